This design comes from an exercise in tuning for small area on the open sky130 flow, not from production work.
Where RTL was checked, it was by simulation tests only, not by an equivalence proof against the original.
The runs stand in the order in which they began. Some may have run side by side, so a run need not build on the results above it, and the first need not be the original design.
The series may have gaps, and a smaller design here may also do less where the tests do not look.
For runs 3 to 6, only the layout was checked, not whether the RTL still works.
Power and IR drop assume default switching activity. The flow treats the clock pin as an ideal source, which a real chip does not have.

**flow/config.mk**
```make
export PLATFORM = sky130hd
export DESIGN_NAME = uart_eeprom_demo
export DESIGN_NICKNAME = uart_eeprom_demo
export VERILOG_FILES = /design/flow/design.v
export SDC_FILE = /design/flow/constraint.sdc
export NUM_CORES = 4
export LEC_CHECK = 0
export CAP_MARGIN = 40
export CORE_MARGIN = 2
export CORE_UTILIZATION = 40
export SLEW_MARGIN = 40
```
**flow/constraint.sdc**
```tcl
create_clock -name core_clock -period 20.0 [get_ports {clk}]
set_input_delay 4.0000 -clock core_clock [delete_from_list [all_inputs] [get_ports {clk}]]
set_output_delay 4.0000 -clock core_clock [all_outputs]
set_load 0.01 [all_outputs]
```
**flow/design.v**
```verilog
module uart_rx #(
	parameter CLK_FRE 	= 50,      	 
	parameter BAUD_RATE = 115200 	 
)(
	input                        clk,               
	input                        rst_n,             
	output reg[7:0]              rx_data,           
	output reg                   rx_data_valid,     
	input                        rx_pin             
);
reg[15:0]       cnt;         
reg[3:0]        bit_cnt;     
localparam BAUD_DIV_CNT = CLK_FRE * 1000000 / BAUD_RATE;
wire cnt_done       = (cnt == BAUD_DIV_CNT - 1);
wire half_cnt_done  = (cnt == BAUD_DIV_CNT/2 - 1);  
localparam S_IDLE = 1'b0;
localparam S_RECV = 1'b1;
reg state;
always@(posedge clk) begin
	if(~rst_n) state <= S_IDLE;
	else case(state)
	S_IDLE: begin
        if(rx_pin==1'b0) state <= S_RECV;
	end
	S_RECV: begin
		if(half_cnt_done && bit_cnt == 10-1) state <= S_IDLE;
	end
	default: state <= S_IDLE;
    endcase
end
always@(posedge clk) begin
	if(~rst_n) cnt <= 0;
    else if(state == S_RECV) begin
        if(cnt_done) cnt <= 0;
	    else cnt <= cnt +  1;	
    end
    else cnt <= 0;
end
always@(posedge clk) begin
	if(~rst_n) bit_cnt <= 0;
    else if(state == S_RECV) begin
		if(half_cnt_done) 
            bit_cnt <= bit_cnt + 1;
		else bit_cnt <= bit_cnt;
    end
    else bit_cnt <= 0;
end
reg [9:0] rx_bits;
always@(posedge clk) begin
	if(~rst_n) rx_bits <= 10'd0;
    else if(state == S_RECV) begin
		if(half_cnt_done) 
            rx_bits[bit_cnt] <= rx_pin;  
		else rx_bits <= rx_bits;
    end
    else rx_bits <= 0;
end
wire recv_done = (half_cnt_done && bit_cnt == 9);
always@(posedge clk) begin
	if(~rst_n) rx_data <= 8'd0;
    else if(recv_done) 
        rx_data <= rx_bits[8:1];  
	else rx_data <= rx_data;
end
always@(posedge clk) begin
	if(~rst_n) rx_data_valid <= 1'b0;
	else if(recv_done)
		rx_data_valid <= 1'b1;
	else rx_data_valid <= 1'b0;
end
endmodule 
module uart_tx #(
	parameter CLK_FRE = 50,       
	parameter BAUD_RATE = 115200  
)
(
	input                        clk,               
	input                        rst_n,             
	input[7:0]                   tx_data,           
	input                        tx_data_req,       
	output reg                   tx_data_ready,     
	output reg                   tx_pin             
);
localparam   BAUD_DIV_CNT = CLK_FRE * 1000000 / BAUD_RATE;
reg[15:0]    cnt;        
reg[3:0]     bit_cnt;    
wire cnt_done = (cnt == BAUD_DIV_CNT-1);
localparam S_IDLE = 1'b0;
localparam S_SEND = 1'b1;
reg state;
always@(posedge clk) begin
	if(~rst_n) state <= S_IDLE;
	else case(state)
	S_IDLE: begin
        if(tx_data_req) state <= S_SEND;
	end
	S_SEND: begin
		if(cnt_done && bit_cnt == 9) state <= S_IDLE;
	end
	default: state <= S_IDLE;
    endcase
end
always@(posedge clk) begin
	if(~rst_n) cnt <= 0;
    else if(state == S_SEND) begin
        if(cnt_done) cnt <= 0;
	    else cnt <= cnt +  1;	
    end
	else cnt <= 0;
end
reg [9:0] tx_bits;  
always@(posedge clk) begin
	if(~rst_n) tx_bits <= 0;
	else if(state == S_IDLE && tx_data_req) tx_bits <= {1'b1, tx_data[7:0],1'b0}; 
    else tx_bits <= tx_bits;
end
always@(posedge clk) begin
	if(~rst_n) bit_cnt <= 3'd0;
	else if(state == S_SEND) begin
        if(cnt_done) bit_cnt <= bit_cnt + 1;
		else bit_cnt <= bit_cnt;
    end
	else bit_cnt <= 0;
end
always@(posedge clk) begin
	if(~rst_n) tx_pin <= 1'b1;
	else if(state == S_SEND) 
		tx_pin <= tx_bits[bit_cnt];
	else tx_pin <= 1'b1;
end
always@(*) begin
	if(state == S_IDLE) tx_data_ready <= 1'b1;
    else tx_data_ready <= 1'b0;
end
endmodule 
`timescale 1ns/1ps
module eeprom_iic_drv #(
	parameter SYS_CLK_FRE   = 50,  
    parameter IIC_CLK_FRE   = 400000,  
    parameter REG_ADDR_SIZE = 2     
)(
	input			clk, 
	input			rst_n,
	output reg		iic_scl, 
	input  wire 	iic_sda_in,   
	output  reg 	iic_sda_out,  
	output  reg 	iic_sda_out_en,  
    input [6:0]                 dev_addr,
	input           	        wr_byte_req,
    input [23:0]                wr_byte_addr,    
    input [5:0] 		        wr_byte_num_sub1,  
	input [7:0] 	            wr_byte_data,
	output reg 	                wr_byte_rden,    	
	output reg 	                wr_byte_busy,
	input           	        rd_byte_req,
    input [23:0]                rd_byte_addr,
    input [5:0] 		        rd_byte_num_sub1,  
	output reg [8-1:0]          rd_byte_data,	
	output reg 	                rd_byte_valid,
    output reg	                rd_byte_busy
);
localparam IIC_CLK_CNT = (SYS_CLK_FRE*1000000) / (IIC_CLK_FRE);
reg [31:0] clk_cnt;
reg iic_clk;
always@(posedge clk) begin
	if(~rst_n) clk_cnt <= 0;
    else if(clk_cnt == IIC_CLK_CNT-1) clk_cnt <= 0;
	else clk_cnt <= clk_cnt + 1'd1;
end
wire iic_clk_start  = (clk_cnt == 0);
wire iic_clk_mid    = (clk_cnt == IIC_CLK_CNT/2-1);
wire iic_clk_done   = (clk_cnt == IIC_CLK_CNT-1);
wire iic_clk_4_1    = (clk_cnt == IIC_CLK_CNT/4-1);
wire iic_clk_4_3    = (clk_cnt == IIC_CLK_CNT*3/4-1);
always@(posedge clk) begin
	if(~rst_n) iic_clk <= 1'b0;
	else if(iic_clk_4_1) iic_clk <= 1'b1;
    else if(iic_clk_4_3) iic_clk <= 1'b0;
    else iic_clk <= iic_clk;
end
reg [3:0] bit_cnt;
reg [7:0] byte_cnt;
reg op_reading;
wire iic_byte_done          = (iic_clk_done && bit_cnt == (9-1)); 
wire iic_wr_addr_done       = (iic_byte_done && byte_cnt == (REG_ADDR_SIZE-1)); 
wire iic_rd_bytes_done      = (iic_byte_done && byte_cnt == rd_byte_num_sub1); 
wire iic_wr_bytes_done      = (iic_byte_done && byte_cnt == wr_byte_num_sub1); 
localparam	S_IDLE		        = 0;
localparam	S_START		        = 1;
localparam	S_DEV_WADDR		    = 2;
localparam	S_REG_ADDR		    = 3;
localparam	S_WRITE_BYTE		= 4;
localparam	S_RESTART		    = 5;
localparam	S_DEV_RADDR		    = 6;
localparam	S_READ_BYTE		    = 7;
localparam	S_STOP              = 8;
reg [3:0] c_state; 
reg [3:0] n_state; 
always @(posedge clk) begin
    if(~rst_n) c_state <= S_IDLE;
    else c_state <= n_state;
end
always @(*) begin
    if(!rst_n) n_state = S_IDLE;
    else begin
        case(c_state)
        S_IDLE: begin
            if(iic_clk_done) begin
                if(wr_byte_req) n_state = S_START;       
                else if(rd_byte_req) n_state = S_START;  
                else n_state = S_IDLE;
            end
            else n_state = S_IDLE;
        end
        S_START: 
            if(iic_clk_done) n_state = S_DEV_WADDR;
            else n_state = S_START;
        S_DEV_WADDR:    
            if(iic_byte_done) n_state = S_REG_ADDR;  
            else n_state = S_DEV_WADDR;
        S_REG_ADDR:
            if(iic_wr_addr_done) begin
                if(op_reading == 1'b1) n_state = S_RESTART;  
                else n_state = S_WRITE_BYTE; 
            end
            else n_state = S_REG_ADDR;
        S_WRITE_BYTE: 
            if(iic_wr_bytes_done) n_state = S_STOP;
            else n_state = S_WRITE_BYTE;
        S_RESTART: 
            if(iic_clk_done) n_state = S_DEV_RADDR;
            else n_state = S_RESTART;
        S_DEV_RADDR: 
            if(iic_byte_done) n_state = S_READ_BYTE;
            else n_state = S_DEV_RADDR;
        S_READ_BYTE: 
            if(iic_rd_bytes_done) n_state = S_STOP;
            else n_state = S_READ_BYTE;
        S_STOP: 
            if(iic_clk_done) n_state = S_IDLE;
            else n_state = S_STOP;
        default: n_state = S_IDLE;
        endcase
    end
end
always @(posedge clk) begin
    if(c_state == S_IDLE && iic_clk_done) begin
        if(wr_byte_req) op_reading <= 1'b0;
        else if(rd_byte_req) op_reading <= 1'b1;
    end
    else op_reading <= op_reading;
end
always @(posedge clk) begin
    if(!rst_n) bit_cnt <= 0;
    else if(c_state != n_state) bit_cnt <= 0;  
    else if(iic_clk_done) begin
        if(bit_cnt == 8) bit_cnt <= 0;
        else bit_cnt <= bit_cnt + 1;
    end
    else bit_cnt <= bit_cnt;
end
always @(posedge clk) begin
    if(!rst_n) byte_cnt <= 0;
    else if(c_state != n_state) byte_cnt <= 0;
    else if(iic_byte_done)
        byte_cnt <= byte_cnt + 1;
    else byte_cnt <= byte_cnt;
end
wire [8:0] dev_wr_addr_z = {dev_addr[6:0],1'b0,1'b0};  
wire [8:0] dev_rd_addr_z = {dev_addr[6:0],1'b1,1'b0};  
wire [8:0] reg_addr_arr_z[0:2];
assign reg_addr_arr_z[2] = op_reading ? {rd_byte_addr[23:16],1'b0} : {wr_byte_addr[23:16],1'b0}; 
assign reg_addr_arr_z[1] = op_reading ? {rd_byte_addr[15:8],1'b0} :  {wr_byte_addr[15:8],1'b0};  
assign reg_addr_arr_z[0] = op_reading ? {rd_byte_addr[7:0],1'b0} :   {wr_byte_addr[7:0],1'b0};
wire [9-1:0] rd_byte_z      =  {8'h00,1'b0};  
wire [9-1:0] rd_last_byte_z =  {8'h00,1'b1};  
wire [9-1:0] wr_byte_z      =  {wr_byte_data[7:0],1'b0};
always@(posedge clk) begin
    if(~rst_n)  
        iic_scl <= 1'b1;
    else 
    case(c_state) 
    S_IDLE:   
        iic_scl <= 1'b1;
    S_START:   
        if(iic_clk_start) iic_scl <= 1'b1;
        else if(iic_clk_4_3) iic_scl <= 1'b0;
        else iic_scl <= iic_scl;
    S_STOP: 
        if(iic_clk_start) iic_scl <= 1'b0;
        else if(iic_clk_4_1) iic_scl <= 1'b1;
        else iic_scl <= iic_scl;
    default: iic_scl <= iic_clk;
    endcase
end
always@(posedge clk) begin
    if(~rst_n) iic_sda_out <= 1'b1;
    else 
    case(c_state) 
    S_IDLE: iic_sda_out <= 1'b1;
    S_START:  
        if(iic_clk_start) iic_sda_out <= 1'b1;
        else if(iic_clk_4_1) iic_sda_out <= 1'b0;
        else iic_sda_out <= iic_sda_out;
    S_DEV_WADDR:        
        iic_sda_out <= dev_wr_addr_z[(9-1)-bit_cnt];  
    S_REG_ADDR:         
        iic_sda_out <= reg_addr_arr_z[byte_cnt][(9-1)-bit_cnt];
    S_WRITE_BYTE:       
        iic_sda_out <= wr_byte_z[(9-1)-bit_cnt];
    S_RESTART: 
        if(iic_clk_start) iic_sda_out <= 1'b1;
        else if(iic_clk_mid) iic_sda_out <= 1'b0;
        else iic_sda_out <= iic_sda_out;
    S_DEV_RADDR:        
        iic_sda_out <= dev_rd_addr_z[(9-1)-bit_cnt];  
    S_READ_BYTE:   
        if(byte_cnt == rd_byte_num_sub1) iic_sda_out <= rd_last_byte_z[(9-1)-bit_cnt];  
        else iic_sda_out <= rd_byte_z[(9-1)-bit_cnt];  
    S_STOP:      
        if(iic_clk_start) iic_sda_out <= 1'b0;
        else if(iic_clk_4_3) iic_sda_out <= 1'b1;
    default: iic_sda_out <= 1'b1;
    endcase
end
always @(*) begin
    if(c_state == S_READ_BYTE) begin
        if(bit_cnt == 8) iic_sda_out_en = 1'b1;
        else iic_sda_out_en = 1'b0;
    end
    else begin
        if(bit_cnt == 8) iic_sda_out_en = 1'b0;
        else iic_sda_out_en = 1'b1;
    end
end
always @(posedge clk) begin
    if(c_state == S_WRITE_BYTE && iic_clk_mid && (bit_cnt == 8)) 
        wr_byte_rden <= 1'b1;
    else wr_byte_rden <= 1'b0;
end
reg [8:0] rd_bits_shift;
always @(posedge clk) begin
    if(!rst_n) rd_bits_shift <= 0;
    else if(c_state == S_READ_BYTE && iic_clk_mid)
        rd_bits_shift <= {rd_bits_shift[6:0],iic_sda_in};
    else rd_bits_shift <= rd_bits_shift;
end
always @(posedge clk) begin
    if(!rst_n) rd_byte_data <= 8'h00;
    else if(c_state == S_READ_BYTE && iic_clk_mid && (bit_cnt == 8)) 
        rd_byte_data <= rd_bits_shift[7:0];
    else rd_byte_data <= rd_byte_data;
end
always @(posedge clk) begin
    if(!rst_n) rd_byte_valid <= 1'b0;
    else if(c_state == S_READ_BYTE && iic_clk_mid && (bit_cnt == 8)) 
        rd_byte_valid <= 1'b1;
    else rd_byte_valid <= 1'b0;
end
wire ee_busy = (c_state != S_IDLE);
always@(*) rd_byte_busy = (ee_busy & op_reading);
always@(*) wr_byte_busy = (ee_busy & ~op_reading);
endmodule
`timescale 1ns/1ps
module uart2eeprom_control  #(
    parameter MAX_BYTE_NUM = 64
)(
	input			clk, 
	input			rst_n,
    input [7:0]    rx_data,           
    input          rx_data_valid,     
    output reg          				wr_byte_req,
    output reg [7:0] 					wr_byte_num_sub1,
    output reg [23:0]   				wr_byte_addr,    
    output reg [7:0] 					wr_byte_data,	
    input  wire        					wr_byte_rden,
    input  wire      					wr_byte_busy
);
localparam ARRAY_SIZE = MAX_BYTE_NUM+6;
reg [7:0] rx_data_shift[0:ARRAY_SIZE-1];  
always @(posedge clk) begin
    if(!rst_n)
        rx_data_shift[0] <= 8'h00;	
	else if(rx_data_valid) 
        rx_data_shift[0] <= rx_data;
	else rx_data_shift[0] <= rx_data_shift[0];	
end
genvar i;  
generate for(i=1;i<ARRAY_SIZE;i=i+1) begin 
	always @(posedge clk) begin
		if(!rst_n) 
			rx_data_shift[i] <= 8'h00;	
		else if(rx_data_valid) 
			rx_data_shift[i] <= rx_data_shift[i-1]; 
		else rx_data_shift[i] <= rx_data_shift[i];			
	end
end
endgenerate
localparam EE_WR_HEADER = 16'hEEC0;
localparam EE_RD_HEADER = 16'hEEC1;
wire ee_wr_header_found = ({rx_data_shift[5],rx_data_shift[4]} == EE_WR_HEADER);
always @(posedge clk) 
	if(ee_wr_header_found) wr_byte_addr <= {rx_data_shift[3],rx_data_shift[2],rx_data_shift[1]};
always @(posedge clk) 
	if(ee_wr_header_found) wr_byte_num_sub1 <= rx_data_shift[0]-1;  
wire [8:0] ee_wr_hi_idx = 9'd6 + wr_byte_num_sub1;
wire ee_wr_req = (ee_wr_hi_idx < ARRAY_SIZE) &&
                 ({rx_data_shift[ee_wr_hi_idx],rx_data_shift[ee_wr_hi_idx-9'd1]} == EE_WR_HEADER);
reg ee_wr_req_d0;
reg ee_wr_req_d1;
always @(posedge clk) ee_wr_req_d0 <= ee_wr_req;
always @(posedge clk) ee_wr_req_d1 <= ee_wr_req_d0;
wire ee_wr_req_rise = ~ee_wr_req_d1 & ee_wr_req_d0;
reg wr_byte_busy_d0;
reg wr_byte_busy_d1;
always @(posedge clk) wr_byte_busy_d0 <= wr_byte_busy;
always @(posedge clk) wr_byte_busy_d1 <= wr_byte_busy_d0;
wire wr_byte_busy_rise = ~wr_byte_busy_d1 & wr_byte_busy_d0;
wire wr_byte_busy_fall = wr_byte_busy_d1 & ~wr_byte_busy_d0;
localparam S_IDLE  		= 0;
localparam S_WRITE_REQ  = 1;
localparam S_WRITE_WAIT = 2;
reg [1:0] state;
always @(posedge clk) begin
	if(~rst_n) state <= S_IDLE;
	else begin
	case(state)
	S_IDLE: begin
		if(ee_wr_req_rise) state <= S_WRITE_REQ;	
		else state <= S_IDLE;
	end
	S_WRITE_REQ: begin
        if(wr_byte_busy_rise) state <= S_WRITE_WAIT;
		else state <= S_WRITE_REQ;
	end
	S_WRITE_WAIT: begin
		if(wr_byte_busy_fall) state <= S_IDLE;
		else state <= S_WRITE_WAIT;
	end
	default: state <= S_IDLE;
	endcase
	end
end
always @(*) wr_byte_req = (state == S_WRITE_REQ);
reg [7:0] wr_byte_cnt;
always @(posedge clk) begin
	if(~rst_n) wr_byte_cnt <= 0;
	else if(state == S_IDLE) wr_byte_cnt <= 0;
	else if(wr_byte_rden) wr_byte_cnt <= wr_byte_cnt + 1;
	else wr_byte_cnt <= wr_byte_cnt;
end
wire [7:0] wr_byte_idx = wr_byte_num_sub1-wr_byte_cnt;
always @(posedge clk) wr_byte_data <= (wr_byte_idx < ARRAY_SIZE) ? rx_data_shift[wr_byte_idx] : 8'h00;
endmodule
`timescale 1ns/1ps
module eeprom2uart_control #(
    parameter MAX_BYTE_NUM = 64
)(
	input			clk, 
	input			rst_n,
    input [7:0]             rx_data,           
    input                   rx_data_valid,     
    output reg              rd_byte_req,
    output reg [5:0] 	    rd_byte_num_sub1,
    output reg [23:0]       rd_byte_addr,
    input [7:0] 	        rd_byte_data,	
    input 	                rd_byte_valid,
    input                   rd_byte_busy,
    input                   tx_data_ready,
    output reg [7:0] 		tx_data,
    output reg 				tx_data_req
);
localparam ARRAY_SIZE = 6;
reg [7:0] rx_data_shift[0:ARRAY_SIZE-1];  
always @(posedge clk) begin
    if(!rst_n)
        rx_data_shift[0] <= 8'h00;	
	else if(rx_data_valid) 
        rx_data_shift[0] <= rx_data;
	else rx_data_shift[0] <= rx_data_shift[0];	
end
genvar i;
generate for(i=1;i<ARRAY_SIZE;i=i+1) begin: loop_rx_arr
	always @(posedge clk) begin
		if(!rst_n) 
			rx_data_shift[i] <= 8'h00;	
		else if(rx_data_valid) 
			rx_data_shift[i] <= rx_data_shift[i-1]; 
		else rx_data_shift[i] <= rx_data_shift[i];			
	end
end
endgenerate
localparam EE_WR_HEADER = 16'hEEC0;
localparam EE_RD_HEADER = 16'hEEC1;
wire ee_rd_req = ({rx_data_shift[5],rx_data_shift[4]} == EE_RD_HEADER);
always @(posedge clk) 
	if(ee_rd_req) rd_byte_addr <= {rx_data_shift[3],rx_data_shift[2],rx_data_shift[1]};
always @(posedge clk) 
	if(ee_rd_req) rd_byte_num_sub1 <= rx_data_shift[0]-1;  
reg ee_rd_req_d0;
reg ee_rd_req_d1;
always @(posedge clk) ee_rd_req_d0 <= ee_rd_req;
always @(posedge clk) ee_rd_req_d1 <= ee_rd_req_d0;
wire ee_rd_req_rise = ~ee_rd_req_d1 & ee_rd_req_d0;
reg rd_byte_busy_d0;
reg rd_byte_busy_d1;
always @(posedge clk) rd_byte_busy_d0 <= rd_byte_busy;
always @(posedge clk) rd_byte_busy_d1 <= rd_byte_busy_d0;
wire rd_byte_busy_rise = ~rd_byte_busy_d1 & rd_byte_busy_d0;
wire rd_byte_busy_fall = rd_byte_busy_d1 & ~rd_byte_busy_d0;
reg tx_data_ready_d0;
reg tx_data_ready_d1;
always @(posedge clk) tx_data_ready_d0 <= tx_data_ready;
always @(posedge clk) tx_data_ready_d1 <= tx_data_ready_d0;
wire tx_data_ready_rise = ~tx_data_ready_d1 & tx_data_ready_d0;
wire tx_data_ready_fall = tx_data_ready_d1 & ~tx_data_ready_d0;
wire tx_bytes_done;
localparam S_IDLE  		= 0;
localparam S_READ_REQ   = 1;
localparam S_READ_WAIT  = 2;
localparam S_TX_REQ     = 3;
localparam S_TX_WAIT    = 4;
localparam S_TX_DONE    = 5;
reg [2:0] state;
always @(posedge clk) begin
	if(~rst_n) state <= S_IDLE;
	else begin
	case(state)
	S_IDLE: begin
		if(ee_rd_req_rise) state <= S_READ_REQ;	
		else state <= S_IDLE;
	end
	S_READ_REQ: begin
		if(rd_byte_busy_rise) state <= S_READ_WAIT;
		else state <= S_READ_REQ;
	end
	S_READ_WAIT: begin
		if(rd_byte_busy_fall) state <= S_TX_REQ;
		else state <= S_READ_WAIT;
	end
    S_TX_REQ: begin
        if(tx_data_ready_fall) state <= S_TX_WAIT;
        else state <= S_TX_REQ;
    end
    S_TX_WAIT: begin
        if(tx_data_ready_rise) state <= S_TX_DONE;
        else state <= S_TX_WAIT;
    end
    S_TX_DONE: begin
        if(tx_bytes_done) state <= S_IDLE;
        else state <= S_TX_REQ;
    end
	default: state <= S_IDLE;
	endcase
	end
end
always @(*) rd_byte_req = (state == S_READ_REQ);
reg [7:0] tx_data_shift[0:MAX_BYTE_NUM-1];  
always @(posedge clk) begin
    if(!rst_n) 
        tx_data_shift[0] <= 8'h00;	
	else if(rd_byte_valid) 
        tx_data_shift[0] <= rd_byte_data;	
end
generate for(i=1;i<MAX_BYTE_NUM;i=i+1) begin: loop_tx_arr
	always @(posedge clk) begin
		if(!rst_n) 
			tx_data_shift[i] <= 8'h00;	
		else if(rd_byte_valid) 
			tx_data_shift[i] <= tx_data_shift[i-1]; 
	end
end
endgenerate
reg [7:0] tx_byte_cnt;
always @(posedge clk) begin
	if(~rst_n) tx_byte_cnt <= 0;
	else if(state == S_IDLE) tx_byte_cnt <= 0;
	else if(state == S_TX_DONE) tx_byte_cnt <= tx_byte_cnt + 1;
	else tx_byte_cnt <= tx_byte_cnt;
end
assign tx_bytes_done = (tx_byte_cnt == rd_byte_num_sub1);
always @(*) tx_data_req <= (state == S_TX_REQ);
wire [7:0] tx_byte_idx = rd_byte_num_sub1-tx_byte_cnt;
always @(*) tx_data <= (tx_byte_idx < MAX_BYTE_NUM) ? tx_data_shift[tx_byte_idx] : 8'h00;  
endmodule
`timescale 1ns/1ps
module uart_eeprom_demo #(
	parameter SYS_CLK_FRE = 50,  
    parameter IIC_CLK_FRE = 400000,  
	parameter BAUD_RATE	= 115200,
	parameter MAX_BYTE_NUM = 64,
    parameter [6:0] DEV_ADDR= {4'b1010, 3'b000},
    parameter REG_ADDR_SIZE = 2
)(
	input			clk, 
	input			rst_n,
	output			ee_scl, 
	input			ee_sda_i,
	output			ee_sda_o,
	output			ee_sda_oe,
    output wire 	uart_txd,
    input wire 		uart_rxd	
);
wire [7:0]    			rx_data;           
wire          			rx_data_valid;     
wire [7:0] 				tx_data;
wire 					tx_data_req;
wire					tx_data_ready;
wire           	        wr_byte_req;
wire [7:0] 		        wr_byte_num_sub1;
wire [23:0]            	wr_byte_addr;    
wire [7:0] 	            wr_byte_data;	
wire 	                wr_byte_rden;
wire                    wr_byte_busy;
wire 					wr_byte_error;
wire           	        rd_byte_req;
wire [7:0] 		        rd_byte_num_sub1;
wire [23:0]             rd_byte_addr;
wire [7:0] 	            rd_byte_data;	
wire 	                rd_byte_valid;
wire                    rd_byte_busy;
uart_rx #(
	.BAUD_RATE(BAUD_RATE),
	.CLK_FRE(SYS_CLK_FRE)
)u0_uart_rx(		
	.clk(clk),	
	.rst_n(rst_n),
	.rx_pin(uart_rxd),
	.rx_data(rx_data),
	.rx_data_valid(rx_data_valid)
);
uart2eeprom_control #(
	.MAX_BYTE_NUM(MAX_BYTE_NUM)
)u_uart2eeprom_control(
	.clk        (clk   ), 
	.rst_n      (rst_n ),
	.rx_data(rx_data),
	.rx_data_valid(rx_data_valid),
	.wr_byte_req    	(wr_byte_req ),
	.wr_byte_num_sub1  	(wr_byte_num_sub1 ),
	.wr_byte_addr   	(wr_byte_addr),  
	.wr_byte_data   	(wr_byte_data),	
	.wr_byte_rden   	(wr_byte_rden),
	.wr_byte_busy   	(wr_byte_busy)
);
wire 	iic_sda_in = ee_sda_i;   
wire 	iic_sda_out;  
wire 	iic_sda_out_en;  
assign ee_sda_o  = iic_sda_out;
assign ee_sda_oe = iic_sda_out_en;
eeprom_iic_drv #(
	.SYS_CLK_FRE(SYS_CLK_FRE),
    .IIC_CLK_FRE(IIC_CLK_FRE),
    .REG_ADDR_SIZE(REG_ADDR_SIZE)
)u_eeprom_iic_drv(
	.clk        (clk   ), 
	.rst_n      (rst_n ),
	.iic_scl       		(ee_scl   		), 
	.iic_sda_in     	(iic_sda_in  	),       
	.iic_sda_out     	(iic_sda_out  	),  
	.iic_sda_out_en   	(iic_sda_out_en ),  
	.dev_addr		(DEV_ADDR),
	.wr_byte_req    	(wr_byte_req ),
	.wr_byte_num_sub1 	(wr_byte_num_sub1 ),
	.wr_byte_addr   	(wr_byte_addr),  
	.wr_byte_data   	(wr_byte_data),	
	.wr_byte_rden   	(wr_byte_rden),
	.wr_byte_busy   	(wr_byte_busy),
	.rd_byte_req    	(rd_byte_req  ),
	.rd_byte_num_sub1  	(rd_byte_num_sub1  ),
	.rd_byte_addr   	(rd_byte_addr ),   
	.rd_byte_data   	(rd_byte_data ),	
	.rd_byte_valid  	(rd_byte_valid),
    .rd_byte_busy   	(rd_byte_busy )	
);
eeprom2uart_control #(
	.MAX_BYTE_NUM(MAX_BYTE_NUM)
)u_eeprom2uart_control(
	.clk        (clk   ), 
	.rst_n      (rst_n ),
	.rx_data(rx_data),
	.rx_data_valid(rx_data_valid),
	.rd_byte_req    	(rd_byte_req  ),
	.rd_byte_num_sub1 	(rd_byte_num_sub1  ),
	.rd_byte_addr   	(rd_byte_addr ),   
	.rd_byte_data   	(rd_byte_data ),	
	.rd_byte_valid  	(rd_byte_valid),
    .rd_byte_busy   	(rd_byte_busy ),
	.tx_data		(tx_data),  
	.tx_data_req	(tx_data_req), 
	.tx_data_ready	(tx_data_ready)		
);
uart_tx #(
	.BAUD_RATE(BAUD_RATE),
	.CLK_FRE(SYS_CLK_FRE)
)u1_uart_tx(		
	.clk(clk),	
	.rst_n(rst_n),
	.tx_data		(tx_data),  
	.tx_data_req	(tx_data_req), 
	.tx_data_ready	(tx_data_ready),
	.tx_pin			(uart_txd)
);
endmodule
```
**flow/run.sh**
```bash
#!/bin/bash
# synth_recipe.tcl (not shown) runs the flow's synth.tcl, then flattens the netlist and writes it again
# the make line also repeats each setting of config.mk as NAME=value (left out here)
make -C /OpenROAD-flow-scripts/flow DESIGN_CONFIG=/design/flow/config.mk WORK_HOME=/design/flow/orfs CLKGATE_MAP_FILE= SYNTH_SCRIPT=/design/flow/synth_recipe.tcl finish
```
==> results.json, run 1 <==
{
  "hold_fails_final_rpt": 0,
  "run_status": "complete, no violations",
  "final_antenna_net_count": 0,
  "timing.critical_path.to_type": "output port",
  "syn_to_final_growth_pct": 12.79,
  "syn_nets": 7284,
  "timing.critical_path.arrival_ns": 3.31,
  "mappedNetlistArea_mm2": 0.06750,
  "globalRouteOverflowTotal": 0,
  "numCtsBuffers": 147,
  "timing.final.crit_period_ns": 7.310,
  "first_global_vias": 58600,
  "ff_to_ff_setup_slack_ns": 12.70,
  "final_cells": 9397,
  "fp.dieH_um": 414.8,
  "yosys.cell_count.top_type": "dfxtp_1",
  "maxCapViolations": 0,
  "dp.final_hpwl_mm": 217.8,
  "routed_wire_length_per_instance_um": 34.42,
  "route.detailed.vias_per_inst": 6.536,
  "placeableCoreArea_mm2": 0.1674,
  "tightestPinTransition_ns": 1.016,
  "tritoncts": "built",
  "cts_max_path_buffers": 3,
  "post-route-period-util_pct": 36.55,
  "floorplan.initialDensity_pct": 40.32,
  "number_of_nets_in_the_layout": 7107,
  "timing.critical_path.from_type": "register",
  "grt_max_degree": 231,
  "ys_ff_latch": 1312,
  "cts.repair_timing.setup_buffer_count": 0,
  "numClockSinks": 1312,
  "via_count_of_the_routed_design": 61420,
  "clock_latency_ns": 0.87,
  "hold-path-cell-count": 0,
  "synth_async_sr_flop_share_pct": 0,
  "criticalPathCategory": "reg -> out",
  "placed_cells": 9113,
  "worstRegToRegCells": 17,
  "firstDrtPassIters": 9,
  "multiInputGateArea_mm2": 0.03901,
  "gp_congestion": 1.058,
  "reg2reg_to": "u_uart2eeprom_control.ee_wr_req_d0$_DFF_P_",
  "timing.final.setup_violations": 0,
  "root_buffer": "clkbuf_16",
  "cp.required_ns": 16.00,
  "slowest_cp_cell": "dfxtp_1",
  "cell_types_with_the_largest_area_share_after_synthesis": "dfxtp_1 37%, mux2i_1 17%, nor2b_1 10%",
  "critical_path.cell_chain": "inv_1, ha_1, nand3b_1, xnor2_1, clkdlybuf4s50_1",
  "critical_path_peak_fanout": 13,
  "die_width_um": 414.8,
  "fin_util_pct": 45.48,
  "setup_tns_ns": 0,
  "synthesis.area_per_instance_um2": 9.327,
  "layout-drive-gt1-share_pct": 9.200,
  "yosys_warnings": 11,
  "synth_sequential_area_ratio_pct": 39.85,
  "clkTransAtPathRegs_ns": 0.06,
  "postRouteWirelength_mm": 323.4,
  "hold_class": "reg -> reg",
  "synth_largest_type_area_fraction_pct": 37.05,
  "timing.max_slew.rel_slack_pct": 31.95,
  "synth.distinct_cells": 92,
  "synthDominantAreaCellType": "dfxtp_1",
  "worstHoldStart": "u_eeprom2uart_control.ee_rd_req_d0$_DFF_P_",
  "finalClockSkew_ns": 0.06472,
  "first_pass_grt_wire_length_mm": 451.6,
  "rsz_0062_raised_after_global_routing": "false",
  "synth_common_cells": "1,249 x dfxtp_1, 1,154 x mux2i_1, 1,110 x nor2b_1",
  "peak_per_stage_delay_on_the_critical_path_ns": 0.67,
  "io_buffer_count": 7,
  "placement_rows": 150,
  "drc_errors": 0,
  "netlist_instances": 7237,
  "postSynth.topFlopCell": "dfxtp_1",
  "globalRouteTotalUtil_pct": 36.17,
  "cts-htree-levels": 4,
  "worstHoldEndpoint": "u_eeprom2uart_control.ee_rd_req_d1$_DFF_P_",
  "drt_iter0_markers": 8646,
  "cts_repair_resize_count": 0,
  "antenna_found_initial": 29,
  "slew_violations": 0,
  "fmaxAchievable_ghz": 0.1368,
  "die_area_mm2": 0.1720,
  "r2r_start": "u_uart2eeprom_control.wr_byte_num_sub1[1]$_DFFE_PN_",
  "ff_latch_area_mm2": 0.02690,
  "filler_cell_count": 16060,
  "synth-edff-count": 63,
  "cts-hold-fix-buffers": 0,
  "design.portCount": 8
}
## area by class of cell
class / instances / share of cell area (%)
Multi-Input combinational cell: 5287 / 51.24
Sequential cell: 1312 / 35.34
Clock buffer: 193 / 5.381
Tap cell: 2204 / 3.622
Timing Repair Buffer: 241 / 2.598
Clock inverter: 70 / 1.410
Inverter: 71 / 0.3501
Antenna cell: 19 / 0.06245
## state kept, by name, indices dropped and copies added (netlist names), 6 cells and up
signal	cells
u_eeprom2uart_control.tx_data_shift	512
u_uart2eeprom_control.rx_data_shift	512
u_eeprom2uart_control.rx_data_shift	48
u_eeprom_iic_drv.clk_cnt	32
u_eeprom2uart_control.rd_byte_addr	24
u_uart2eeprom_control.wr_byte_addr	24
u0_uart_rx.cnt	16
u1_uart_tx.cnt	16
u1_uart_tx.tx_bits	9
u0_uart_rx.rx_bits	8
u0_uart_rx.rx_data	8
u_eeprom2uart_control.tx_byte_cnt	8
u_eeprom_iic_drv.byte_cnt	8
u_eeprom_iic_drv.rd_bits_shift	8
u_eeprom_iic_drv.rd_byte_data	8
u_uart2eeprom_control.wr_byte_cnt	8
u_uart2eeprom_control.wr_byte_data	8
u_uart2eeprom_control.wr_byte_num_sub1	8
u_eeprom2uart_control.rd_byte_num_sub1	6
## stage by stage
step	setup slack (ns)	hold slack (ns)	area (um2)
6_report	12.69	0.3604	76130
2_1_floorplan	14.66	0.3235	67500
3_5_place_dp	13.01	0.3551	70800
5_1_grt	12.50	0.3628	76090
4_1_cts	12.62	0.3630	75970
3_3_place_gp	12.80	0.3493	70510
## placed cells by master (no fill, tap or decap), types with 108 or more instances in the layout
master and instances:
buf_4 210, nor2b_1 1106, a22oi_1 318, a222oi_1 108, clkbuf_16 151, o21ai_0 163, nand3_1 179, a21oi_1 206
a221oi_1 110, dfxtp_1 1247, mux2i_1 1154, nor2_1 236, a22o_1 108, nand2_1 378
## critical path: cells and delay by family (launching register included)
kind,cells,cell delay (ns)
buf+inv,2,0.84
fa+ha+maj,1,0.33
simple gates,1,0.40
xor+xnor,1,0.24
flops,1,0.67
## cells by family after synthesis
logic type	count (synthesis)	share of synthesized area [%]
compound gates	1541	16.83
flops	1312	39.85
buf+inv	638	3.615
simple gates	2393	19.52
fa+ha+maj	43	0.8194
xor+xnor	123	1.681
mux	1187	17.68
## per-layer routing
layer	track usage, %	vias up	routed length (um)
met3	10.09	1425	30440
met1	43.43	29890	124700
li1	-	26340	-
met2	55.34	3749	139200
met4	26.44	14	28900
met5	0	-	92
## worst max path at each step
stage                                               endpoint                                      from  slack (ns)
after floorplan           u1_uart_tx.tx_bits[4]$_SDFFE_PN0P_                                     rst_n       14.66
after detailed placement  u1_uart_tx.tx_bits[1]$_SDFFE_PN0P_                                     rst_n       13.01
final                                              ee_sda_oe  u_eeprom_iic_drv.bit_cnt[0]$_SDFFE_PP0P_       12.69
after global routing                               ee_sda_oe  u_eeprom_iic_drv.bit_cnt[0]$_SDFFE_PP0P_       12.50
after global placement    u1_uart_tx.tx_bits[3]$_SDFFE_PN0P_                                     rst_n       12.80
after CTS                                          ee_sda_oe  u_eeprom_iic_drv.bit_cnt[0]$_SDFFE_PP0P_       12.62
Power of run 1 is not shown: the default activity estimate is doubtful for this run.
==> inputs of run 2 (changes only) <==
==> flow/design.v (replaced) <==
`timescale 1ns/1ps
module uart_eeprom_demo #(
	parameter SYS_CLK_FRE = 50,
	parameter IIC_CLK_FRE = 400000,
	parameter BAUD_RATE	= 115200,
	parameter MAX_BYTE_NUM = 64,
	parameter [6:0] DEV_ADDR= {4'b1010, 3'b000},
	parameter REG_ADDR_SIZE = 2
)(
	input			clk,
	input			rst_n,
	output reg		ee_scl,
	input			ee_sda_i,
	output reg		ee_sda_o,
	output reg		ee_sda_oe,
	output reg	 	uart_txd,
	input wire 		uart_rxd
);
integer j;
reg [5:0] ph;
always @(posedge clk) ph <= ph + 6'd1;
reg        rx_state;
reg [8:0]  rx_cnt;
reg [3:0]  rx_bit;
reg [7:0]  rx_sh;
reg        rx_vld;
wire rx_half = (rx_cnt == 9'd216);
wire rx_full = (rx_cnt == 9'd433);
wire rx_done = rx_half && (rx_bit == 4'd9);
always @(posedge clk) begin
	if (!rst_n) rx_state <= 1'b0;
	else if (!rx_state) begin
		if (!uart_rxd) rx_state <= 1'b1;
	end
	else if (rx_done) rx_state <= 1'b0;
end
always @(posedge clk) begin
	if (!rst_n) rx_cnt <= 9'd0;
	else if (rx_state) rx_cnt <= rx_full ? 9'd0 : rx_cnt + 9'd1;
	else rx_cnt <= 9'd0;
end
always @(posedge clk) begin
	if (!rst_n) rx_bit <= 4'd0;
	else if (rx_state) begin
		if (rx_half) rx_bit <= rx_bit + 4'd1;
	end
	else rx_bit <= 4'd0;
end
always @(posedge clk)
	if (rx_state && rx_half && rx_bit != 4'd9) rx_sh <= {uart_rxd, rx_sh[7:1]};
always @(posedge clk) begin
	if (!rst_n) rx_vld <= 1'b0;
	else rx_vld <= rx_done;
end
reg [7:0] S [0:6];
always @(posedge clk) if (rx_vld) begin
	S[0] <= rx_sh;
	for (j = 1; j < 7; j = j + 1) S[j] <= S[j-1];
end
reg [6:0] rxc;
always @(posedge clk) begin
	if (!rst_n) rxc <= 7'd0;
	else if (rx_vld && rxc != 7'd70) rxc <= rxc + 7'd1;
end
wire s5_ee   = (S[5] == 8'hEE);
wire s4_c0   = (S[4][7:1] == 7'b1100000);
wire hdr_any = (rxc >= 7'd6) && s5_ee && s4_c0;
wire hdr_wr  = hdr_any && !S[4][0];
wire hdr_rd  = hdr_any &&  S[4][0];
reg hf6;
always @(posedge clk) if (rx_vld) hf6 <= s5_ee && s4_c0 && !S[4][0];
reg [8:0] RR [0:63];
reg [5:0] rhead;                         
always @(posedge clk) begin
	for (j = 0; j < 63; j = j + 1) RR[j] <= RR[j+1];
	RR[63] <= (ph == rhead + 6'd1) ? {hf6, S[6]} : RR[0];
end
always @(posedge clk) if (rx_vld) rhead <= rhead + 6'd1;
reg [7:0]  wns;
reg [15:0] waddr;
always @(posedge clk) if (hdr_wr) begin
	waddr <= {S[2], S[1]};
	wns   <= S[0] - 8'd1;
end
wire [5:0] fpos = rhead + 6'd1 - wns[5:0] - ph;
wire ee_wr_req = (wns[7:6] == 2'd0) && ({1'b0, wns[5:0]} + 7'd6 < rxc) &&
                 ((wns[5:0] == 6'd0) ? hf6 : RR[fpos][8]);
reg wreq_d0, wreq_d1, wbusy_d0, wbusy_d1;
wire wr_byte_busy;
always @(posedge clk) begin
	wreq_d0  <= ee_wr_req;
	wreq_d1  <= wreq_d0;
	wbusy_d0 <= wr_byte_busy;
	wbusy_d1 <= wbusy_d0;
end
localparam W_IDLE = 2'd0, W_REQ = 2'd1, W_WAIT = 2'd2;
reg [1:0] wstate;
always @(posedge clk) begin
	if (!rst_n) wstate <= W_IDLE;
	else case (wstate)
	W_IDLE: if (~wreq_d1 & wreq_d0) wstate <= W_REQ;
	W_REQ:  if (~wbusy_d1 & wbusy_d0) wstate <= W_WAIT;
	W_WAIT: if (wbusy_d1 & ~wbusy_d0) wstate <= W_IDLE;
	default: wstate <= W_IDLE;
	endcase
end
wire wr_byte_req = (wstate == W_REQ);
reg  wr_byte_rden;
reg [7:0] wcnt;
always @(posedge clk) begin
	if (!rst_n) wcnt <= 8'd0;
	else if (wstate == W_IDLE) wcnt <= 8'd0;
	else if (wr_byte_rden) wcnt <= wcnt + 8'd1;
end
wire [7:0] widx = wns - wcnt;
wire [5:0] wpos = rhead + 6'd7 - widx[5:0] - ph;
reg  [7:0] wdat;
always @(*) begin
	if (widx >= {1'b0, rxc}) wdat = 8'h00;
	else if (widx < 8'd7) wdat = S[widx[2:0]];
	else wdat = RR[wpos][7:0];
end
reg [7:0] wr_byte_data;
always @(posedge clk) wr_byte_data <= wdat;
reg [5:0]  rns;
reg [15:0] raddr;
always @(posedge clk) if (hdr_rd) begin
	raddr <= {S[2], S[1]};
	rns   <= S[0][5:0] - 6'd1;
end
reg rreq_d0, rreq_d1, rbusy_d0, rbusy_d1, txr_d0, txr_d1;
wire rd_byte_busy;
wire tx_ready;
always @(posedge clk) begin
	rreq_d0  <= hdr_rd;
	rreq_d1  <= rreq_d0;
	rbusy_d0 <= rd_byte_busy;
	rbusy_d1 <= rbusy_d0;
	txr_d0   <= tx_ready;
	txr_d1   <= txr_d0;
end
localparam E_IDLE = 3'd0, E_RREQ = 3'd1, E_RWAIT = 3'd2, E_TREQ = 3'd3, E_TWAIT = 3'd4, E_TDONE = 3'd5;
reg [2:0] estate;
reg [7:0] tbc;
wire tx_bytes_done = (tbc == {2'b00, rns});
always @(posedge clk) begin
	if (!rst_n) estate <= E_IDLE;
	else case (estate)
	E_IDLE:  if (~rreq_d1 & rreq_d0) estate <= E_RREQ;
	E_RREQ:  if (~rbusy_d1 & rbusy_d0) estate <= E_RWAIT;
	E_RWAIT: if (rbusy_d1 & ~rbusy_d0) estate <= E_TREQ;
	E_TREQ:  if (txr_d1 & ~txr_d0) estate <= E_TWAIT;
	E_TWAIT: if (~txr_d1 & txr_d0) estate <= E_TDONE;
	E_TDONE: estate <= tx_bytes_done ? E_IDLE : E_TREQ;
	default: estate <= E_IDLE;
	endcase
end
wire rd_byte_req = (estate == E_RREQ);
wire tx_req      = (estate == E_TREQ);
always @(posedge clk) begin
	if (!rst_n) tbc <= 8'd0;
	else if (estate == E_IDLE) tbc <= 8'd0;
	else if (estate == E_TDONE) tbc <= tbc + 8'd1;
end
reg [7:0] TR [0:63];
reg [5:0] thead;                         
reg       tpend;                         
reg [6:0] tcnt;                          
reg [7:0] rd_bits;
reg       rd_vld;
wire tcommit = tpend && (ph == thead + 6'd1);
always @(posedge clk) begin
	for (j = 0; j < 63; j = j + 1) TR[j] <= TR[j+1];
	TR[63] <= tcommit ? rd_bits : TR[0];
end
always @(posedge clk) begin
	if (rd_vld) tpend <= 1'b1;
	else if (tcommit) tpend <= 1'b0;
	if (tcommit) thead <= thead + 6'd1;
end
always @(posedge clk) begin
	if (!rst_n) tcnt <= 7'd0;
	else if (rd_vld && tcnt != 7'd64) tcnt <= tcnt + 7'd1;
end
reg       tx_state;
reg [8:0] tx_cnt;
reg [3:0] tx_bit;
reg [7:0] tx_d;
reg       tx_fetch;
reg [5:0] tx_tgt;
wire tx_cdone = (tx_cnt == 9'd433);
assign tx_ready = !tx_state;
wire tx_load = !tx_state && tx_req;
wire [7:0] tidx = {2'b00, rns} - tbc;
always @(posedge clk) begin
	if (!rst_n) tx_state <= 1'b0;
	else if (!tx_state) begin
		if (tx_req) tx_state <= 1'b1;
	end
	else if (tx_cdone && tx_bit == 4'd9) tx_state <= 1'b0;
end
always @(posedge clk) begin
	if (!rst_n) tx_cnt <= 9'd0;
	else if (tx_state) tx_cnt <= tx_cdone ? 9'd0 : tx_cnt + 9'd1;
	else tx_cnt <= 9'd0;
end
always @(posedge clk) begin
	if (!rst_n) tx_bit <= 4'd0;
	else if (tx_state) begin
		if (tx_cdone) tx_bit <= tx_bit + 4'd1;
	end
	else tx_bit <= 4'd0;
end
always @(posedge clk) begin
	if (tx_load) begin
		tx_d     <= 8'h00;
		tx_fetch <= (tidx < {1'b0, tcnt});
		tx_tgt   <= thead - tidx[5:0];
	end
	else if (tx_fetch && ph == tx_tgt) begin
		tx_d     <= TR[0];
		tx_fetch <= 1'b0;
	end
end
always @(posedge clk) begin
	if (!rst_n) uart_txd <= 1'b1;
	else if (tx_state) begin
		case (tx_bit)
		4'd0: uart_txd <= 1'b0;
		4'd1: uart_txd <= tx_d[0];
		4'd2: uart_txd <= tx_d[1];
		4'd3: uart_txd <= tx_d[2];
		4'd4: uart_txd <= tx_d[3];
		4'd5: uart_txd <= tx_d[4];
		4'd6: uart_txd <= tx_d[5];
		4'd7: uart_txd <= tx_d[6];
		4'd8: uart_txd <= tx_d[7];
		default: uart_txd <= 1'b1;
		endcase
	end
	else uart_txd <= 1'b1;
end
reg [6:0] clk_cnt;
always @(posedge clk) begin
	if (!rst_n) clk_cnt <= 7'd0;
	else if (clk_cnt == 7'd124) clk_cnt <= 7'd0;
	else clk_cnt <= clk_cnt + 7'd1;
end
wire iic_clk_start = (clk_cnt == 7'd0);
wire iic_clk_mid   = (clk_cnt == 7'd61);
wire iic_clk_done  = (clk_cnt == 7'd124);
wire iic_clk_4_1   = (clk_cnt == 7'd30);
wire iic_clk_4_3   = (clk_cnt == 7'd92);
reg iic_clk;
always @(posedge clk) begin
	if (!rst_n) iic_clk <= 1'b0;
	else if (iic_clk_4_1) iic_clk <= 1'b1;
	else if (iic_clk_4_3) iic_clk <= 1'b0;
end
reg [3:0] bit_cnt;
reg [7:0] byte_cnt;
reg op_reading;
wire iic_byte_done     = iic_clk_done && (bit_cnt == 4'd8);
wire iic_wr_addr_done  = iic_byte_done && (byte_cnt == 8'd1);
wire iic_rd_bytes_done = iic_byte_done && (byte_cnt == {2'b00, rns});
wire iic_wr_bytes_done = iic_byte_done && (byte_cnt == {2'b00, wns[5:0]});
localparam S_IDLE = 4'd0, S_START = 4'd1, S_DEV_WADDR = 4'd2, S_REG_ADDR = 4'd3,
           S_WRITE_BYTE = 4'd4, S_RESTART = 4'd5, S_DEV_RADDR = 4'd6,
           S_READ_BYTE = 4'd7, S_STOP = 4'd8;
reg [3:0] c_state, n_state;
always @(posedge clk) begin
	if (!rst_n) c_state <= S_IDLE;
	else c_state <= n_state;
end
always @(*) begin
	if (!rst_n) n_state = S_IDLE;
	else begin
		case (c_state)
		S_IDLE:       n_state = (iic_clk_done && (wr_byte_req || rd_byte_req)) ? S_START : S_IDLE;
		S_START:      n_state = iic_clk_done ? S_DEV_WADDR : S_START;
		S_DEV_WADDR:  n_state = iic_byte_done ? S_REG_ADDR : S_DEV_WADDR;
		S_REG_ADDR:   n_state = iic_wr_addr_done ? (op_reading ? S_RESTART : S_WRITE_BYTE) : S_REG_ADDR;
		S_WRITE_BYTE: n_state = iic_wr_bytes_done ? S_STOP : S_WRITE_BYTE;
		S_RESTART:    n_state = iic_clk_done ? S_DEV_RADDR : S_RESTART;
		S_DEV_RADDR:  n_state = iic_byte_done ? S_READ_BYTE : S_DEV_RADDR;
		S_READ_BYTE:  n_state = iic_rd_bytes_done ? S_STOP : S_READ_BYTE;
		S_STOP:       n_state = iic_clk_done ? S_IDLE : S_STOP;
		default:      n_state = S_IDLE;
		endcase
	end
end
always @(posedge clk) begin
	if (c_state == S_IDLE && iic_clk_done) begin
		if (wr_byte_req) op_reading <= 1'b0;
		else if (rd_byte_req) op_reading <= 1'b1;
	end
end
always @(posedge clk) begin
	if (!rst_n) bit_cnt <= 4'd0;
	else if (c_state != n_state) bit_cnt <= 4'd0;
	else if (iic_clk_done) bit_cnt <= (bit_cnt == 4'd8) ? 4'd0 : bit_cnt + 4'd1;
end
always @(posedge clk) begin
	if (!rst_n) byte_cnt <= 8'd0;
	else if (c_state != n_state) byte_cnt <= 8'd0;
	else if (iic_byte_done) byte_cnt <= byte_cnt + 8'd1;
end
wire [8:0] dev_wr_addr_z = {DEV_ADDR, 1'b0, 1'b0};
wire [8:0] dev_rd_addr_z = {DEV_ADDR, 1'b1, 1'b0};
wire [7:0] reg_addr_byte = op_reading ? (byte_cnt[0] ? raddr[15:8] : raddr[7:0])
                                      : (byte_cnt[0] ? waddr[15:8] : waddr[7:0]);
wire [8:0] reg_addr_z = {reg_addr_byte, 1'b0};
wire [8:0] wr_byte_z  = {wr_byte_data, 1'b0};
wire [3:0] sel = 4'd8 - bit_cnt;
always @(posedge clk) begin
	if (!rst_n) ee_scl <= 1'b1;
	else case (c_state)
	S_IDLE:  ee_scl <= 1'b1;
	S_START: if (iic_clk_start) ee_scl <= 1'b1; else if (iic_clk_4_3) ee_scl <= 1'b0;
	S_STOP:  if (iic_clk_start) ee_scl <= 1'b0; else if (iic_clk_4_1) ee_scl <= 1'b1;
	default: ee_scl <= iic_clk;
	endcase
end
always @(posedge clk) begin
	if (!rst_n) ee_sda_o <= 1'b1;
	else case (c_state)
	S_IDLE:       ee_sda_o <= 1'b1;
	S_START:      if (iic_clk_start) ee_sda_o <= 1'b1; else if (iic_clk_4_1) ee_sda_o <= 1'b0;
	S_DEV_WADDR:  ee_sda_o <= dev_wr_addr_z[sel];
	S_REG_ADDR:   ee_sda_o <= reg_addr_z[sel];
	S_WRITE_BYTE: ee_sda_o <= wr_byte_z[sel];
	S_RESTART:    if (iic_clk_start) ee_sda_o <= 1'b1; else if (iic_clk_mid) ee_sda_o <= 1'b0;
	S_DEV_RADDR:  ee_sda_o <= dev_rd_addr_z[sel];
	S_READ_BYTE:  ee_sda_o <= (bit_cnt == 4'd8) && (byte_cnt == {2'b00, rns});
	S_STOP:       if (iic_clk_start) ee_sda_o <= 1'b0; else if (iic_clk_4_3) ee_sda_o <= 1'b1;
	default:      ee_sda_o <= 1'b1;
	endcase
end
always @(*) begin
	if (c_state == S_READ_BYTE) ee_sda_oe = (bit_cnt == 4'd8);
	else ee_sda_oe = (bit_cnt != 4'd8);
end
always @(posedge clk)
	wr_byte_rden <= (c_state == S_WRITE_BYTE) && iic_clk_mid && (bit_cnt == 4'd8);
always @(posedge clk)
	if (c_state == S_READ_BYTE && iic_clk_mid && bit_cnt != 4'd8)
		rd_bits <= {rd_bits[6:0], ee_sda_i};
always @(posedge clk) begin
	if (!rst_n) rd_vld <= 1'b0;
	else rd_vld <= (c_state == S_READ_BYTE) && iic_clk_mid && (bit_cnt == 4'd8);
end
wire ee_busy = (c_state != S_IDLE);
assign rd_byte_busy = ee_busy & op_reading;
assign wr_byte_busy = ee_busy & ~op_reading;
endmodule
==> run 2 against run 1 <==
Still clean. Via count down 62%. Synthesized cell count shrank 57%. Hold slack worse by 0.045 ns. Sequential share of layout area is 26 points higher. Synthesized area fell by 41%. Clock skew down 0.041 ns. Final area fell by 39%. Count of clock-buffer cells in the layout shrank 19. Register-to-register slack better by 0.30 ns. Global-route usage decreased by 19 points. Die area down 40%. First-iteration DRC count is 80% lower. Critical path type unchanged. Critical endpoint unchanged. Highest routed layer is now met4.
==> results.json, run 2 <==
{
  "run_status": "complete, no violations",
  "clock_latency_ns": 0.73,
  "tightestPinTransition_ns": 0.9092,
  "floorplan.initialDensity_pct": 40.19,
  "timing.critical_path.to_type": "output port",
  "hold_fails_final_rpt": 0,
  "post-route-period-util_pct": 35.37,
  "placeableCoreArea_mm2": 0.09971,
  "mostFrequentLayoutCells": "1,213 x dfxtp_1, 168 x nand2_1, 142 x nor2_1",
  "criticalPathCategory": "reg -> out",
  "globalRouteTotalUtil_pct": 16.74,
  "synthDominantAreaCellType": "dfxtp_1",
  "route.detailed.vias_per_inst": 5.080,
  "timing.critical_path.arrival_ns": 3.07,
  "critical_path_peak_fanout": 10,
  "cts_max_path_buffers": 3,
  "syn_nets": 3181,
  "setup_tns_ns": 0,
  "fp.dieH_um": 320.5,
  "placement_rows": 116,
  "cts-htree-levels": 4,
  "netlist_instances": 3083,
  "antenna_found_initial": 0,
  "design.portCount": 8,
  "tritoncts": "built",
  "synth_async_sr_flop_share_pct": 0,
  "critical_path.cell_chain": "inv_1, ha_1, and3b_1, xnor2_1, clkdlybuf4s50_1",
  "top_register": "RR",
  "finalClockSkew_ns": 0.02361,
  "timing.final.crit_period_ns": 7.074,
  "final_common_cell": "dfxtp_1",
  "ys_ff_latch": 1353,
  "io_buffer_count": 7,
  "synth_sequential_area_ratio_pct": 71.06,
  "root_buffer": "clkbuf_16",
  "mappedNetlistArea_mm2": 0.04008,
  "cp.required_ns": 16.00,
  "yosys_warnings": 4,
  "routed_wire_length_per_instance_um": 18.92,
  "drt_iter0_markers": 1752,
  "number_of_nets_in_the_layout": 3229,
  "grt_max_degree": 65,
  "via_count_of_the_routed_design": 23040,
  "synth_largest_type_area_fraction_pct": 60.64,
  "postRouteWirelength_mm": 85.80,
  "yosys.cell_count.top_type": "dfxtp_1",
  "numCtsBuffers": 130,
  "firstDrtPassIters": 6,
  "rsz_0062_raised_after_global_routing": "false",
  "first_pass_grt_wire_length_mm": 134.3,
  "fmaxAchievable_ghz": 0.1414,
  "syn_to_final_growth_pct": 15.10,
  "synth_common_cells": "1,214 x dfxtp_1, 168 x nand2_1, 145 x nor2_1",
  "die_width_um": 320.5,
  "synth.distinct_cells": 84,
  "gp_congestion": 0.8370,
  "synthesis.area_per_instance_um2": 13.00,
  "drc_errors": 0,
  "timing.max_slew.rel_slack_pct": 39.39,
  "hold-worst-slack_ns": 0.3151,
  "clkTransAtPathRegs_ns": 0.07,
  "numClockSinks": 1353,
  "slew_violations": 0,
  "die_area_mm2": 0.1027,
  "globalRouteOverflowTotal": 0,
  "dp.final_hpwl_mm": 54.28,
  "cell_types_with_the_largest_area_share_after_synthesis": "dfxtp_1 61%, edfxtp_1 10%, ha_1 2.6%",
  "largest_register_ffs": 576,
  "hold_class": "reg -> reg",
  "synth-edff-count": 139,
  "peak_per_stage_delay_on_the_critical_path_ns": 0.68,
  "timing.final.setup_violations": 0,
  "maxCapViolations": 0,
  "final_antenna_net_count": 0,
  "slowest_cp_cell": "dfxtp_1",
  "postSynth.topFlopCell": "dfxtp_1",
  "cts.repair_timing.setup_buffer_count": 0,
  "cts-hold-fix-buffers": 0,
  "largest_registers": "RR (576), TR (512), S (56)",
  "timing.critical_path.from_type": "register",
  "cts_repair_resize_count": 0,
  "first_global_vias": 23070,
  "layout-drive-gt1-share_pct": 10.69
}
-- run 2: cell count changes after synthesis, sizes merged, moves of 125 or more --
| cell | previous run | this run |
|---|---|---|
| nand2 | 381 | 168 |
| a21oi | 215 | 90 |
| nor2b | 1110 | 15 |
| a22oi | 318 | 110 |
| mux2i | 1154 | 53 |
| clkbuf | 416 | 78 |
-- run 2: worst paths after layout --
check | slack, ns | depth (start not counted) | start | to
min | 0.32 | 0 | TR[13][0]$_DFF_P_ | TR[12][0]$_DFF_P_
min reg2reg | 0.32 | 0 | TR[13][0]$_DFF_P_ | TR[12][0]$_DFF_P_
max | 12.93 | 5 | bit_cnt[0]$_SDFFE_PP0P_ | ee_sda_oe
max reg2reg | 13.00 | 20 | wns[0]$_DFFE_PP_ | wr_byte_data[4]$_SDFF_PP0_
-- run 2: worst max-delay path: cells and delay by family, from the launching register on --
family,cells,cell delay (ns)
adder cells (fa/ha/maj),1,0.30
AND/OR/NAND/NOR,1,0.26
buffers and inverters,2,0.89
XOR/XNOR,1,0.20
flip-flops,1,0.68
-- run 2: cell families (layout without fill, tap and decap cells) --
| kind of cell | count (synthesis) | count (layout) | synth area share (%) |
|---|---|---|---|
| AOI/OAI and AO/OA | 503 | 503 | 9.038 |
| buffers and inverters | 227 | 380 | 2.288 |
| DFF | 1353 | 1353 | 71.06 |
| adders and majority gates | 95 | 95 | 3.184 |
| and+or+nand+nor | 673 | 673 | 8.473 |
| muxes | 94 | 94 | 2.869 |
| other | 0 | 1 | 0 |
| xor gates and xnor gates | 138 | 138 | 3.091 |
-- run 2: through the flow --
step | util, % | instances | worst slack [ns] | area [um2]
floorplan | - | 3083 | 14.42 | 40080
global placement | 41.74 | 4297 | 13.13 | 41620
detailed placement | 41.81 | 4297 | 13.19 | 41690
CTS | 46.25 | 4534 | 12.87 | 46120
global route | 46.26 | 4534 | 12.71 | 46130
finish | 46.26 | 4535 | 12.93 | 46130
-- run 2: routing by layer --
layer  wire length [um]  share of wire (%)  vias to the layer above  GRT usage, %
met5                  0                  0                        -             0
met4               2390                2.8                        0         6.448
met3               5548                6.5                      185         3.770
met2              37680                 44                      654         25.43
met1              40190                 47                    11140         23.20
li1                   -                  -                    11060             -
-- run 2: layout make-up --
class / instances / area, um2
multi-input combinational: 1503 / 10870
clock buffer: 174 / 3687
sequential: 1353 / 28480
antenna: 1 / 2.502
timing repair buffer: 45 / 359.1
inverter: 98 / 367.9
tap: 1298 / 1624
clock inverter: 63 / 743.2
fill: 8867 / 53580
Power of run 2 is not shown: the default activity estimate is doubtful for this run.
==> inputs of run 3 (changes only) <==
--- a/flow/design.v
+++ b/flow/design.v
@@ -69,22 +69,45 @@
 wire hdr_rd  = hdr_any &&  S[4][0];
 reg hf6;
 always @(posedge clk) if (rx_vld) hf6 <= s5_ee && s4_c0 && !S[4][0];
-reg [8:0] RR [0:63];
+reg [7:0] RR [0:63];
 reg [5:0] rhead;                         
+wire [7:0] rtap = (ph == rhead + 6'd1) ? S[6] : RR[0];    
 always @(posedge clk) begin
 	for (j = 0; j < 63; j = j + 1) RR[j] <= RR[j+1];
-	RR[63] <= (ph == rhead + 6'd1) ? {hf6, S[6]} : RR[0];
+	RR[63] <= rtap;
 end
 always @(posedge clk) if (rx_vld) rhead <= rhead + 6'd1;
+reg  tap_ee;
+always @(posedge clk) tap_ee <= (rtap == 8'hEE);
+wire tap_pair = tap_ee && (rtap == 8'hC0);
 reg [7:0]  wns;
 reg [15:0] waddr;
 always @(posedge clk) if (hdr_wr) begin
 	waddr <= {S[2], S[1]};
 	wns   <= S[0] - 8'd1;
 end
-wire [5:0] fpos = rhead + 6'd1 - wns[5:0] - ph;
-wire ee_wr_req = (wns[7:6] == 2'd0) && ({1'b0, wns[5:0]} + 7'd6 < rxc) &&
-                 ((wns[5:0] == 6'd0) ? hf6 : RR[fpos][8]);
+wire [6:0] rxc_nx = (rxc == 7'd70) ? rxc : rxc + 7'd1;
+reg fA;
+always @(posedge clk) if (ph == rhead + 6'd3 - wns[5:0]) fA <= tap_pair;
+wire pA = (wns[5:0] == 6'd0) ? (s5_ee && s4_c0 && !S[4][0]) :
+          (wns[5:0] == 6'd1) ? hf6 : fA;
+wire v1 = (wns[7:6] == 2'd0) && ({1'b0, wns[5:0]} + 7'd6 < rxc_nx) && pA;
+reg fB;
+always @(posedge clk) if (ph == rhead + 6'd4 - rx_sh[5:0]) fB <= tap_pair;
+wire [7:0] bm1 = rx_sh - 8'd1;
+wire pB = (rx_sh == 8'd1) ? (s5_ee && s4_c0 && !S[4][0]) :
+          (rx_sh == 8'd2) ? hf6 : fB;
+wire v2 = (bm1[7:6] == 2'd0) && ({1'b0, bm1[5:0]} + 7'd6 < rxc_nx) && pB;
+reg v2r, rx_vld_d, ee_wr_req;
+always @(posedge clk) begin
+	rx_vld_d <= rx_vld;
+	if (rx_vld) v2r <= v2;
+end
+always @(posedge clk) begin
+	if (!rst_n) ee_wr_req <= 1'b0;
+	else if (rx_vld) ee_wr_req <= v1;
+	else if (rx_vld_d && hdr_wr) ee_wr_req <= v2r;
+end
 reg wreq_d0, wreq_d1, wbusy_d0, wbusy_d1;
 wire wr_byte_busy;
 always @(posedge clk) begin
@@ -118,7 +141,7 @@
 always @(*) begin
 	if (widx >= {1'b0, rxc}) wdat = 8'h00;
 	else if (widx < 8'd7) wdat = S[widx[2:0]];
-	else wdat = RR[wpos][7:0];
+	else wdat = RR[wpos];
 end
 reg [7:0] wr_byte_data;
 always @(posedge clk) wr_byte_data <= wdat;
--- a/flow/config.mk
+++ b/flow/config.mk
@@ -8,4 +8,5 @@
 export CAP_MARGIN = 40
 export CORE_MARGIN = 2
 export CORE_UTILIZATION = 40
+export CTS_BUF_LIST = sky130_fd_sc_hd__clkbuf_4
 export SLEW_MARGIN = 40
==> run 3 against run 2 <==
Count of clock-buffer cells in the layout up 286. Final cell count rose by 4.1%. Critical path depth stayed put. Wire length down 2.3%. Non-clock buffer count grew 3. Largest cell class unchanged.
==> results.json, run 3 <==
{
  "run_status": "complete, no violations",
  "postRouteWirelength_mm": 83.85,
  "peak_per_stage_delay_on_the_critical_path_ns": 0.58,
  "cell_types_with_the_largest_area_share_after_synthesis": "dfxtp_1 60%, edfxtp_1 11%, ha_1 3.4%",
  "synth-edff-count": 142,
  "via_count_of_the_routed_design": 23510,
  "dp.final_hpwl_mm": 52.34,
  "postSynth.topFlopCell": "dfxtp_1",
  "cts-hold-fix-buffers": 0,
  "globalRouteTotalUtil_pct": 17.20,
  "cp.required_ns": 16.00,
  "mostFrequentLayoutCells": "1,151 x dfxtp_1, 460 x clkbuf_4, 172 x nand2_1",
  "final_common_cell": "dfxtp_1",
  "timing.final.setup_violations": 0,
  "fraction_of_the_mapped_netlist_area_in_compound_gates_pct": 9.065,
  "timing.critical_path.to_type": "output port",
  "yosys_warnings": 4,
  "drt_iter0_markers": 2039,
  "layout-drive-gt1-share_pct": 17.13,
  "die_area_mm2": 0.09906,
  "critical_path.cell_chain": "inv_1, ha_1, and3b_1, xnor2_1, clkdlybuf4s50_1",
  "synth_fa_ha_area_share_pct": 3.901,
  "largest_registers": "RR (512), TR (512), S (56)",
  "route.detailed.vias_per_inst": 4.979,
  "slowest_cp_cell": "dfxtp_1",
  "synth-xor-area-share_pct": 3.904,
  "worstRegToRegCells": 19,
  "clkTransAtPathRegs_ns": 0.07,
  "number_of_nets_in_the_layout": 3364,
  "timing.critical_path.from_type": "register",
  "placeableCoreArea_mm2": 0.09529,
  "die_width_um": 314.7,
  "cts_max_path_buffers": 4,
  "numClockSinks": 1295,
  "synth_largest_type_area_fraction_pct": 59.77,
  "clock_latency_ns": 1.14,
  "netlist_instances": 2984,
  "setup_tns_ns": 0,
  "synth_async_sr_flop_share_pct": 0,
  "synth_sequential_area_ratio_pct": 70.81,
  "numCtsBuffers": 325,
  "design.portCount": 8,
  "yosys.cell_count.top_type": "dfxtp_1",
  "antenna_found_initial": 3,
  "cts_repair_resize_count": 0,
  "maxCapViolations": 0,
  "worstHoldStart": "TR[7][1]$_DFF_P_",
  "cts-htree-levels": 5,
  "tritoncts": "built",
  "fmaxAchievable_ghz": 0.1376,
  "final_antenna_net_count": 0,
  "yosys-mux-area-fraction_pct": 1.707,
  "critical_path_peak_fanout": 10,
  "main_combinational_cell_family_by_area_after_synthesis": "compound AO/OA/AOI/OAI gates",
  "timing.final.crit_period_ns": 7.265,
  "rsz_0062_raised_after_global_routing": "false",
  "mappedNetlistArea_mm2": 0.03862,
  "timing.max_slew.rel_slack_pct": 41.52,
  "grt_max_degree": 74,
  "timing.critical_path.arrival_ns": 3.27,
  "root_buffer": "clkbuf_4",
  "ff_to_ff_setup_slack_ns": 12.95,
  "worstHoldEndpoint": "TR[6][1]$_DFF_P_",
  "io_buffer_count": 7,
  "first_pass_grt_wire_length_mm": 133.3,
  "synthesis.area_per_instance_um2": 12.94,
  "synth.distinct_cells": 82,
  "syn_nets": 3103,
  "yosys.area_share.simple_pct": 8.242,
  "gp_congestion": 0.8540,
  "floorplan.initialDensity_pct": 40.53,
  "fp.dieH_um": 314.7,
  "hold-path-cell-count": 0,
  "firstDrtPassIters": 9,
  "reg2reg_to": "wr_byte_data[0]$_SDFF_PP0_",
  "post-route-period-util_pct": 36.33,
  "synth_common_cells": "1,153 x dfxtp_1, 172 x nand2_1, 155 x nor2_1",
  "hold_fails_final_rpt": 0,
  "placement_rows": 113,
  "syn_to_final_growth_pct": 14.07,
  "synthDominantAreaCellType": "dfxtp_1",
  "cts.repair_timing.setup_buffer_count": 0,
  "drc_errors": 0,
  "first_global_vias": 23980,
  "routed_wire_length_per_instance_um": 17.76,
  "hold_class": "reg -> reg",
  "finalClockSkew_ns": 0.1064,
  "criticalPathCategory": "reg -> out",
  "slew_violations": 0,
  "globalRouteOverflowTotal": 0,
  "tightestPinTransition_ns": 0.8772,
  "ys_ff_latch": 1295,
  "r2r_start": "wns[0]$_DFFE_PP_"
}
## run 3: cell types whose count changed in the layout (fill, tap and decap cells not counted), sizes merged, moves of 15 or more
cell    change
a222oi     +35
a22oi      -44
clkbuf    +286
clkinv     +31
dfxtp      -61
ha         +24
mux2       -18
mux2i      -22
o21ai      +15
xor2       +19
## run 3: final cells by class
cell class | instances | area [um2]
multi-input cells | 1462 | 10520
well taps | 1265 | 1583
fillers | 8743 | 51240
flip-flops and latches | 1295 | 27350
clock buffers | 460 | 3453
inverters | 113 | 424.2
diodes | 5 | 12.51
repair buffers | 48 | 420.4
clock inverters | 73 | 296.5
## run 3: through the flow
stage | hold WS [ns] | util (%) | area (um2) | setup slack (ns) | std cells
floorplan | 0.3096 | - | 38620 | 14.45 | 2984
global placement | 0.3096 | 42.18 | 40200 | 13.17 | 4179
detailed placement | 0.3121 | 42.23 | 40240 | 13.02 | 4181
CTS | 0.2460 | 46.16 | 43990 | 12.51 | 4714
global route | 0.2591 | 46.23 | 44050 | 12.46 | 4719
finish | 0.2521 | 46.23 | 44060 | 12.73 | 4721
## run 3: kinds of logic (layout without fill, tap and decap cells)
kind of cell    Yosys count  count (layout)
xor+xnor                167             167
simple gates            646             646
mux                      51              51
compound gates          483             483
fa+ha+maj               115             115
other cells               0               5
buf+inv                 227             694
flops                  1295            1295
## run 3: worst max path at each step
stage	end	depth (start not counted)	startpoint
final	ee_sda_oe	5	bit_cnt[0]$_SDFFE_PP0P_
after global routing	ee_sda_oe	5	bit_cnt[0]$_SDFFE_PP0P_
after CTS	ee_sda_oe	5	bit_cnt[0]$_SDFFE_PP0P_
after detailed placement	wr_byte_data[0]$_SDFF_PP0_	20	wns[0]$_DFFE_PP_
after global placement	wr_byte_data[0]$_SDFF_PP0_	20	wns[0]$_DFFE_PP_
after floorplan	ee_sda_oe	6	bit_cnt[0]$_SDFFE_PP0P_
## run 3: worst max-delay path, delay by kind of cell, from the launching register on
family,cells,cell delay (ns)
AND/OR/NAND/NOR,1,0.26
flip-flops,1,0.58
adder cells (fa/ha/maj),1,0.29
buffers and inverters,2,0.80
XOR/XNOR,1,0.25
## run 3: metal layers
| layer | wire length (um) | part of all wire (%) | global-route usage (%) | up-vias |
|---|---|---|---|---|
| met5 | 0 | 0 | 0 | - |
| met2 | 37000 | 44 | 25.54 | 862 |
| li1 | - | - | - | 11280 |
| met3 | 6092 | 7.3 | 4.677 | 158 |
| met4 | 1721 | 2.1 | 7.143 | 0 |
| met1 | 39040 | 47 | 23.67 | 11210 |
Power of run 3 is not shown: the default activity estimate is doubtful for this run.
==> inputs of run 4 (changes only) <==
--- a/flow/config.mk
+++ b/flow/config.mk
@@ -8,5 +8,6 @@
 export CAP_MARGIN = 40
 export CORE_MARGIN = 2
 export CORE_UTILIZATION = 40
-export CTS_BUF_LIST = sky130_fd_sc_hd__clkbuf_4
+export CTS_BUF_LIST = sky130_fd_sc_hd__clkbuf_2 sky130_fd_sc_hd__clkbuf_4 sky130_fd_sc_hd__clkbuf_8
+export CTS_CLUSTER_SIZE = 30
 export SLEW_MARGIN = 40
==> run 4 against run 3 <==
Flip-flop and latch count is the same. Via count down 2.7%. Hold slack improved by 0.039 ns. Final cell count is 3.8% lower. Die area unchanged. Final area grew 1.4%. Count of clock-buffer cells in the layout decreased by 151. Sequential share of layout area shrank 0.87 points.
==> results.json, run 4 <==
{
  "via_count_of_the_routed_design": 22860,
  "r2r_start": "wns[0]$_DFFE_PP_",
  "globalRouteTotalUtil_pct": 17.01,
  "peak_per_stage_delay_on_the_critical_path_ns": 1.00,
  "dr.max_layer_used": "met4",
  "cts_max_path_buffers": 3,
  "synthesis.area_per_instance_um2": 12.94,
  "criticalPathCategory": "reg -> reg",
  "timing.critical_path.arrival_ns": 7.82,
  "fp.dieH_um": 314.7,
  "placement_rows": 113,
  "mappedNetlistArea_mm2": 0.03862,
  "stdcell_area_mm2": 0.04468,
  "slew_violations": 0,
  "mostFrequentLayoutCells": "1,151 x dfxtp_1, 238 x clkbuf_8, 172 x nand2_1",
  "synth.distinct_cells": 82,
  "slowest_cp_cell": "fa_1",
  "clock_latency_ns": 0.89,
  "number_of_nets_in_the_layout": 3232,
  "routed_wire_length_per_instance_um": 18.34,
  "timing.final.setup_violations": 0,
  "synth_async_sr_flop_share_pct": 0,
  "firstDrtPassIters": 7,
  "drc_errors": 0,
  "timing.critical_path.from_type": "register",
  "synth_common_cells": "1,153 x dfxtp_1, 172 x nand2_1, 155 x nor2_1",
  "first_global_vias": 22870,
  "syn_nets": 3103,
  "netlist_instances": 2984,
  "ff_latch_area_mm2": 0.02735,
  "rsz_0062_raised_after_global_routing": "false",
  "worstSetupStartpoint": "wns[0]$_DFFE_PP_",
  "postSynth.topFlopCell": "dfxtp_1",
  "cts-htree-levels": 4,
  "antenna_found_initial": 1,
  "ys_ff_latch": 1295,
  "maxCapViolations": 0,
  "run_status": "complete, no violations",
  "synth-edff-count": 142,
  "root_buffer": "clkbuf_8",
  "tightestPinTransition_ns": 0.9044,
  "route.detailed.vias_per_inst": 5.034,
  "cts.repair_timing.setup_buffer_count": 0,
  "largest_registers": "RR (512), TR (512), S (56)",
  "hold_class": "reg -> reg",
  "syn_to_final_growth_pct": 15.69,
  "placed_cell_area_mm2": 0.04024,
  "synthDominantAreaCellType": "dfxtp_1",
  "layout-drive-gt1-share_pct": 14.14,
  "timing.final.crit_period_ns": 7.051,
  "met2RoutedLength_mm": 36.20,
  "grt_max_degree": 74,
  "final_antenna_net_count": 0,
  "clkTransAtPathRegs_ns": 0.06,
  "gp_congestion": 0.8540,
  "cell_types_with_the_largest_area_share_after_synthesis": "dfxtp_1 60%, edfxtp_1 11%, ha_1 3.4%",
  "yosys_warnings": 4,
  "critical_path.cell_chain": "inv_1, ha_1, inv_1, fa_1, inv_1, fa_1, ha_1, ha_1, inv_1, fa_1, xnor2_2, buf_4, nand2_1, nor2_2, buf_4, a22oi_1, mux4_2, a41o_1, a211oi_1",
  "final_common_cell": "dfxtp_1",
  "placeableCoreArea_mm2": 0.09529,
  "io_buffer_count": 7,
  "setup_tns_ns": 0,
  "numClockSinks": 1295,
  "critPathTopFamily": "adder cells",
  "die_area_mm2": 0.09906,
  "dp.final_hpwl_mm": 52.34,
  "floorplan.initialDensity_pct": 40.53,
  "routedLengthMet1_mm": 38.75,
  "die_width_um": 314.7,
  "finalClockSkew_ns": 0.04380,
  "globalRouteOverflowTotal": 0,
  "timing.critical_path.to_type": "register",
  "fin_util_pct": 46.89,
  "hold-worst-slack_ns": 0.2909,
  "numCtsBuffers": 193,
  "fmaxAchievable_ghz": 0.1418,
  "critical_path_peak_fanout": 25,
  "synth_sequential_area_ratio_pct": 70.81,
  "drt_iter0_markers": 2145,
  "cp.required_ns": 20.77,
  "cts-hold-fix-buffers": 0,
  "multiInputGateArea_mm2": 0.01052,
  "post-route-period-util_pct": 35.26,
  "cts_repair_resize_count": 0,
  "filler_cell_count": 8523,
  "design.portCount": 8,
  "first_pass_grt_wire_length_mm": 130.9,
  "worstHoldStart": "TR[20][6]$_DFF_P_",
  "crit_buf_inv": 6,
  "detailroute.wirelength.met3_mm": 6.224,
  "timing.max_slew.rel_slack_pct": 39.71,
  "crit_path_frequent_cell": "inv_1",
  "yosys.cell_count.top_type": "dfxtp_1",
  "synth_largest_type_area_fraction_pct": 59.77,
  "postRouteWirelength_mm": 83.31,
  "tritoncts": "built",
  "hold_fails_final_rpt": 0
}
run 4: cell types whose count changed in the layout (fill, tap and decap cells not counted), sizes merged:
cell      change
bufinv        +5
clkbuf      -151
clkinv       -37
clkinvlp      -1
diode         -3
inv           +8
run 4: path summary, 6_finish.rpt:
| check | to | slack, ns | cells past startpoint |
|---|---|---|---|
| hold reg to reg | TR[19][6]$_DFF_P_ | 0.29 | 0 |
| setup / recovery | wr_byte_data[0]$_SDFF_PP0_ | 12.95 | 19 |
| hold / removal | TR[19][6]$_DFF_P_ | 0.29 | 0 |
| setup reg to reg | wr_byte_data[0]$_SDFF_PP0_ | 12.95 | 19 |
run 4: layer usage:
layer,global-route usage (%),up-vias
met5,0,-
met4,6.861,0
met3,4.309,163
met2,25.23,843
met1,23.71,10970
li1,-,10890
run 4: stage by stage:
step	setup WS, ns	std cells
final	12.95	4542
after global routing	12.56	4541
after CTS	12.82	4538
after detailed placement	13.02	4181
after global placement	13.17	4179
after floorplan	14.45	2984
run 4: area by class of cell:
class	instances	share of cell area (%)
antenna	2	0.01120
clock buffer	309	8.524
clock inverter	48	1.285
inverter	113	0.9493
multi-input combinational	1462	23.54
sequential	1295	61.21
tap	1265	3.542
timing repair buffer	48	0.9409
run 4: cell families (layout without fill, tap and decap cells):
logic type      count (synthesis)  in the layout  synth area share [%]
simple gates                  646            646                 8.242
fa+ha+maj                     115            115                 3.901
mux                            51             51                 1.707
xor+xnor                      167            167                 3.904
flops                        1295           1295                 70.81
buf+inv                       227            518                 2.375
compound gates                483            483                 9.065
other cells                     0              2                     0
Power of run 4 is not shown: the default activity estimate is doubtful for this run.
==> inputs of run 5 (changes only) <==
--- a/flow/design.v
+++ b/flow/design.v
@@ -17,8 +17,6 @@
 	input wire 		uart_rxd
 );
 integer j;
-reg [5:0] ph;
-always @(posedge clk) ph <= ph + 6'd1;
 reg        rx_state;
 reg [8:0]  rx_cnt;
 reg [3:0]  rx_bit;
@@ -52,31 +50,31 @@
 	if (!rst_n) rx_vld <= 1'b0;
 	else rx_vld <= rx_done;
 end
-reg [7:0] S [0:6];
-always @(posedge clk) if (rx_vld) begin
-	S[0] <= rx_sh;
-	for (j = 1; j < 7; j = j + 1) S[j] <= S[j-1];
-end
-reg [6:0] rxc;
+reg rclr;
 always @(posedge clk) begin
-	if (!rst_n) rxc <= 7'd0;
-	else if (rx_vld && rxc != 7'd70) rxc <= rxc + 7'd1;
+	if (!rst_n) rclr <= 1'b1;
+	else if (rx_vld) rclr <= 1'b0;
 end
 wire s5_ee   = (S[5] == 8'hEE);
 wire s4_c0   = (S[4][7:1] == 7'b1100000);
-wire hdr_any = (rxc >= 7'd6) && s5_ee && s4_c0;
+reg  [7:0] S [0:6];
+reg  hf6;                                
+always @(posedge clk) if (rx_vld || rclr) begin
+	S[0] <= rx_vld ? rx_sh : 8'h00;
+	for (j = 1; j < 7; j = j + 1) S[j] <= S[j-1];
+	hf6  <= s5_ee && s4_c0 && !S[4][0];
+end
+wire hdr_any = !rclr && s5_ee && s4_c0;
 wire hdr_wr  = hdr_any && !S[4][0];
 wire hdr_rd  = hdr_any &&  S[4][0];
-reg hf6;
-always @(posedge clk) if (rx_vld) hf6 <= s5_ee && s4_c0 && !S[4][0];
 reg [7:0] RR [0:63];
-reg [5:0] rhead;                         
-wire [7:0] rtap = (ph == rhead + 6'd1) ? S[6] : RR[0];    
+reg [5:0] q;
+always @(posedge clk) if (!rx_vld) q <= q - 6'd1;
+wire [7:0] rtap = rclr ? 8'h00 : (q == 6'd2) ? S[6] : RR[0];
 always @(posedge clk) begin
 	for (j = 0; j < 63; j = j + 1) RR[j] <= RR[j+1];
 	RR[63] <= rtap;
 end
-always @(posedge clk) if (rx_vld) rhead <= rhead + 6'd1;
 reg  tap_ee;
 always @(posedge clk) tap_ee <= (rtap == 8'hEE);
 wire tap_pair = tap_ee && (rtap == 8'hC0);
@@ -86,19 +84,19 @@
 	waddr <= {S[2], S[1]};
 	wns   <= S[0] - 8'd1;
 end
-wire [6:0] rxc_nx = (rxc == 7'd70) ? rxc : rxc + 7'd1;
 reg fA;
-always @(posedge clk) if (ph == rhead + 6'd3 - wns[5:0]) fA <= tap_pair;
+always @(posedge clk) if (q == wns[5:0]) fA <= tap_pair;
 wire pA = (wns[5:0] == 6'd0) ? (s5_ee && s4_c0 && !S[4][0]) :
           (wns[5:0] == 6'd1) ? hf6 : fA;
-wire v1 = (wns[7:6] == 2'd0) && ({1'b0, wns[5:0]} + 7'd6 < rxc_nx) && pA;
-reg fB;
-always @(posedge clk) if (ph == rhead + 6'd4 - rx_sh[5:0]) fB <= tap_pair;
+wire v1 = (wns[7:6] == 2'd0) && pA;
 wire [7:0] bm1 = rx_sh - 8'd1;
+reg fB;
+always @(posedge clk) if (q == bm1[5:0]) fB <= tap_pair;
 wire pB = (rx_sh == 8'd1) ? (s5_ee && s4_c0 && !S[4][0]) :
           (rx_sh == 8'd2) ? hf6 : fB;
-wire v2 = (bm1[7:6] == 2'd0) && ({1'b0, bm1[5:0]} + 7'd6 < rxc_nx) && pB;
+wire v2 = (bm1[7:6] == 2'd0) && pB;
 reg v2r, rx_vld_d, ee_wr_req;
+wire relatch = rx_vld_d && hdr_wr;      
 always @(posedge clk) begin
 	rx_vld_d <= rx_vld;
 	if (rx_vld) v2r <= v2;
@@ -106,7 +104,7 @@
 always @(posedge clk) begin
 	if (!rst_n) ee_wr_req <= 1'b0;
 	else if (rx_vld) ee_wr_req <= v1;
-	else if (rx_vld_d && hdr_wr) ee_wr_req <= v2r;
+	else if (relatch) ee_wr_req <= v2r;
 end
 reg wreq_d0, wreq_d1, wbusy_d0, wbusy_d1;
 wire wr_byte_busy;
@@ -136,12 +134,37 @@
 	else if (wr_byte_rden) wcnt <= wcnt + 8'd1;
 end
 wire [7:0] widx = wns - wcnt;
-wire [5:0] wpos = rhead + 6'd7 - widx[5:0] - ph;
+wire [7:0] rt16 = RR[16];
+wire [7:0] rt32 = RR[32];
+wire [7:0] rt48 = RR[48];
+wire [5:0] p0 = q + 6'd4 - widx[5:0];
+wire x0_at = (p0[3:0] == 4'd0);
+wire x1_at = (p0[3:0] == 4'd15);
+wire [1:0] xsel = p0[5:4] + {1'b0, x1_at};
+reg  [7:0] xtap;
+always @(*) begin
+	case (xsel)
+	2'd0: xtap = rtap;
+	2'd1: xtap = rt16;
+	2'd2: xtap = rt32;
+	default: xtap = rt48;
+	endcase
+end
+wire [5:0] py = q + 6'd5 - bm1[5:0] + wcnt[5:0];
+wire [7:0] ytap = py[5] ? rt32 : rtap;
+reg  [7:0] X0, X1, Y0;
+always @(posedge clk) begin
+	if (rx_vld || wr_byte_rden) X0 <= X1;
+	else if (relatch) X0 <= Y0;
+	else if (x0_at) X0 <= xtap;
+	if (!rx_vld && !relatch && !wr_byte_rden && x1_at) X1 <= xtap;
+	if (py[4:0] == 5'd0) Y0 <= ytap;
+end
 reg  [7:0] wdat;
 always @(*) begin
-	if (widx >= {1'b0, rxc}) wdat = 8'h00;
+	if (widx >= 8'd70) wdat = 8'h00;
 	else if (widx < 8'd7) wdat = S[widx[2:0]];
-	else wdat = RR[wpos];
+	else wdat = X0;
 end
 reg [7:0] wr_byte_data;
 always @(posedge clk) wr_byte_data <= wdat;
@@ -186,31 +209,31 @@
 	else if (estate == E_TDONE) tbc <= tbc + 8'd1;
 end
 reg [7:0] TR [0:63];
-reg [5:0] thead;                         
+reg [5:0] tq;                            
 reg       tpend;                         
-reg [6:0] tcnt;                          
+reg       tclr;                          
 reg [7:0] rd_bits;
 reg       rd_vld;
-wire tcommit = tpend && (ph == thead + 6'd1);
+wire tcommit = tpend && (tq == 6'd63);
 always @(posedge clk) begin
 	for (j = 0; j < 63; j = j + 1) TR[j] <= TR[j+1];
-	TR[63] <= tcommit ? rd_bits : TR[0];
+	TR[63] <= tclr ? 8'h00 : tcommit ? rd_bits : TR[0];
 end
 always @(posedge clk) begin
 	if (rd_vld) tpend <= 1'b1;
 	else if (tcommit) tpend <= 1'b0;
-	if (tcommit) thead <= thead + 6'd1;
+	if (!tcommit) tq <= tq - 6'd1;
 end
 always @(posedge clk) begin
-	if (!rst_n) tcnt <= 7'd0;
-	else if (rd_vld && tcnt != 7'd64) tcnt <= tcnt + 7'd1;
+	if (!rst_n) tclr <= 1'b1;
+	else if (rd_vld) tclr <= 1'b0;
 end
 reg       tx_state;
 reg [8:0] tx_cnt;
 reg [3:0] tx_bit;
-reg [7:0] tx_d;
-reg       tx_fetch;
-reg [5:0] tx_tgt;
+reg       tx_nz;                         
+reg [5:0] tx_tgt;                        
+reg       nb;                            
 wire tx_cdone = (tx_cnt == 9'd433);
 assign tx_ready = !tx_state;
 wire tx_load = !tx_state && tx_req;
@@ -236,32 +259,17 @@
 end
 always @(posedge clk) begin
 	if (tx_load) begin
-		tx_d     <= 8'h00;
-		tx_fetch <= (tidx < {1'b0, tcnt});
-		tx_tgt   <= thead - tidx[5:0];
-	end
-	else if (tx_fetch && ph == tx_tgt) begin
-		tx_d     <= TR[0];
-		tx_fetch <= 1'b0;
+		tx_nz  <= (tidx[7:6] == 2'd0);
+		tx_tgt <= tq - tidx[5:0];
 	end
+	else tx_tgt <= tx_tgt - 6'd1;
+	if (tx_tgt == 6'd1) nb <= tx_nz & TR[0][tx_bit[2:0]];
 end
 always @(posedge clk) begin
 	if (!rst_n) uart_txd <= 1'b1;
-	else if (tx_state) begin
-		case (tx_bit)
-		4'd0: uart_txd <= 1'b0;
-		4'd1: uart_txd <= tx_d[0];
-		4'd2: uart_txd <= tx_d[1];
-		4'd3: uart_txd <= tx_d[2];
-		4'd4: uart_txd <= tx_d[3];
-		4'd5: uart_txd <= tx_d[4];
-		4'd6: uart_txd <= tx_d[5];
-		4'd7: uart_txd <= tx_d[6];
-		4'd8: uart_txd <= tx_d[7];
-		default: uart_txd <= 1'b1;
-		endcase
-	end
-	else uart_txd <= 1'b1;
+	else if (!tx_state) uart_txd <= 1'b1;
+	else if (tx_cnt == 9'd0)
+		uart_txd <= (tx_bit == 4'd0) ? 1'b0 : (tx_bit == 4'd9) ? 1'b1 : nb;
 end
 reg [6:0] clk_cnt;
 always @(posedge clk) begin
==> flow/flow/run.sh (new file) <==
#!/bin/bash
# Standard layout, with clock tree synthesis using small clock buffers,
# larger sink clusters and no dummy loads.
set -euo pipefail
export CTS_ARGS="-sink_clustering_enable -repair_clock_nets -buf_list sky130_fd_sc_hd__clkbuf_4 -sink_clustering_size 10 -sink_clustering_max_diameter 50 -dont_use_dummy_load"
bash standard.sh > standard_flow.log 2>&1
==> flow/standard.sh (new file) <==
#!/bin/bash
# synth_recipe.tcl (not shown) runs the flow's synth.tcl, then flattens the netlist and writes it again
# the make line also repeats each setting of config.mk as NAME=value (left out here)
make -C /OpenROAD-flow-scripts/flow DESIGN_CONFIG=/design/flow/config.mk WORK_HOME=/design/flow/orfs CLKGATE_MAP_FILE= SYNTH_SCRIPT=/design/flow/synth_recipe.tcl "${@:-finish}"
--- a/flow/config.mk
+++ b/flow/config.mk
@@ -8,6 +8,4 @@
 export CAP_MARGIN = 40
 export CORE_MARGIN = 2
 export CORE_UTILIZATION = 40
-export CTS_BUF_LIST = sky130_fd_sc_hd__clkbuf_2 sky130_fd_sc_hd__clkbuf_4 sky130_fd_sc_hd__clkbuf_8
-export CTS_CLUSTER_SIZE = 30
 export SLEW_MARGIN = 40
removed: flow/run.sh
==> run 5 against run 4 <==
Final cell count shrank 22%. Wire length decreased by 36%. Final area shrank 17%. Die area decreased by 11%. Count of clock-buffer cells in the layout down 152. Critical endpoint is now ee_sda_oe. Critical path depth decreased by 14. Worst setup slack improved by 0.041 ns. Via count shrank 30%. Register-to-register slack better by 2.1 ns. Critical path type is now reg -> out. First-iteration DRC count down 61%. Clock skew up 0.066 ns.
==> results.json, run 5 <==
{
  "run_status": "complete, no violations",
  "criticalPathCategory": "reg -> out",
  "fin_util_pct": 43.35,
  "drc_errors": 0,
  "r2r_start": "wns[0]$_DFFE_PP_",
  "final_common_cell": "dfxtp_1",
  "clkTransAtPathRegs_ns": 0.10,
  "synth-edff-count": 161,
  "cts_max_path_buffers": 3,
  "mappedNetlistArea_mm2": 0.03440,
  "peak_per_stage_delay_on_the_critical_path_ns": 0.64,
  "routed_wire_length_per_instance_um": 14.87,
  "fp.dieH_um": 297.3,
  "globalRouteTotalUtil_pct": 12.36,
  "route.detailed.vias_per_inst": 4.498,
  "syn_nets": 2385,
  "first_global_vias": 16520,
  "placed_cells": 3401,
  "synth.distinct_cells": 86,
  "largest_registers": "RR (512), TR (512), S (56)",
  "floorplan.initialDensity_pct": 40.40,
  "cts-htree-levels": 4,
  "timing.critical_path.arrival_ns": 3.01,
  "netlist_instances": 2302,
  "drt_iter0_markers": 827,
  "fmaxAchievable_ghz": 0.1427,
  "final_antenna_net_count": 0,
  "tightestPinTransition_ns": 0.9167,
  "leakagePower_nw": 14.19,
  "die_width_um": 297.3,
  "antenna_found_initial": 1,
  "mostFrequentLayoutCells": "1,132 x dfxtp_1, 161 x edfxtp_1, 157 x clkbuf_4",
  "number_of_nets_in_the_layout": 2500,
  "critPathTopFamily": "buffers and inverters",
  "rsz_0062_raised_after_global_routing": "false",
  "numCtsBuffers": 157,
  "timing.max_slew.rel_slack_pct": 38.42,
  "dp.final_hpwl_mm": 34.03,
  "ff_to_ff_setup_slack_ns": 15.00,
  "synth_largest_type_area_fraction_pct": 65.93,
  "gr-usage-met2_pct": 18.95,
  "ff_latch_area_mm2": 0.02752,
  "met3_usage_pct": 3.360,
  "hold_class": "reg -> reg",
  "globalRouteOverflowTotal": 0,
  "cts_repair_resize_count": 0,
  "timing.final.crit_period_ns": 7.010,
  "design.portCount": 8,
  "synthDominantAreaCellType": "dfxtp_1",
  "synthesis.area_per_instance_um2": 14.94,
  "cts.repair_timing.setup_buffer_count": 0,
  "first_pass_grt_wire_length_mm": 86.96,
  "grt_most_used_layer": "met2",
  "critical_path.cell_chain": "inv_1, ha_1, and3b_1, xnor2_1, clkdlybuf4s50_1",
  "io_buffer_count": 7,
  "placement_rows": 107,
  "via_count_of_the_routed_design": 16020,
  "yosys_warnings": 4,
  "timing.critical_path.to": "ee_sda_oe",
  "hold_fails_final_rpt": 0,
  "postRouteWirelength_mm": 52.96,
  "tritoncts": "built",
  "cts-hold-fix-buffers": 0,
  "finalClockSkew_ns": 0.1102,
  "finalWorstSetupSlack_ns": 12.99,
  "timing.critical_path.depth": 5,
  "clock_latency_ns": 0.98,
  "timing.critical_path.to_type": "output port",
  "ys_ff_latch": 1294,
  "power_density_mw_per_mm2": 108.5,
  "timing.critical_path.from_type": "register",
  "setup_tns_ns": 0,
  "post-route-period-util_pct": 35.05,
  "layout-drive-gt1-share_pct": 9.524,
  "crit_buf_inv": 2,
  "global_route_track_usage_on_met1_pct": 16.38,
  "numClockSinks": 1294,
  "maxCapViolations": 0,
  "filler_cell_count": 7690,
  "postSynth.topFlopCell": "dfxtp_1",
  "slew_violations": 0,
  "synth_sequential_area_ratio_pct": 79.99,
  "worstRegToRegCells": 16,
  "synth_async_sr_flop_share_pct": 0,
  "cell_types_with_the_largest_area_share_after_synthesis": "dfxtp_1 66%, edfxtp_1 14%, ha_1 2.5%",
  "timing.final.setup_violations": 0,
  "reg2reg_to": "X0[0]$_DFFE_PP_",
  "die_area_mm2": 0.08836,
  "place_worst_setup_slack_ns": 13.68,
  "firstDrtPassIters": 5,
  "worstSetupStartpoint": "bit_cnt[0]$_SDFFE_PP0P_",
  "synth_common_cells": "1,133 x dfxtp_1, 161 x edfxtp_1, 125 x nor2_1",
  "multiInputGateArea_mm2": 0.006336,
  "grt_max_degree": 49,
  "cp.required_ns": 16.00,
  "slowest_cp_cell": "dfxtp_1",
  "final_cells": 3561,
  "ir_worst_vdd_uv": 62.71,
  "placeableCoreArea_mm2": 0.08515,
  "yosys.cell_count.top_type": "dfxtp_1",
  "critical_path_peak_fanout": 14,
  "root_buffer": "clkbuf_4",
  "syn_to_final_growth_pct": 7.307,
  "gp_congestion": 0.8036
}
[run 5: cell count changes in the layout (fill, tap and decap cells not counted), sizes merged, moves of 42 or more]
cell / previous run / this run
o21ai: 78 / 28
clkbuf: 309 / 157
nand3: 81 / 39
a222oi: 60 / 0
a22oi: 66 / 0
nand2: 172 / 77
[run 5: stage by stage]
| stage | hold slack (ns) | cell area [um2] | power [mW] |
|---|---|---|---|
| 6_report | 0.2563 | 36910 | 4.004 |
| 5_1_grt | 0.2493 | 36910 | 4.206 |
| 4_1_cts | 0.2419 | 36880 | 4.078 |
| 3_5_place_dp | 0.3121 | 35700 | 2.975 |
| 2_1_floorplan | 0.3096 | 34400 | 2.918 |
| 3_3_place_gp | 0.3096 | 35690 | 2.966 |
[run 5: worst min-delay path by stage]
stage | from | slack [ns] | cells after the start | to
floorplan | RR[1][0]$_DFF_P_ | 0.31 | 0 | RR[0][0]$_DFF_P_
global placement | TR[28][0]$_DFF_P_ | 0.31 | 0 | TR[27][0]$_DFF_P_
detailed placement | TR[44][5]$_DFF_P_ | 0.31 | 0 | TR[43][5]$_DFF_P_
finish | RR[47][0]$_DFF_P_ | 0.26 | 0 | RR[46][0]$_DFF_P_
global route | TR[17][6]$_DFF_P_ | 0.25 | 0 | TR[16][6]$_DFF_P_
CTS | TR[17][6]$_DFF_P_ | 0.24 | 0 | TR[16][6]$_DFF_P_
[run 5: cell families after synthesis]
group	share of synthesized area (%)
flip-flops	79.99
AND/OR/NAND/NOR	6.423
buffers and inverters	1.713
AO/OA/AOI/OAI	3.637
XOR/XNOR	2.855
adder cells (fa/ha/maj)	3.092
multiplexers	2.291
[run 5: power breakdown]
part,internal [mW],total [mW],switching (mW),leakage [nW]
clock,0.362,1.09,0.729,0.722
sequential,2.65,2.67,0.0249,10.8
combinational,0.106,0.240,0.135,2.68
[run 5: layout make-up]
| class | instances | share of cell area (%) |
|---|---|---|
| clock buffer | 157 | 3.193 |
| tap | 1144 | 3.878 |
| multi-input combinational | 863 | 17.16 |
| sequential | 1294 | 74.54 |
| antenna | 2 | 0.01356 |
| inverter | 88 | 0.8948 |
| timing repair buffer | 13 | 0.3118 |
[run 5: metal layers]
layer  vias to the layer above  wire length, um
li1                       7927                -
met2                       316            23340
met5                         -                0
met4                         0             1642
met3                       120             2481
met1                      7654            25500
==> inputs of run 6 (changes only) <==
==> flow/flow/run.sh (replaced) <==
#!/bin/bash
# Standard layout, with clock tree synthesis using small clock buffers,
# larger sink clusters and no dummy loads.
set -euo pipefail
export CTS_ARGS="-sink_clustering_enable -repair_clock_nets -buf_list sky130_fd_sc_hd__clkbuf_8 -sink_clustering_size 16 -sink_clustering_max_diameter 80 -dont_use_dummy_load"
bash standard.sh > standard_flow.log 2>&1
==> run 6 against run 5 <==
Still clean on timing, DRC and antenna. Hold slack improved by 0.041 ns. Count of clock-buffer cells in the layout fell by 66. Non-clock buffer count did not move. First-iteration DRC count down 7.4%. Largest cell class unchanged. Largest power group unchanged.
==> results.json, run 6 <==
{
  "power_density_mw_per_mm2": 109.2,
  "critical_path_peak_fanout": 14,
  "numClockSinks": 1294,
  "timing.max_slew.rel_slack_pct": 40.26,
  "power_total_mw": 4.039,
  "timing.final.setup_violations": 0,
  "stdcell_area_mm2": 0.03699,
  "globalRouteOverflowTotal": 0,
  "syn_nets": 2385,
  "die_width_um": 297.3,
  "clock_latency_ns": 0.70,
  "route.detailed.vias_per_inst": 4.490,
  "rsz_0062_raised_after_global_routing": "false",
  "floorplan.initialDensity_pct": 40.40,
  "placeableCoreArea_mm2": 0.08515,
  "globalRouteTotalUtil_pct": 12.05,
  "root_buffer": "clkbuf_8",
  "synth_largest_type_area_fraction_pct": 65.93,
  "largest_registers": "RR (512), TR (512), S (56)",
  "io_buffer_count": 7,
  "finalClockSkew_ns": 0.03863,
  "firstDrtPassIters": 7,
  "gp_congestion": 0.8036,
  "maxCapViolations": 0,
  "finalWorstSetupSlack_ns": 13.27,
  "numCtsBuffers": 91,
  "fmaxAchievable_ghz": 0.1485,
  "timing.final.crit_period_ns": 6.733,
  "timing.critical_path.from_type": "register",
  "first_global_vias": 15990,
  "number_of_nets_in_the_layout": 2434,
  "design.portCount": 8,
  "antenna_found_initial": 3,
  "layout-drive-gt1-share_pct": 6.982,
  "fp.dieH_um": 297.3,
  "fin_util_pct": 43.44,
  "syn_to_final_growth_pct": 7.522,
  "drt_iter0_markers": 766,
  "hold_class": "reg -> reg",
  "dp.final_hpwl_mm": 34.03,
  "ff_to_ff_setup_slack_ns": 14.94,
  "synthDominantAreaCellType": "dfxtp_1",
  "via_count_of_the_routed_design": 15690,
  "setup_tns_ns": 0,
  "post-route-period-util_pct": 33.66,
  "criticalPathCategory": "reg -> out",
  "clkTransAtPathRegs_ns": 0.10,
  "placed_cell_area_mm2": 0.03570,
  "cts_max_path_buffers": 3,
  "synth_common_cells": "1,133 x dfxtp_1, 161 x edfxtp_1, 125 x nor2_1",
  "cts-htree-levels": 3,
  "r2r_start": "wns[0]$_DFFE_PP_",
  "worstHoldStart": "RR[23][6]$_DFF_P_",
  "run_status": "complete, no violations",
  "cp.required_ns": 16.00,
  "synth.distinct_cells": 86,
  "synth_sequential_area_ratio_pct": 79.99,
  "mostFrequentLayoutCells": "1,132 x dfxtp_1, 161 x edfxtp_1, 122 x nor2_1",
  "final_common_cell": "dfxtp_1",
  "synthesis.area_per_instance_um2": 14.94,
  "synth_async_sr_flop_share_pct": 0,
  "cts-hold-fix-buffers": 0,
  "tritoncts": "built",
  "ys_ff_latch": 1294,
  "routed_wire_length_per_instance_um": 15.03,
  "postRouteWirelength_mm": 52.53,
  "worstSetupStartpoint": "bit_cnt[0]$_SDFFE_PP0P_",
  "mappedNetlistArea_mm2": 0.03440,
  "hold_fails_final_rpt": 0,
  "timing.critical_path.to_type": "output port",
  "yosys_warnings": 4,
  "grt_max_degree": 49,
  "place_worst_setup_slack_ns": 13.68,
  "timing.critical_path.arrival_ns": 2.73,
  "cell_types_with_the_largest_area_share_after_synthesis": "dfxtp_1 66%, edfxtp_1 14%, ha_1 2.5%",
  "die_area_mm2": 0.08836,
  "slew_violations": 0,
  "drc_errors": 0,
  "synth-edff-count": 161,
  "postSynth.topFlopCell": "dfxtp_1",
  "tightestPinTransition_ns": 0.8892,
  "cts_repair_resize_count": 0,
  "first_pass_grt_wire_length_mm": 85.35,
  "leakagePower_nw": 14.13,
  "placement_rows": 107,
  "ir_worst_vdd_uv": 52.01,
  "final_antenna_net_count": 0,
  "cts.repair_timing.setup_buffer_count": 0,
  "yosys.cell_count.top_type": "dfxtp_1",
  "netlist_instances": 2302
}
run 6: layer usage:
layer | global-route usage, % | vias to the layer above | part of all wire, %
met4 | 5.375 | 0 | 3.5
met3 | 2.366 | 116 | 4.7
li1 | - | 7731 | -
met5 | 0 | - | 0
met2 | 18.64 | 317 | 44
met1 | 16.42 | 7530 | 48
run 6: critical path: stages (launching register included):
cell and delay, ns:
dfxtp_1 0.64, inv_1 0.18, ha_1 0.28, and3b_1 0.22, xnor2_1 0.16, clkdlybuf4s50_1 0.57
run 6: final timing paths:
path,endpoint,depth (start not counted)
setup reg to reg,X0[0]$_DFFE_PP_,16
hold reg to reg,RR[22][6]$_DFF_P_,0
hold / removal,RR[22][6]$_DFF_P_,0
setup / recovery,ee_sda_oe,5
run 6: cell type report:
type / instances / area [um2]
multi-input combinational: 863 / 6336
antenna: 2 / 5.005
fill: 7608 / 48160
timing repair buffer: 13 / 115.1
clock buffer: 91 / 1252
sequential: 1294 / 27520
tap: 1144 / 1431
inverter: 88 / 330.3
run 6: cell families (layout without fill, tap and decap cells):
logic type	Yosys count	in the layout	synth area share [%]
mux	64	64	2.291
xor+xnor	108	108	2.855
fa+ha+maj	79	79	3.092
simple gates	426	426	6.423
other cells	0	2	0
compound gates	186	186	3.637
buf+inv	145	192	1.713
flops	1294	1294	79.99
run 6: metrics by stage:
stage               hold slack, ns  cells
detailed placement          0.3121   3401
global route                0.3017   3494
CTS                         0.2933   3492
finish                      0.2971   3495
floorplan                   0.3096   2302
global placement            0.3096   3401
run 6: power breakdown:
group,leakage [nW],internal (mW),switching [mW]
combinational,2.68,0.106,0.135
clock,0.654,0.409,0.717
sequential,10.8,2.65,0.0253
total,14.1,3.16,0.877
==> inputs of run 7 (changes only) <==
--- a/flow/design.v
+++ b/flow/design.v
@@ -166,8 +166,6 @@
 	else if (widx < 8'd7) wdat = S[widx[2:0]];
 	else wdat = X0;
 end
-reg [7:0] wr_byte_data;
-always @(posedge clk) wr_byte_data <= wdat;
 reg [5:0]  rns;
 reg [15:0] raddr;
 always @(posedge clk) if (hdr_rd) begin
@@ -326,11 +324,16 @@
 		else if (rd_byte_req) op_reading <= 1'b1;
 	end
 end
-always @(posedge clk) begin
-	if (!rst_n) bit_cnt <= 4'd0;
-	else if (c_state != n_state) bit_cnt <= 4'd0;
-	else if (iic_clk_done) bit_cnt <= (bit_cnt == 4'd8) ? 4'd0 : bit_cnt + 4'd1;
-end
+reg [3:0] bit_cnt_nx;
+always @(*) begin
+	if (!rst_n) bit_cnt_nx = 4'd0;
+	else if (c_state != n_state) bit_cnt_nx = 4'd0;
+	else if (iic_clk_done) bit_cnt_nx = (bit_cnt == 4'd8) ? 4'd0 : bit_cnt + 4'd1;
+	else bit_cnt_nx = bit_cnt;
+end
+always @(posedge clk) bit_cnt <= bit_cnt_nx;
+reg wbit;
+always @(posedge clk) wbit <= (bit_cnt_nx[3] == 1'b0) && wdat[3'd7 - bit_cnt_nx[2:0]];
 always @(posedge clk) begin
 	if (!rst_n) byte_cnt <= 8'd0;
 	else if (c_state != n_state) byte_cnt <= 8'd0;
@@ -341,7 +344,6 @@
 wire [7:0] reg_addr_byte = op_reading ? (byte_cnt[0] ? raddr[15:8] : raddr[7:0])
                                       : (byte_cnt[0] ? waddr[15:8] : waddr[7:0]);
 wire [8:0] reg_addr_z = {reg_addr_byte, 1'b0};
-wire [8:0] wr_byte_z  = {wr_byte_data, 1'b0};
 wire [3:0] sel = 4'd8 - bit_cnt;
 always @(posedge clk) begin
 	if (!rst_n) ee_scl <= 1'b1;
@@ -359,7 +361,7 @@
 	S_START:      if (iic_clk_start) ee_sda_o <= 1'b1; else if (iic_clk_4_1) ee_sda_o <= 1'b0;
 	S_DEV_WADDR:  ee_sda_o <= dev_wr_addr_z[sel];
 	S_REG_ADDR:   ee_sda_o <= reg_addr_z[sel];
-	S_WRITE_BYTE: ee_sda_o <= wr_byte_z[sel];
+	S_WRITE_BYTE: ee_sda_o <= wbit;
 	S_RESTART:    if (iic_clk_start) ee_sda_o <= 1'b1; else if (iic_clk_mid) ee_sda_o <= 1'b0;
 	S_DEV_RADDR:  ee_sda_o <= dev_rd_addr_z[sel];
 	S_READ_BYTE:  ee_sda_o <= (bit_cnt == 4'd8) && (byte_cnt == {2'b00, rns});
==> flow/flow/run.sh (replaced) <==
#!/bin/bash
# Standard layout, with clock tree synthesis using small clock buffers,
# larger sink clusters and no dummy loads.
set -euo pipefail
export CTS_ARGS="-sink_clustering_enable -repair_clock_nets -buf_list sky130_fd_sc_hd__clkbuf_4 -sink_clustering_size 10 -sink_clustering_max_diameter 50 -dont_use_dummy_load"
bash standard.sh > standard_flow.log 2>&1
==> run 7 against run 6 <==
Final cell count increased by 1.4%. Total power decreased by 1.4%. Worst setup slack got worse by 0.19 ns. Synthesized cell count decreased by 1.2%. Die area decreased by 0.29%. Sequential power about the same. Wire length decreased by 0.85%. Synthesized area decreased by 0.29%. Core utilization about the same. Via count increased by 1.8%. Non-clock buffer count increased by 4. Largest cell class unchanged.
==> results.json, run 7 <==
{
  "run_status": "complete, no violations",
  "route.detailed.vias_per_inst": 4.507,
  "ys_ff_latch": 1287,
  "layout-drive-gt1-share_pct": 9.625,
  "globalRouteOverflowTotal": 0,
  "tightestPinTransition_ns": 0.7963,
  "worstSetupStartpoint": "bit_cnt[0]$_DFF_P_",
  "cts_max_path_buffers": 3,
  "synth-xor-area-share_pct": 2.962,
  "antenna_found_initial": 4,
  "timing.critical_path.from_type": "register",
  "syn_to_final_growth_pct": 7.569,
  "power_total_mw": 3.981,
  "design.portCount": 8,
  "clock_latency_ns": 1.01,
  "cts.repair_timing.setup_buffer_count": 0,
  "critical_path.cell_chain": "inv_1, ha_1, and3b_1, xnor2_1, clkdlybuf4s50_1",
  "number_of_nets_in_the_layout": 2485,
  "cts-htree-levels": 4,
  "setup_tns_ns": 0,
  "first_pass_grt_wire_length_mm": 85.42,
  "mappedNetlistArea_mm2": 0.03430,
  "numClockSinks": 1287,
  "cts-hold-fix-buffers": 0,
  "final_antenna_net_count": 0,
  "die_width_um": 296.8,
  "leakagePower_nw": 14.16,
  "tritoncts": "built",
  "firstDrtPassIters": 5,
  "maxCapViolations": 0,
  "largest_registers": "RR (512), TR (512), S (56)",
  "clkTransAtPathRegs_ns": 0.09,
  "synth_sequential_area_ratio_pct": 79.82,
  "slew_violations": 0,
  "final_common_cell": "dfxtp_1",
  "yosys_warnings": 4,
  "timing.final.crit_period_ns": 6.921,
  "multiInputGateArea_mm2": 0.006466,
  "yosys.area_share.simple_pct": 6.143,
  "yosys-mux-area-fraction_pct": 3.163,
  "filler_cell_count": 7530,
  "worstRegToRegCells": 19,
  "synth.distinct_cells": 78,
  "cts_repair_resize_count": 0,
  "rsz_0062_raised_after_global_routing": "false",
  "criticalPathCategory": "reg -> out",
  "synthesis.area_per_instance_um2": 15.08,
  "hold-worst-slack_ns": 0.2537,
  "fraction_of_the_mapped_netlist_area_in_compound_gates_pct": 3.312,
  "post-route-period-util_pct": 34.60,
  "timing.critical_path.to_type": "output port",
  "placeableCoreArea_mm2": 0.08501,
  "critical_path_peak_fanout": 11,
  "critPathTopFamily": "buffers and inverters",
  "placement_rows": 107,
  "main_combinational_cell_family_by_area_after_synthesis": "simple AND/OR/NAND/NOR gates",
  "synthDominantAreaCellType": "dfxtp_1",
  "globalRouteTotalUtil_pct": 12.21,
  "peak_per_stage_delay_on_the_critical_path_ns": 0.55,
  "synth_largest_type_area_fraction_pct": 65.72,
  "first_global_vias": 16290,
  "dp.final_hpwl_mm": 33.43,
  "drt_iter0_markers": 764,
  "slowest_cp_cell": "clkdlybuf4s50_1",
  "gp_congestion": 0.8504,
  "ir_worst_vdd_uv": 55.60,
  "synth_async_sr_flop_share_pct": 0,
  "crit_buf_inv": 2,
  "finalClockSkew_ns": 0.1044,
  "via_count_of_the_routed_design": 15980,
  "hold_fails_final_rpt": 0,
  "root_buffer": "clkbuf_4",
  "timing.critical_path.depth": 5,
  "timing.final.setup_violations": 0,
  "ff_latch_area_mm2": 0.02738,
  "io_buffer_count": 7,
  "mostFrequentLayoutCells": "1,125 x dfxtp_1, 161 x edfxtp_1, 155 x clkbuf_4",
  "postSynth.topFlopCell": "dfxtp_1",
  "hold_class": "reg -> reg",
  "timing.max_slew.rel_slack_pct": 46.92,
  "synth_fa_ha_area_share_pct": 3.101,
  "cp.required_ns": 16.00,
  "place_worst_setup_slack_ns": 13.25,
  "yosys.cell_count.top_type": "dfxtp_1",
  "netlist_instances": 2275,
  "reg2reg_to": "X0[7]$_DFFE_PP_",
  "routed_wire_length_per_instance_um": 14.69,
  "finalWorstSetupSlack_ns": 13.08,
  "postRouteWirelength_mm": 52.09,
  "timing.critical_path.to": "ee_sda_oe",
  "ff_to_ff_setup_slack_ns": 14.25,
  "r2r_start": "wns[0]$_DFFE_PP_",
  "cell_types_with_the_largest_area_share_after_synthesis": "dfxtp_1 66%, edfxtp_1 14%, ha_1 2.5%",
  "drc_errors": 0,
  "stdcell_area_mm2": 0.03690,
  "synth_common_cells": "1,126 x dfxtp_1, 161 x edfxtp_1, 133 x nor2_1",
  "numCtsBuffers": 155,
  "placed_cell_area_mm2": 0.03571,
  "floorplan.initialDensity_pct": 40.35,
  "synth-edff-count": 161,
  "grt_max_degree": 58,
  "timing.critical_path.arrival_ns": 2.92,
  "die_area_mm2": 0.08811,
  "fmaxAchievable_ghz": 0.1445,
  "syn_nets": 2358,
  "power_density_mw_per_mm2": 107.9,
  "fp.dieH_um": 296.8
}
run 7: metal layers:
layer	vias to the layer above	GRT usage (%)	wire, um
met5	-	0	0
met4	0	5.487	1568
met3	118	3.782	2784
met2	328	18.20	22600
met1	7663	16.31	25130
li1	7868	-	-
run 7: kinds of logic (layout without fill, tap and decap cells):
kind of cell / Yosys count / after routing
AO/OA/AOI/OAI: 167 / 167
flip-flops: 1287 / 1287
other: 0 / 1
buffers and inverters: 130 / 255
AND/OR/NAND/NOR: 420 / 420
adder cells (fa/ha/maj): 79 / 79
multiplexers: 76 / 76
XOR/XNOR: 116 / 116
run 7: worst min-delay path by stage:
stage               cells after the start           endpoint  slack [ns]              start
finish                                  0  RR[27][3]$_DFF_P_        0.25  RR[28][3]$_DFF_P_
global route                            0  RR[27][3]$_DFF_P_        0.26  RR[28][3]$_DFF_P_
CTS                                     0  RR[18][2]$_DFF_P_        0.25  RR[19][2]$_DFF_P_
detailed placement                      0  RR[29][1]$_DFF_P_        0.31  RR[30][1]$_DFF_P_
global placement                        0  TR[33][0]$_DFF_P_        0.31  TR[34][0]$_DFF_P_
floorplan                               0   RR[0][0]$_DFF_P_        0.31   RR[1][0]$_DFF_P_
run 7: per-stage QoR:
| step | utilization (%) | instances |
|---|---|---|
| 3_5_place_dp | 42.01 | 3389 |
| 4_1_cts | 43.38 | 3544 |
| 2_1_floorplan | - | 2275 |
| 3_3_place_gp | 41.96 | 3387 |
| 5_1_grt | 43.40 | 3545 |
| 6_report | 43.40 | 3545 |
run 7: power breakdown:
part           internal [mW]  switching [mW]
Clock                  0.357           0.728
Combinational          0.110           0.129
Sequential              2.63          0.0234
Total                   3.10           0.880
run 7: layout make-up:
type,count,share of cell area [%]
inverter,83,0.8444
clock buffer,155,3.154
sequential,1287,74.20
multi-input combinational,858,17.53
antenna,1,0.006782
tap,1144,3.880
timing repair buffer,17,0.3866
==> inputs of run 8 (changes only) <==
==> flow/run.sh (new file) <==
#!/bin/bash
# synth_recipe.tcl (not shown) runs the flow's synth.tcl, then flattens the netlist and writes it again
# the make line also repeats each setting of config.mk as NAME=value (left out here)
make -C /OpenROAD-flow-scripts/flow DESIGN_CONFIG=/design/flow/config.mk WORK_HOME=/design/flow/orfs CLKGATE_MAP_FILE= SYNTH_SCRIPT=/design/flow/synth_recipe.tcl finish
--- a/flow/config.mk
+++ b/flow/config.mk
@@ -8,4 +8,7 @@
 export CAP_MARGIN = 40
 export CORE_MARGIN = 2
 export CORE_UTILIZATION = 40
+export CTS_BUF_LIST = sky130_fd_sc_hd__clkbuf_4
+export CTS_CLUSTER_DIAMETER = 50
+export CTS_CLUSTER_SIZE = 10
 export SLEW_MARGIN = 40
removed: flow/flow/run.sh
removed: flow/standard.sh
==> run 8 against run 7 <==
Still clean on timing, DRC and antenna. Sequential share of layout area down 1.3 points. Non-clock buffer count unchanged. Via count up 0.70%. First-iteration DRC count up 9.0%. Final area up 1.8%. Final cell count up 1.8%. Synthesized cell count unchanged. Die area unchanged. Critical path depth unchanged.
==> results.json, run 8 <==
{
  "gp_congestion": 0.8504,
  "ff_latch_area_mm2": 0.02738,
  "power_density_mw_per_mm2": 113.0,
  "ir_worst_vdd_uv": 56.05,
  "fin_util_pct": 44.19,
  "yosys_warnings": 4,
  "ff_to_ff_setup_slack_ns": 14.26,
  "place_worst_setup_slack_ns": 13.25,
  "worstHoldStart": "RR[19][2]$_DFF_P_",
  "fp.dieH_um": 296.8,
  "floorplan.initialDensity_pct": 40.35,
  "globalRouteTotalUtil_pct": 12.25,
  "timing.final.crit_period_ns": 6.960,
  "finalClockSkew_ns": 0.06216,
  "timing.critical_path.to_type": "output port",
  "synth_largest_type_area_fraction_pct": 65.72,
  "ys_ff_latch": 1287,
  "timing.critical_path.from_type": "register",
  "final_cells": 3609,
  "grt_max_degree": 58,
  "cts-htree-levels": 4,
  "leakagePower_nw": 14.51,
  "drt_iter0_markers": 833,
  "hold_fails_final_rpt": 0,
  "synth_common_cells": "1,126 x dfxtp_1, 161 x edfxtp_1, 133 x nor2_1",
  "hold-path-cell-count": 0,
  "placed_cells": 3389,
  "route.detailed.vias_per_inst": 4.458,
  "hold-worst-slack_ns": 0.2844,
  "mostFrequentLayoutCells": "1,125 x dfxtp_1, 186 x clkbuf_4, 161 x edfxtp_1",
  "final_antenna_net_count": 0,
  "critPathTopFamily": "buffers and inverters",
  "worstHoldEndpoint": "RR[18][2]$_DFF_P_",
  "cts.repair_timing.setup_buffer_count": 0,
  "clock_latency_ns": 1.01,
  "synth_async_sr_flop_share_pct": 0,
  "postSynth.topFlopCell": "dfxtp_1",
  "postRouteWirelength_mm": 52.26,
  "layout-drive-gt1-share_pct": 11.73,
  "yosys.cell_count.top_type": "dfxtp_1",
  "placed_cell_area_mm2": 0.03571,
  "drc_errors": 0,
  "finalWorstSetupSlack_ns": 13.04,
  "setup_tns_ns": 0,
  "fmaxAchievable_ghz": 0.1437,
  "crit_buf_inv": 2,
  "filler_cell_count": 7508,
  "slowest_cp_cell": "clkdlybuf4s50_1",
  "critical_path_peak_fanout": 11,
  "antenna_found_initial": 5,
  "rsz_0062_raised_after_global_routing": "false",
  "power_total_mw": 4.245,
  "maxCapViolations": 0,
  "firstDrtPassIters": 5,
  "largest_registers": "RR (512), TR (512), S (56)",
  "slew_violations": 0,
  "critical_path.cell_chain": "inv_1, ha_1, and3b_1, xnor2_1, clkdlybuf4s50_1",
  "criticalPathCategory": "reg -> out",
  "placeableCoreArea_mm2": 0.08501,
  "post-route-period-util_pct": 34.80,
  "design.portCount": 8,
  "first_global_vias": 16390,
  "timing.max_slew.rel_slack_pct": 47.42,
  "cell_types_with_the_largest_area_share_after_synthesis": "dfxtp_1 66%, edfxtp_1 14%, ha_1 2.5%",
  "stdcell_area_mm2": 0.03757,
  "via_count_of_the_routed_design": 16090,
  "run_status": "complete, no violations",
  "worstRegToRegCells": 19,
  "root_buffer": "clkbuf_4",
  "reg2reg_to": "X0[6]$_DFFE_PP_",
  "synth_sequential_area_ratio_pct": 79.82,
  "first_pass_grt_wire_length_mm": 85.76,
  "synthesis.area_per_instance_um2": 15.08,
  "syn_nets": 2358,
  "die_area_mm2": 0.08811,
  "timing.final.setup_violations": 0,
  "cts_repair_resize_count": 0,
  "synthDominantAreaCellType": "dfxtp_1",
  "globalRouteOverflowTotal": 0,
  "cp.required_ns": 16.00,
  "numCtsBuffers": 155,
  "numClockSinks": 1287,
  "dp.final_hpwl_mm": 33.43,
  "cts-hold-fix-buffers": 0,
  "multiInputGateArea_mm2": 0.006466,
  "r2r_start": "wns[0]$_DFFE_PP_",
  "peak_per_stage_delay_on_the_critical_path_ns": 0.55,
  "final_common_cell": "dfxtp_1",
  "io_buffer_count": 7,
  "cts_max_path_buffers": 3,
  "timing.critical_path.arrival_ns": 2.96,
  "die_width_um": 296.8,
  "clkTransAtPathRegs_ns": 0.11,
  "synth-edff-count": 161,
  "synth.distinct_cells": 78,
  "routed_wire_length_per_instance_um": 14.48,
  "tritoncts": "built",
  "tightestPinTransition_ns": 0.7886,
  "netlist_instances": 2275,
  "placement_rows": 107,
  "mappedNetlistArea_mm2": 0.03430,
  "number_of_nets_in_the_layout": 2485,
  "syn_to_final_growth_pct": 9.525,
  "hold_class": "reg -> reg"
}
[run 8: cell counts after synthesis]
Identical to the previous run, type by type.
[run 8: final cells by class]
class / instances / share of cell area [%]
diodes: 2 / 0.01332
well taps: 1144 / 3.810
multi-input cells: 858 / 17.21
repair buffers: 17 / 0.3797
flip-flops and latches: 1287 / 72.88
clock inverters: 32 / 1.159
inverters: 83 / 0.8293
clock buffers: 186 / 3.717
[run 8: how the worst max path moves through the flow]
stage | end | slack, ns | cells past startpoint | start
after floorplan | ee_sda_oe | 14.55 | 6 | bit_cnt[0]$_DFF_P_
after global placement | wbit$_DFF_P_ | 13.26 | 11 | rst_n
after detailed placement | wbit$_DFF_P_ | 13.25 | 11 | rst_n
after CTS | ee_sda_oe | 12.87 | 5 | bit_cnt[0]$_DFF_P_
after global routing | ee_sda_oe | 12.78 | 5 | bit_cnt[0]$_DFF_P_
final | ee_sda_oe | 13.04 | 5 | bit_cnt[0]$_DFF_P_
[run 8: cell families after synthesis]
kind of cell,count (synthesis),synth area share (%)
AND/OR/NAND/NOR,420,6.143
XOR/XNOR,116,2.962
buffers and inverters,130,1.503
multiplexers,76,3.163
AO/OA/AOI/OAI,167,3.312
flip-flops,1287,79.82
adder cells (fa/ha/maj),79,3.101
[run 8: per-layer routing]
metal  routed length (um)  global-route usage, %  share of wire (%)  vias up
li1                     -                      -                  -     7936
met1                25280                  16.35                 48     7718
met2                22780                  18.30                 44      325
met3                 2752                  3.687                5.3      110
met4                 1450                  5.620                2.8        0
met5                    0                      0                  0        -
[run 8: power by group]
part	total [mW]	internal [mW]	leakage [nW]	switching [mW]
sequential	2.66	2.63	10.7	0.0233
clock	1.35	0.568	1.07	0.782
combinational	0.238	0.110	2.71	0.129
==> inputs of run 9 (changes only) <==
--- a/flow/design.v
+++ b/flow/design.v
@@ -22,8 +22,9 @@
 reg [3:0]  rx_bit;
 reg [7:0]  rx_sh;
 reg        rx_vld;
-wire rx_half = (rx_cnt == 9'd216);
-wire rx_full = (rx_cnt == 9'd433);
+wire [8:0] rx_cnt_inc = {rx_cnt[7:0], ~(rx_cnt[8] ^ rx_cnt[4])};
+wire rx_half = (rx_cnt == 9'h026);       
+wire rx_full = (rx_cnt == 9'h0b6);       
 wire rx_done = rx_half && (rx_bit == 4'd9);
 always @(posedge clk) begin
 	if (!rst_n) rx_state <= 1'b0;
@@ -34,7 +35,7 @@
 end
 always @(posedge clk) begin
 	if (!rst_n) rx_cnt <= 9'd0;
-	else if (rx_state) rx_cnt <= rx_full ? 9'd0 : rx_cnt + 9'd1;
+	else if (rx_state) rx_cnt <= rx_full ? 9'd0 : rx_cnt_inc;
 	else rx_cnt <= 9'd0;
 end
 always @(posedge clk) begin
@@ -232,7 +233,8 @@
 reg       tx_nz;                         
 reg [5:0] tx_tgt;                        
 reg       nb;                            
-wire tx_cdone = (tx_cnt == 9'd433);
+wire tx_cdone = (tx_cnt == 9'h0b6);      
+wire [8:0] tx_cnt_inc = {tx_cnt[7:0], ~(tx_cnt[8] ^ tx_cnt[4])};
 assign tx_ready = !tx_state;
 wire tx_load = !tx_state && tx_req;
 wire [7:0] tidx = {2'b00, rns} - tbc;
@@ -245,7 +247,7 @@
 end
 always @(posedge clk) begin
 	if (!rst_n) tx_cnt <= 9'd0;
-	else if (tx_state) tx_cnt <= tx_cdone ? 9'd0 : tx_cnt + 9'd1;
+	else if (tx_state) tx_cnt <= tx_cdone ? 9'd0 : tx_cnt_inc;
 	else tx_cnt <= 9'd0;
 end
 always @(posedge clk) begin
@@ -272,14 +274,14 @@
 reg [6:0] clk_cnt;
 always @(posedge clk) begin
 	if (!rst_n) clk_cnt <= 7'd0;
-	else if (clk_cnt == 7'd124) clk_cnt <= 7'd0;
-	else clk_cnt <= clk_cnt + 7'd1;
+	else if (clk_cnt == 7'h50) clk_cnt <= 7'd0;
+	else clk_cnt <= {clk_cnt[5:0], ~(clk_cnt[6] ^ clk_cnt[5])};
 end
-wire iic_clk_start = (clk_cnt == 7'd0);
-wire iic_clk_mid   = (clk_cnt == 7'd61);
-wire iic_clk_done  = (clk_cnt == 7'd124);
-wire iic_clk_4_1   = (clk_cnt == 7'd30);
-wire iic_clk_4_3   = (clk_cnt == 7'd92);
+wire iic_clk_start = (clk_cnt == 7'h00);    
+wire iic_clk_mid   = (clk_cnt == 7'h5e);    
+wire iic_clk_done  = (clk_cnt == 7'h50);    
+wire iic_clk_4_1   = (clk_cnt == 7'h43);    
+wire iic_clk_4_3   = (clk_cnt == 7'h13);    
 reg iic_clk;
 always @(posedge clk) begin
 	if (!rst_n) iic_clk <= 1'b0;
==> flow/flow/run.sh (new file) <==
#!/bin/bash
# Standard layout, with clock tree synthesis using small clock buffers,
# larger sink clusters and no dummy loads.
set -euo pipefail
export CTS_ARGS="-sink_clustering_enable -repair_clock_nets -buf_list sky130_fd_sc_hd__clkbuf_4 -sink_clustering_size 10 -sink_clustering_max_diameter 50 -dont_use_dummy_load"
bash standard.sh > standard_flow.log 2>&1
==> flow/standard.sh (new file) <==
#!/bin/bash
# synth_recipe.tcl (not shown) runs the flow's synth.tcl, then flattens the netlist and writes it again
# the make line also repeats each setting of config.mk as NAME=value (left out here)
make -C /OpenROAD-flow-scripts/flow DESIGN_CONFIG=/design/flow/config.mk WORK_HOME=/design/flow/orfs CLKGATE_MAP_FILE= SYNTH_SCRIPT=/design/flow/synth_recipe.tcl "${@:-finish}"
--- a/flow/config.mk
+++ b/flow/config.mk
@@ -7,8 +7,5 @@
 export LEC_CHECK = 0
 export CAP_MARGIN = 40
 export CORE_MARGIN = 2
-export CORE_UTILIZATION = 40
-export CTS_BUF_LIST = sky130_fd_sc_hd__clkbuf_4
-export CTS_CLUSTER_DIAMETER = 50
-export CTS_CLUSTER_SIZE = 10
+export CORE_UTILIZATION = 65
 export SLEW_MARGIN = 40
removed: flow/run.sh
==> run 9 against run 8 <==
Sequential share of layout area is 3.4 points higher. Sequential power hardly changed. Via count is 2.8% lower. Clock power is 22% lower. Non-clock buffer count is 3 lower. Die area is 39% lower. Critical path type unchanged. Critical endpoint unchanged. Largest power group unchanged.
==> results.json, run 9 <==
{
  "run_status": "complete, no violations",
  "root_buffer": "clkbuf_4",
  "finalClockSkew_ns": 0.08684,
  "mostFrequentLayoutCells": "1,125 x dfxtp_1, 161 x edfxtp_1, 148 x clkbuf_4",
  "hold_fails_final_rpt": 0,
  "timing.max_slew.rel_slack_pct": 46.66,
  "timing.critical_path.to_type": "output port",
  "first_global_vias": 15660,
  "drt_iter0_markers": 919,
  "postRouteWirelength_mm": 50.79,
  "routed_wire_length_per_instance_um": 16.71,
  "share_clk_of_total_power_pct": 26.7,
  "synth-edff-count": 161,
  "multiInputGateArea_mm2": 0.006080,
  "route.detailed.vias_per_inst": 5.144,
  "netlist_instances": 2239,
  "mappedNetlistArea_mm2": 0.03389,
  "placement_rows": 83,
  "drc_errors": 0,
  "worstHoldStart": "RR[42][6]$_DFF_P_",
  "syn_to_final_growth_pct": 5.856,
  "synth_largest_type_area_fraction_pct": 66.52,
  "cts-htree-levels": 4,
  "filler_cell_count": 3464,
  "r2r_start": "wns[0]$_DFFE_PP_",
  "clock_latency_ns": 0.97,
  "cts_max_path_buffers": 3,
  "cts_repair_resize_count": 0,
  "slew_violations": 0,
  "cts.repair_timing.setup_buffer_count": 0,
  "final_common_cell": "dfxtp_1",
  "antenna_found_initial": 3,
  "floorplan.initialDensity_pct": 65.92,
  "ir_worst_vdd_uv": 85.04,
  "hold-worst-slack_ns": 0.2662,
  "total_internal_power_mw": 3.078,
  "grt_max_degree": 49,
  "numClockSinks": 1287,
  "layout-drive-gt1-share_pct": 9.207,
  "placeableCoreArea_mm2": 0.05141,
  "fmaxAchievable_ghz": 0.1434,
  "critical_path_peak_fanout": 7,
  "design.portCount": 8,
  "io_buffer_count": 7,
  "synth.distinct_cells": 82,
  "clkTransAtPathRegs_ns": 0.09,
  "tritoncts": "built",
  "criticalPathCategory": "reg -> out",
  "syn_nets": 2312,
  "globalRouteTotalUtil_pct": 19.98,
  "worstHoldEndpoint": "RR[41][6]$_DFF_P_",
  "power_switching_share_pct": 21.81,
  "power.net_switching_mw": 0.8585,
  "maxCapViolations": 0,
  "pwr-share-seq_pct": 67.5,
  "yosys_warnings": 4,
  "timing.critical_path.from_type": "register",
  "die_width_um": 232.3,
  "yosys.cell_count.top_type": "dfxtp_1",
  "synth_async_sr_flop_share_pct": 0,
  "via_count_of_the_routed_design": 15630,
  "firstDrtPassIters": 8,
  "postSynth.topFlopCell": "dfxtp_1",
  "post-route-period-util_pct": 34.86,
  "ff_latch_area_mm2": 0.02738,
  "power_density_mw_per_mm2": 109.7,
  "pwr-share-comb_pct": 5.9,
  "hold-path-cell-count": 0,
  "cp.required_ns": 16.00,
  "rsz_0062_raised_after_global_routing": "false",
  "timing.final.crit_period_ns": 6.972,
  "gp_congestion": 0.8823,
  "setup_tns_ns": 0,
  "first_pass_grt_wire_length_mm": 82.81,
  "leakagePower_nw": 14.07,
  "worstRegToRegCells": 19,
  "synth_common_cells": "1,126 x dfxtp_1, 161 x edfxtp_1, 113 x nor2_1",
  "globalRouteOverflowTotal": 0,
  "die_area_mm2": 0.05398,
  "reg2reg_to": "X0[6]$_DFFE_PP_",
  "ff_to_ff_setup_slack_ns": 14.54,
  "synthDominantAreaCellType": "dfxtp_1",
  "tightestPinTransition_ns": 0.8001,
  "timing.critical_path.arrival_ns": 2.97,
  "largest_registers": "RR (512), TR (512), S (56)",
  "fp.dieH_um": 232.3,
  "number_of_nets_in_the_layout": 2432,
  "cell_types_with_the_largest_area_share_after_synthesis": "dfxtp_1 67%, edfxtp_1 14%, ha_1 2.2%",
  "numCtsBuffers": 148,
  "final_antenna_net_count": 0,
  "cts-hold-fix-buffers": 0,
  "hold_class": "reg -> reg",
  "ys_ff_latch": 1287,
  "timing.final.setup_violations": 0,
  "dp.final_hpwl_mm": 33.18,
  "synthesis.area_per_instance_um2": 15.14,
  "synth_sequential_area_ratio_pct": 80.78
}
run 9: cell types whose count changed after synthesis, moves of 5 or more:
cell,delta
clkbuf_1,+5
xnor2_1,-16
nand3_1,-6
o22ai_1,+6
and3_1,-6
nor2_1,-20
ha_1,-10
mux4_2,-7
and2_1,+15
o21a_1,+5
run 9: power groups by stage:
stage,combinational (mW),clock [mW],sequential [mW]
global route,0.255,1.19,2.66
detailed placement,0.233,0,2.72
floorplan,0.174,0,2.70
finish,0.231,1.05,2.66
CTS,0.234,1.10,2.66
global placement,0.216,0,2.72
run 9: cell families (layout without fill, tap and decap cells):
logic type               after synthesis  count (layout)  share of synthesized area [%]
flip-flops                          1287            1287                          80.78
AND/OR/NAND/NOR                      398             398                          5.985
AO/OA/AOI/OAI                        188             188                          3.722
buffers and inverters                130             248                          1.469
XOR/XNOR                              97              97                          2.507
multiplexers                          70              70                          2.765
adder cells (fa/ha/maj)               69              69                          2.769
other                                  0               2                              0
run 9: per-layer routing:
layer,up-vias,track usage [%],part of all wire (%)
met5,-,0,0
met1,7500,27.67,48
met4,0,8.974,3.0
met2,312,30.09,45
met3,100,4.875,4.3
li1,7722,-,-
run 9: through the flow:
step                setup slack, ns  utilization (%)  power [mW]  instances  cell area, um2
finish                        13.03            69.78       3.937       3039           35870
global route                  12.80            69.78       4.111       3039           35870
CTS                           12.92            69.71       3.986       3036           35840
detailed placement            13.04            67.55       2.949       2888           34720
global placement              13.13            67.50       2.931       2888           34700
floorplan                     14.28                -       2.877       2239           33890
run 9: worst max-delay path by stage:
stage / to / slack [ns] / start
after floorplan: wbit$_DFF_P_ / 14.28 / rst_n
final: ee_sda_oe / 13.03 / bit_cnt[0]$_DFF_P_
after CTS: ee_sda_oe / 12.92 / bit_cnt[0]$_DFF_P_
after global routing: ee_sda_oe / 12.80 / bit_cnt[0]$_DFF_P_
after global placement: wbit$_DFF_P_ / 13.13 / rst_n
after detailed placement: wbit$_DFF_P_ / 13.04 / rst_n
run 9: area by class of cell:
| cell class | count | share of cell area [%] |
|---|---|---|
| Sequential cell | 1287 | 76.32 |
| Antenna cell | 2 | 0.01395 |
| Tap cell | 680 | 2.372 |
| Multi-Input combinational cell | 822 | 16.95 |
| Timing Repair Buffer | 14 | 0.3523 |
| Clock buffer | 148 | 3.097 |
| Inverter | 86 | 0.8999 |
run 9: critical path: stages, from the launching register on:
cell	delay, ns
dfxtp_1	0.44
clkinv_1	0.26
ha_1	0.31
and3b_1	0.24
xnor2_1	0.22
clkdlybuf4s50_1	0.58
==> inputs of run 10 (changes only) <==
==> flow/flow/run.sh (replaced) <==
#!/bin/bash
# Standard layout, with clock tree synthesis using small clock buffers,
# larger sink clusters and no dummy loads.
set -euo pipefail
export CTS_ARGS="-sink_clustering_enable -repair_clock_nets -buf_list sky130_fd_sc_hd__clkbuf_4 -root_buf sky130_fd_sc_hd__clkbuf_4 -sink_clustering_buffer sky130_fd_sc_hd__clkbuf_8 -sink_clustering_size 20 -sink_clustering_max_diameter 60 -dont_use_dummy_load"
bash standard.sh > standard_flow.log 2>&1
==> run 10 against run 9 <==
Still clean. Count of clock-buffer cells in the layout down 70. Sequential share of layout area up 0.21 points. Synthesized cell count unchanged. Hold slack worse by 0.033 ns. Final area down 0.27%. Largest cell class unchanged. Largest power group unchanged. Highest routed layer unchanged.
==> results.json, run 10 <==
{
  "run_status": "complete, no violations",
  "timing.critical_path.arrival_ns": 2.81,
  "layout-drive-gt1-share_pct": 6.384,
  "cts_repair_resize_count": 0,
  "io_buffer_count": 7,
  "ys_ff_latch": 1287,
  "critical_path_peak_fanout": 7,
  "finalClockSkew_ns": 0.1069,
  "number_of_nets_in_the_layout": 2362,
  "timing.max_slew.rel_slack_pct": 45.23,
  "hold-worst-slack_ns": 0.2334,
  "synth_async_sr_flop_share_pct": 0,
  "power_density_mw_per_mm2": 109.0,
  "fmaxAchievable_ghz": 0.1469,
  "first_pass_grt_wire_length_mm": 81.13,
  "maxCapViolations": 0,
  "fp.dieH_um": 232.3,
  "synth-edff-count": 161,
  "slew_violations": 0,
  "dp.final_hpwl_mm": 33.18,
  "tritoncts": "built",
  "fin_util_pct": 69.60,
  "via_count_of_the_routed_design": 15170,
  "globalRouteOverflowTotal": 0,
  "route.detailed.vias_per_inst": 5.111,
  "slowest_cp_cell": "clkdlybuf4s50_1",
  "firstDrtPassIters": 5,
  "synth_largest_type_area_fraction_pct": 66.52,
  "grt_max_degree": 49,
  "placed_cell_area_mm2": 0.03472,
  "peak_per_stage_delay_on_the_critical_path_ns": 0.57,
  "cts-hold-fix-buffers": 0,
  "largest_registers": "RR (512), TR (512), S (56)",
  "mostFrequentLayoutCells": "1,125 x dfxtp_1, 161 x edfxtp_1, 110 x nor2_1",
  "hold_class": "reg -> reg",
  "power_total_mw": 3.899,
  "place_worst_setup_slack_ns": 13.04,
  "cell_types_with_the_largest_area_share_after_synthesis": "dfxtp_1 67%, edfxtp_1 14%, ha_1 2.2%",
  "placed_cells": 2888,
  "antenna_found_initial": 2,
  "finalWorstSetupSlack_ns": 13.19,
  "synthesis.area_per_instance_um2": 15.14,
  "postRouteWirelength_mm": 50.24,
  "clock_latency_ns": 0.88,
  "cts-htree-levels": 3,
  "critical_path.cell_chain": "clkinv_1, ha_1, and3b_1, xnor2_1, clkdlybuf4s50_1",
  "clkTransAtPathRegs_ns": 0.11,
  "timing.critical_path.to_type": "output port",
  "synth_sequential_area_ratio_pct": 80.78,
  "design.portCount": 8,
  "post-route-period-util_pct": 34.04,
  "yosys.cell_count.top_type": "dfxtp_1",
  "final_common_cell": "dfxtp_1",
  "ir_worst_vdd_uv": 89.78,
  "gp_congestion": 0.8823,
  "filler_cell_count": 3437,
  "die_area_mm2": 0.05398,
  "rsz_0062_raised_after_global_routing": "false",
  "floorplan.initialDensity_pct": 65.92,
  "hold_fails_final_rpt": 0,
  "globalRouteTotalUtil_pct": 19.42,
  "final_antenna_net_count": 0,
  "numClockSinks": 1287,
  "first_global_vias": 14980,
  "placement_rows": 83,
  "die_width_um": 232.3,
  "final_cells": 2969,
  "synthDominantAreaCellType": "dfxtp_1",
  "timing.critical_path.from_type": "register",
  "numCtsBuffers": 78,
  "drc_errors": 0,
  "leakagePower_nw": 13.92,
  "drt_iter0_markers": 967,
  "tightestPinTransition_ns": 0.8216,
  "timing.final.setup_violations": 0,
  "root_buffer": "clkbuf_4",
  "routed_wire_length_per_instance_um": 16.92,
  "syn_to_final_growth_pct": 5.571,
  "criticalPathCategory": "reg -> out",
  "placeableCoreArea_mm2": 0.05141,
  "stdcell_area_mm2": 0.03578,
  "timing.final.crit_period_ns": 6.808,
  "yosys_warnings": 4,
  "postSynth.topFlopCell": "dfxtp_1",
  "netlist_instances": 2239,
  "cp.required_ns": 16.00,
  "cts_max_path_buffers": 3,
  "cts.repair_timing.setup_buffer_count": 0,
  "synth_common_cells": "1,126 x dfxtp_1, 161 x edfxtp_1, 113 x nor2_1",
  "synth.distinct_cells": 82,
  "syn_nets": 2312,
  "mappedNetlistArea_mm2": 0.03389,
  "setup_tns_ns": 0
}
run 10: cell counts after synthesis:
Identical to the previous run, type by type.
run 10: power breakdown:
| group | switching [mW] | internal (mW) | total, mW |
|---|---|---|---|
| Sequential | 0.0230 | 2.63 | 2.66 |
| Combinational | 0.126 | 0.104 | 0.230 |
| Clock | 0.684 | 0.329 | 1.01 |
| Total | 0.833 | 3.07 | 3.90 |
run 10: worst paths after layout:
path / start / to / slack [ns] / cells past startpoint
worst min-delay path: TR[56][5]$_DFF_P_ / TR[55][5]$_DFF_P_ / 0.23 / 0
worst min register to register: TR[56][5]$_DFF_P_ / TR[55][5]$_DFF_P_ / 0.23 / 0
worst max register to register: wns[0]$_DFFE_PP_ / X0[6]$_DFFE_PP_ / 14.57 / 19
worst max-delay path: bit_cnt[0]$_DFF_P_ / ee_sda_oe / 13.19 / 5
run 10: cell type report:
cell class                      count  area (um2)  area share, %
Sequential cell                  1287       27380          76.52
Multi-Input combinational cell    822        6077          16.99
Clock buffer                       78        1017          2.843
Tap cell                          680       850.8          2.378
Inverter                           86       322.8         0.9023
Timing Repair Buffer               14       126.4         0.3532
Antenna cell                        2       5.005        0.01399
run 10: worst max-delay path: cells and delay by family (launching register included):
family	cells	cell delay, ns
buffers and inverters	2	0.83
flip-flops	1	0.43
adder cells (fa/ha/maj)	1	0.31
AND/OR/NAND/NOR	1	0.24
XOR/XNOR	1	0.22
run 10: cells by family (layout without fill, tap and decap cells):
logic type / after synthesis / in the layout / share of synthesized area (%)
compound gates: 188 / 188 / 3.722
xor+xnor: 97 / 97 / 2.507
fa+ha+maj: 69 / 69 / 2.769
buf+inv: 130 / 178 / 1.469
flops: 1287 / 1287 / 80.78
mux: 70 / 70 / 2.765
other cells: 0 / 2 / 0
simple gates: 398 / 398 / 5.985
run 10: routing by layer:
metal	track usage [%]	share of wire (%)	vias to the layer above	wire length [um]
li1	-	-	7535	-
met2	29.23	44	252	22130
met4	8.193	3.2	0	1629
met3	3.266	3.9	84	1954
met1	28.11	49	7303	24530
met5	0	0	-	0
==> inputs of run 11 (changes only) <==
==> flow/flow/run.sh (replaced) <==
#!/bin/bash
# Standard layout, with clock tree synthesis using small clock buffers,
# larger sink clusters and no dummy loads.
set -euo pipefail
export CTS_ARGS="-sink_clustering_enable -repair_clock_nets -buf_list sky130_fd_sc_hd__clkbuf_4 -root_buf sky130_fd_sc_hd__clkbuf_4 -sink_clustering_buffer sky130_fd_sc_hd__clkbuf_16 -sink_clustering_size 36 -sink_clustering_max_diameter 70 -dont_use_dummy_load"
bash standard.sh > standard_flow.log 2>&1
==> run 11 against run 10 <==
Final area rose by 0.20%. Highest routed layer unchanged. Final cell count fell by 1.0%. Global-route usage rose by 0.44 points. Flip-flop and latch count did not move. Hold slack improved by 0.022 ns. Critical path type unchanged. Synthesized area did not move. Core utilization rose by 0.14 points. Synthesized cell count did not move. Sequential power barely moved. Register-to-register slack got worse by 0.02 ns. Clock power rose by 5%. Non-clock buffer count did not move. Still clean.
==> results.json, run 11 <==
{
  "syn_nets": 2312,
  "final_common_cell": "dfxtp_1",
  "hold_class": "reg -> reg",
  "placeableCoreArea_mm2": 0.05141,
  "synth_largest_type_area_fraction_pct": 66.52,
  "layout-drive-gt1-share_pct": 5.098,
  "cp.required_ns": 16.00,
  "cts-htree-levels": 2,
  "fmaxAchievable_ghz": 0.1440,
  "synth_async_sr_flop_share_pct": 0,
  "via_count_of_the_routed_design": 15060,
  "post-route-period-util_pct": 34.72,
  "final_cells": 2938,
  "finalClockSkew_ns": 0.1223,
  "number_of_nets_in_the_layout": 2331,
  "grt_max_degree": 49,
  "timing.max_slew.rel_slack_pct": 46.61,
  "placed_cells": 2888,
  "timing.critical_path.from_type": "register",
  "pwr-share-seq_pct": 67.2,
  "timing.critical_path.to_type": "output port",
  "synth_sequential_area_ratio_pct": 80.78,
  "run_status": "complete, no violations",
  "critical_path_peak_fanout": 7,
  "synth-edff-count": 161,
  "mappedNetlistArea_mm2": 0.03389,
  "die_area_mm2": 0.05398,
  "netlist_instances": 2239,
  "cell_types_with_the_largest_area_share_after_synthesis": "dfxtp_1 67%, edfxtp_1 14%, ha_1 2.2%",
  "placement_rows": 83,
  "drt_iter0_markers": 970,
  "globalRouteOverflowTotal": 0,
  "hold_fails_final_rpt": 0,
  "worstSetupStartpoint": "bit_cnt[0]$_DFF_P_",
  "first_global_vias": 15020,
  "hold-worst-slack_ns": 0.2550,
  "power_density_mw_per_mm2": 110.2,
  "clock_latency_ns": 0.98,
  "fp.dieH_um": 232.3,
  "pwr-share-comb_pct": 5.8,
  "drc_errors": 0,
  "cts-hold-fix-buffers": 0,
  "postSynth.topFlopCell": "dfxtp_1",
  "tritoncts": "built",
  "io_buffer_count": 7,
  "yosys_warnings": 4,
  "ir_worst_vdd_uv": 106.5,
  "cts_repair_resize_count": 0,
  "place_worst_setup_slack_ns": 13.04,
  "power.net_switching_mw": 0.8317,
  "timing.critical_path.to": "ee_sda_oe",
  "dp.final_hpwl_mm": 33.18,
  "synthesis.area_per_instance_um2": 15.14,
  "syn_to_final_growth_pct": 5.782,
  "first_pass_grt_wire_length_mm": 83.22,
  "yosys.cell_count.top_type": "dfxtp_1",
  "design.portCount": 8,
  "antenna_found_initial": 2,
  "firstDrtPassIters": 5,
  "root_buffer": "clkbuf_4",
  "share_clk_of_total_power_pct": 26.9,
  "timing.final.setup_violations": 0,
  "worstRegToRegCells": 19,
  "die_width_um": 232.3,
  "r2r_start": "wns[0]$_DFFE_PP_",
  "numCtsBuffers": 47,
  "ff_to_ff_setup_slack_ns": 14.55,
  "largest_registers": "RR (512), TR (512), S (56)",
  "mostFrequentLayoutCells": "1,125 x dfxtp_1, 161 x edfxtp_1, 110 x nor2_1",
  "total_internal_power_mw": 3.120,
  "synthDominantAreaCellType": "dfxtp_1",
  "cts.repair_timing.setup_buffer_count": 0,
  "reg2reg_to": "X0[6]$_DFFE_PP_",
  "synth_common_cells": "1,126 x dfxtp_1, 161 x edfxtp_1, 113 x nor2_1",
  "ys_ff_latch": 1287,
  "gp_congestion": 0.8823,
  "slew_violations": 0,
  "cts_max_path_buffers": 3,
  "globalRouteTotalUtil_pct": 19.86,
  "clkTransAtPathRegs_ns": 0.12,
  "postRouteWirelength_mm": 51.74,
  "timing.final.crit_period_ns": 6.944,
  "setup_tns_ns": 0,
  "leakagePower_nw": 13.93,
  "power_switching_share_pct": 21.05,
  "route.detailed.vias_per_inst": 5.127,
  "finalWorstSetupSlack_ns": 13.06,
  "numClockSinks": 1287,
  "criticalPathCategory": "reg -> out",
  "routed_wire_length_per_instance_um": 17.61,
  "synth.distinct_cells": 82,
  "tightestPinTransition_ns": 0.8008,
  "floorplan.initialDensity_pct": 65.92,
  "timing.critical_path.arrival_ns": 2.94,
  "final_antenna_net_count": 0,
  "maxCapViolations": 0,
  "rsz_0062_raised_after_global_routing": "false"
}
==> run 11: cell families after synthesis <==
group	share of synthesized area (%)
flops	80.78
simple gates	5.985
compound gates	3.722
buf+inv	1.469
xor+xnor	2.507
mux	2.765
fa+ha+maj	2.769
==> run 11: area by class of cell <==
class	instances	area, um2
diodes	2	5.005
fillers	3345	15560
repair buffers	14	126.4
well taps	680	850.8
clock buffers	47	1089
flip-flops and latches	1287	27380
multi-input cells	822	6077
inverters	86	322.8
==> run 11: how the worst min path moves through the flow <==
stage                      startpoint           endpoint  slack [ns]  depth (start not counted)
global route        TR[62][4]$_DFF_P_  TR[61][4]$_DFF_P_        0.25                          0
detailed placement  TR[12][6]$_DFF_P_  TR[11][6]$_DFF_P_        0.31                          0
finish              TR[62][4]$_DFF_P_  TR[61][4]$_DFF_P_        0.25                          0
floorplan            RR[1][0]$_DFF_P_   RR[0][0]$_DFF_P_        0.31                          0
global placement     RR[2][7]$_DFF_P_   RR[1][7]$_DFF_P_        0.31                          0
CTS                 TR[60][4]$_DFF_P_  TR[59][4]$_DFF_P_        0.25                          0
==> run 11: through the flow <==
| step | power [mW] | instance area, um2 | utilization [%] |
|---|---|---|---|
| floorplan | 2.877 | 33890 | - |
| global placement | 2.931 | 34700 | 67.50 |
| detailed placement | 2.949 | 34720 | 67.55 |
| CTS | 3.984 | 35810 | 69.67 |
| global route | 4.087 | 35850 | 69.73 |
| finish | 3.952 | 35850 | 69.74 |
==> run 11: critical path, stage by stage, from the launching register on <==
cell,delay [ns]
dfxtp_1,0.45
clkinv_1,0.26
ha_1,0.31
and3b_1,0.24
xnor2_1,0.20
clkdlybuf4s50_1,0.57
==> run 11: power groups by stage <==
stage                     sequential [mW]  clock, mW  combinational (mW)
after global routing                 2.66       1.17               0.256
after floorplan                      2.70          0               0.174
after CTS                            2.66       1.09               0.234
after detailed placement             2.72          0               0.233
final                                2.66       1.06               0.231
after global placement               2.72          0               0.216
==> run 11: per-layer routing <==
layer,global-route usage [%],up-vias,wire length (um)
met4,6.050,0,1515
met1,28.42,7303,25140
met3,2.972,80,1515
met5,0,-,0
met2,31.63,193,23580
li1,-,7486,-
==> inputs of run 12 (changes only) <==
==> flow/flow/run.sh (replaced) <==
#!/bin/bash
# Layout = the standard flow (standard.sh) with two changes:
#  1. synthesis maps the logic with an area-oriented ABC script
#     (flow/abc_area_map.script) in place of ORFS's abc_speed.script; the
#     rest of the synthesis (synth_recipe.tcl, registers, flatten, renames)
#     is unchanged;
#  2. clock tree synthesis uses small clock buffers, fixed sink clusters and
#     no dummy loads.
set -euo pipefail
here=$(pwd)
rm -rf "$here/scripts_area"
cp -r "$FLOW_HOME/scripts" "$here/scripts_area"
cp "$here/flow/abc_area_map.script" "$here/scripts_area/abc_speed.script"
sed "s|^make -C|make SCRIPTS_DIR=$here/scripts_area -C|" standard.sh > standard_area_synth.sh
bash standard_area_synth.sh synth > synth_flow.log 2>&1
export CTS_ARGS="-sink_clustering_enable -repair_clock_nets -buf_list sky130_fd_sc_hd__clkbuf_4 -root_buf sky130_fd_sc_hd__clkbuf_4 -sink_clustering_buffer sky130_fd_sc_hd__clkbuf_8 -sink_clustering_size 16 -sink_clustering_max_diameter 50 -dont_use_dummy_load"
bash standard.sh > standard_flow.log 2>&1
==> flow/flow/abc_area_map.script (new file) <==
strash
dc2
dch -f
amap
strash
dc2
dch -f
amap
==> run 12 against run 11 <==
Global-route usage increased by 0.28 points. First-iteration DRC count decreased by 3.6%. Flip-flop and latch count unchanged. Count of clock-buffer cells in the layout increased by 51. Combinational power increased by 22%. Core utilization increased by 0.81 points. Hold slack improved by 0.016 ns. Critical path type is now in -> reg. Largest power group unchanged.
==> results.json, run 12 <==
{
  "final_cells": 3051,
  "run_status": "complete, no violations",
  "synth_common_cells": "1,126 x dfxtp_1, 194 x clkinv_1, 161 x edfxtp_1",
  "io_buffer_count": 7,
  "hold_fails_final_rpt": 0,
  "reg2reg_to": "X0[7]$_DFFE_PP_",
  "route.detailed.vias_per_inst": 5.195,
  "largest_registers": "RR (512), TR (512), S (56)",
  "antenna_found_initial": 2,
  "postSynth.topFlopCell": "dfxtp_1",
  "power_density_mw_per_mm2": 115.6,
  "synthesis.area_per_instance_um2": 14.61,
  "yosys_warnings": 4,
  "root_buffer": "clkbuf_4",
  "fmaxAchievable_ghz": 0.1393,
  "timing.critical_path.from_type": "input port",
  "critical_path.cell_chain": "clkdlybuf4s50_1, clkinv_1, nor2_1, clkinv_1, a31oi_1, o21ai_0, nor4_1, clkinv_1, nor2_1, o221ai_1, clkinv_1, a221oi_1, or3_1, a31oi_1",
  "mappedNetlistArea_mm2": 0.03306,
  "filler_cell_count": 3272,
  "place_worst_setup_slack_ns": 12.06,
  "setup_tns_ns": 0,
  "netlist_instances": 2263,
  "placeableCoreArea_mm2": 0.05017,
  "timing.critical_path.depth": 14,
  "die_area_mm2": 0.05268,
  "numClockSinks": 1287,
  "drt_iter0_markers": 935,
  "postRouteWirelength_mm": 51.11,
  "slew_violations": 0,
  "hold-path-cell-count": 0,
  "routed_wire_length_per_instance_um": 16.75,
  "cts.repair_timing.setup_buffer_count": 0,
  "floorplan.initialDensity_pct": 65.89,
  "final_antenna_net_count": 0,
  "grt_max_degree": 58,
  "synthDominantAreaCellType": "dfxtp_1",
  "multiInputGateArea_mm2": 0.005019,
  "peak_per_stage_delay_on_the_critical_path_ns": 0.67,
  "placement_rows": 82,
  "post-route-period-util_pct": 35.89,
  "timing.critical_path.arrival_ns": 7.95,
  "cts_repair_resize_count": 0,
  "yosys.cell_count.top_type": "dfxtp_1",
  "design.portCount": 8,
  "layout-drive-gt1-share_pct": 4.882,
  "cp.required_ns": 20.77,
  "drc_errors": 0,
  "rsz_0062_raised_after_global_routing": "false",
  "die_width_um": 229.5,
  "fin_util_pct": 70.55,
  "gp_congestion": 0.8675,
  "r2r_start": "wns[0]$_DFFE_PP_",
  "first_pass_grt_wire_length_mm": 83.44,
  "crit_path_frequent_cell": "clkinv_1",
  "slowest_cp_cell": "clkdlybuf4s50_1",
  "number_of_nets_in_the_layout": 2451,
  "via_count_of_the_routed_design": 15850,
  "synth-edff-count": 161,
  "ff_to_ff_setup_slack_ns": 13.62,
  "globalRouteOverflowTotal": 0,
  "crit_buf_inv": 5,
  "finalClockSkew_ns": 0.1105,
  "critPathTopFamily": "buffers and inverters",
  "timing.final.setup_violations": 0,
  "globalRouteTotalUtil_pct": 20.14,
  "leakagePower_nw": 13.32,
  "syn_nets": 2336,
  "mostFrequentLayoutCells": "1,126 x dfxtp_1, 194 x clkinv_1, 161 x edfxtp_1",
  "timing.final.crit_period_ns": 7.178,
  "synth.distinct_cells": 50,
  "ff_latch_area_mm2": 0.02738,
  "worstHoldEndpoint": "TR[55][3]$_DFF_P_",
  "placed_cells": 2949,
  "synth_largest_type_area_fraction_pct": 68.19,
  "numCtsBuffers": 98,
  "dp.final_hpwl_mm": 33.61,
  "timing.max_slew.rel_slack_pct": 44.89,
  "finalWorstSetupSlack_ns": 12.82,
  "tritoncts": "built",
  "fp.dieH_um": 229.5,
  "clock_latency_ns": 0.93,
  "cell_types_with_the_largest_area_share_after_synthesis": "dfxtp_1 68%, edfxtp_1 15%, ha_1 2.2%",
  "tightestPinTransition_ns": 0.8255,
  "firstDrtPassIters": 6,
  "cts_max_path_buffers": 3,
  "cts-hold-fix-buffers": 0,
  "cts-htree-levels": 3,
  "clkTransAtPathRegs_ns": 0.10,
  "final_common_cell": "dfxtp_1",
  "worstRegToRegCells": 23,
  "timing.critical_path.to_type": "register",
  "syn_to_final_growth_pct": 7.066,
  "ys_ff_latch": 1287,
  "ir_worst_vdd_uv": 89.84,
  "first_global_vias": 15870,
  "synth_sequential_area_ratio_pct": 82.81,
  "synth_async_sr_flop_share_pct": 0,
  "maxCapViolations": 0,
  "worstHoldStart": "TR[56][3]$_DFF_P_",
  "critical_path_peak_fanout": 9,
  "criticalPathCategory": "in -> reg",
  "hold_class": "reg -> reg"
}
run 12: changes by cell type in the layout (fill, tap and decap cells not counted), sizes merged, moves of 18 or more:
cell | before | now
clkinv | 1 | 194
inv | 85 | 0
clkbuf | 47 | 99
xnor2 | 52 | 1
mux2i | 43 | 0
xor2 | 45 | 2
nand2 | 74 | 110
and2 | 29 | 1
o21ai | 45 | 73
o221ai | 3 | 27
a22oi | 2 | 23
mux4 | 18 | 0
run 12: logic make-up (layout without fill, tap and decap cells):
| family | count (synthesis) | count (layout) | share of synthesized area [%] |
|---|---|---|---|
| flip-flops | 1287 | 1287 | 82.81 |
| AND/OR/NAND/NOR | 381 | 381 | 5.170 |
| AO/OA/AOI/OAI | 329 | 329 | 6.896 |
| buffers and inverters | 194 | 307 | 2.203 |
| adder cells (fa/ha/maj) | 69 | 69 | 2.839 |
| XOR/XNOR | 3 | 3 | 0.07950 |
| other | 0 | 3 | 0 |
run 12: layer usage:
metal | part of all wire, % | global-route usage (%) | up-vias
met5 | 0 | 0 | -
met4 | 2.6 | 7.082 | 0
met3 | 4.4 | 4.021 | 107
met2 | 45 | 31.57 | 343
met1 | 47 | 28.25 | 7528
li1 | - | - | 7871
run 12: worst max path at each step:
| stage | slack (ns) | start | to |
|---|---|---|---|
| CTS | 12.99 | rst_n | wbit$_DFF_P_ |
| detailed placement | 12.06 | rst_n | wbit$_DFF_P_ |
| global route | 12.53 | rst_n | wbit$_DFF_P_ |
| finish | 12.82 | rst_n | wbit$_DFF_P_ |
| global placement | 12.24 | rst_n | wbit$_DFF_P_ |
| floorplan | 13.33 | rst_n | wbit$_DFF_P_ |
run 12: cell type report:
type | count | area share (%)
sequential | 1287 | 77.35
antenna | 3 | 0.02121
inverter | 194 | 2.057
timing repair buffer | 15 | 0.3676
tap | 672 | 2.376
multi-input combinational | 782 | 14.18
clock buffer | 98 | 3.652
run 12: power breakdown:
part,switching (mW),total (mW),internal (mW)
Sequential,0.0343,2.69,2.66
Clock,0.706,1.12,0.412
Combinational,0.176,0.281,0.105
Total,0.917,4.09,3.17
run 12: through the flow:
stage	area [um2]	hold WS (ns)	power (mW)
4_1_cts	35370	0.2755	4.127
3_5_place_dp	34080	0.3121	3.025
3_3_place_gp	34040	0.3097	3.007
6_report	35390	0.2706	4.091
5_1_grt	35390	0.2666	4.274
2_1_floorplan	33060	0.3096	2.946
==> inputs of run 13 (changes only) <==
--- a/flow/flow/run.sh
+++ b/flow/flow/run.sh
@@ -13,5 +13,5 @@
 cp "$here/flow/abc_area_map.script" "$here/scripts_area/abc_speed.script"
 sed "s|^make -C|make SCRIPTS_DIR=$here/scripts_area -C|" standard.sh > standard_area_synth.sh
 bash standard_area_synth.sh synth > synth_flow.log 2>&1
-export CTS_ARGS="-sink_clustering_enable -repair_clock_nets -buf_list sky130_fd_sc_hd__clkbuf_4 -root_buf sky130_fd_sc_hd__clkbuf_4 -sink_clustering_buffer sky130_fd_sc_hd__clkbuf_8 -sink_clustering_size 16 -sink_clustering_max_diameter 50 -dont_use_dummy_load"
+export CTS_ARGS="-sink_clustering_enable -repair_clock_nets -buf_list sky130_fd_sc_hd__clkbuf_4 -root_buf sky130_fd_sc_hd__clkbuf_4 -sink_clustering_buffer sky130_fd_sc_hd__clkbuf_8 -sink_clustering_size 18 -sink_clustering_max_diameter 55 -dont_use_dummy_load"
 bash standard.sh > standard_flow.log 2>&1
==> run 13 against run 12 <==
Still clean. Via count decreased by 0.78%. Synthesized area unchanged. Non-clock buffer count unchanged. Critical path type unchanged. Largest power group unchanged. Highest routed layer unchanged.
==> results.json, run 13 <==
{
  "tightestPinTransition_ns": 0.8211,
  "numCtsBuffers": 85,
  "synth-edff-count": 161,
  "setup_tns_ns": 0,
  "globalRouteOverflowTotal": 0,
  "gp_congestion": 0.8675,
  "slew_violations": 0,
  "share_clk_of_total_power_pct": 26.1,
  "postSynth.topFlopCell": "dfxtp_1",
  "ys_ff_latch": 1287,
  "cell_types_with_the_largest_area_share_after_synthesis": "dfxtp_1 68%, edfxtp_1 15%, ha_1 2.2%",
  "timing.critical_path.arrival_ns": 7.96,
  "synth_largest_type_area_fraction_pct": 68.19,
  "drc_errors": 0,
  "pwr-share-comb_pct": 7.0,
  "clkTransAtPathRegs_ns": 0.12,
  "power_switching_share_pct": 22.44,
  "placement_rows": 82,
  "synth_sequential_area_ratio_pct": 82.81,
  "syn_to_final_growth_pct": 6.510,
  "cts-htree-levels": 3,
  "root_buffer": "clkbuf_4",
  "rsz_0062_raised_after_global_routing": "false",
  "die_width_um": 229.5,
  "die_area_mm2": 0.05268,
  "fmaxAchievable_ghz": 0.1387,
  "postRouteWirelength_mm": 50.74,
  "cts_max_path_buffers": 3,
  "first_global_vias": 15680,
  "leakagePower_nw": 13.22,
  "power_total_mw": 4.023,
  "cts_repair_resize_count": 0,
  "cts.repair_timing.setup_buffer_count": 0,
  "total_internal_power_mw": 3.120,
  "first_pass_grt_wire_length_mm": 82.28,
  "firstDrtPassIters": 5,
  "synthesis.area_per_instance_um2": 14.61,
  "mostFrequentLayoutCells": "1,126 x dfxtp_1, 194 x clkinv_1, 161 x edfxtp_1",
  "via_count_of_the_routed_design": 15730,
  "hold_fails_final_rpt": 0,
  "grt_most_used_layer": "met2",
  "yosys_warnings": 4,
  "io_buffer_count": 7,
  "power.net_switching_mw": 0.9029,
  "synth_common_cells": "1,126 x dfxtp_1, 194 x clkinv_1, 161 x edfxtp_1",
  "met3_usage_pct": 3.586,
  "final_common_cell": "dfxtp_1",
  "cts-hold-fix-buffers": 0,
  "tritoncts": "built",
  "grt_max_degree": 58,
  "pwr-share-seq_pct": 66.9,
  "placed_cell_area_mm2": 0.03408,
  "dp.final_hpwl_mm": 33.61,
  "run_status": "complete, no violations",
  "netlist_instances": 2263,
  "placed_cells": 2949,
  "placeableCoreArea_mm2": 0.05017,
  "global_route_track_usage_on_met1_pct": 27.99,
  "worstHoldStart": "TR[13][4]$_DFF_P_",
  "yosys.cell_count.top_type": "dfxtp_1",
  "timing.max_slew.rel_slack_pct": 45.18,
  "criticalPathCategory": "in -> reg",
  "floorplan.initialDensity_pct": 65.89,
  "hold_class": "reg -> reg",
  "clock_latency_ns": 0.87,
  "post-route-period-util_pct": 36.05,
  "routed_wire_length_per_instance_um": 16.71,
  "mappedNetlistArea_mm2": 0.03306,
  "timing.critical_path.from_type": "input port",
  "final_cells": 3036,
  "stdcell_area_mm2": 0.03521,
  "number_of_nets_in_the_layout": 2438,
  "critical_path_peak_fanout": 9,
  "synth_async_sr_flop_share_pct": 0,
  "layout-drive-gt1-share_pct": 4.359,
  "largest_registers": "RR (512), TR (512), S (56)",
  "numClockSinks": 1287,
  "timing.final.crit_period_ns": 7.209,
  "drt_iter0_markers": 1051,
  "synth.distinct_cells": 50,
  "antenna_found_initial": 1,
  "worstSetupStartpoint": "rst_n",
  "synthDominantAreaCellType": "dfxtp_1",
  "power_density_mw_per_mm2": 114.2,
  "route.detailed.vias_per_inst": 5.180,
  "timing.critical_path.to_type": "register",
  "syn_nets": 2336,
  "finalClockSkew_ns": 0.1490,
  "cp.required_ns": 20.75,
  "globalRouteTotalUtil_pct": 19.84,
  "r2r_start": "wns[0]$_DFFE_PP_",
  "ir_worst_vdd_uv": 89.47,
  "gr-usage-met2_pct": 30.93,
  "design.portCount": 8,
  "fp.dieH_um": 229.5,
  "timing.final.setup_violations": 0,
  "final_antenna_net_count": 0,
  "maxCapViolations": 0
}
run 13: cell types whose count changed in the layout (fill, tap and decap cells not counted), sizes merged:
cell / delta
clkbuf: -13
diode: -2
run 13: worst paths after layout:
path                       end  cells past startpoint  slack (ns)
max               wbit$_DFF_P_                     14       12.79
max reg2reg    X0[4]$_DFFE_PP_                     23       13.57
min reg2reg  TR[12][4]$_DFF_P_                      0        0.29
min          TR[12][4]$_DFF_P_                      0        0.29
run 13: critical path: stages:
cell and delay (ns):
clkdlybuf4s50_1 0.67, clkinv_1 0.14, nor2_1 0.25, clkinv_1 0.13, a31oi_1 0.22, o21ai_0 0.11, nor4_1 0.49, clkinv_1 0.37
nor2_1 0.28, o221ai_1 0.37, clkinv_1 0.26, a221oi_1 0.12, or3_1 0.40, a31oi_1 0.14
run 13: power by group through the flow:
stage	Sequential [mW]	Combinational (mW)	Clock (mW)
2_1_floorplan	2.74	0.207	0
3_3_place_gp	2.75	0.257	0
3_5_place_dp	2.75	0.275	0
4_1_cts	2.69	0.277	1.09
5_1_grt	2.70	0.323	1.18
6_report	2.69	0.281	1.05
run 13: cells by family after synthesis:
| logic type | Yosys count | synth area share [%] |
|---|---|---|
| flops | 1287 | 82.81 |
| simple gates | 381 | 5.170 |
| compound gates | 329 | 6.896 |
| buf+inv | 194 | 2.203 |
| fa+ha+maj | 69 | 2.839 |
| xor+xnor | 3 | 0.07950 |
run 13: stage by stage:
stage,hold WS (ns),util (%),worst slack [ns]
after global routing,0.2893,70.18,12.49
after global placement,0.3097,67.84,12.24
after floorplan,0.3096,-,13.33
after CTS,0.2902,70.15,12.98
final,0.2909,70.18,12.79
after detailed placement,0.3121,67.93,12.06
run 13: final cells by class:
| type | instances | area (um2) |
|---|---|---|
| clock buffers | 85 | 1114 |
| diodes | 1 | 2.502 |
| repair buffers | 15 | 130.1 |
| inverters | 194 | 728.2 |
| flip-flops and latches | 1287 | 27380 |
| fillers | 3318 | 14960 |
| well taps | 672 | 840.8 |
| multi-input cells | 782 | 5019 |
run 13: per-layer routing:
metal	part of all wire, %	routed length [um]	vias to the layer above
met5	0	0	-
met4	2.5	1282	0
met3	4.2	2117	87
met2	45	22890	301
met1	48	24450	7481
li1	-	-	7856
==> inputs of run 14 (changes only) <==
==> flow/flow/abc_area_map.script (replaced) <==
strash
ifraig
dc2
dch -f
amap
strash
dc2
dch -f
amap
==> run 14 against run 13 <==
Still clean on timing, DRC and antenna. Core utilization is essentially flat. Die area down 0.27%. Clock power is essentially flat. Register-to-register slack improved by 0.35 ns. Clock skew down 0.0037 ns. Global-route usage is 0.31 points lower. Maximum frequency rose by 4.5%. Combinational power decreased by 22%. Hold slack improved by 0.0076 ns. Critical path depth down 8. First-iteration DRC count increased by 1.9%. Flip-flop and latch count did not move. Largest cell class unchanged. Largest power group unchanged.
==> results.json, run 14 <==
{
  "run_status": "complete, no violations",
  "peak_per_stage_delay_on_the_critical_path_ns": 0.57,
  "io_buffer_count": 7,
  "drc_errors": 0,
  "synthesis.area_per_instance_um2": 14.70,
  "synth_sequential_area_ratio_pct": 83.04,
  "cp.required_ns": 16.00,
  "crit_path_frequent_cell": "clkinv_1",
  "design.portCount": 8,
  "numClockSinks": 1287,
  "route.detailed.vias_per_inst": 5.190,
  "gp_congestion": 0.8774,
  "ys_ff_latch": 1287,
  "yosys.cell_count.top_type": "dfxtp_1",
  "final_cells": 3018,
  "syn_to_final_growth_pct": 6.626,
  "placed_cells": 2932,
  "stdcell_area_mm2": 0.03515,
  "largest_registers": "RR (512), TR (512), S (56)",
  "dp.final_hpwl_mm": 32.99,
  "timing.critical_path.arrival_ns": 2.90,
  "clkTransAtPathRegs_ns": 0.10,
  "postSynth.topFlopCell": "dfxtp_1",
  "first_global_vias": 15600,
  "numCtsBuffers": 85,
  "timing.final.crit_period_ns": 6.897,
  "netlist_instances": 2243,
  "firstDrtPassIters": 7,
  "maxCapViolations": 0,
  "cts_repair_resize_count": 0,
  "timing.critical_path.to_type": "output port",
  "synthDominantAreaCellType": "dfxtp_1",
  "postRouteWirelength_mm": 49.79,
  "r2r_start": "wns[0]$_DFFE_PP_",
  "synth_async_sr_flop_share_pct": 0,
  "synth-edff-count": 161,
  "cts-htree-levels": 3,
  "placeableCoreArea_mm2": 0.05007,
  "placement_rows": 82,
  "ir_worst_vdd_uv": 93.06,
  "rsz_0062_raised_after_global_routing": "false",
  "timing.max_slew.rel_slack_pct": 46.86,
  "leakagePower_nw": 13.19,
  "ff_to_ff_setup_slack_ns": 13.92,
  "finalClockSkew_ns": 0.1453,
  "first_pass_grt_wire_length_mm": 81.16,
  "routed_wire_length_per_instance_um": 16.50,
  "fmaxAchievable_ghz": 0.1450,
  "timing.final.setup_violations": 0,
  "layout-drive-gt1-share_pct": 4.520,
  "final_common_cell": "dfxtp_1",
  "post-route-period-util_pct": 34.49,
  "power_density_mw_per_mm2": 112.1,
  "mostFrequentLayoutCells": "1,126 x dfxtp_1, 199 x clkinv_1, 161 x edfxtp_1",
  "slew_violations": 0,
  "worstHoldStart": "TR[1][1]$_DFF_P_",
  "placed_cell_area_mm2": 0.03402,
  "floorplan.initialDensity_pct": 65.85,
  "root_buffer": "clkbuf_4",
  "timing.critical_path.from_type": "register",
  "globalRouteOverflowTotal": 0,
  "fp.dieH_um": 229.2,
  "hold_fails_final_rpt": 0,
  "die_width_um": 229.2,
  "tritoncts": "built",
  "number_of_nets_in_the_layout": 2420,
  "cts_max_path_buffers": 3,
  "criticalPathCategory": "reg -> out",
  "tightestPinTransition_ns": 0.7769,
  "mappedNetlistArea_mm2": 0.03297,
  "via_count_of_the_routed_design": 15660,
  "worstSetupStartpoint": "bit_cnt[0]$_DFF_P_",
  "die_area_mm2": 0.05254,
  "drt_iter0_markers": 1071,
  "cts-hold-fix-buffers": 0,
  "hold_class": "reg -> reg",
  "synth_largest_type_area_fraction_pct": 68.37,
  "final_antenna_net_count": 0,
  "cts.repair_timing.setup_buffer_count": 0,
  "synth.distinct_cells": 48,
  "critical_path_peak_fanout": 8,
  "globalRouteTotalUtil_pct": 19.53,
  "slowest_cp_cell": "clkdlybuf4s50_1",
  "antenna_found_initial": 1,
  "syn_nets": 2316,
  "synth_common_cells": "1,126 x dfxtp_1, 199 x clkinv_1, 161 x edfxtp_1",
  "cell_types_with_the_largest_area_share_after_synthesis": "dfxtp_1 68%, edfxtp_1 15%, clkinv_1 2.3%",
  "setup_tns_ns": 0,
  "yosys_warnings": 4,
  "clock_latency_ns": 0.88,
  "grt_max_degree": 58,
  "critical_path.cell_chain": "clkinv_1, ha_1, nand3_1, clkinv_1, o21ai_0, clkdlybuf4s50_1"
}
-- run 14: cell types whose count changed after synthesis, sizes merged, moves of 10 or more --
cell and delta:
nand2 -36, nor3 +13, o22ai +16, a21oi +10, o221ai -10, o21ai -23
a222oi +10, nor2 +22
-- run 14: metrics by stage --
step	total power [mW]	utilization [%]	hold WS [ns]	setup WS, ns
after floorplan	2.882	-	0.3096	13.72
after global placement	2.935	67.85	0.3096	12.61
after detailed placement	2.949	67.95	0.3121	12.54
after CTS	3.980	70.18	0.2899	12.99
after global routing	4.111	70.21	0.2914	12.86
final	3.940	70.21	0.2986	13.10
-- run 14: worst paths after layout --
| kind | to | cells after the start |
|---|---|---|
| min reg2reg | TR[0][1]$_DFF_P_ | 0 |
| max | ee_sda_oe | 6 |
| max reg2reg | X0[4]$_DFFE_PP_ | 27 |
| min | TR[0][1]$_DFF_P_ | 0 |
-- run 14: cell families after synthesis --
family | synth area share [%]
flops | 83.04
fa+ha+maj | 2.846
compound gates | 6.892
buf+inv | 2.266
simple gates | 4.960
-- run 14: critical path, delay by kind of cell (launching register included) --
kind | cells | cell delay [ns]
buffers and inverters | 3 | 0.94
AOI/OAI and AO/OA | 1 | 0.22
adders and majority gates | 1 | 0.26
and+or+nand+nor | 1 | 0.18
DFF | 1 | 0.50
-- run 14: cell type report --
| cell class | count | area [um2] |
|---|---|---|
| flip-flops and latches | 1287 | 27380 |
| fillers | 3363 | 14910 |
| multi-input cells | 757 | 4931 |
| clock buffers | 85 | 1114 |
| well taps | 672 | 840.8 |
| inverters | 199 | 747.0 |
| repair buffers | 17 | 142.6 |
| diodes | 1 | 2.502 |
-- run 14: power by group --
| group | switching (mW) | total [mW] | internal (mW) |
|---|---|---|---|
| logic | 0.141 | 0.220 | 0.0783 |
| clock network | 0.691 | 1.05 | 0.358 |
| registers | 0.0284 | 2.67 | 2.64 |
| total | 0.861 | 3.94 | 3.08 |
-- run 14: metal layers --
| layer | wire (um) | track usage [%] |
|---|---|---|
| met1 | 24060 | 28.11 |
| met2 | 21930 | 29.76 |
| met3 | 2422 | 3.586 |
| met4 | 1380 | 7.589 |
| met5 | 0 | 0 |
==> inputs of run 15 (changes only) <==
==> flow/flow/abc_area_map.script (replaced) <==
strash
dc2
dch -f
amap
strash
dc2
dch -f
amap
--- a/flow/config.mk
+++ b/flow/config.mk
@@ -5,7 +5,7 @@
 export SDC_FILE = /design/flow/constraint.sdc
 export NUM_CORES = 4
 export LEC_CHECK = 0
-export CAP_MARGIN = 40
+export CAP_MARGIN = 10
 export CORE_MARGIN = 2
 export CORE_UTILIZATION = 65
-export SLEW_MARGIN = 40
+export SLEW_MARGIN = 10
==> run 15 against run 14 <==
First-iteration DRC count down 4.9%. Clock power about the same. Flip-flop and latch count unchanged. Wire length up 0.87%. Register-to-register slack worse by 0.12 ns. Largest power group unchanged. Final cell count up 0.56%. Combinational power up 25%. Worst setup slack worse by 0.35 ns. Synthesized area up 0.27%. Maximum frequency down 4.8%. Global-route usage up 0.093 points. Non-clock buffer count down 3.
==> results.json, run 15 <==
{
  "synth_largest_type_area_fraction_pct": 68.19,
  "power_switching_share_pct": 22.34,
  "mappedNetlistArea_mm2": 0.03306,
  "cts.repair_timing.setup_buffer_count": 0,
  "placed_cell_area_mm2": 0.03404,
  "design.portCount": 8,
  "post-route-period-util_pct": 36.24,
  "timing.critical_path.to_type": "register",
  "number_of_nets_in_the_layout": 2437,
  "synth_common_cells": "1,126 x dfxtp_1, 194 x clkinv_1, 161 x edfxtp_1",
  "synthesis.area_per_instance_um2": 14.61,
  "ys_ff_latch": 1287,
  "globalRouteTotalUtil_pct": 19.62,
  "timing.max_slew.rel_slack_pct": 20.80,
  "timing.final.setup_violations": 0,
  "placement_rows": 82,
  "ir_worst_vdd_uv": 83.48,
  "share_clk_of_total_power_pct": 26.1,
  "die_width_um": 229.5,
  "mostFrequentLayoutCells": "1,126 x dfxtp_1, 194 x clkinv_1, 161 x edfxtp_1",
  "cp.required_ns": 20.70,
  "critical_path_peak_fanout": 9,
  "timing.critical_path.from_type": "input port",
  "slew_violations": 0,
  "postRouteWirelength_mm": 50.23,
  "placeableCoreArea_mm2": 0.05017,
  "synth_sequential_area_ratio_pct": 82.81,
  "yosys_warnings": 4,
  "final_common_cell": "dfxtp_1",
  "power_density_mw_per_mm2": 114.2,
  "hold_class": "reg -> reg",
  "firstDrtPassIters": 5,
  "numCtsBuffers": 85,
  "cts-htree-levels": 3,
  "timing.final.crit_period_ns": 7.247,
  "fp.dieH_um": 229.5,
  "floorplan.initialDensity_pct": 65.89,
  "cts_max_path_buffers": 3,
  "routed_wire_length_per_instance_um": 16.55,
  "hold_fails_final_rpt": 0,
  "die_area_mm2": 0.05268,
  "layout-drive-gt1-share_pct": 4.064,
  "criticalPathCategory": "in -> reg",
  "clock_latency_ns": 0.89,
  "finalClockSkew_ns": 0.1139,
  "synth.distinct_cells": 50,
  "dp.final_hpwl_mm": 33.56,
  "postSynth.topFlopCell": "dfxtp_1",
  "pwr-share-comb_pct": 6.9,
  "multiInputGateArea_mm2": 0.004970,
  "largest_registers": "RR (512), TR (512), S (56)",
  "synth-edff-count": 161,
  "total_internal_power_mw": 3.118,
  "fmaxAchievable_ghz": 0.1380,
  "numClockSinks": 1287,
  "globalRouteOverflowTotal": 0,
  "io_buffer_count": 7,
  "hold-path-cell-count": 0,
  "netlist_instances": 2263,
  "clkTransAtPathRegs_ns": 0.10,
  "first_pass_grt_wire_length_mm": 81.36,
  "drc_errors": 0,
  "root_buffer": "clkbuf_4",
  "rsz_0062_raised_after_global_routing": "false",
  "synth_async_sr_flop_share_pct": 0,
  "timing.critical_path.arrival_ns": 7.95,
  "run_status": "complete, no violations",
  "maxCapViolations": 0,
  "final_antenna_net_count": 0,
  "grt_max_degree": 58,
  "ff_latch_area_mm2": 0.02738,
  "pwr-share-seq_pct": 67.0,
  "cts-hold-fix-buffers": 0,
  "syn_nets": 2336,
  "power.net_switching_mw": 0.8970,
  "worstRegToRegCells": 24,
  "stdcell_area_mm2": 0.03515,
  "cell_types_with_the_largest_area_share_after_synthesis": "dfxtp_1 68%, edfxtp_1 15%, ha_1 2.2%",
  "route.detailed.vias_per_inst": 5.178,
  "yosys.cell_count.top_type": "dfxtp_1",
  "tightestPinTransition_ns": 1.179,
  "drt_iter0_markers": 1018,
  "leakagePower_nw": 13.21,
  "tritoncts": "built",
  "setup_tns_ns": 0,
  "antenna_found_initial": 1,
  "synthDominantAreaCellType": "dfxtp_1",
  "via_count_of_the_routed_design": 15720,
  "first_global_vias": 15580,
  "syn_to_final_growth_pct": 6.340,
  "cts_repair_resize_count": 0,
  "gp_congestion": 0.8675,
  "filler_cell_count": 3355
}
[run 15: cell count changes after synthesis, moves of 10 or more]
| cell | previous run | this run |
|---|---|---|
| a21oi_1 | 60 | 50 |
| a222oi_1 | 19 | 9 |
| nand2_1 | 74 | 110 |
| nor2_1 | 153 | 131 |
| nor3_1 | 58 | 45 |
| o21ai_0 | 50 | 73 |
| o221ai_1 | 17 | 27 |
| o22ai_1 | 43 | 27 |
[run 15: power groups by stage]
| stage | Combinational (mW) | Clock, mW | Sequential, mW |
|---|---|---|---|
| after floorplan | 0.207 | 0 | 2.74 |
| after global placement | 0.257 | 0 | 2.75 |
| after detailed placement | 0.271 | 0 | 2.75 |
| after CTS | 0.273 | 1.09 | 2.69 |
| after global routing | 0.316 | 1.18 | 2.70 |
| final | 0.275 | 1.05 | 2.69 |
[run 15: layer usage]
layer	share of wire (%)	GRT usage (%)	wire, um
met2	44	30.14	22090
met1	48	27.62	23870
met5	0	0	0
met4	3.3	8.340	1659
met3	5.2	3.723	2614
[run 15: per-stage QoR]
stage	std cells	util, %	hold WS (ns)	setup slack, ns	power (mW)
global placement	2949	67.84	0.3097	12.24	3.007
floorplan	2263	-	0.3096	13.33	2.946
finish	3035	70.07	0.2744	12.75	4.015
global route	3035	70.07	0.2691	12.41	4.190
CTS	3034	70.06	0.2679	12.92	4.049
detailed placement	2949	67.84	0.3121	12.05	3.021
[run 15: kinds of logic (layout without fill, tap and decap cells)]
| logic type | Yosys count | count (layout) | synth area share, % |
|---|---|---|---|
| fa+ha+maj | 69 | 69 | 2.839 |
| flops | 1287 | 1287 | 82.81 |
| other cells | 0 | 1 | 0 |
| xor+xnor | 3 | 3 | 0.07950 |
| simple gates | 381 | 381 | 5.170 |
| buf+inv | 194 | 293 | 2.203 |
| compound gates | 329 | 329 | 6.896 |
[run 15: worst paths after layout]
kind / start / end / slack [ns]
worst max-delay path: rst_n / wbit$_DFF_P_ / 12.75
worst min-delay path: TR[1][3]$_DFF_P_ / TR[0][3]$_DFF_P_ / 0.27
worst max register to register: wns[0]$_DFFE_PP_ / X0[4]$_DFFE_PP_ / 13.80
worst min register to register: TR[1][3]$_DFF_P_ / TR[0][3]$_DFF_P_ / 0.27
[run 15: critical path: stages]
cell and delay [ns]:
clkdlybuf4s50_1 0.68, clkinv_1 0.14, nor2_1 0.23, clkinv_1 0.13, a31oi_1 0.22, o21ai_0 0.11, nor4_1 0.47, clkinv_1 0.37
nor2_1 0.28, o221ai_1 0.38, clkinv_1 0.28, a221oi_1 0.12, or3_1 0.41, a31oi_1 0.13
[run 15: layout make-up]
type | count | area share [%]
inverter | 194 | 2.071
sequential | 1287 | 77.88
tap | 672 | 2.392
clock buffer | 85 | 3.168
timing repair buffer | 14 | 0.3488
antenna | 1 | 0.007118
multi-input combinational | 782 | 14.14
==> inputs of run 16 (changes only) <==
==> flow/flow/abc_area_map.script (replaced) <==
strash
ifraig
dc2
dch -f
amap
strash
dc2
dch -f
amap
==> run 16 against run 15 <==
Still clean. Worst setup slack improved by 0.37 ns. Synthesized area decreased by 0.27%. Count of clock-buffer cells in the layout unchanged. Wire length decreased by 0.40%. Sequential power about the same. Final area decreased by 0.16%. Maximum frequency increased by 5.4%. Clock power about the same. Highest routed layer unchanged.
==> results.json, run 16 <==
{
  "run_status": "complete, no violations",
  "antenna_found_initial": 2,
  "root_buffer": "clkbuf_4",
  "slew_violations": 0,
  "critical_path_peak_fanout": 8,
  "postSynth.topFlopCell": "dfxtp_1",
  "layout-drive-gt1-share_pct": 4.266,
  "yosys.cell_count.top_type": "dfxtp_1",
  "gp_congestion": 0.8774,
  "post-route-period-util_pct": 34.39,
  "synth_common_cells": "1,126 x dfxtp_1, 199 x clkinv_1, 161 x edfxtp_1",
  "setup_tns_ns": 0,
  "filler_cell_count": 3310,
  "power_density_mw_per_mm2": 112.1,
  "rsz_0062_raised_after_global_routing": "false",
  "largest_registers": "RR (512), TR (512), S (56)",
  "io_buffer_count": 7,
  "crit_path_frequent_cell": "clkinv_1",
  "syn_to_final_growth_pct": 6.459,
  "crit_buf_inv": 3,
  "netlist_instances": 2243,
  "number_of_nets_in_the_layout": 2419,
  "design.portCount": 8,
  "globalRouteTotalUtil_pct": 19.83,
  "timing.final.crit_period_ns": 6.877,
  "globalRouteOverflowTotal": 0,
  "cts-hold-fix-buffers": 0,
  "timing.critical_path.to_type": "output port",
  "mappedNetlistArea_mm2": 0.03297,
  "maxCapViolations": 0,
  "postRouteWirelength_mm": 50.03,
  "cts.repair_timing.setup_buffer_count": 0,
  "ir_worst_vdd_uv": 85.61,
  "via_count_of_the_routed_design": 15670,
  "synth_sequential_area_ratio_pct": 83.04,
  "cts_repair_resize_count": 0,
  "place_worst_setup_slack_ns": 12.52,
  "routed_wire_length_per_instance_um": 16.57,
  "placed_cells": 2931,
  "synth_async_sr_flop_share_pct": 0,
  "placement_rows": 82,
  "route.detailed.vias_per_inst": 5.189,
  "first_pass_grt_wire_length_mm": 82.35,
  "ys_ff_latch": 1287,
  "synthesis.area_per_instance_um2": 14.70,
  "finalWorstSetupSlack_ns": 13.12,
  "mostFrequentLayoutCells": "1,126 x dfxtp_1, 199 x clkinv_1, 161 x edfxtp_1",
  "finalClockSkew_ns": 0.1119,
  "yosys_warnings": 4,
  "placeableCoreArea_mm2": 0.05007,
  "final_antenna_net_count": 0,
  "die_area_mm2": 0.05254,
  "timing.critical_path.from_type": "register",
  "hold_class": "reg -> reg",
  "hold_fails_final_rpt": 0,
  "critPathTopFamily": "buffers and inverters",
  "final_common_cell": "dfxtp_1",
  "first_global_vias": 15760,
  "numCtsBuffers": 85,
  "clkTransAtPathRegs_ns": 0.10,
  "grt_max_degree": 58,
  "numClockSinks": 1287,
  "synth-edff-count": 161,
  "leakagePower_nw": 13.17,
  "clock_latency_ns": 0.91,
  "timing.critical_path.arrival_ns": 2.88,
  "tritoncts": "built",
  "cp.required_ns": 16.00,
  "criticalPathCategory": "reg -> out",
  "fp.dieH_um": 229.2,
  "timing.max_slew.rel_slack_pct": 19.96,
  "dp.final_hpwl_mm": 32.84,
  "fmaxAchievable_ghz": 0.1454,
  "synthDominantAreaCellType": "dfxtp_1",
  "timing.final.setup_violations": 0,
  "final_cells": 3019,
  "critical_path.cell_chain": "clkinv_1, ha_1, nand3_1, clkinv_1, o21ai_0, clkdlybuf4s50_1",
  "peak_per_stage_delay_on_the_critical_path_ns": 0.57,
  "die_width_um": 229.2,
  "cell_types_with_the_largest_area_share_after_synthesis": "dfxtp_1 68%, edfxtp_1 15%, clkinv_1 2.3%",
  "cts_max_path_buffers": 3,
  "synth.distinct_cells": 48,
  "drt_iter0_markers": 941,
  "cts-htree-levels": 3,
  "floorplan.initialDensity_pct": 65.85,
  "tightestPinTransition_ns": 1.191,
  "slowest_cp_cell": "clkdlybuf4s50_1",
  "syn_nets": 2316,
  "synth_largest_type_area_fraction_pct": 68.37,
  "firstDrtPassIters": 8,
  "drc_errors": 0
}
## run 16: metal layers
metal	track usage, %	part of all wire, %	wire length, um	vias to the layer above
met5	0	0	0	-
met4	7.041	2.8	1413	0
met3	4.407	5.0	2507	113
met2	30.63	45	22310	347
met1	27.94	48	23790	7390
li1	-	-	-	7815
## run 16: stage by stage
step | instance area (um2) | hold WS [ns] | total power [mW] | utilization, %
global placement | 33970 | 0.3096 | 2.935 | 67.85
global route | 35100 | 0.2597 | 4.104 | 70.10
CTS | 35080 | 0.2395 | 3.975 | 70.07
floorplan | 32970 | 0.3096 | 2.882 | -
detailed placement | 33970 | 0.3121 | 2.943 | 67.85
finish | 35100 | 0.2492 | 3.935 | 70.10
## run 16: worst paths after layout
path / slack [ns] / from / end / cells after the start
hold / removal: 0.25 / TR[56][3]$_DFF_P_ / TR[55][3]$_DFF_P_ / 0
setup / recovery: 13.12 / bit_cnt[0]$_DFF_P_ / ee_sda_oe / 6
hold reg to reg: 0.25 / TR[56][3]$_DFF_P_ / TR[55][3]$_DFF_P_ / 0
setup reg to reg: 13.90 / clk_cnt[5]$_SDFF_PP0_ / wbit$_DFF_P_ / 20
## run 16: cell families after synthesis
logic type,share of synthesized area (%)
flops,83.04
compound gates,6.892
fa+ha+maj,2.846
simple gates,4.960
buf+inv,2.266
## run 16: where the power goes
group          leakage (nW)  total [mW]  internal [mW]  switching [mW]
Combinational          1.84       0.215         0.0764           0.138
Sequential             10.7        2.67           2.64          0.0282
Clock                 0.588        1.05          0.358           0.691
## run 16: final cells by class
class | count | area, um2 | share of cell area [%]
Tap cell | 672 | 840.8 | 2.396
Sequential cell | 1287 | 27380 | 78.00
Multi-Input combinational cell | 757 | 4876 | 13.89
Inverter | 199 | 747.0 | 2.128
Clock buffer | 85 | 1114 | 3.173
Timing Repair Buffer | 16 | 137.6 | 0.3921
Antenna cell | 3 | 7.507 | 0.02139
## run 16: worst register-to-register path, stage by stage (launching register included)
cell and delay (ns):
dfxtp_1 0.35, clkinv_1 0.09, nand3_1 0.11, nor2_1 0.46, clkinv_1 0.37, nor2_1 0.61
clkinv_1 0.28, nor2_1 0.16, nor2_1 0.07, a21o_1 0.16, a2111oi_0 0.63, nor2_1 0.10
a221oi_1 0.25, o211ai_1 0.44, nor3_1 0.82, clkinv_1 0.35, o22ai_1 0.25, nor2_1 0.06
nor3_1 0.17, o21ai_0 0.10, nor4bb_1 0.17
==> inputs of run 17 (changes only) <==
--- a/flow/config.mk
+++ b/flow/config.mk
@@ -7,5 +7,5 @@
 export LEC_CHECK = 0
 export CAP_MARGIN = 10
 export CORE_MARGIN = 2
-export CORE_UTILIZATION = 65
+export CORE_UTILIZATION = 72
 export SLEW_MARGIN = 10
==> run 17 against run 16 <==
Core utilization up 7.1 points. Combinational power rose by 13%. Wire length rose by 17%. Highest routed layer unchanged. Still clean.
==> results.json, run 17 <==
{
  "run_status": "complete, no violations",
  "cts_max_path_buffers": 3,
  "gp_congestion": 0.9185,
  "firstDrtPassIters": 10,
  "maxCapViolations": 0,
  "first_pass_grt_wire_length_mm": 93.13,
  "cts_repair_resize_count": 0,
  "timing.final.setup_violations": 0,
  "power_total_mw": 3.984,
  "ir_worst_vdd_uv": 98.04,
  "first_global_vias": 16840,
  "finalClockSkew_ns": 0.1103,
  "cts.repair_timing.setup_buffer_count": 0,
  "cts-hold-fix-buffers": 0,
  "number_of_nets_in_the_layout": 2415,
  "io_buffer_count": 7,
  "timing.final.crit_period_ns": 6.850,
  "globalRouteOverflowTotal": 0,
  "design.portCount": 8,
  "numCtsBuffers": 82,
  "leakagePower_nw": 13.14,
  "syn_to_final_growth_pct": 6.023,
  "rsz_0062_raised_after_global_routing": "false",
  "cp.required_ns": 16.00,
  "synth-xor-area-share_pct": 0,
  "postRouteWirelength_mm": 58.36,
  "drc_errors": 0,
  "yosys.cell_count.top_type": "dfxtp_1",
  "hold_fails_final_rpt": 0,
  "fmaxAchievable_ghz": 0.1460,
  "synth-edff-count": 161,
  "synth_sequential_area_ratio_pct": 83.04,
  "antenna_found_initial": 2,
  "final_cells": 2941,
  "ys_ff_latch": 1287,
  "via_count_of_the_routed_design": 16220,
  "tritoncts": "built",
  "clkTransAtPathRegs_ns": 0.10,
  "timing.critical_path.to_type": "output port",
  "die_width_um": 218.0,
  "synth_common_cells": "1,126 x dfxtp_1, 199 x clkinv_1, 161 x edfxtp_1",
  "cts-htree-levels": 3,
  "root_buffer": "clkbuf_4",
  "route.detailed.vias_per_inst": 5.516,
  "tightestPinTransition_ns": 1.166,
  "slew_violations": 0,
  "hold_class": "reg -> reg",
  "main_combinational_cell_family_by_area_after_synthesis": "compound AO/OA/AOI/OAI gates",
  "placed_cells": 2858,
  "timing.critical_path.arrival_ns": 2.85,
  "grt_max_degree": 58,
  "synthesis.area_per_instance_um2": 14.70,
  "clock_latency_ns": 0.91,
  "final_common_cell": "dfxtp_1",
  "yosys_warnings": 4,
  "power_density_mw_per_mm2": 114.0,
  "drt_iter0_markers": 1432,
  "final_antenna_net_count": 0,
  "fp.dieH_um": 218.0,
  "postSynth.topFlopCell": "dfxtp_1",
  "synth.distinct_cells": 48,
  "post-route-period-util_pct": 34.25,
  "yosys-mux-area-fraction_pct": 0,
  "die_area_mm2": 0.04752,
  "largest_registers": "RR (512), TR (512), S (56)",
  "layout-drive-gt1-share_pct": 4.103,
  "cell_types_with_the_largest_area_share_after_synthesis": "dfxtp_1 68%, edfxtp_1 15%, clkinv_1 2.3%",
  "synth_fa_ha_area_share_pct": 2.846,
  "synth_async_sr_flop_share_pct": 0,
  "synthDominantAreaCellType": "dfxtp_1",
  "mostFrequentLayoutCells": "1,126 x dfxtp_1, 199 x clkinv_1, 161 x edfxtp_1",
  "mappedNetlistArea_mm2": 0.03297,
  "placement_rows": 78,
  "hold-worst-slack_ns": 0.2978,
  "syn_nets": 2316,
  "synth_largest_type_area_fraction_pct": 68.37,
  "globalRouteTotalUtil_pct": 25.78,
  "dp.final_hpwl_mm": 36.81,
  "numClockSinks": 1287,
  "floorplan.initialDensity_pct": 72.81,
  "netlist_instances": 2243,
  "timing.max_slew.rel_slack_pct": 21.69,
  "routed_wire_length_per_instance_um": 19.84,
  "yosys.area_share.simple_pct": 4.960,
  "fraction_of_the_mapped_netlist_area_in_compound_gates_pct": 6.892,
  "criticalPathCategory": "reg -> out",
  "placeableCoreArea_mm2": 0.04528,
  "setup_tns_ns": 0,
  "timing.critical_path.from_type": "register",
  "critical_path_peak_fanout": 8
}
## run 17: cell counts after synthesis
Identical to the previous run, type by type.
## run 17: where the power goes
part / switching, mW / internal (mW) / total (mW) / leakage [nW]
clock: 0.721 / 0.346 / 1.07 / 0.566
combinational: 0.165 / 0.0783 / 0.243 / 1.84
sequential: 0.0302 / 2.64 / 2.67 / 10.7
## run 17: kinds of logic after synthesis
kind of cell	Yosys count
compound gates	323
buf+inv	199
simple gates	365
flops	1287
fa+ha+maj	69
## run 17: critical path: stages (launching register included)
cell	delay [ns]
dfxtp_1	0.49
clkinv_1	0.20
ha_1	0.27
nand3_1	0.17
clkinv_1	0.14
o21ai_0	0.22
clkdlybuf4s50_1	0.57
## run 17: area by class of cell
cell class | instances | area [um2]
tap | 600 | 750.7
inverter | 199 | 747.0
antenna | 1 | 2.502
timing repair buffer | 15 | 130.1
fill | 2447 | 10330
sequential | 1287 | 27380
clock buffer | 82 | 1072
multi-input combinational | 757 | 4876
## run 17: stage by stage
stage	setup WS (ns)	area [um2]	utilization (%)
after floorplan	13.72	32970	-
final	13.15	34950	77.19
after global placement	12.53	33870	74.80
after global routing	12.80	34950	77.19
after detailed placement	12.38	33870	74.80
after CTS	13.10	34940	77.17
## run 17: final timing paths
path / from / slack [ns] / to / depth (start not counted)
hold reg to reg: TR[4][3]$_DFF_P_ / 0.30 / TR[3][3]$_DFF_P_ / 0
hold / removal: TR[4][3]$_DFF_P_ / 0.30 / TR[3][3]$_DFF_P_ / 0
setup / recovery: bit_cnt[0]$_DFF_P_ / 13.15 / ee_sda_oe / 6
setup reg to reg: wns[0]$_DFFE_PP_ / 13.52 / X0[0]$_DFFE_PP_ / 26
## run 17: per-layer routing
layer	vias to the layer above	routed length (um)	track usage [%]
li1	7781	-	-
met1	7822	25010	34.15
met2	489	28760	43.42
met3	130	2988	4.296
met4	0	1607	9.093
met5	-	0	0

==> what the ideal ports hide <==
The flow's constraints put no driver on any port. The routed layouts listed below were extracted and timed again, unchanged, in two steps.
Step 1 assumes that a clkbuf_16 drives the clock port and a buf_2 every other input.
Step 2 also shifts input and output timing later by t, the mid clock arrival at the registers, as if the neighbouring blocks saw the same clock.
Three values: no drivers, after step 1, after step 2; two values: the first two.
| run | shift t [ns] | setup WS [ns] | hold slack, ns | slew at the worst register clock pin (ns) |
|---|---|---|---|---|
| run 1 | 0.923 | 12.690 / 12.601 / 12.705 | 0.360 / 0.360 / 0.360 | 0.08 / 0.08 |
| run 2 | 0.790 | 12.926 / 12.859 / 13.003 | 0.315 / 0.315 / 0.315 | 0.07 / 0.07 |
| run 3 | 1.157 | 12.735 / 12.670 / 12.948 | 0.252 / 0.252 / 0.252 | 0.08 / 0.08 |
| run 4 | 0.915 | 12.949 / 12.927 / 12.949 | 0.291 / 0.291 / 0.291 | 0.07 / 0.07 |
| run 5 | 0.984 | 12.990 / 12.935 / 13.660 | 0.256 / 0.256 / 0.256 | 0.11 / 0.11 |
| run 6 | 0.738 | 13.267 / 13.214 / 13.689 | 0.297 / 0.297 / 0.297 | 0.11 / 0.11 |
| run 7 | 1.004 | 13.079 / 13.024 / 13.249 | 0.254 / 0.254 / 0.254 | 0.11 / 0.11 |
| run 8 | 1.038 | 13.040 / 12.984 / 13.240 | 0.284 / 0.284 / 0.284 | 0.12 / 0.12 |
| run 9 | 0.973 | 13.028 / 12.972 / 13.043 | 0.266 / 0.266 / 0.266 | 0.12 / 0.12 |
| run 10 | 0.883 | 13.192 / 13.136 / 13.035 | 0.233 / 0.233 / 0.233 | 0.12 / 0.12 |
| run 11 | 0.967 | 13.056 / 13.000 / 13.057 | 0.255 / 0.255 / 0.255 | 0.12 / 0.12 |
| run 12 | 0.909 | 12.822 / 12.845 / 11.936 | 0.271 / 0.271 / 0.271 | 0.10 / 0.10 |
| run 13 | 0.850 | 12.791 / 12.815 / 11.965 | 0.291 / 0.291 / 0.291 | 0.12 / 0.12 |
| run 14 | 0.859 | 13.103 / 13.050 / 12.850 | 0.299 / 0.299 / 0.299 | 0.11 / 0.11 |
| run 15 | 0.879 | 12.753 / 12.781 / 11.902 | 0.274 / 0.274 / 0.274 | 0.11 / 0.11 |
| run 16 | 0.909 | 13.123 / 13.072 / 12.391 | 0.249 / 0.249 / 0.249 | 0.11 / 0.11 |
| run 17 | 0.903 | 13.150 / 13.100 / 12.320 | 0.298 / 0.298 / 0.298 | 0.12 / 0.12 |
After both steps every run listed still meets setup and hold. For run 12, which loses most, drivers alone change the setup slack by +0.023 ns; drivers and shift together by -0.886 ns.
